This is an optimization exercise on Yosys and OpenROAD, whose aim is small area, a short achievable clock period and few clock cycles per item, not a production implementation.
At most, simulation tests tie the RTL to the original design; equivalence was not proved.
Order is by start time. A run may have started before the one above it ended, and the first run may already hold edits.
Some runs may be left out. An edit can pass the tests and still lose a function that they never use.
The RTL of runs 3, 4, 12, 13, 16, 20, 27 and 29 to 31 was laid out without a check of its function.

==> flow/run.sh <==
#!/bin/bash
# synth_recipe.tcl (not shown) runs the flow's synth.tcl, then flattens the netlist and writes it again
# the make line also repeats each setting of config.mk as NAME=value (left out here)
make -C /OpenROAD-flow-scripts/flow DESIGN_CONFIG=/design/flow/config.mk WORK_HOME=/design/flow/orfs CLKGATE_MAP_FILE= SYNTH_SCRIPT=/design/flow/synth_recipe.tcl finish
==> flow/config.mk <==
export PLATFORM = sky130hd
export DESIGN_NAME = MS_DMAC_AHBL
export DESIGN_NICKNAME = MS_DMAC_AHBL
export VERILOG_FILES = /design/flow/design.v
export SDC_FILE = /design/flow/constraint.sdc
export NUM_CORES = 4
export LEC_CHECK = 0
export CAP_MARGIN = 20
export CORE_MARGIN = 2
export CORE_UTILIZATION = 40
export SLEW_MARGIN = 20
==> flow/constraint.sdc <==
create_clock -name core_clock -period 7.0 [get_ports {HCLK}]
set_input_delay 1.4000 -clock core_clock [delete_from_list [all_inputs] [get_ports {HCLK}]]
set_output_delay 1.4000 -clock core_clock [all_outputs]
set_load 0.01 [all_outputs]
==> flow/design.v <==
`timescale          1ns/1ps
`default_nettype    none
module MS_DMAC_AHBL (
    input   wire    HCLK,
    input   wire    HRESETn,
    output  wire    IRQ,
    input wire          HSEL,
    input wire [31:0]   HADDR,
    input wire [1:0]    HTRANS,
    input wire          HWRITE,
    input wire          HREADY,
    input wire [31:0]   HWDATA,
    input wire [2:0]    HSIZE,
    output wire         HREADYOUT,
    output wire [31:0]  HRDATA,
    output wire [31:0]  M_HADDR,
    output wire [1:0]   M_HTRANS,
    output wire [2:0] 	M_HSIZE,
    output wire         M_HWRITE,
    output wire [31:0]  M_HWDATA,
    input wire          M_HREADY,
    input wire [31:0]   M_HRDATA
);
    localparam  CTRL_REG_OFF    =   8'h00, 
                STATUS_REG_OFF  =   8'h04, 
                SADDR_REG_OFF   =   8'h08,
                DADDR_REG_OFF   =   8'h0C,
                SIZE_REG_OFF    =   8'h10,
                TRIG_REG_OFF    =   8'h14;
    wire [31:0] STATUS_REG;
    wire done;
    wire last;
    wire done_set;
    assign      STATUS_REG  = {31'h0,done};
    assign      IRQ         = done;
    reg             last_HSEL;
    reg [31:0]      last_HADDR;
    reg             last_HWRITE;
    reg [1:0]       last_HTRANS;
    always@ (posedge HCLK) begin
        if(HREADY) begin
            last_HSEL       <= HSEL;
            last_HADDR      <= HADDR;
            last_HWRITE     <= HWRITE;
            last_HTRANS     <= HTRANS;
        end
    end
    wire rd_enable = last_HSEL & (~last_HWRITE) & last_HTRANS[1];
    wire wr_enable = last_HSEL & (last_HWRITE) & last_HTRANS[1];
        reg [32-1:0] CTRL_REG;
        wire CTRL_REG_sel = wr_enable & (last_HADDR[15:0] == CTRL_REG_OFF);
        always @(posedge HCLK or negedge HRESETn)
            if (~HRESETn)
                CTRL_REG <= 'h0;
            else if (CTRL_REG_sel)
                CTRL_REG <= HWDATA[32-1:0];
        reg [32-1:0] SADDR_REG;
        wire SADDR_REG_sel = wr_enable & (last_HADDR[15:0] == SADDR_REG_OFF);
        always @(posedge HCLK or negedge HRESETn)
            if (~HRESETn)
                SADDR_REG <= 'h0;
            else if (SADDR_REG_sel)
                SADDR_REG <= HWDATA[32-1:0];
        reg [32-1:0] DADDR_REG;
        wire DADDR_REG_sel = wr_enable & (last_HADDR[15:0] == DADDR_REG_OFF);
        always @(posedge HCLK or negedge HRESETn)
            if (~HRESETn)
                DADDR_REG <= 'h0;
            else if (DADDR_REG_sel)
                DADDR_REG <= HWDATA[32-1:0];
        reg [16-1:0] SIZE_REG;
        wire SIZE_REG_sel = wr_enable & (last_HADDR[15:0] == SIZE_REG_OFF);
        always @(posedge HCLK or negedge HRESETn)
            if (~HRESETn)
                SIZE_REG <= 'h0;
            else if (SIZE_REG_sel)
                SIZE_REG <= HWDATA[16-1:0];
    reg             TRIG_REG;
    wire TRIG_REG_sel = wr_enable & (last_HADDR[15:0] == TRIG_REG_OFF);
    always @(posedge HCLK or negedge HRESETn)
    begin
        if (~HRESETn)
            TRIG_REG <= 1'h0;
        else if (TRIG_REG_sel)
            TRIG_REG <= HWDATA[0];
        else if(done_set)
            TRIG_REG <= 1'h0;
    end  
    wire [0-0:0] CTRL_REG_EN = CTRL_REG[0:0];
    wire [11-8:0] CTRL_REG_TRIGGER = CTRL_REG[11:8];
    wire [17-16:0] CTRL_REG_SRC_TYPE = CTRL_REG[17:16];
    wire [18-18:0] CTRL_REG_SRC_AI = CTRL_REG[18:18];
    wire [25-24:0] CTRL_REG_DEST_TYPE = CTRL_REG[25:24];
    wire [26-26:0] CTRL_REG_DEST_AI = CTRL_REG[26:26];
    assign HRDATA =
        (last_HADDR[15:0] == CTRL_REG_OFF) ? CTRL_REG :
        (last_HADDR[15:0] == STATUS_REG_OFF) ? STATUS_REG :
        (last_HADDR[15:0] == SADDR_REG_OFF) ? SADDR_REG :
        (last_HADDR[15:0] == DADDR_REG_OFF) ? DADDR_REG :
        (last_HADDR[15:0] == SIZE_REG_OFF) ? SIZE_REG :
        (last_HADDR[15:0] == TRIG_REG_OFF) ? TRIG_REG :
        32'hDEADBEEF; 
    localparam  IDLE_STATE  =   5'b00001,
                RA_STATE    =   5'b00010, 
                RD_STATE    =   5'b00100,
                WA_STATE    =   5'b01000,
                WD_STATE    =   5'b10000;
    reg [4:0] state, nstate;
    always @(posedge HCLK or negedge HRESETn)
        if(!HRESETn) state <= IDLE_STATE;
        else state <= nstate;
    always @*
        case(state)
            IDLE_STATE: if(TRIG_REG & CTRL_REG_EN) 
                            nstate = RA_STATE; 
                        else 
                            nstate = IDLE_STATE;
            RA_STATE:   if(M_HREADY) nstate = RD_STATE; else nstate = RA_STATE;
            RD_STATE:   if(M_HREADY) nstate = WA_STATE; else nstate = RD_STATE;
            WA_STATE:   if(M_HREADY) nstate = WD_STATE; else nstate = WA_STATE;
            WD_STATE:   if(M_HREADY) begin
                            if(last)
                                nstate = IDLE_STATE;
                            else  
                                nstate = RA_STATE; 
                        end else nstate = WD_STATE;
            default: nstate = state;
        endcase 
    reg  [15:0] CNTR;
    wire [17:0] R_CNTR_TYPE = CNTR << CTRL_REG_SRC_TYPE;
    wire [17:0] W_CNTR_TYPE = CNTR << CTRL_REG_DEST_TYPE;
    wire [31:0] R_ADDR = (CTRL_REG_SRC_AI) ? (SADDR_REG + R_CNTR_TYPE) : SADDR_REG;
    wire [31:0] W_ADDR = CTRL_REG_DEST_AI ? (DADDR_REG + W_CNTR_TYPE) : DADDR_REG;
    always @(posedge HCLK or negedge HRESETn)
        if(!HRESETn) CNTR <= 16'h0;
        else if (TRIG_REG_sel) CNTR <= 16'h0;
        else if((state==WD_STATE) & M_HREADY & ~last) CNTR <= CNTR + 16'h1;
    reg done_r;
    assign last     = (CNTR == SIZE_REG);
    assign done_set = (state==WD_STATE) & M_HREADY & last;
    always @(posedge HCLK or negedge HRESETn)
        if(!HRESETn) done_r <= 1'b0;
        else if (TRIG_REG_sel) done_r <= 1'b0;
        else if (done_set) done_r <= 1'b1;
    assign done = done_r & CTRL_REG_EN;
    assign HREADYOUT = 1'b1;
    reg [31:0] rdata;
    always @(posedge HCLK)
        if((state == RD_STATE) & M_HREADY)
            rdata <= M_HRDATA;
    assign M_HADDR = (state == RA_STATE) ? R_ADDR : W_ADDR;
    assign M_HTRANS =  M_HREADY & ((state == RA_STATE) || (state == WA_STATE)) ? 2'h2 : 2'h0;
    assign M_HWDATA = (state == WD_STATE)  ? rdata : 32'hEEEEEEEE;
    assign M_HWRITE = (state == WA_STATE)  ? 1'b1 : 1'b0; 
    assign M_HSIZE = (state == RA_STATE) ? CTRL_REG_SRC_TYPE : CTRL_REG_DEST_TYPE;
endmodule
==> qor.csv, run 1 <==
metric,value,unit
fp.dieH,181,um
die_x,181,um
areaGrowthSynthToFinish,21.5,%
grt_overflow,0,
port_buffers,187,
top_level_ports,211,
critPathMaxStageDelay,860,ps
gp_routability_congestion,0.871,
vias_per_cell,5.83,
fin_ws,603,ps
setup.worst_path.start_class,flip-flop,
worstSetupPathType,flip-flop to output pin,
cts_hold_buf,0,
hold_class,flip-flop to flip-flop,
setup_viol_count_final,0,
insertion_delay,440,ps
cts_setup_buffers,0,
cts_root_buf,clkbuf_16,
synth_flop_cell,dfrtp_1,
path_depth,12,
yosysTopAreaCellShare,26.9,%
core,0.0307,sq mm
cts_num_sinks,186,
initial_core_util,40.7,%
drt_first_pass_iters,6,
dr_total_vias,10125,
grt_pass1_wl,58400,um
path_buf_inv,2,
reg2reg_slack,2930,ps
crit_chain,buf_4 > mux2i_1 > nor2_1 > fa_1 > a211oi_1 > o211a_1 > o31ai_2 > a31oi_2 > nor2_1 > xnor2_1 > mux2i_1 > clkdlybuf4s50_1,
synth_edf_count,51,
ys_types,84,
finalClockSkew,13.7,ps
num-fill-cells,2808,
critPathArrivalTime,5000,ps
worst_pin_slew,1170,ps
drive_above_1_share,15.4,%
synth_seq_area_share,39.3,%
first_global_vias,9917,
holdPathStages,1,
hold_viol,0,
yosys-top-cells-area,"dfrtp_1, edfxtp_1, mux2_2",
synth_cells,1191,
antenna_found_initial,0,
clockBufferDepth,2,
path_max_fanout,15,
tns,0,ps
clkSlewWorstSetupHoldPaths,70,ps
synth_warnings,1,
synthArstFlopShare,72.6,%
reg2regPathDepth,6,
yosysTopAreaCell,dfrtp_1,
dp_hpwl,27200,um
grt_max_degree,87,
dieArea,0.0326,sq mm
cts_made_buffers,17,
drc,0,
cpMaxStageDelayCell,dfrtp_1,
cp-end-kind,output pin,
drt_iter0_drc,817,
period_share,91.4,%
cts_resized,0,
slew_violations,0,
relSlewSlack,21.8,%
htree_levels,4,
cts_tree,done,
min_period,6400,ps
routed_wl,37700,um
antenna_left,0,
dp_slack,1160,ps
final_nets,1473,
status,no timing/DRC/antenna violations,
avgSynthCellArea,10.5,sq um
maxCapViolations,0,
clock.fmax,0.156,GHz
yosysMostFrequentCell,dfrtp_1,
cpLargestDelayFamily,compound AO/OA/AOI/OAI gates,
finalHoldWorstSlack,487,ps
netlist_area,0.0125,sq mm
synth_common_cells,"dfrtp_1, nand2_1, mux2_2",
rows,64,
required,5600,ps
synth_seq_cells,186,
rsz0062_at_grt,no,
wire_per_inst,21.7,um
grt_util_all_layers,22.9,%
antenna_cells,0,
==> layer usage <==
| layer | vias to the layer above | global-route usage (%) | wire [um] |
|---|---|---|---|
| met1 | 4996 | 31.8 | 16900 |
| met2 | 393 | 35.4 | 17100 |
| met4 | 0 | 6.48 | 849 |
| met3 | 43 | 5.80 | 2850 |
| li1 | 4693 | - | - |
| met5 | - | 0 | 0 |
==> worst paths after layout <==
check	start	to
max	CTRL_REG[16]	M_HADDR[30]
min	CTRL_REG[14]	CTRL_REG[14]
max reg2reg	last_HADDR[1]	CTRL_REG[16]
min reg2reg	CTRL_REG[14]	CTRL_REG[14]
max in group asynchronous	HRESETn	DADDR_REG[24]
min in group asynchronous	HRESETn	CTRL_REG[19]
==> state kept, by name, summed over array words and instances (netlist names) <==
name and cells:
SIZE_REG 16, CTRL_REG 32, DADDR_REG 32, last_HWRITE 1, TRIG_REG 1, CNTR 16
last_HTRANS 1, rdata 32, last_HSEL 1, state 5, done_r 1, SADDR_REG 32
last_HADDR 16
==> cell usage in the layout, fill, tap and decap left out, types with 11 or more instances in the layout <==
| cell type | count |
|---|---|
| o21ai_0 | 52 |
| clkbuf_16 | 17 |
| mux2_2 | 80 |
| or3_1 | 11 |
| a21o_1 | 15 |
| dfrtp_1 | 134 |
| buf_4 | 16 |
| nand3_1 | 21 |
| nand2b_1 | 27 |
| clkdlybuf4s50_1 | 186 |
| and2_1 | 18 |
| a22o_1 | 12 |
| edfxtp_1 | 51 |
| nor2_1 | 55 |
| a211oi_1 | 18 |
| a21oi_1 | 78 |
| mux4_2 | 20 |
| xor2_1 | 32 |
| nor2b_1 | 22 |
| ha_1 | 37 |
| and3_1 | 18 |
| nand4_1 | 12 |
| inv_1 | 19 |
| o211ai_1 | 13 |
| mux2i_1 | 47 |
| a221o_1 | 15 |
| nand2_1 | 90 |
| xnor2_1 | 37 |
| mux2_4 | 30 |
==> cells by family (layout without fill, tap and decap cells) <==
kind of cell / after synthesis / count (layout) / synth area share, %
and+or+nand+nor: 320 / 320 / 13.6
AOI/OAI and AO/OA: 284 / 284 / 15.4
DFF: 186 / 186 / 39.3
muxes: 182 / 182 / 18.6
buffers and inverters: 109 / 257 / 4.11
xor gates and xnor gates: 69 / 69 / 4.84
adders and majority gates: 39 / 39 / 4.03
other: 2 / 3 / 0.0601
==> through the flow <==
stage | cell area [sq um] | util (%) | instances
floorplan | 12500 | - | 1192
global route | 15200 | 49.5 | 1736
finish | 15200 | 49.5 | 1736
global placement | 14600 | 47.4 | 1703
CTS | 15200 | 49.4 | 1735
detailed placement | 14600 | 47.4 | 1703
==> worst reg2reg max path, delay by kind of cell (launching register included) <==
kind             cells  cell delay (ps)
muxes                1              440
DFF                  1              390
and+or+nand+nor      5             3120
==> cell type report <==
| cell class | instances | area (sq um) | area share [%] |
|---|---|---|---|
| clock inverters | 15 | 175 | 1.15 |
| well taps | 396 | 495 | 3.27 |
| multi-input cells | 897 | 7070 | 46.6 |
| repair buffers | 204 | 2010 | 13.2 |
| inverters | 21 | 78.8 | 0.520 |
| flip-flops and latches | 186 | 4910 | 32.4 |
| clock buffers | 17 | 425 | 2.80 |
Testbench counts, summed over its fixed seeds: cycles 151,325, items 25,289.
Power of run 1 is not shown: the default activity estimate is doubtful for this run.
==> run 2: changes to the inputs <==
==> flow/design.v (replaced) <==
`timescale          1ns/1ps
`default_nettype    none
module MS_DMAC_AHBL (
    input   wire    HCLK,
    input   wire    HRESETn,
    output  wire    IRQ,
    input wire          HSEL,
    input wire [31:0]   HADDR,
    input wire [1:0]    HTRANS,
    input wire          HWRITE,
    input wire          HREADY,
    input wire [31:0]   HWDATA,
    input wire [2:0]    HSIZE,
    output wire         HREADYOUT,
    output wire [31:0]  HRDATA,
    output wire [31:0]  M_HADDR,
    output wire [1:0]   M_HTRANS,
    output wire [2:0] 	M_HSIZE,
    output wire         M_HWRITE,
    output wire [31:0]  M_HWDATA,
    input wire          M_HREADY,
    input wire [31:0]   M_HRDATA
);
    reg [5:0]   sel;
    reg         sel_none;
    reg         wflag;
    wire [15:0] a = HADDR[15:0];
    wire [5:0]  dec = { a == 16'h14, a == 16'h10, a == 16'h0C,
                        a == 16'h08, a == 16'h04, a == 16'h00 };
    always @(posedge HCLK) begin
        if (HREADY) begin
            sel      <= dec;
            sel_none <= ~|dec;
            wflag    <= HSEL & HWRITE & HTRANS[1];
        end
    end
    wire we_ctrl  = wflag & sel[0];
    wire we_saddr = wflag & sel[2];
    wire we_daddr = wflag & sel[3];
    wire we_size  = wflag & sel[4];
    wire we_trig  = wflag & sel[5];
    reg [31:0]  CTRL_REG;
    reg [31:0]  SADDR_REG;
    reg [31:0]  DADDR_REG;
    reg [15:0]  SIZE_REG;
    reg         TRIG_REG;
    reg         done_r;
    wire        done_set;
    always @(posedge HCLK or negedge HRESETn)
        if (~HRESETn) CTRL_REG <= 32'h0;
        else if (we_ctrl) CTRL_REG <= HWDATA;
    always @(posedge HCLK or negedge HRESETn)
        if (~HRESETn) SADDR_REG <= 32'h0;
        else if (we_saddr) SADDR_REG <= HWDATA;
    always @(posedge HCLK or negedge HRESETn)
        if (~HRESETn) DADDR_REG <= 32'h0;
        else if (we_daddr) DADDR_REG <= HWDATA;
    always @(posedge HCLK or negedge HRESETn)
        if (~HRESETn) SIZE_REG <= 16'h0;
        else if (we_size) SIZE_REG <= HWDATA[15:0];
    always @(posedge HCLK or negedge HRESETn)
        if (~HRESETn) TRIG_REG <= 1'b0;
        else if (we_trig) TRIG_REG <= HWDATA[0];
        else if (done_set) TRIG_REG <= 1'b0;
    always @(posedge HCLK or negedge HRESETn)
        if (~HRESETn) done_r <= 1'b0;
        else if (we_trig) done_r <= 1'b0;
        else if (done_set) done_r <= 1'b1;
    wire        EN        = CTRL_REG[0];
    wire [1:0]  SRC_TYPE  = CTRL_REG[17:16];
    wire        SRC_AI    = CTRL_REG[18];
    wire [1:0]  DEST_TYPE = CTRL_REG[25:24];
    wire        DEST_AI   = CTRL_REG[26];
    assign IRQ = done_r & EN;
    assign HRDATA = ({32{sel[0]}}   & CTRL_REG)
                  | ({32{sel[1]}}   & {31'h0, IRQ})
                  | ({32{sel[2]}}   & SADDR_REG)
                  | ({32{sel[3]}}   & DADDR_REG)
                  | ({32{sel[4]}}   & {16'h0, SIZE_REG})
                  | ({32{sel[5]}}   & {31'h0, TRIG_REG})
                  | ({32{sel_none}} & 32'hDEADBEEF);
    assign HREADYOUT = 1'b1;
    localparam  S_IDLE = 3'd0,   
                S_R0   = 3'd1,   
                S_RD   = 3'd2,   
                S_WN   = 3'd3,   
                S_WP   = 3'd4,   
                S_WF   = 3'd5,   
                S_BUB  = 3'd6,   
                S_FDP  = 3'd7;   
    reg [2:0]   st, nst;
    reg         htrans_r;
    reg         hwrite_r;
    reg [15:0]  rem;             
    reg [31:0]  cur;             
    reg [31:0]  alt;             
    wire last = (rem == 16'h0);
    wire trig_nx = we_trig ? HWDATA[0] : TRIG_REG;
    wire en_nx   = we_ctrl ? HWDATA[0] : EN;
    wire start   = trig_nx & en_nx;
    always @* begin
        nst = st;
        case (st)
            S_IDLE: if (start)    nst = S_R0;
            S_R0:   if (M_HREADY) nst = last ? S_BUB : S_RD;
            S_RD:   if (M_HREADY) nst = last ? S_WP  : S_WN;
            S_WN:   if (M_HREADY) nst = S_RD;
            S_WP:   if (M_HREADY) nst = S_WF;
            S_WF:   if (M_HREADY) nst = S_FDP;
            S_BUB:  if (M_HREADY) nst = S_WF;
            S_FDP:  if (M_HREADY) nst = S_IDLE;
        endcase
    end
    always @(posedge HCLK or negedge HRESETn)
        if (~HRESETn) begin
            st       <= S_IDLE;
            htrans_r <= 1'b0;
            hwrite_r <= 1'b0;
        end else begin
            st       <= nst;
            htrans_r <= (nst == S_R0) | (nst == S_RD) | (nst == S_WN) |
                        (nst == S_WP) | (nst == S_WF);
            hwrite_r <= (nst == S_WN) | (nst == S_WP) | (nst == S_WF);
        end
    assign done_set = (st == S_FDP) & M_HREADY;
    wire is_rd = (st == S_R0) | (st == S_RD);
    wire swap  = ((st == S_R0) & last) | (st == S_RD) | (st == S_WN);
    wire incr  = ((st == S_R0) & ~last) | (st == S_WP);
    wire [1:0]  typ  = is_rd ? SRC_TYPE : DEST_TYPE;
    wire        ai   = is_rd ? SRC_AI   : DEST_AI;
    wire [3:0]  step = ai ? (4'h1 << typ) : 4'h0;
    wire [31:0] nxt  = cur + {28'h0, step};
    always @(posedge HCLK) begin
        if (st == S_IDLE) begin
            cur <= SADDR_REG;
            alt <= DADDR_REG;
            rem <= SIZE_REG;
        end else if (M_HREADY) begin
            if (swap) begin
                cur <= alt;
                alt <= nxt;
            end else if (incr)
                cur <= nxt;
            if (is_rd)
                rem <= rem - 16'h1;
        end
    end
    reg         dp_r, dp_w;
    reg         rsel, wsel;
    reg [31:0]  buf0, buf1;
    always @(posedge HCLK)
        if (M_HREADY) begin
            dp_r <= htrans_r & ~hwrite_r;
            dp_w <= htrans_r &  hwrite_r;
        end
    always @(posedge HCLK)
        if (st == S_IDLE) begin
            rsel <= 1'b0;
            wsel <= 1'b0;
        end else if (M_HREADY) begin
            if (dp_r) rsel <= ~rsel;
            if (dp_w) wsel <= ~wsel;
        end
    always @(posedge HCLK) begin
        if (dp_r & ~rsel) buf0 <= M_HRDATA;
        if (dp_r &  rsel) buf1 <= M_HRDATA;
    end
    assign M_HADDR  = cur;
    assign M_HTRANS = {htrans_r, 1'b0};
    assign M_HWRITE = hwrite_r;
    assign M_HSIZE  = {1'b0, hwrite_r ? DEST_TYPE : SRC_TYPE};
    assign M_HWDATA = wsel ? buf1 : buf0;
endmodule
==> qor.csv, run 2 <==
metric,value,unit
dieArea,0.0329,sq mm
grt_pass1_wl,52600,um
dp_slack,3030,ps
critPathMostFrequentCell,nand2_1,
cpMaxStageDelayCell,nor2_4,
finalClockSkew,16.7,ps
setup.worst_path.start_class,flip-flop,
first_global_vias,9048,
hold_viol,0,
cts_setup_buffers,0,
gp_routability_congestion,0.765,
antenna_left,0,
synth_common_cells,"mux2_2, edfxtp_1, dfrtp_1",
avgSynthCellArea,12.7,sq um
grt_max_degree,73,
dr_total_vias,8782,
synthArstFlopShare,43.3,%
worstSetupPathType,flip-flop to flip-flop,
top_level_ports,211,
netlist_area,0.0126,sq mm
cts_tree,done,
tns,0,ps
cts_num_sinks,275,
vias_per_cell,5.52,
drive_above_1_share,20.6,%
insertion_delay,550,ps
core,0.0307,sq mm
clock.fmax,0.251,GHz
areaGrowthSynthToFinish,26.7,%
rows,64,
port_buffers,187,
initial_core_util,40.9,%
worst_pin_slew,1000,ps
synth_cells,994,
fin_ws,3020,ps
yosys-top-cells-area,"edfxtp_1, dfrtp_1, mux2_2",
required,7220,ps
antenna_found_initial,0,
slew_violations,0,
synth_seq_area_share,60.7,%
fp.dieH,181,um
setup_viol_count_final,0,
path_buf_inv,2,
cts_resized,0,
layout_commonest_cell,clkdlybuf4s50_1,
antenna_cells,0,
synth_edf_count,154,
final_nets,1286,
path_max_fanout,25,
status,no timing/DRC/antenna violations,
rsz0062_at_grt,no,
dp_hpwl,21000,um
htree_levels,1,
die_x,181,um
clkSlewWorstSetupHoldPaths,60,ps
cts_root_buf,clkbuf_16,
maxCapViolations,0,
drc,0,
drt_iter0_drc,751,
relSlewSlack,32.7,%
yosysMostFrequentCell,mux2_2,
synth_flop_cell,edfxtp_1,
cpLargestDelayFamily,simple AND/OR/NAND/NOR gates,
yosysTopAreaCell,edfxtp_1,
grt_overflow,0,
synth_seq_cells,275,
clockBufferDepth,3,
critPathMaxStageDelay,720,ps
yosysTopAreaCellShare,36.8,%
routed_wl,33700,um
cts_hold_buf,0,
cts_made_buffers,31,
ys_types,57,
critPathArrivalTime,4200,ps
drt_first_pass_iters,7,
grt_util_all_layers,20.5,%
hold_class,flip-flop to flip-flop,
cp-end-kind,flip-flop,
period_share,56.8,%
layout_common_cells,"clkdlybuf4s50_1, mux2_2, edfxtp_1",
crit_chain,inv_1 > ha_1 > nor3b_2 > nand3b_2 > o41a_1 > nor2_4 > nand2_1 > nand2_1 > buf_4,
wire_per_inst,21.2,um
min_period,3980,ps
synth_warnings,1,
==> run 2: cell count changes in the layout (fill, tap and decap cells not counted), sizes merged, moves of 18 or more <==
cell / delta
a222oi: +18
edfxtp: +103
ha: -32
mux2: +46
mux2i: -45
mux4: -20
nand2b: -28
nor2b: -18
==> run 2: final timing paths <==
kind / from / endpoint / slack [ps] / cells past startpoint
setup reg to reg: rem[0] / alt[24] / 3020 / 9
hold / removal: CTRL_REG[12] / CTRL_REG[12] / 500 / 1
hold reg to reg: CTRL_REG[12] / CTRL_REG[12] / 500 / 1
setup / recovery: rem[0] / alt[24] / 3020 / 9
max in group asynchronous: HRESETn / SADDR_REG[23] / 4690 / 2
min in group asynchronous: HRESETn / CTRL_REG[12] / 860 / 1
==> run 2: area by class of cell <==
| type | count | area, sq um |
|---|---|---|
| clock buffer | 34 | 787 |
| clock inverter | 22 | 332 |
| fill | 2694 | 14800 |
| inverter | 15 | 56.3 |
| multi-input combinational | 646 | 4630 |
| sequential | 275 | 7640 |
| tap | 396 | 495 |
| timing repair buffer | 204 | 2000 |
==> run 2: metrics by stage <==
step | area, sq um | utilization, % | std cells | hold slack, ps
finish | 15900 | 51.8 | 1592 | 504
global route | 15900 | 51.8 | 1592 | 515
CTS | 15900 | 51.8 | 1592 | 506
detailed placement | 14800 | 48.2 | 1536 | 493
global placement | 14800 | 48.2 | 1536 | 487
floorplan | 12600 | - | 995 | 478
==> run 2: worst reg2reg max path, cell delays in order, from the launching register on <==
cell and delay (ps):
edfxtp_1 430, inv_1 90, ha_1 180, nor3b_2 280, nand3b_2 250, o41a_1 560, nor2_4 730, nand2_1 120
nand2_1 550, buf_4 460
==> run 2: cell families (layout without fill, tap and decap cells) <==
group,Yosys count,in the layout,share of synthesized area [%]
AOI/OAI and AO/OA,186,186,9.38
xor gates and xnor gates,44,44,3.06
adders and majority gates,7,7,0.736
buffers and inverters,74,275,2.60
DFF,275,275,60.7
muxes,163,163,14.6
other,2,3,0.0597
and+or+nand+nor,243,243,8.85
==> run 2: metal layers <==
metal	GRT usage [%]	wire length, um
met5	0	0
met4	5.33	624
met3	3.04	1970
met2	34.4	16300
met1	27.9	14800
Testbench counts for the RTL of run 2, summed over its fixed seeds: cycles 100,757, items 25,289.
Power of run 2 is not shown: the default activity estimate is doubtful for this run.
==> run 3: changes to the inputs <==
==> flow/design.v (replaced) <==
`timescale          1ns/1ps
`default_nettype    none
module MS_DMAC_AHBL (
    input   wire    HCLK,
    input   wire    HRESETn,
    output  wire    IRQ,
    input wire          HSEL,
    input wire [31:0]   HADDR,
    input wire [1:0]    HTRANS,
    input wire          HWRITE,
    input wire          HREADY,
    input wire [31:0]   HWDATA,
    input wire [2:0]    HSIZE,
    output wire         HREADYOUT,
    output wire [31:0]  HRDATA,
    output wire [31:0]  M_HADDR,
    output wire [1:0]   M_HTRANS,
    output wire [2:0] 	M_HSIZE,
    output wire         M_HWRITE,
    output wire [31:0]  M_HWDATA,
    input wire          M_HREADY,
    input wire [31:0]   M_HRDATA
);
    reg         we_ctrl, we_saddr, we_daddr, we_size, we_trig;
    wire [15:0] a = HADDR[15:0];
    wire        a_ctrl  = (a == 16'h00);
    wire        a_stat  = (a == 16'h04);
    wire        a_saddr = (a == 16'h08);
    wire        a_daddr = (a == 16'h0C);
    wire        a_size  = (a == 16'h10);
    wire        a_trig  = (a == 16'h14);
    wire        a_none  = ~(a_ctrl | a_stat | a_saddr | a_daddr | a_size | a_trig);
    wire        wr_ap   = HSEL & HWRITE & HTRANS[1];
    always @(posedge HCLK) begin
        if (HREADY) begin
            we_ctrl  <= wr_ap & a_ctrl;
            we_saddr <= wr_ap & a_saddr;
            we_daddr <= wr_ap & a_daddr;
            we_size  <= wr_ap & a_size;
            we_trig  <= wr_ap & a_trig;
        end
    end
    reg [31:0]  CTRL_REG;
    reg [31:0]  SADDR_REG;
    reg [31:0]  DADDR_REG;
    reg [15:0]  SIZE_REG;
    reg         TRIG_REG;
    reg         done_r;
    reg         irq_r;
    wire        done_set;
    wire [31:0] ctrl_nx  = we_ctrl  ? HWDATA        : CTRL_REG;
    wire [31:0] saddr_nx = we_saddr ? HWDATA        : SADDR_REG;
    wire [31:0] daddr_nx = we_daddr ? HWDATA        : DADDR_REG;
    wire [15:0] size_nx  = we_size  ? HWDATA[15:0]  : SIZE_REG;
    wire        trig_nx  = we_trig  ? HWDATA[0]     : (TRIG_REG & ~done_set);
    wire        done_nx  = we_trig  ? 1'b0          : (done_r | done_set);
    wire        irq_nx   = done_nx & ctrl_nx[0];
    always @(posedge HCLK or negedge HRESETn)
        if (~HRESETn) begin
            CTRL_REG  <= 32'h0;
            SADDR_REG <= 32'h0;
            DADDR_REG <= 32'h0;
            SIZE_REG  <= 16'h0;
            TRIG_REG  <= 1'b0;
            done_r    <= 1'b0;
            irq_r     <= 1'b0;
        end else begin
            CTRL_REG  <= ctrl_nx;
            SADDR_REG <= saddr_nx;
            DADDR_REG <= daddr_nx;
            SIZE_REG  <= size_nx;
            TRIG_REG  <= trig_nx;
            done_r    <= done_nx;
            irq_r     <= irq_nx;
        end
    wire        EN        = CTRL_REG[0];
    wire [1:0]  SRC_TYPE  = CTRL_REG[17:16];
    wire        SRC_AI    = CTRL_REG[18];
    wire [1:0]  DEST_TYPE = CTRL_REG[25:24];
    wire        DEST_AI   = CTRL_REG[26];
    assign IRQ = irq_r;
    reg [31:0]  rdata_r;
    always @(posedge HCLK)
        rdata_r <= ({32{a_ctrl}}  & ctrl_nx)
                 | ({32{a_stat}}  & {31'h0, irq_nx})
                 | ({32{a_saddr}} & saddr_nx)
                 | ({32{a_daddr}} & daddr_nx)
                 | ({32{a_size}}  & {16'h0, size_nx})
                 | ({32{a_trig}}  & {31'h0, trig_nx})
                 | ({32{a_none}}  & 32'hDEADBEEF);
    assign HRDATA    = rdata_r;
    assign HREADYOUT = 1'b1;
    reg         s_r0;        
    reg         s_rd;        
    reg         s_wn;        
    reg         s_wp;        
    reg         s_wf;        
    reg         s_bub;       
    reg         s_fdp;       
    reg         htrans_r;
    reg         hwrite_r;
    reg [1:0]   hsize_r;
    reg [15:0]  rem;         
    reg         last;        
    reg [31:0]  cur;         
    reg [31:0]  alt;         
    wire idle  = ~(s_r0 | s_rd | s_wn | s_wp | s_wf | s_bub | s_fdp);
    wire rdy   = M_HREADY;
    wire start = idle & trig_nx & ctrl_nx[0];
    wire n_r0  = start;
    wire n_rd  = rdy ? ((s_r0 & ~last) | s_wn)  : s_rd;
    wire n_wn  = rdy ? (s_rd & ~last)           : s_wn;
    wire n_wp  = rdy ? (s_rd & last)            : s_wp;
    wire n_wf  = rdy ? (s_wp | s_bub)           : s_wf;
    wire n_bub = rdy ? (s_r0 & last)            : s_bub;
    wire n_fdp = rdy ? s_wf                     : s_fdp;
    wire n_r0h = ~rdy & s_r0;
    assign done_set = s_fdp & rdy;
    always @(posedge HCLK or negedge HRESETn)
        if (~HRESETn) begin
            s_r0     <= 1'b0;
            s_rd     <= 1'b0;
            s_wn     <= 1'b0;
            s_wp     <= 1'b0;
            s_wf     <= 1'b0;
            s_bub    <= 1'b0;
            s_fdp    <= 1'b0;
            htrans_r <= 1'b0;
            hwrite_r <= 1'b0;
        end else begin
            s_r0     <= n_r0 | n_r0h;
            s_rd     <= n_rd;
            s_wn     <= n_wn;
            s_wp     <= n_wp;
            s_wf     <= n_wf;
            s_bub    <= n_bub;
            s_fdp    <= n_fdp;
            htrans_r <= n_r0 | n_r0h | n_rd | n_wn | n_wp | n_wf;
            hwrite_r <= n_wn | n_wp | n_wf;
        end
    always @(posedge HCLK)
        hsize_r <= (n_wn | n_wp | n_wf) ? ctrl_nx[25:24] : ctrl_nx[17:16];
    wire is_rd = s_r0 | s_rd;
    wire swap  = rdy & ((s_r0 & last) | s_rd | s_wn);
    wire incr  = rdy & ((s_r0 & ~last) | s_wp);
    wire [1:0]  typ  = is_rd ? SRC_TYPE : DEST_TYPE;
    wire        ai   = is_rd ? SRC_AI   : DEST_AI;
    wire [3:0]  step = ai ? (4'h1 << typ) : 4'h0;
    wire [31:0] nxt  = cur + {28'h0, step};
    always @(posedge HCLK) begin
        if (idle) begin
            cur  <= SADDR_REG;
            alt  <= DADDR_REG;
            rem  <= SIZE_REG;
            last <= (SIZE_REG == 16'h0);
        end else begin
            if (swap) begin
                cur <= alt;
                alt <= nxt;
            end else if (incr)
                cur <= nxt;
            if (rdy & is_rd) begin
                rem  <= rem - 16'h1;
                last <= (rem == 16'h1);
            end
        end
    end
    reg         dp_r, dp_r0, dp_w;
    reg [31:0]  qa, qb;
    always @(posedge HCLK)
        if (rdy) begin
            dp_r  <= htrans_r & ~hwrite_r;
            dp_r0 <= s_r0;
            dp_w  <= htrans_r &  hwrite_r;
        end
    always @(posedge HCLK) begin
        if (dp_r & dp_r0)
            qa <= M_HRDATA;
        else if (dp_w & rdy)
            qa <= qb;
        if (dp_r & ~dp_r0)
            qb <= M_HRDATA;
    end
    assign M_HADDR  = cur;
    assign M_HTRANS = {htrans_r, 1'b0};
    assign M_HWRITE = hwrite_r;
    assign M_HSIZE  = {1'b0, hsize_r};
    assign M_HWDATA = qa;
endmodule
--- a/flow/config.mk
+++ b/flow/config.mk
@@ -5,7 +5,10 @@
 export SDC_FILE = /design/flow/constraint.sdc
 export NUM_CORES = 4
 export LEC_CHECK = 0
+export ABC_CLOCK_PERIOD_IN_PS = 2500
 export CAP_MARGIN = 20
 export CORE_MARGIN = 2
 export CORE_UTILIZATION = 40
+export SETUP_SLACK_MARGIN = 4.5
 export SLEW_MARGIN = 20
+export TNS_END_PERCENT = 100
==> qor.csv, run 3 <==
metric,value,unit
wire_per_inst,21.2,um
grt_overflow,0,
yosysMostFrequentCell,edfxtp_1,
crit_path_start,s_r0,
path_max_fanout,5,
cts_tree,done,
critPathCapture,alt[16],
clockBufferDepth,3,
core,0.0328,sq mm
finalClockSkew,16.6,ps
htree_levels,2,
dp_hpwl,22700,um
dp_slack,2450,ps
setup_viol_count_final,0,
setup.worst_path.start_class,flip-flop,
required,7250,ps
fin_ws,4140,ps
cts_made_buffers,35,
relSlewSlack,31.6,%
dieArea,0.0350,sq mm
antenna_cells,0,
layout_commonest_cell,edfxtp_1,
top_level_ports,211,
layout_common_cells,"edfxtp_1, mux2_2, dfrtp_1",
gp_routability_congestion,0.791,
tns,0,ps
avgSynthCellArea,12.9,sq um
antenna_left,0,
synth_warnings,1,
worstSetupPathType,flip-flop to flip-flop,
critPathArrivalTime,3110,ps
drive_above_1_share,38.1,%
cts_num_sinks,311,
rows,66,
cp-end-kind,flip-flop,
drc,0,
areaGrowthSynthToFinish,34.7,%
grt_pass1_wl,57700,um
port_buffers,187,
synth_edf_count,153,
grt_max_degree,77,
synth_common_cells,"edfxtp_1, mux2_2, dfrtp_1",
dr_total_vias,9514,
fp.dieH,187,um
rr_endpoint,alt[16],
synth_cells,1041,
worst_pin_slew,1020,ps
cts_root_buf,clkbuf_16,
synth_seq_area_share,62.6,%
slew_violations,0,
antenna_found_initial,0,
netlist_area,0.0134,sq mm
hold_viol,0,
rsz0062_at_grt,yes,
grt_util_all_layers,21.2,%
yosys-top-cells-area,"edfxtp_1, dfrtp_1, mux2_2",
min_period,2860,ps
final_nets,1424,
first_global_vias,9748,
clock.fmax,0.350,GHz
insertion_delay,520,ps
drt_first_pass_iters,5,
reg2regPathDepth,13,
maxCapViolations,0,
cts_hold_buf,0,
hold_class,flip-flop to flip-flop,
synthArstFlopShare,39.9,%
vias_per_cell,5.35,
yosysTopAreaCellShare,34.3,%
synth_seq_cells,311,
yosysTopAreaCell,edfxtp_1,
synth_flop_cell,edfxtp_1,
initial_core_util,40.8,%
regToRegStartpoint,s_r0,
drt_iter0_drc,650,
period_share,40.9,%
routed_wl,37700,um
status,no timing/DRC/antenna violations,
reg2reg_slack,4140,ps
die_x,187,um
clkSlewWorstSetupHoldPaths,60,ps
ys_types,59,
run 3: cell count changes in the layout (fill, tap and decap cells not counted), sizes merged, moves of 11 or more:
cell	previous run	this run
buf	18	181
clkdlybuf4s50	186	67
clkbuf	34	67
dfxtp	2	34
a222oi	18	0
o21ai	55	38
a22o	0	15
clkdlybuf4s15	0	15
a211o	0	14
mux2	161	147
a21oi	63	52
a221oi	0	11
xnor2	26	15
run 3: how the worst min path moves through the flow:
stage,startpoint,to,slack (ps),cells after the start
6_report,CTRL_REG[2],CTRL_REG[2],500,1
3_3_place_gp,CTRL_REG[29],CTRL_REG[29],480,1
2_1_floorplan,CTRL_REG[29],CTRL_REG[29],470,1
3_5_place_dp,CTRL_REG[29],CTRL_REG[29],490,1
4_1_cts,CTRL_REG[29],CTRL_REG[29],500,1
5_1_grt,CTRL_REG[29],CTRL_REG[29],510,1
run 3: cell type report:
type,instances,area [sq um]
Clock inverter,15,140
Multi-Input combinational cell,657,5400
Timing Repair Buffer,291,2490
Inverter,14,57.6
Sequential cell,311,8380
Tap cell,442,553
Clock buffer,49,1000
Fill cell,2820,14800
run 3: critical path, cell delays in order (launching register included):
cell      delay [ps]
dfrtp_2          440
nor2_4           190
nor3b_2           80
a31oi_2          270
nor2_4            80
ha_4             170
fa_2             390
a211oi_4         260
buf_12           170
nor2_4            70
buf_4            140
nand3_4           80
xor2_4           170
a21oi_1           80
run 3: repair_timing:
item,CTS,global route
setup buffers,60,26
resized for setup,458,77
gates cloned,8,0
setup endpoints to repair,332,155
pin swaps,68,53
run 3: per-stage QoR:
step                hold WS (ps)  area (sq um)  util (%)  std cells
finish                       496         18000      55.0       1779
CTS                          500         17600      53.8       1753
floorplan                    472         13600         -       1042
detailed placement           487         15900      48.4       1621
global route                 510         18000      55.0       1779
global placement             480         15900      48.4       1621
run 3: layer usage:
| metal | vias up | global-route usage [%] | wire [um] |
|---|---|---|---|
| li1 | 4383 | - | - |
| met3 | 44 | 4.18 | 2360 |
| met2 | 345 | 34.3 | 17600 |
| met1 | 4742 | 29.7 | 17100 |
| met5 | - | 0 | 0 |
| met4 | 0 | 4.70 | 698 |
run 3: cells by family after synthesis:
group / share of synthesized area (%)
buffers and inverters: 2.50
multiplexers: 12.6
flip-flops: 62.6
XOR/XNOR: 2.75
AND/OR/NAND/NOR: 9.67
adder cells (fa/ha/maj): 0.710
other: 0.0561
AO/OA/AOI/OAI: 9.15
Power of run 3 is not shown: the default activity estimate is doubtful for this run.
==> run 4: changes to the inputs <==
==> flow/config.mk (replaced) <==
export PLATFORM = sky130hd
export DESIGN_NAME = MS_DMAC_AHBL
export DESIGN_NICKNAME = MS_DMAC_AHBL
export VERILOG_FILES = /design/flow/design.v
export SDC_FILE = /design/flow/constraint.sdc
export NUM_CORES = 4
export LEC_CHECK = 0
export CAP_MARGIN = 20
export CORE_MARGIN = 2
export CORE_UTILIZATION = 40
export SLEW_MARGIN = 20
==> qor.csv, run 4 <==
metric,value,unit
htree_levels,2,
clkSlewWorstSetupHoldPaths,60,ps
grt_pass1_wl,53800,um
critPathMostFrequentCell,nor2_2,
gp_routability_congestion,0.803,
die_x,187,um
layout_common_cells,"clkdlybuf4s50_1, edfxtp_1, mux2_2",
finalClockSkew,11.3,ps
setup_viol_count_final,0,
worstSetupPathType,flip-flop to flip-flop,
finalHoldWorstSlack,497,ps
cpMaxStageDelayCell,a211oi_1,
synth_cells,1041,
yosysTopAreaCell,edfxtp_1,
synth_edf_count,153,
dp_cells,1627,
yosysTopAreaCellShare,34.3,%
setup.worst_path.start_class,flip-flop,
top_level_ports,211,
drt_first_pass_iters,7,
fp.dieH,187,um
dieArea,0.0350,sq mm
period_share,51.9,%
clockBufferDepth,3,
synth_common_cells,"edfxtp_1, mux2_2, dfrtp_1",
min_period,3640,ps
first_global_vias,9104,
cts_root_buf,clkbuf_16,
avgSynthCellArea,12.9,sq um
drt_iter0_drc,584,
slew_violations,0,
path_max_fanout,10,
antenna_cells,0,
seqCellArea,0.00838,sq mm
hold_class,flip-flop to flip-flop,
critPathMaxStageDelay,520,ps
cts_setup_buffers,0,
synth_flop_cell,edfxtp_1,
crit_chain,nor2_2 > nor3b_1 > a31oi_1 > nor2_1 > ha_1 > fa_1 > a211oi_1 > nor2_2 > nand3_1 > xor2_1 > a21oi_1,
ys_types,59,
synth_seq_cells,311,
drive_above_1_share,19.6,%
dr_total_vias,9090,
grt_util_all_layers,19.6,%
maxCapViolations,0,
core,0.0328,sq mm
status,no timing/DRC/antenna violations,
antenna_left,0,
insertion_delay,510,ps
multiInputGateArea,0.00472,sq mm
cts_resized,0,
rows,66,
cp-end-kind,flip-flop,
drc,0,
routed_wl,34300,um
dp_slack,3020,ps
synth_warnings,1,
port_buffers,187,
wire_per_inst,20.3,um
cts_hold_buf,0,
layout_commonest_cell,clkdlybuf4s50_1,
netlist_area,0.0134,sq mm
cts_made_buffers,36,
required,7240,ps
final_nets,1337,
cts_num_sinks,311,
final_cells,1691,
synthArstFlopShare,39.9,%
antenna_found_initial,0,
synth_seq_area_share,62.6,%
reg2regPathDepth,11,
dp_hpwl,22500,um
rsz0062_at_grt,no,
holdPathStages,1,
relSlewSlack,28.4,%
tns,0,ps
grt_max_degree,75,
critPathArrivalTime,3880,ps
yosysMostFrequentCell,edfxtp_1,
worst_pin_slew,1070,ps
vias_per_cell,5.38,
hold_viol,0,
fin_ws,3360,ps
grt_overflow,0,
yosys-top-cells-area,"edfxtp_1, dfrtp_1, mux2_2",
areaGrowthSynthToFinish,26.3,%
cts_tree,done,
num-fill-cells,2875,
initial_core_util,40.8,%
clock.fmax,0.275,GHz
-- run 4: cell families (layout without fill, tap and decap cells) --
| family | count (synthesis) | after routing | synth area share (%) |
|---|---|---|---|
| and+or+nand+nor | 266 | 266 | 9.67 |
| xor gates and xnor gates | 42 | 42 | 2.75 |
| other | 2 | 3 | 0.0561 |
| buffers and inverters | 76 | 283 | 2.50 |
| AOI/OAI and AO/OA | 187 | 187 | 9.15 |
| adders and majority gates | 7 | 7 | 0.710 |
| muxes | 150 | 150 | 12.6 |
| DFF | 311 | 311 | 62.6 |
-- run 4: final cells by class --
class / count / share of cell area, %
sequential: 311 / 49.5
multi-input combinational: 655 / 27.9
timing repair buffer: 205 / 11.9
clock buffer: 45 / 6.01
tap: 442 / 3.27
clock inverter: 19 / 1.08
inverter: 14 / 0.311
-- run 4: path summary, 6_finish.rpt --
kind,end,startpoint,slack [ps]
worst max-delay path,alt[20],s_rd,3360
worst min-delay path,CTRL_REG[21],CTRL_REG[21],500
worst max register to register,alt[20],s_rd,3360
worst min register to register,CTRL_REG[21],CTRL_REG[21],500
max in group asynchronous,DADDR_REG[13],HRESETn,4580
min in group asynchronous,CTRL_REG[21],HRESETn,930
-- run 4: per-stage QoR --
step	util, %	instance area [sq um]
finish	51.6	16900
global placement	47.9	15700
global route	51.6	16900
floorplan	-	13400
detailed placement	47.9	15700
CTS	51.6	16900
-- run 4: worst max-delay path: cells and delay by family (launching register included) --
family	cells	cell delay [ps]
DFF	1	450
AOI/OAI and AO/OA	3	850
and+or+nand+nor	5	1020
adders and majority gates	2	660
xor gates and xnor gates	1	370
-- run 4: layer usage --
layer  GRT usage, %  share of wire [%]
met1           29.0                 48
met2           29.9                 44
met3           3.64                6.0
met4           4.30                1.5
met5              0                  0
Power of run 4 is not shown: the default activity estimate is doubtful for this run.
==> run 5: changes to the inputs <==
--- a/flow/design.v
+++ b/flow/design.v
@@ -102,6 +102,7 @@
     reg [1:0]   hsize_r;
     reg [15:0]  rem;         
     reg         last;        
+    wire        last_nx;
     reg [31:0]  cur;         
     reg [31:0]  alt;         
     wire idle  = ~(s_r0 | s_rd | s_wn | s_wp | s_wf | s_bub | s_fdp);
@@ -138,32 +139,42 @@
             htrans_r <= n_r0 | n_r0h | n_rd | n_wn | n_wp | n_wf;
             hwrite_r <= n_wn | n_wp | n_wf;
         end
-    always @(posedge HCLK)
-        hsize_r <= (n_wn | n_wp | n_wf) ? ctrl_nx[25:24] : ctrl_nx[17:16];
+    wire n_wr   = n_wn | n_wp | n_wf;
+    wire n_swap = ((n_r0 | n_r0h) & last_nx) | n_rd | n_wn;
+    wire n_incr = ((n_r0 | n_r0h) & ~last_nx) | n_wp;
+    wire [1:0]  n_typ = n_wr ? ctrl_nx[25:24] : ctrl_nx[17:16];
+    wire        n_ai  = n_wr ? ctrl_nx[26]    : ctrl_nx[18];
+    reg         op_swap, op_incr;
+    reg [3:0]   step;
+    always @(posedge HCLK or negedge HRESETn)
+        if (~HRESETn) begin
+            op_swap <= 1'b0;
+            op_incr <= 1'b0;
+        end else begin
+            op_swap <= n_swap;
+            op_incr <= n_incr;
+        end
+    always @(posedge HCLK) begin
+        hsize_r <= n_typ;
+        step    <= n_ai ? (4'h1 << n_typ) : 4'h0;
+    end
     wire is_rd = s_r0 | s_rd;
-    wire swap  = rdy & ((s_r0 & last) | s_rd | s_wn);
-    wire incr  = rdy & ((s_r0 & ~last) | s_wp);
-    wire [1:0]  typ  = is_rd ? SRC_TYPE : DEST_TYPE;
-    wire        ai   = is_rd ? SRC_AI   : DEST_AI;
-    wire [3:0]  step = ai ? (4'h1 << typ) : 4'h0;
-    wire [31:0] nxt  = cur + {28'h0, step};
-    always @(posedge HCLK) begin
+    wire swap  = rdy & op_swap;
+    wire incr  = rdy & op_incr;
+    wire [31:0] nxt = cur + {28'h0, step};
+    wire [15:0] rem_nx  = idle ? SIZE_REG : (rdy & is_rd) ? rem - 16'h1 : rem;
+    assign      last_nx = idle ? (SIZE_REG == 16'h0) : (rdy & is_rd) ? (rem == 16'h1) : last;
+    always @(posedge HCLK) begin
+        rem  <= rem_nx;
+        last <= last_nx;
         if (idle) begin
             cur  <= SADDR_REG;
             alt  <= DADDR_REG;
-            rem  <= SIZE_REG;
-            last <= (SIZE_REG == 16'h0);
-        end else begin
-            if (swap) begin
-                cur <= alt;
-                alt <= nxt;
-            end else if (incr)
-                cur <= nxt;
-            if (rdy & is_rd) begin
-                rem  <= rem - 16'h1;
-                last <= (rem == 16'h1);
-            end
-        end
+        end else if (swap) begin
+            cur <= alt;
+            alt <= nxt;
+        end else if (incr)
+            cur <= nxt;
     end
     reg         dp_r, dp_r0, dp_w;
     reg [31:0]  qa, qb;
--- a/flow/config.mk
+++ b/flow/config.mk
@@ -5,7 +5,10 @@
 export SDC_FILE = /design/flow/constraint.sdc
 export NUM_CORES = 4
 export LEC_CHECK = 0
+export ABC_CLOCK_PERIOD_IN_PS = 2000
 export CAP_MARGIN = 20
 export CORE_MARGIN = 2
 export CORE_UTILIZATION = 40
+export SETUP_SLACK_MARGIN = 5
 export SLEW_MARGIN = 20
+export TNS_END_PERCENT = 100
==> qor.csv, run 5 <==
metric,value,unit
status,no timing/DRC/antenna violations,
initial_core_util,40.4,%
synth_flop_cell,edfxtp_1,
finalClockSkew,16.8,ps
hold_class,flip-flop to flip-flop,
insertion_delay,520,ps
die_x,190,um
synth_edf_count,152,
synth_seq_area_share,61.3,%
worstSetupPathType,flip-flop to output pin,
routed_wl,44800,um
worst_pin_slew,888,ps
dieArea,0.0362,sq mm
core,0.0344,sq mm
relSlewSlack,40.8,%
cts_num_sinks,317,
num-fill-cells,2660,
cts_made_buffers,36,
dp_hpwl,25400,um
drive_above_1_share,49.1,%
yosysTopAreaCellShare,32.9,%
tns,0,ps
drc,0,
wire_per_inst,23.1,um
clockBufferDepth,3,
critPathMaxStageDelay,490,ps
maxCapViolations,0,
layout_common_cells,"edfxtp_1, mux2_2, dfrtp_1",
path_max_fanout,5,
drt_first_pass_iters,5,
synth_common_cells,"edfxtp_1, mux2_2, dfrtp_1",
synth_cells,1124,
areaGrowthSynthToFinish,49.1,%
layout_commonest_cell,edfxtp_1,
netlist_area,0.0139,sq mm
crit_chain,buf_6,
rows,68,
setup_viol_count_final,0,
port_buffers,187,
min_period,2580,ps
yosys-top-cells-area,"edfxtp_1, dfrtp_1, mux2_2",
synth_seq_cells,317,
grt_pass1_wl,65200,um
ys_types,62,
cpLargestDelayFamily,flip-flops,
yosysMostFrequentCell,edfxtp_1,
required,5600,ps
critPathArrivalTime,1180,ps
antenna_left,0,
clock.fmax,0.387,GHz
cts_tree,done,
dr_total_vias,10734,
slew_violations,0,
cp-end-kind,output pin,
grt_overflow,0,
setup.worst_path.start_class,flip-flop,
period_share,36.9,%
gp_routability_congestion,0.771,
first_global_vias,10671,
top_level_ports,211,
vias_per_cell,5.54,
cts_root_buf,clkbuf_16,
avgSynthCellArea,12.3,sq um
antenna_cells,0,
drt_iter0_drc,765,
grt_max_degree,87,
grt_util_all_layers,23.8,%
antenna_found_initial,0,
synthArstFlopShare,39.7,%
yosysTopAreaCell,edfxtp_1,
synth_warnings,1,
fp.dieH,190,um
cpMaxStageDelayCell,edfxtp_1,
rsz0062_at_grt,yes,
htree_levels,2,
clkSlewWorstSetupHoldPaths,60,ps
hold_viol,0,
final_nets,1571,
path_buf_inv,1,
[run 5: metrics by stage]
step	std cells	hold slack [ps]	setup WS, ps	instance area (sq um)	utilization (%)
6_report	1937	496	4420	20700	60.2
5_1_grt	1937	514	4390	20700	60.2
4_1_cts	1895	498	4400	19800	57.5
3_5_place_dp	1715	479	2320	16500	48.0
3_3_place_gp	1715	470	2360	16500	48.0
2_1_floorplan	1125	449	4170	14400	-
[run 5: repair_timing]
item,in CTS,in global routing
gates resized for setup,763,127
pin swaps,90,61
gates cloned,21,4
endpoints found under the setup margin,350,386
setup buffers,96,38
hold buffers,0,0
[run 5: final timing paths]
kind	from	cells past startpoint	slack (ps)	end
worst max register to register	cur[0]	10	4480	cur[14]
max in group asynchronous	HRESETn	2	5270	SADDR_REG[15]
worst max-delay path	cur[16]	1	4420	M_HADDR[16]
worst min-delay path	CTRL_REG[13]	1	500	CTRL_REG[13]
worst min register to register	CTRL_REG[13]	1	500	CTRL_REG[13]
min in group asynchronous	HRESETn	1	870	SADDR_REG[24]
[run 5: logic make-up (layout without fill, tap and decap cells)]
group / Yosys count / after routing / synth area share (%)
simple gates: 309 / 316 / 10.6
buf+inv: 92 / 440 / 2.72
compound gates: 191 / 193 / 8.85
mux: 168 / 168 / 13.4
xor+xnor: 38 / 38 / 2.40
fa+ha+maj: 7 / 7 / 0.685
other cells: 2 / 3 / 0.0541
flops: 317 / 317 / 61.3
[run 5: final cells by class]
type | count | area [sq um] | area share (%)
Sequential cell | 317 | 8530 | 41.3
Multi-Input combinational cell | 725 | 6680 | 32.3
Timing Repair Buffer | 345 | 3390 | 16.4
Clock buffer | 45 | 1020 | 4.92
Tap cell | 455 | 569 | 2.75
Clock inverter | 18 | 238 | 1.15
Inverter | 25 | 133 | 0.641
Timing Repair inverter | 7 | 126 | 0.611
[run 5: layer usage]
layer,vias up,routed length (um),GRT usage (%)
met4,0,1460,8.77
met5,-,0,0
met1,5396,19300,33.7
met2,451,20700,37.0
li1,4795,-,-
met3,92,3320,3.94
Testbench counts for the RTL of run 5, summed over its fixed seeds: cycles 100,757, items 25,289.
Power of run 5 is not shown: the default activity estimate is doubtful for this run.
==> run 6: changes to the inputs <==
--- a/flow/config.mk
+++ b/flow/config.mk
@@ -5,10 +5,10 @@
 export SDC_FILE = /design/flow/constraint.sdc
 export NUM_CORES = 4
 export LEC_CHECK = 0
-export ABC_CLOCK_PERIOD_IN_PS = 2000
+export ABC_CLOCK_PERIOD_IN_PS = 2500
 export CAP_MARGIN = 20
 export CORE_MARGIN = 2
 export CORE_UTILIZATION = 40
-export SETUP_SLACK_MARGIN = 5
+export SETUP_SLACK_MARGIN = 4.5
 export SLEW_MARGIN = 20
 export TNS_END_PERCENT = 100
==> qor.csv, run 6 <==
metric,value,unit
status,no timing/DRC/antenna violations,
period_share,36.7,%
synth_cells,1124,
drt_first_pass_iters,5,
relSlewSlack,40.7,%
synth_flop_cell,edfxtp_1,
die_x,190,um
cts_num_sinks,317,
worst_pin_slew,889,ps
dr_total_vias,10014,
cts_root_buf,clkbuf_16,
areaGrowthSynthToFinish,29.8,%
routed_wl,39500,um
cpLargestDelayFamily,flip-flops,
slew_violations,0,
dp_hpwl,25200,um
setup_viol_count_final,0,
grt_pass1_wl,59900,um
stdcell_area,0.0180,sq mm
yosysMostFrequentCell,edfxtp_1,
netlist_area,0.0139,sq mm
synth_seq_area_share,61.3,%
maxCapViolations,0,
multiInputGateArea,0.00544,sq mm
hold_viol,0,
seqCellArea,0.00851,sq mm
clkSlewWorstSetupHoldPaths,60,ps
wire_per_inst,21.5,um
worstSetupPathType,flip-flop to output pin,
finalClockSkew,28.8,ps
drive_above_1_share,32.6,%
hold_class,flip-flop to flip-flop,
crit_chain,buf_2,
synth_seq_cells,317,
placed_area,0.0162,sq mm
gp_routability_congestion,0.862,
vias_per_cell,5.45,
antenna_found_initial,0,
min_period,2570,ps
path_max_fanout,2,
antenna_left,0,
cts_tree,done,
synth_common_cells,"edfxtp_1, mux2_2, dfrtp_1",
grt_overflow,0,
synth_edf_count,152,
setup.worst_path.start_class,flip-flop,
clockBufferDepth,3,
grt_max_degree,69,
critPathMaxStageDelay,450,ps
yosysTopAreaCell,edfxtp_1,
drc,0,
grt_util_all_layers,21.7,%
initial_core_util,40.4,%
critPathArrivalTime,1170,ps
top_level_ports,211,
htree_levels,2,
tns,0,ps
utilization,52.4,%
synthArstFlopShare,39.7,%
fp.dieH,190,um
port_buffers,187,
first_global_vias,9947,
antenna_cells,0,
drt_iter0_drc,777,
rows,68,
layout_common_cells,"edfxtp_1, mux2_2, dfrtp_1",
cpMaxStageDelayCell,edfxtp_1,
yosysTopAreaCellShare,32.9,%
cts_made_buffers,36,
path_buf_inv,1,
avgSynthCellArea,12.3,sq um
cts_hold_buf,0,
clock.fmax,0.390,GHz
synth_warnings,1,
required,5600,ps
dieArea,0.0362,sq mm
rsz0062_at_grt,yes,
final_nets,1471,
layout_commonest_cell,edfxtp_1,
cp-end-kind,output pin,
yosys-top-cells-area,"edfxtp_1, dfrtp_1, mux2_2",
core,0.0344,sq mm
insertion_delay,530,ps
ys_types,62,
num-fill-cells,3036,
-- run 6: cell types whose count changed in the layout (fill, tap and decap cells not counted), sizes merged --
cell	delta
nand3	+1
inv	-4
and3	-2
clkdlybuf4s15	+11
dlymetal6s2s	+4
dlygate4sd2	-5
bufinv	-3
clkdlybuf4s50	+3
buf	-117
clkbuf	+23
a21o	-1
nand2	-4
clkinv	-4
-- run 6: kinds of logic (layout without fill, tap and decap cells) --
| kind of cell | count (synthesis) | in the layout | share of synthesized area, % |
|---|---|---|---|
| buf+inv | 92 | 348 | 2.72 |
| fa+ha+maj | 7 | 7 | 0.685 |
| compound gates | 191 | 192 | 8.85 |
| xor+xnor | 38 | 38 | 2.40 |
| mux | 168 | 168 | 13.4 |
| other cells | 2 | 3 | 0.0541 |
| simple gates | 309 | 311 | 10.6 |
| flops | 317 | 317 | 61.3 |
-- run 6: cell type report --
type | instances | area share (%)
Timing Repair Buffer | 258 | 12.1
Multi-Input combinational cell | 719 | 30.2
Tap cell | 455 | 3.16
Inverter | 25 | 0.598
Clock inverter | 14 | 0.792
Sequential cell | 317 | 47.3
Clock buffer | 51 | 5.84
-- run 6: per-stage QoR --
step | hold slack, ps | cells | worst slack, ps
final | 498 | 1839 | 4430
after global routing | 510 | 1839 | 4410
after CTS | 493 | 1828 | 4410
after detailed placement | 471 | 1713 | 2620
after global placement | 470 | 1713 | 2650
after floorplan | 449 | 1125 | 4170
-- run 6: worst register-to-register path, stage by stage, from the launching register on --
cell and delay (ps):
edfxtp_1 420, ha_1 230, inv_1 70, fa_2 380, nor2b_4 170, o211ai_4 200, a2111oi_4 420, xnor2_2 200
o22ai_1 120
-- run 6: metal layers --
metal  track usage [%]  vias to the layer above  wire length, um
met5                 0                        -                0
met4              5.84                        0              832
met3              3.31                       63             2360
met2              33.2                      364            17700
met1              32.1                     4986            18600
li1                  -                     4601                -
-- run 6: worst paths after layout --
kind / from / to / slack (ps) / cells past startpoint
worst max-delay path: cur[0] / M_HADDR[0] / 4430 / 1
worst min-delay path: done_r / done_r / 500 / 2
worst max register to register: cur[0] / cur[28] / 4530 / 8
worst min register to register: done_r / done_r / 500 / 2
max in group asynchronous: HRESETn / SIZE_REG[7] / 4950 / 2
min in group asynchronous: HRESETn / SADDR_REG[19] / 970 / 1
-- run 6: what timing repair did --
action                     in CTS  in global routing
setup endpoints to repair     310                186
cloned                          5                  3
setup buffers                  45                  8
resized for setup             458                 73
pin swaps                      15                 12
Power of run 6 is not shown: the default activity estimate is doubtful for this run.
==> run 7: changes to the inputs <==
--- a/flow/config.mk
+++ b/flow/config.mk
@@ -8,7 +8,8 @@
 export ABC_CLOCK_PERIOD_IN_PS = 2500
 export CAP_MARGIN = 20
 export CORE_MARGIN = 2
-export CORE_UTILIZATION = 40
+export CORE_UTILIZATION = 65
+export PLACE_DENSITY = 0.75
 export SETUP_SLACK_MARGIN = 4.5
 export SLEW_MARGIN = 20
 export TNS_END_PERCENT = 100
==> qor.csv, run 7 <==
metric,value,unit
hold_viol,0,
setup_viol_count_final,0,
vias_per_cell,6.35,
first_global_vias,10205,
grt_pass1_wl,57400,um
required,5600,ps
htree_levels,1,
cts_made_buffers,31,
yosysMostFrequentCell,edfxtp_1,
port_buffers,187,
ys_types,62,
num-fill-cells,1094,
setup.worst_path.start_class,flip-flop,
fp.dieH,150,um
slew_violations,0,
synth_seq_cells,317,
crit_chain,buf_6,
dr_total_vias,10571,
cp-end-kind,output pin,
drt_iter0_drc,1079,
finalHoldWorstSlack,498,ps
synth_flop_cell,edfxtp_1,
path_max_fanout,4,
core,0.0210,sq mm
wire_per_inst,23.3,um
drc,0,
drt_first_pass_iters,6,
status,no timing/DRC/antenna violations,
rows,53,
synth_cells,1124,
dieArea,0.0225,sq mm
routed_wl,38800,um
finalClockSkew,26.4,ps
cpMaxStageDelayCell,edfxtp_1,
period_share,37.6,%
grt_overflow,0,
yosysTopAreaCellShare,32.9,%
yosysTopAreaCell,edfxtp_1,
die_x,150,um
relSlewSlack,38.3,%
cts_tree,done,
seqCellArea,0.00851,sq mm
clkSlewWorstSetupHoldPaths,70,ps
critPathArrivalTime,1230,ps
avgSynthCellArea,12.3,sq um
hold_class,flip-flop to flip-flop,
synth_common_cells,"edfxtp_1, mux2_2, dfrtp_1",
worstSetupPathType,flip-flop to output pin,
path_buf_inv,1,
dp_hpwl,23100,um
top_level_ports,211,
synth_edf_count,152,
clockBufferDepth,3,
antenna_found_initial,0,
cts_num_sinks,317,
rsz0062_at_grt,yes,
grt_max_degree,90,
critPathMaxStageDelay,490,ps
areaGrowthSynthToFinish,28.3,%
final_nets,1480,
tns,0,ps
initial_core_util,66.2,%
layout_common_cells,"edfxtp_1, mux2_2, dfrtp_1",
drive_above_1_share,33.6,%
synth_seq_area_share,61.3,%
insertion_delay,570,ps
antenna_left,0,
synth_warnings,1,
grt_util_all_layers,33.3,%
netlist_area,0.0139,sq mm
maxCapViolations,0,
gp_routability_congestion,0.827,
synthArstFlopShare,39.7,%
cpLargestDelayFamily,flip-flops,
min_period,2630,ps
clock.fmax,0.380,GHz
cts_root_buf,clkbuf_16,
yosys-top-cells-area,"edfxtp_1, dfrtp_1, mux2_2",
layout_commonest_cell,edfxtp_1,
multiInputGateArea,0.00540,sq mm
antenna_cells,0,
worst_pin_slew,925,ps
run 7: cell counts after synthesis:
Identical to the previous run, type by type.
run 7: logic make-up after synthesis:
family / share of synthesized area (%)
buf+inv: 2.72
fa+ha+maj: 0.685
xor+xnor: 2.40
flops: 61.3
other cells: 0.0541
simple gates: 10.6
compound gates: 8.85
mux: 13.4
run 7: layer usage:
layer  share of wire [%]  GRT usage [%]  vias up
li1                    -              -     4603
met1                  41           48.1     5185
met2                  47           52.5      688
met3                 9.6           5.91       95
met4                 2.6           9.34        0
met5                   0              0        -
run 7: final cells by class:
| type | instances | share of cell area (%) |
|---|---|---|
| Timing Repair inverter | 1 | 0.0492 |
| Multi-Input combinational cell | 716 | 30.3 |
| Inverter | 25 | 0.745 |
| Sequential cell | 317 | 47.8 |
| Clock buffer | 42 | 5.56 |
| Timing Repair Buffer | 274 | 13.0 |
| Tap cell | 275 | 1.93 |
| Clock inverter | 16 | 0.654 |
run 7: worst paths after layout:
check,depth (start not counted),startpoint,end,slack (ps)
setup / recovery,1,cur[17],M_HADDR[17],4370
min in group asynchronous,1,HRESETn,CTRL_REG[7],910
hold reg to reg,1,CTRL_REG[3],CTRL_REG[3],500
setup reg to reg,7,cur[4],alt[24],4460
hold / removal,1,CTRL_REG[3],CTRL_REG[3],500
max in group asynchronous,2,HRESETn,CTRL_REG[25],5020
run 7: timing repair:
item	CTS	global route
gates cloned	4	0
endpoints found under the setup margin	304	210
pin swaps	13	14
hold buffers	0	0
setup buffers	54	18
hold endpoints to repair	0	0
gates resized for setup	482	61
run 7: stage by stage:
step / instances / instance area (sq um) / utilization (%) / setup WS, ps
finish: 1666 / 17800 / 85.0 / 4370
global route: 1666 / 17800 / 85.0 / 4360
CTS: 1648 / 17600 / 83.8 / 4350
detailed placement: 1532 / 16000 / 76.4 / 2510
global placement: 1532 / 16000 / 76.4 / 2540
floorplan: 1125 / 14000 / - / 4170
Power of run 7 is not shown: the default activity estimate is doubtful for this run.
==> run 8: changes to the inputs <==
--- a/flow/config.mk
+++ b/flow/config.mk
@@ -8,8 +8,8 @@
 export ABC_CLOCK_PERIOD_IN_PS = 2500
 export CAP_MARGIN = 20
 export CORE_MARGIN = 2
-export CORE_UTILIZATION = 65
-export PLACE_DENSITY = 0.75
+export CORE_UTILIZATION = 40
+export CTS_BUF_LIST = sky130_fd_sc_hd__clkbuf_4 sky130_fd_sc_hd__clkbuf_8
 export SETUP_SLACK_MARGIN = 4.5
 export SLEW_MARGIN = 20
 export TNS_END_PERCENT = 100
==> qor.csv, run 8 <==
metric,value,unit
synth_cells,1124,
grt_overflow,0,
yosysMostFrequentCell,edfxtp_1,
utilization,53.1,%
setup_viol_count_final,0,
slew_violations,0,
rr_endpoint,cur[26],
dieArea,0.0362,sq mm
finalClockSkew,38.2,ps
status,no timing/DRC/antenna violations,
initial_core_util,40.4,%
grt_util_all_layers,21.8,%
cts_tree,done,
crit_path_start,cur[0],
critPathMaxStageDelay,410,ps
wire_per_inst,21.1,um
critPathMostFrequentCell,buf_6,
reg2reg_slack,4420,ps
synth_seq_area_share,61.3,%
clockBufferDepth,3,
antenna_cells,0,
first_global_vias,10095,
critPathArrivalTime,1260,ps
cts_num_sinks,317,
tns,0,ps
insertion_delay,600,ps
cpLargestDelayFamily,flip-flops,
antenna_found_initial,0,
die_x,190,um
fp.dieH,190,um
grt_max_degree,69,
grt_pass1_wl,60400,um
reg2regPathDepth,10,
avgSynthCellArea,12.3,sq um
synth_seq_cells,317,
netlist_area,0.0139,sq mm
hold_class,flip-flop to flip-flop,
synthArstFlopShare,39.7,%
drive_above_1_share,36.9,%
critPathCapture,M_HADDR[0],
synth_flop_cell,edfxtp_1,
port_buffers,187,
hp-start,done_r,
cpMaxStageDelayCell,edfxtp_1,
routed_wl,40100,um
crit_chain,buf_6 > buf_6,
drt_first_pass_iters,7,
rows,68,
relSlewSlack,39.7,%
yosys-top-cells-area,"edfxtp_1, dfrtp_1, mux2_2",
drt_iter0_drc,725,
dr_total_vias,10228,
path_depth,2,
layout_common_cells,"edfxtp_1, mux2_2, dfrtp_1",
rsz0062_at_grt,yes,
cts_root_buf,clkbuf_8,
synth_warnings,1,
cts_made_buffers,54,
vias_per_cell,5.40,
layout_commonest_cell,edfxtp_1,
ys_types,62,
antenna_left,0,
path_buf_inv,2,
worst_pin_slew,904,ps
yosysTopAreaCellShare,32.9,%
cp-end-kind,output pin,
htree_levels,2,
min_period,2660,ps
synth_common_cells,"edfxtp_1, mux2_2, dfrtp_1",
worstSetupPathType,flip-flop to output pin,
clock.fmax,0.376,GHz
setup.worst_path.start_class,flip-flop,
gp_routability_congestion,0.862,
clkSlewWorstSetupHoldPaths,60,ps
top_level_ports,211,
hold_viol,0,
period_share,38.0,%
regToRegStartpoint,cur[0],
drc,0,
cts_hold_buf,0,
areaGrowthSynthToFinish,31.5,%
yosysTopAreaCell,edfxtp_1,
synth_edf_count,152,
required,5600,ps
maxCapViolations,0,
holdPathStages,2,
final_nets,1508,
dp_hpwl,25200,um
core,0.0344,sq mm
path_max_fanout,2,
==> run 8: changes by cell type in the layout (fill, tap and decap cells not counted), moves of 7 or more <==
cell / before / now
clkbuf_8: 2 / 66
clkbuf_16: 38 / 2
clkbuf_4: 2 / 21
buf_6: 23 / 32
clkinv_1: 1 / 8
==> run 8: worst min path at each step <==
stage                        end  slack (ps)
finish                    done_r         490
global route        CTRL_REG[31]         510
CTS                       done_r         490
detailed placement        done_r         470
global placement          done_r         470
floorplan                 done_r         450
==> run 8: worst min-delay path: stages (launching register included) <==
cell     delay, ps
dfrtp_1        320
a21oi_1         60
nor2_1          80
==> run 8: per-layer routing <==
layer  vias up  part of all wire (%)  wire length (um)  GRT usage, %
met4         0                   2.3               920          6.47
met1      5087                    47             18900          31.9
met5         -                     0                 0             0
met3        62                   6.4              2550          3.75
li1       4678                     -                 -             -
met2       401                    44             17700          33.3
==> run 8: metrics by stage <==
stage / area (sq um) / setup slack (ps) / hold WS (ps) / instances
after floorplan: 14000 / 4170 / 449 / 1125
after global placement: 16200 / 2650 / 470 / 1713
after detailed placement: 16200 / 2620 / 471 / 1713
after CTS: 17800 / 4340 / 487 / 1872
after global routing: 18200 / 4300 / 510 / 1895
final: 18200 / 4340 / 493 / 1895
==> run 8: kinds of logic after synthesis <==
| kind of cell | synth area share, % |
|---|---|
| AND/OR/NAND/NOR | 10.6 |
| AO/OA/AOI/OAI | 8.85 |
| flip-flops | 61.3 |
| adder cells (fa/ha/maj) | 0.685 |
| multiplexers | 13.4 |
| XOR/XNOR | 2.40 |
| buffers and inverters | 2.72 |
| other | 0.0541 |
==> run 8: cell type report <==
| type | count | area (sq um) |
|---|---|---|
| sequential | 317 | 8510 |
| fill | 3023 | 16100 |
| timing repair buffer | 277 | 2380 |
| clock inverter | 16 | 113 |
| multi-input combinational | 719 | 5500 |
| tap | 455 | 569 |
| inverter | 25 | 108 |
| clock buffer | 86 | 1060 |
==> run 8: repair_timing <==
| action | CTS | global route |
|---|---|---|
| gates cloned | 6 | 3 |
| setup endpoints to repair | 309 | 210 |
| pin swaps | 18 | 28 |
| resized for setup | 510 | 83 |
| buffers inserted | 51 | 20 |
Power of run 8 is not shown: the default activity estimate is doubtful for this run.
==> run 9: changes to the inputs <==
==> flow/flow/run.sh (new file) <==
#!/bin/bash
# Standard layout, with every port buffered by the smallest buffer
# (timing repair resizes them where it needs to).
set -euo pipefail
export BUFFER_PORTS_ARGS="-buffer_cell sky130_fd_sc_hd__buf_1"
bash standard.sh synth > synth.log 2>&1
bash standard.sh > layout.log 2>&1
==> flow/standard.sh (new file) <==
#!/bin/bash
# synth_recipe.tcl (not shown) runs the flow's synth.tcl, then flattens the netlist and writes it again
# the make line also repeats each setting of config.mk as NAME=value (left out here)
make -C /OpenROAD-flow-scripts/flow DESIGN_CONFIG=/design/flow/config.mk WORK_HOME=/design/flow/orfs CLKGATE_MAP_FILE= SYNTH_SCRIPT=/design/flow/synth_recipe.tcl "${@:-finish}"
==> flow/config.mk (replaced) <==
export PLATFORM = sky130hd
export DESIGN_NAME = MS_DMAC_AHBL
export DESIGN_NICKNAME = MS_DMAC_AHBL
export VERILOG_FILES = /design/flow/design.v
export SDC_FILE = /design/flow/constraint.sdc
export NUM_CORES = 4
export LEC_CHECK = 0
export ABC_AREA = 1
export ABC_CLOCK_PERIOD_IN_PS = 2500
export CAP_MARGIN = 20
export CORE_MARGIN = 2
export CORE_UTILIZATION = 40
export SETUP_SLACK_MARGIN = 4.5
export SLEW_MARGIN = 20
export TNS_END_PERCENT = 100
removed: flow/run.sh
==> qor.csv, run 9 <==
metric,value,unit
num-fill-cells,3393,
drive_above_1_share,11.8,%
crit_chain,buf_1,
fp.dieH,194,um
synth_edf_count,152,
dieArea,0.0376,sq mm
yosysTopAreaCell,edfxtp_1,
status,no timing/DRC/antenna violations,
cts_made_buffers,36,
antenna_cells,0,
port_buffers,187,
worstSetupPathType,flip-flop to output pin,
relSlewSlack,38.0,%
drt_iter0_drc,843,
netlist_area,0.0144,sq mm
initial_core_util,40.6,%
core,0.0355,sq mm
grt_pass1_wl,61200,um
areaGrowthSynthToFinish,20.2,%
setup.worst_path.start_class,flip-flop,
cp-end-kind,output pin,
htree_levels,2,
avgSynthCellArea,8.99,sq um
dr_total_vias,11514,
yosys-top-cells-area,"edfxtp_1, dfrtp_1, nand2_1",
required,5600,ps
antenna_left,0,
drt_first_pass_iters,5,
seqCellArea,0.00850,sq mm
wire_per_inst,17.0,um
cpMaxStageDelayCell,edfxtp_1,
dp_hpwl,26800,um
drc,0,
maxCapViolations,0,
cts_tree,done,
cpLargestDelayFamily,flip-flops,
insertion_delay,530,ps
clockBufferDepth,3,
path_buf_inv,1,
rsz0062_at_grt,yes,
clock.fmax,0.382,GHz
path_max_fanout,5,
synth_seq_cells,317,
antenna_found_initial,0,
cts_num_sinks,317,
synth_common_cells,"nand2_1, nor2_1, edfxtp_1",
ys_types,47,
period_share,37.4,%
gp_routability_congestion,0.852,
top_level_ports,211,
grt_overflow,0,
critPathArrivalTime,1220,ps
synthArstFlopShare,39.7,%
yosysTopAreaCellShare,31.7,%
finalClockSkew,17.7,ps
clkSlewWorstSetupHoldPaths,60,ps
synth_cells,1603,
worst_pin_slew,931,ps
yosysMostFrequentCell,nand2_1,
synth_seq_area_share,59.0,%
grt_util_all_layers,20.6,%
cts_root_buf,clkbuf_16,
hold_viol,0,
layout_common_cells,"nand2_1, buf_1, nor2_1",
grt_max_degree,87,
hold_class,flip-flop to flip-flop,
vias_per_cell,4.99,
min_period,2620,ps
multiInputGateArea,0.00518,sq mm
first_global_vias,10904,
final_nets,1933,
synth_warnings,1,
cts_hold_buf,0,
tns,0,ps
slew_violations,0,
die_x,194,um
critPathMaxStageDelay,510,ps
layout_commonest_cell,nand2_1,
setup_viol_count_final,0,
routed_wl,39300,um
rows,69,
synth_flop_cell,edfxtp_1,
==> run 9: cell count changes in the layout (fill, tap and decap cells not counted), moves of 22 or more <==
cell / change
a21oi_1: -22
buf_1: +160
buf_2: -79
clkbuf_16: +35
clkbuf_8: -58
clkdlybuf4s50_1: -68
inv_1: +121
mux2_2: -109
mux2i_1: -22
nand2_1: +407
nand3_1: +45
nor2_1: +82
o21ai_0: +87
==> run 9: cells by family after synthesis <==
| family | synth area share, % |
|---|---|
| multiplexers | 2.81 |
| XOR/XNOR | 1.03 |
| AND/OR/NAND/NOR | 23.3 |
| AO/OA/AOI/OAI | 7.21 |
| other | 0.0521 |
| buffers and inverters | 5.96 |
| adder cells (fa/ha/maj) | 0.660 |
| flip-flops | 59.0 |
==> run 9: layout make-up <==
type                            instances  share of cell area (%)
Inverter                              147                    3.26
Timing Repair inverter                  1                  0.0434
Clock inverter                         17                   0.990
Timing Repair Buffer                  240                    7.34
Clock buffer                           49                    6.01
Multi-Input combinational cell       1076                    29.9
Tap cell                              461                    3.33
Sequential cell                       317                    49.1
==> run 9: worst paths after layout <==
path,start,to,slack [ps],cells after the start
max,cur[25],M_HADDR[25],4390,1
max reg2reg,cur[0],alt[30],4640,11
min,CTRL_REG[19],CTRL_REG[19],470,2
min reg2reg,CTRL_REG[19],CTRL_REG[19],470,2
min in group asynchronous,HRESETn,SADDR_REG[27],970,1
max in group asynchronous,HRESETn,s_bub,4860,2
==> run 9: through the flow <==
stage / util [%] / worst slack, ps / instance area, sq um / hold WS [ps] / instances
floorplan: - / 4480 / 14500 / 438 / 1604
global placement: 43.8 / 3270 / 15500 / 451 / 2199
detailed placement: 43.8 / 3260 / 15500 / 457 / 2199
CTS: 48.4 / 4370 / 17200 / 471 / 2300
global route: 48.8 / 4360 / 17300 / 495 / 2308
finish: 48.8 / 4390 / 17300 / 467 / 2308
==> run 9: repair_timing <==
action                                  4_1_cts  5_1_grt
endpoints found under the setup margin      315      135
resized for setup                            51       34
cloned                                        1        1
pin swaps                                     2        5
buffers inserted                             34        7
==> run 9: per-layer routing <==
metal  vias to the layer above  global-route usage [%]  wire (um)  share of wire [%]
li1                       5667                       -          -                  -
met1                      5407                    30.5      18800                 48
met2                       369                    31.0      17100                 44
met3                        69                    3.22       2350                6.0
met4                         2                    6.36       1040                2.6
met5                         -                    1.02         51               0.13
Power of run 9 is not shown: the default activity estimate is doubtful for this run.
==> run 10: changes to the inputs <==
--- a/flow/config.mk
+++ b/flow/config.mk
@@ -5,11 +5,11 @@
 export SDC_FILE = /design/flow/constraint.sdc
 export NUM_CORES = 4
 export LEC_CHECK = 0
-export ABC_AREA = 1
 export ABC_CLOCK_PERIOD_IN_PS = 2500
 export CAP_MARGIN = 20
 export CORE_MARGIN = 2
 export CORE_UTILIZATION = 40
+export GPL_TIMING_DRIVEN = 0
 export SETUP_SLACK_MARGIN = 4.5
 export SLEW_MARGIN = 20
 export TNS_END_PERCENT = 100
==> qor.csv, run 10 <==
metric,value,unit
synth_common_cells,"edfxtp_1, mux2_2, dfrtp_1",
antenna_found_initial,0,
synth_edf_count,152,
antenna_cells,0,
fp.dieH,190,um
worstSetupPathType,flip-flop to output pin,
initial_core_util,40.4,%
wire_per_inst,21.2,um
relSlewSlack,46.6,%
synth_seq_cells,317,
synth_seq_area_share,61.3,%
layout_common_cells,"buf_1, edfxtp_1, mux2_2",
synth_flop_cell,edfxtp_1,
synthArstFlopShare,39.7,%
setup.worst_path.start_class,flip-flop,
netlist_area,0.0139,sq mm
htree_levels,2,
clockBufferDepth,3,
final_nets,1518,
yosysTopAreaCell,edfxtp_1,
first_global_vias,10038,
hold_class,flip-flop to flip-flop,
drt_iter0_drc,820,
yosysMostFrequentCell,edfxtp_1,
clkSlewWorstSetupHoldPaths,60,ps
period_share,37.3,%
cts_num_sinks,317,
routed_wl,40000,um
dr_total_vias,10227,
critPathMaxStageDelay,510,ps
final_cells,1886,
maxCapViolations,0,
path_buf_inv,1,
min_period,2610,ps
cpLargestDelayFamily,flip-flops,
cts_tree,done,
avgSynthCellArea,12.3,sq um
critPathArrivalTime,1210,ps
hold_viol,0,
yosysTopAreaCellShare,32.9,%
grt_max_degree,42,
port_buffers,186,
grt_util_met2,34.0,%
drc,0,
required,5600,ps
core,0.0344,sq mm
die_x,190,um
slew_violations,0,
status,no timing/DRC/antenna violations,
drt_first_pass_iters,5,
crit_chain,clkbuf_2,
setup_viol_count_final,0,
rsz0062_at_grt,yes,
num-fill-cells,3026,
gp_routability_congestion,0.852,
finalClockSkew,22.7,ps
antenna_left,0,
path_max_fanout,6,
insertion_delay,530,ps
ys_types,62,
vias_per_cell,5.42,
drive_above_1_share,26.5,%
grt_util_all_layers,21.5,%
areaGrowthSynthToFinish,25.9,%
clock.fmax,0.383,GHz
cts_root_buf,clkbuf_16,
synth_warnings,1,
cts_hold_buf,0,
grt_pass1_wl,59200,um
grt_util_met1,30.3,%
dp_hpwl,28500,um
rows,68,
yosys-top-cells-area,"edfxtp_1, dfrtp_1, mux2_2",
grtUsageMet3,3.46,%
cpMaxStageDelayCell,edfxtp_1,
worst_pin_slew,800,ps
cp-end-kind,output pin,
dieArea,0.0362,sq mm
grt.busiest_layer,met2,
cts_made_buffers,35,
synth_cells,1124,
layout_commonest_cell,buf_1,
grt_overflow,0,
dp_cells,1772,
top_level_ports,211,
run 10: cell families (layout without fill, tap and decap cells):
| family | after synthesis | in the layout | synth area share, % |
|---|---|---|---|
| xor+xnor | 38 | 38 | 2.40 |
| mux | 168 | 168 | 13.4 |
| other cells | 2 | 3 | 0.0541 |
| compound gates | 191 | 191 | 8.85 |
| buf+inv | 92 | 398 | 2.72 |
| flops | 317 | 317 | 61.3 |
| fa+ha+maj | 7 | 7 | 0.685 |
| simple gates | 309 | 309 | 10.6 |
run 10: layout make-up:
| cell class | count | area (sq um) | area share, % |
|---|---|---|---|
| Timing Repair Buffer | 242 | 1390 | 7.95 |
| Sequential cell | 317 | 8500 | 48.7 |
| Buffer | 67 | 419 | 2.40 |
| Tap cell | 455 | 569 | 3.26 |
| Clock buffer | 53 | 1060 | 6.10 |
| Inverter | 25 | 97.6 | 0.559 |
| Clock inverter | 11 | 67.6 | 0.387 |
| Multi-Input combinational cell | 716 | 5350 | 30.7 |
run 10: metrics by stage:
step	cell area, sq um	setup TNS [ps]	hold slack (ps)	utilization (%)	worst slack, ps
floorplan	14000	0	449	-	4170
global placement	15300	-191650	478	44.5	-1540
detailed placement	15500	0	475	45.0	3500
CTS	17000	0	493	49.5	4370
global route	17500	0	503	50.8	4360
finish	17500	0	495	50.8	4390
run 10: final timing paths:
check | startpoint | to | slack, ps | depth (start not counted)
max | cur[24] | M_HADDR[24] | 4390 | 1
min | s_bub | s_bub | 500 | 1
max reg2reg | cur[0] | cur[30] | 4510 | 9
min reg2reg | s_bub | s_bub | 500 | 1
max in group asynchronous | HRESETn | DADDR_REG[10] | 5140 | 5
min in group asynchronous | HRESETn | s_wn | 790 | 1
run 10: timing repair:
action,CTS,global route
pin swaps,6,19
endpoints found under the hold margin,0,0
gates cloned,0,3
buffers inserted,31,16
endpoints found under the setup margin,172,131
resized for setup,71,81
run 10: per-layer routing:
metal | share of wire, % | wire length, um
met5 | 0 | 0
met4 | 2.8 | 1120
met3 | 6.7 | 2670
met2 | 45 | 18200
met1 | 45 | 18000
Power of run 10 is not shown: the default activity estimate is doubtful for this run.
==> run 11: changes to the inputs <==
--- a/flow/config.mk
+++ b/flow/config.mk
@@ -9,7 +9,6 @@
 export CAP_MARGIN = 20
 export CORE_MARGIN = 2
 export CORE_UTILIZATION = 40
-export GPL_TIMING_DRIVEN = 0
 export SETUP_SLACK_MARGIN = 4.5
 export SLEW_MARGIN = 20
 export TNS_END_PERCENT = 100
==> qor.csv, run 11 <==
metric,value,unit
tns,0,ps
grt_util_all_layers,20.9,%
slew_violations,0,
cts_tree,done,
grt_pass1_wl,58100,um
hold_viol,0,
netlist_area,0.0139,sq mm
reg2regPathDepth,7,
fp.dieH,190,um
yosysTopAreaCell,edfxtp_1,
critPathMaxStageDelay,460,ps
vias_per_cell,5.46,
final_nets,1467,
holdPathStages,2,
synthArstFlopShare,39.7,%
dieArea,0.0362,sq mm
synth_seq_area_share,61.3,%
multiInputGateArea,0.00534,sq mm
reg2reg_slack,4500,ps
top_level_ports,211,
yosysMostFrequentCell,edfxtp_1,
antenna_left,0,
min_period,2550,ps
required,5600,ps
path_buf_inv,1,
grt_overflow,0,
setup.worst_path.start_class,flip-flop,
htree_levels,2,
fin_ws,4450,ps
cts_hold_buf,0,
insertion_delay,530,ps
cpMaxStageDelayCell,edfxtp_1,
layout_commonest_cell,edfxtp_1,
drt_first_pass_iters,5,
cts_num_sinks,317,
synth_flop_cell,edfxtp_1,
clock.fmax,0.392,GHz
ys_types,62,
cts_made_buffers,35,
gp_routability_congestion,0.838,
rr_endpoint,cur[27],
antenna_found_initial,1,
crit_chain,clkbuf_2,
worst_pin_slew,840,ps
initial_core_util,40.4,%
worstSetupPathType,flip-flop to output pin,
layout_common_cells,"edfxtp_1, buf_1, mux2_2",
cp-end-kind,output pin,
dp_slack,2860,ps
dr_total_vias,10007,
avgSynthCellArea,12.3,sq um
finalHoldWorstSlack,490,ps
yosys-top-cells-area,"edfxtp_1, dfrtp_1, mux2_2",
yosysTopAreaCellShare,32.9,%
synth_common_cells,"edfxtp_1, mux2_2, dfrtp_1",
rows,68,
wire_per_inst,20.9,um
period_share,36.4,%
grt_max_degree,69,
clockBufferDepth,3,
areaGrowthSynthToFinish,23.2,%
antenna_cells,0,
relSlewSlack,44.0,%
die_x,190,um
synth_edf_count,152,
dp_cells,1715,
first_global_vias,9633,
critPathArrivalTime,1150,ps
cts_root_buf,clkbuf_16,
final_cells,1834,
min_to,done_r,
routed_wl,38300,um
maxCapViolations,0,
port_buffers,187,
synth_seq_cells,317,
num-fill-cells,3094,
synth_warnings,1,
finalClockSkew,14.2,ps
cpLargestDelayFamily,flip-flops,
hold_class,flip-flop to flip-flop,
drc,0,
drt_iter0_drc,573,
hp-start,done_r,
seqCellArea,0.00850,sq mm
synth_cells,1124,
clkSlewWorstSetupHoldPaths,60,ps
path_max_fanout,2,
setup_viol_count_final,0,
dp_hpwl,24900,um
regToRegStartpoint,cur[3],
rsz0062_at_grt,yes,
drive_above_1_share,25.6,%
core,0.0344,sq mm
status,no timing/DRC/antenna violations,
## run 11: cell counts after synthesis
Identical to the previous run, type by type.
## run 11: what timing repair did
item,CTS,global route
buffers inserted,40,13
pin swaps,7,7
cloned,2,1
setup endpoints to repair,159,72
resized for setup,70,50
## run 11: worst max-delay path by stage
stage	cells past startpoint	slack, ps	from	endpoint
after floorplan	5	4170	HADDR[8]	we_daddr
after global placement	7	2870	HADDR[3]	rdata_r[14]
after detailed placement	7	2860	HADDR[3]	rdata_r[14]
after CTS	1	4380	cur[28]	M_HADDR[28]
after global routing	1	4420	cur[15]	M_HADDR[15]
final	1	4450	cur[20]	M_HADDR[20]
## run 11: layer usage
metal / track usage, % / wire, um / up-vias
met5: 0 / 0 / -
met4: 5.72 / 810 / 0
met3: 4.10 / 2630 / 62
met2: 31.6 / 17000 / 357
met1: 30.8 / 17900 / 4993
li1: - / - / 4595
## run 11: kinds of logic after synthesis
logic type      Yosys count  synth area share, %
flops                   317                 61.3
simple gates            309                 10.6
compound gates          191                 8.85
mux                     168                 13.4
buf+inv                  92                 2.72
xor+xnor                 38                 2.40
fa+ha+maj                 7                0.685
other cells               2               0.0541
## run 11: stage by stage
step | utilization [%] | cell area [sq um]
2_1_floorplan | - | 14000
3_3_place_gp | 43.9 | 15100
3_5_place_dp | 43.9 | 15100
4_1_cts | 48.8 | 16800
5_1_grt | 49.7 | 17100
6_report | 49.7 | 17100
## run 11: final cells by class
| class | count | share of cell area [%] |
|---|---|---|
| Clock inverter | 6 | 0.454 |
| Inverter | 25 | 0.776 |
| Sequential cell | 317 | 49.7 |
| Tap cell | 455 | 3.33 |
| Multi-Input combinational cell | 718 | 31.2 |
| Clock buffer | 57 | 5.96 |
| Timing Repair Buffer | 256 | 8.54 |
## run 11: worst min-delay path, cell delays in order (launching register included)
cell and delay, ps:
dfrtp_1 320, a21oi_1 50, nor2_1 80
Power of run 11 is not shown: the default activity estimate is doubtful for this run.
==> run 12: changes to the inputs <==
--- a/flow/design.v
+++ b/flow/design.v
@@ -107,7 +107,7 @@
     reg [31:0]  alt;         
     wire idle  = ~(s_r0 | s_rd | s_wn | s_wp | s_wf | s_bub | s_fdp);
     wire rdy   = M_HREADY;
-    wire start = idle & trig_nx & ctrl_nx[0];
+    wire start = idle & (we_trig ? HWDATA[0] : TRIG_REG) & ctrl_nx[0];
     wire n_r0  = start;
     wire n_rd  = rdy ? ((s_r0 & ~last) | s_wn)  : s_rd;
     wire n_wn  = rdy ? (s_rd & ~last)           : s_wn;
@@ -142,10 +142,7 @@
     wire n_wr   = n_wn | n_wp | n_wf;
     wire n_swap = ((n_r0 | n_r0h) & last_nx) | n_rd | n_wn;
     wire n_incr = ((n_r0 | n_r0h) & ~last_nx) | n_wp;
-    wire [1:0]  n_typ = n_wr ? ctrl_nx[25:24] : ctrl_nx[17:16];
-    wire        n_ai  = n_wr ? ctrl_nx[26]    : ctrl_nx[18];
     reg         op_swap, op_incr;
-    reg [3:0]   step;
     always @(posedge HCLK or negedge HRESETn)
         if (~HRESETn) begin
             op_swap <= 1'b0;
@@ -154,14 +151,17 @@
             op_swap <= n_swap;
             op_incr <= n_incr;
         end
-    always @(posedge HCLK) begin
-        hsize_r <= n_typ;
-        step    <= n_ai ? (4'h1 << n_typ) : 4'h0;
-    end
+    always @(posedge HCLK)
+        hsize_r <= n_wr ? ctrl_nx[25:24] : ctrl_nx[17:16];
     wire is_rd = s_r0 | s_rd;
     wire swap  = rdy & op_swap;
     wire incr  = rdy & op_incr;
-    wire [31:0] nxt = cur + {28'h0, step};
+    wire [1:0]  typ  = hwrite_r ? DEST_TYPE : SRC_TYPE;
+    wire        ai   = hwrite_r ? DEST_AI   : SRC_AI;
+    wire [2:0]  st3  = {ai & (typ == 2'd2), ai & (typ == 2'd1), ai & (typ == 2'd0)};
+    wire [3:0]  lo   = {1'b0, cur[2:0]} + {1'b0, st3};
+    wire        c3   = lo[3] | (ai & (typ == 2'd3));
+    wire [31:0] nxt  = {cur[31:3] + {28'h0, c3}, lo[2:0]};
     wire [15:0] rem_nx  = idle ? SIZE_REG : (rdy & is_rd) ? rem - 16'h1 : rem;
     assign      last_nx = idle ? (SIZE_REG == 16'h0) : (rdy & is_rd) ? (rem == 16'h1) : last;
     always @(posedge HCLK) begin
==> qor.csv, run 12 <==
metric,value,unit
core,0.0335,sq mm
antenna_found_initial,1,
slew_violations,0,
crit_path_start,hwrite_r,
drive_above_1_share,32.3,%
htree_levels,2,
clock.fmax,0.296,GHz
grt_overflow,0,
drc,0,
netlist_area,0.0136,sq mm
grt_max_degree,93,
cts_hold_buf,0,
placed_area,0.0149,sq mm
num-fill-cells,2846,
synth_common_cells,"edfxtp_1, mux2_2, dfrtp_1",
cts_made_buffers,35,
grt_pass1_wl,58200,um
hold_viol,0,
dieArea,0.0355,sq mm
synth_seq_cells,313,
clockBufferDepth,3,
synth_seq_area_share,61.8,%
synthArstFlopShare,40.3,%
layout_common_cells,"buf_1, edfxtp_1, mux2_2",
critPathArrivalTime,3780,ps
insertion_delay,530,ps
finalClockSkew,27.8,ps
path_max_fanout,5,
cpLargestDelayFamily,simple AND/OR/NAND/NOR gates,
cpMaxStageDelayCell,dfrtp_2,
synth_cells,1074,
cts_tree,done,
hold_class,flip-flop to flip-flop,
drt_iter0_drc,861,
yosysMostFrequentCell,edfxtp_1,
clkSlewWorstSetupHoldPaths,60,ps
path_buf_inv,1,
dp_hpwl,23200,um
seqCellArea,0.00842,sq mm
maxCapViolations,0,
min_period,3380,ps
top_level_ports,211,
stdcell_area,0.0178,sq mm
cp-end-kind,flip-flop,
crit_chain,nand2b_4 > o22a_1 > or2_4 > inv_2 > ha_4 > a21o_1 > a21oi_2 > o21ai_2 > ha_2 > ha_4 > nand2_4 > or3_4 > or3_4 > or4_4 > nand3_2,
first_global_vias,9862,
ys_types,59,
rsz0062_at_grt,yes,
avgSynthCellArea,12.7,sq um
grt_util_all_layers,21.3,%
yosysTopAreaCell,edfxtp_1,
drt_first_pass_iters,5,
tns,0,ps
cts_num_sinks,313,
port_buffers,187,
rows,67,
cts_root_buf,clkbuf_16,
final_nets,1461,
worstSetupPathType,flip-flop to flip-flop,
gp_routability_congestion,0.781,
layout_commonest_cell,buf_1,
setup_viol_count_final,0,
routed_wl,38900,um
yosys-top-cells-area,"edfxtp_1, dfrtp_1, mux2_2",
period_share,48.3,%
fp.dieH,188,um
initial_core_util,40.6,%
dr_total_vias,9952,
synth_edf_count,152,
setup.worst_path.start_class,flip-flop,
multiInputGateArea,0.00561,sq mm
yosysTopAreaCellShare,33.5,%
synth_warnings,1,
status,no timing/DRC/antenna violations,
required,7400,ps
antenna_left,0,
hp-start,CTRL_REG[10],
worst_pin_slew,1180,ps
relSlewSlack,20.9,%
die_x,188,um
regToRegStartpoint,hwrite_r,
wire_per_inst,21.4,um
vias_per_cell,5.47,
areaGrowthSynthToFinish,30.6,%
synth_flop_cell,edfxtp_1,
critPathMaxStageDelay,440,ps
-- run 12: layout make-up --
type	instances	share of cell area, %
diodes	1	0.0141
well taps	448	3.15
inverters	25	0.549
clock buffers	52	5.86
clock inverters	12	0.690
repair inverters	1	0.0422
multi-input cells	676	31.5
flip-flops and latches	313	47.4
repair buffers	293	10.8
-- run 12: per-stage QoR --
| stage | hold slack [ps] | std cells | utilization (%) | setup WS [ps] |
|---|---|---|---|---|
| 6_report | 495 | 1821 | 53.0 | 3620 |
| 4_1_cts | 499 | 1796 | 51.0 | 3680 |
| 2_1_floorplan | 472 | 1075 | - | 3710 |
| 5_1_grt | 512 | 1821 | 53.0 | 3530 |
| 3_3_place_gp | 479 | 1661 | 44.4 | 2840 |
| 3_5_place_dp | 486 | 1661 | 44.4 | 2830 |
-- run 12: logic make-up (layout without fill, tap and decap cells) --
kind of cell             Yosys count  in the layout  share of synthesized area [%]
adder cells (fa/ha/maj)            9              9                          0.882
AND/OR/NAND/NOR                  297            297                           10.5
multiplexers                     155            155                           12.7
flip-flops                       313            313                           61.8
buffers and inverters             88            383                           2.75
AO/OA/AOI/OAI                    179            181                           9.22
other                              2              4                         0.0552
XOR/XNOR                          31             31                           1.99
-- run 12: timing repair --
item / 4_1_cts / 5_1_grt
setup buffers: 63 / 23
endpoints found under the hold margin: 0 / 0
pin swaps: 49 / 69
setup endpoints to repair: 232 / 133
gates cloned: 8 / 1
gates resized for setup: 99 / 101
-- run 12: metal layers --
metal / track usage, % / share of wire, %
met1: 30.7 / 45
met2: 32.9 / 45
met3: 4.13 / 7.4
met4: 5.86 / 2.7
met5: 0 / 0
-- run 12: final timing paths --
path	endpoint	slack (ps)	cells after the start
worst min-delay path	CTRL_REG[10]	500	1
worst min register to register	CTRL_REG[10]	500	1
max in group asynchronous	htrans_r	4820	2
worst max register to register	alt[31]	3620	15
worst max-delay path	alt[31]	3620	15
min in group asynchronous	SADDR_REG[23]	1030	1
Power of run 12 is not shown: the default activity estimate is doubtful for this run.
==> run 13: changes to the inputs <==
--- a/flow/design.v
+++ b/flow/design.v
@@ -161,7 +161,17 @@
     wire [2:0]  st3  = {ai & (typ == 2'd2), ai & (typ == 2'd1), ai & (typ == 2'd0)};
     wire [3:0]  lo   = {1'b0, cur[2:0]} + {1'b0, st3};
     wire        c3   = lo[3] | (ai & (typ == 2'd3));
-    wire [31:0] nxt  = {cur[31:3] + {28'h0, c3}, lo[2:0]};
+    wire [31:0] nxt;
+    assign nxt[2:0] = lo[2:0];
+    genvar i;
+    generate
+        for (i = 3; i < 32; i = i + 1) begin : g_inc
+            if (i == 3)
+                assign nxt[i] = cur[i] ^ c3;
+            else
+                assign nxt[i] = cur[i] ^ (c3 & (&cur[i-1:3]));
+        end
+    endgenerate
     wire [15:0] rem_nx  = idle ? SIZE_REG : (rdy & is_rd) ? rem - 16'h1 : rem;
     assign      last_nx = idle ? (SIZE_REG == 16'h0) : (rdy & is_rd) ? (rem == 16'h1) : last;
     always @(posedge HCLK) begin
==> qor.csv, run 13 <==
metric,value,unit
status,no timing/DRC/antenna violations,
htree_levels,2,
setup_viol_count_final,0,
dieArea,0.0360,sq mm
stdcell_area,0.0178,sq mm
wire_per_inst,21.4,um
yosys-top-cells-area,"edfxtp_1, dfrtp_1, mux2_2",
insertion_delay,540,ps
yosysTopAreaCellShare,33.0,%
cts_tree,done,
relSlewSlack,43.4,%
vias_per_cell,5.52,
synth_common_cells,"edfxtp_1, mux2_2, nand2_1",
grt_max_degree,64,
path_max_fanout,8,
cts_root_buf,clkbuf_16,
gp_routability_congestion,0.811,
final_nets,1501,
crit_path_start,hwrite_r,
synth_edf_count,152,
antenna_left,0,
yosysTopAreaCell,edfxtp_1,
maxCapViolations,0,
grt_pass1_wl,60400,um
setup.worst_path.start_class,flip-flop,
antenna_cells,0,
synth-xor-area-share,1.90,%
fp.dieH,190,um
cp-end-kind,flip-flop,
port_buffers,187,
worstSetupPathType,flip-flop to flip-flop,
antenna_found_initial,1,
ys_types,66,
worst_pin_slew,849,ps
yosysMostFrequentCell,edfxtp_1,
utilization,51.9,%
dr_total_vias,10326,
clkSlewWorstSetupHoldPaths,60,ps
top_level_ports,211,
initial_core_util,40.3,%
synth_warnings,1,
cts_num_sinks,313,
synthAdderAreaFrac,0.688,%
clock.fmax,0.360,GHz
core,0.0343,sq mm
required,7250,ps
num-fill-cells,2961,
die_x,190,um
layout_commonest_cell,buf_1,
clockBufferDepth,3,
areaGrowthSynthToFinish,28.9,%
grt_overflow,0,
synth_flop_cell,edfxtp_1,
hp-start,CTRL_REG[7],
tns,0,ps
hold_viol,0,
synthMuxAreaShare,12.5,%
avgSynthCellArea,12.0,sq um
period_share,39.7,%
rsz0062_at_grt,yes,
cts_made_buffers,37,
hold_class,flip-flop to flip-flop,
netlist_area,0.0138,sq mm
dp_hpwl,24600,um
seqCellArea,0.00842,sq mm
layout_common_cells,"buf_1, edfxtp_1, mux2_2",
multiInputGateArea,0.00581,sq mm
cts_hold_buf,0,
rows,68,
synth_seq_area_share,60.9,%
drt_first_pass_iters,5,
regToRegStartpoint,hwrite_r,
drt_iter0_drc,696,
synth_top_family_by_area,simple AND/OR/NAND/NOR gates,
synthArstFlopShare,40.3,%
synth_cells,1147,
critPathArrivalTime,3030,ps
finalClockSkew,26.0,ps
routed_wl,40000,um
min_period,2780,ps
slew_violations,0,
grt_util_all_layers,21.8,%
yosys.area_share.simple,12.7,%
drive_above_1_share,30.8,%
placed_area,0.0153,sq mm
drc,0,
synth-compound-area-share,8.26,%
synth_seq_cells,313,
first_global_vias,10040,
==> run 13: changes by cell type after synthesis, sizes merged, moves of 9 or more <==
cell    change
nand2      +56
a221o      -38
nand3      +18
nor2       -15
a21o       -14
o21ai      +14
a221oi     +13
nand4      +11
clkbuf     +10
a21oi       +9
==> run 13: final cells by class <==
class,count,area share [%]
well taps,455,3.20
inverters,18,0.421
multi-input cells,747,32.6
clock buffers,52,6.15
clock inverters,16,1.07
repair buffers,270,9.28
flip-flops and latches,313,47.3
==> run 13: logic make-up after synthesis <==
logic type      Yosys count
simple gates            366
flops                   313
compound gates          180
mux                     155
buf+inv                  94
xor+xnor                 30
fa+ha+maj                 7
other cells               2
==> run 13: metrics by stage <==
stage	hold WS (ps)	std cells	setup WS [ps]
after CTS	499	1862	4230
after global placement	477	1729	3130
after global routing	506	1871	4080
final	494	1871	4220
after floorplan	460	1148	4210
after detailed placement	485	1729	3130
==> run 13: worst paths after layout <==
path / endpoint / slack (ps) / depth (start not counted)
min in group asynchronous: irq_r / 740 / 1
max in group asynchronous: SADDR_REG[31] / 5140 / 2
worst max register to register: cur[4] / 4220 / 11
worst min register to register: CTRL_REG[7] / 490 / 1
worst max-delay path: cur[4] / 4220 / 11
worst min-delay path: CTRL_REG[7] / 490 / 1
==> run 13: metal layers <==
metal | vias to the layer above | share of wire, % | GRT usage (%)
li1 | 4722 | - | -
met1 | 5079 | 45 | 31.5
met2 | 449 | 45 | 33.7
met3 | 74 | 7.3 | 3.74
met4 | 2 | 2.7 | 6.65
met5 | - | 0.033 | 0
==> run 13: repair_timing <==
item | in CTS | in global routing
buffers inserted | 56 | 7
resized for setup | 94 | 52
endpoints found under the setup margin | 186 | 120
pin swaps | 57 | 31
cloned | 9 | 2
==> run 13: critical path, stage by stage (launching register included) <==
cell and delay, ps:
dfrtp_2 450, o32a_1 380, nor2_1 210, ha_4 260, a2111oi_4 430, buf_12 190
inv_8 50, ha_4 150, xnor2_2 140, nand2_1 70, o21ai_1 80, a21oi_1 70
Power of run 13 is not shown: the default activity estimate is doubtful for this run.
==> run 14: changes to the inputs <==
--- a/flow/design.v
+++ b/flow/design.v
@@ -107,7 +107,7 @@
     reg [31:0]  alt;         
     wire idle  = ~(s_r0 | s_rd | s_wn | s_wp | s_wf | s_bub | s_fdp);
     wire rdy   = M_HREADY;
-    wire start = idle & (we_trig ? HWDATA[0] : TRIG_REG) & ctrl_nx[0];
+    wire start = idle & trig_nx & ctrl_nx[0];
     wire n_r0  = start;
     wire n_rd  = rdy ? ((s_r0 & ~last) | s_wn)  : s_rd;
     wire n_wn  = rdy ? (s_rd & ~last)           : s_wn;
@@ -142,7 +142,10 @@
     wire n_wr   = n_wn | n_wp | n_wf;
     wire n_swap = ((n_r0 | n_r0h) & last_nx) | n_rd | n_wn;
     wire n_incr = ((n_r0 | n_r0h) & ~last_nx) | n_wp;
+    wire [1:0]  n_typ = n_wr ? ctrl_nx[25:24] : ctrl_nx[17:16];
+    wire        n_ai  = n_wr ? ctrl_nx[26]    : ctrl_nx[18];
     reg         op_swap, op_incr;
+    reg [3:0]   step;
     always @(posedge HCLK or negedge HRESETn)
         if (~HRESETn) begin
             op_swap <= 1'b0;
@@ -151,27 +154,14 @@
             op_swap <= n_swap;
             op_incr <= n_incr;
         end
-    always @(posedge HCLK)
-        hsize_r <= n_wr ? ctrl_nx[25:24] : ctrl_nx[17:16];
+    always @(posedge HCLK) begin
+        hsize_r <= n_typ;
+        step    <= n_ai ? (4'h1 << n_typ) : 4'h0;
+    end
     wire is_rd = s_r0 | s_rd;
     wire swap  = rdy & op_swap;
     wire incr  = rdy & op_incr;
-    wire [1:0]  typ  = hwrite_r ? DEST_TYPE : SRC_TYPE;
-    wire        ai   = hwrite_r ? DEST_AI   : SRC_AI;
-    wire [2:0]  st3  = {ai & (typ == 2'd2), ai & (typ == 2'd1), ai & (typ == 2'd0)};
-    wire [3:0]  lo   = {1'b0, cur[2:0]} + {1'b0, st3};
-    wire        c3   = lo[3] | (ai & (typ == 2'd3));
-    wire [31:0] nxt;
-    assign nxt[2:0] = lo[2:0];
-    genvar i;
-    generate
-        for (i = 3; i < 32; i = i + 1) begin : g_inc
-            if (i == 3)
-                assign nxt[i] = cur[i] ^ c3;
-            else
-                assign nxt[i] = cur[i] ^ (c3 & (&cur[i-1:3]));
-        end
-    endgenerate
+    wire [31:0] nxt = cur + {28'h0, step};
     wire [15:0] rem_nx  = idle ? SIZE_REG : (rdy & is_rd) ? rem - 16'h1 : rem;
     assign      last_nx = idle ? (SIZE_REG == 16'h0) : (rdy & is_rd) ? (rem == 16'h1) : last;
     always @(posedge HCLK) begin
--- a/flow/config.mk
+++ b/flow/config.mk
@@ -9,6 +9,8 @@
 export CAP_MARGIN = 20
 export CORE_MARGIN = 2
 export CORE_UTILIZATION = 40
+export CTS_CLUSTER_DIAMETER = 60
+export CTS_CLUSTER_SIZE = 30
 export SETUP_SLACK_MARGIN = 4.5
 export SLEW_MARGIN = 20
 export TNS_END_PERCENT = 100
==> qor.csv, run 14 <==
metric,value,unit
status,no timing/DRC/antenna violations,
worst_pin_slew,842,ps
grt_max_degree,69,
critPathMaxStageDelay,480,ps
placed_area,0.0151,sq mm
top_level_ports,211,
cpLargestDelayFamily,flip-flops,
synth_flop_cell,edfxtp_1,
insertion_delay,560,ps
wire_per_inst,20.7,um
maxCapViolations,0,
antenna_cells,0,
vias_per_cell,5.42,
drt_first_pass_iters,5,
synth_edf_count,152,
clkSlewWorstSetupHoldPaths,90,ps
dp_hpwl,24900,um
drc,0,
final_nets,1454,
initial_core_util,40.4,%
grt_overflow,0,
yosysTopAreaCell,edfxtp_1,
path_max_fanout,4,
synth_common_cells,"edfxtp_1, mux2_2, dfrtp_1",
synth_seq_cells,317,
dr_total_vias,9840,
cts_root_buf,clkbuf_16,
antenna_found_initial,0,
rsz0062_at_grt,yes,
layout_common_cells,"edfxtp_1, mux2_2, buf_1",
cts_tree,done,
period_share,37.1,%
die_x,190,um
hold_class,flip-flop to flip-flop,
gp_routability_congestion,0.838,
routed_wl,37600,um
clockBufferDepth,3,
critPathArrivalTime,1200,ps
synth_cells,1124,
core,0.0344,sq mm
ys_types,62,
layout_commonest_cell,edfxtp_1,
synth_warnings,1,
synthArstFlopShare,39.7,%
netlist_area,0.0139,sq mm
cpMaxStageDelayCell,edfxtp_1,
finalHoldWorstSlack,493,ps
stdcell_area,0.0169,sq mm
htree_levels,1,
slew_violations,0,
dp_cells,1715,
drive_above_1_share,27.1,%
final_cells,1814,
port_buffers,187,
rows,68,
first_global_vias,9461,
setup.worst_path.start_class,flip-flop,
antenna_left,0,
cts_num_sinks,317,
hold_viol,0,
clock.fmax,0.385,GHz
fp.dieH,190,um
grt_util_all_layers,20.4,%
cts_hold_buf,0,
path_buf_inv,1,
cts_made_buffers,25,
drt_iter0_drc,676,
relSlewSlack,43.9,%
synth_seq_area_share,61.3,%
yosysMostFrequentCell,edfxtp_1,
dieArea,0.0362,sq mm
crit_chain,clkbuf_2,
yosysTopAreaCellShare,32.9,%
min_period,2600,ps
finalClockSkew,20.2,ps
yosys-top-cells-area,"edfxtp_1, dfrtp_1, mux2_2",
cp-end-kind,output pin,
setup_viol_count_final,0,
areaGrowthSynthToFinish,21.9,%
tns,0,ps
avgSynthCellArea,12.3,sq um
required,5600,ps
worstSetupPathType,flip-flop to output pin,
grt_pass1_wl,57100,um
## run 14: cell types whose count changed in the layout (fill, tap and decap cells not counted), moves of 11 or more
cell | previous run | this run
a221oi_2 | 11 | 0
nand4_1 | 21 | 9
clkbuf_2 | 10 | 28
o21ai_1 | 20 | 9
a221o_1 | 1 | 21
clkbuf_16 | 41 | 28
a21oi_2 | 12 | 0
a21oi_1 | 33 | 63
o21ai_0 | 30 | 42
buf_1 | 156 | 135
a31oi_1 | 14 | 3
nand3_1 | 39 | 20
mux2i_1 | 11 | 23
## run 14: per-stage QoR
stage               util, %  setup slack (ps)
global route           49.2              4380
CTS                    48.3              4370
global placement       43.9              2870
detailed placement     43.9              2860
floorplan                 -              4170
finish                 49.2              4400
## run 14: logic make-up after synthesis
group / share of synthesized area, %
adders and majority gates: 0.685
other: 0.0541
muxes: 13.4
buffers and inverters: 2.72
and+or+nand+nor: 10.6
AOI/OAI and AO/OA: 8.85
xor gates and xnor gates: 2.40
DFF: 61.3
## run 14: worst reg2reg max path: stages, from the launching register on
cell and delay [ps]:
edfxtp_1 440, buf_4 160, buf_4 140, ha_4 280, nor2b_4 220, o211ai_4 200
a2111oi_4 480, xnor2_2 220, o22ai_2 120
## run 14: what timing repair did
| action | CTS | global route |
|---|---|---|
| resized for setup | 70 | 65 |
| buffers inserted | 41 | 9 |
| gates cloned | 2 | 1 |
| endpoints found under the setup margin | 161 | 112 |
| pin swaps | 4 | 9 |
## run 14: final timing paths
path | startpoint | end | depth (start not counted) | slack, ps
setup / recovery | cur[28] | M_HADDR[28] | 1 | 4400
hold / removal | done_r | done_r | 2 | 490
setup reg to reg | cur[2] | cur[28] | 8 | 4480
hold reg to reg | done_r | done_r | 2 | 490
max in group asynchronous | HRESETn | DADDR_REG[5] | 2 | 4980
min in group asynchronous | HRESETn | DADDR_REG[23] | 1 | 820
## run 14: metal layers
| layer | global-route usage (%) | share of wire [%] | routed length [um] | vias to the layer above |
|---|---|---|---|---|
| li1 | - | - | - | 4564 |
| met5 | 0 | 0 | 0 | - |
| met3 | 3.61 | 7.6 | 2850 | 49 |
| met1 | 30.1 | 46 | 17300 | 4865 |
| met2 | 31.4 | 44 | 16600 | 362 |
| met4 | 4.50 | 2.1 | 773 | 0 |
## run 14: layout make-up
type                       count  area (sq um)
fill                        3087         17500
sequential                   317          8500
multi-input combinational    719          5380
timing repair buffer         252          1420
clock buffer                  28           701
tap                          455           569
clock inverter                18           199
inverter                      25           133
Testbench counts for the RTL of run 14, summed over its fixed seeds: cycles 100,757, items 25,289.
Power of run 14 is not shown: the default activity estimate is doubtful for this run.
==> run 15: changes to the inputs <==
--- a/flow/config.mk
+++ b/flow/config.mk
@@ -9,8 +9,8 @@
 export CAP_MARGIN = 20
 export CORE_MARGIN = 2
 export CORE_UTILIZATION = 40
-export CTS_CLUSTER_DIAMETER = 60
-export CTS_CLUSTER_SIZE = 30
+export CTS_CLUSTER_DIAMETER = 120
+export CTS_CLUSTER_SIZE = 28
 export SETUP_SLACK_MARGIN = 4.5
 export SLEW_MARGIN = 20
 export TNS_END_PERCENT = 100
==> qor.csv, run 15 <==
metric,value,unit
num-fill-cells,3145,
dieArea,0.0362,sq mm
wire_per_inst,20.9,um
cpMaxStageDelayCell,edfxtp_1,
antenna_left,0,
cts_num_sinks,317,
drt_iter0_drc,687,
dr_total_vias,9807,
port_buffers,187,
grt_max_degree,69,
critPathArrivalTime,1170,ps
maxCapViolations,0,
synth_common_cells,"edfxtp_1, mux2_2, dfrtp_1",
cpLargestDelayFamily,flip-flops,
first_global_vias,9434,
synth_edf_count,152,
synth_seq_cells,317,
slew_violations,0,
dp_hpwl,24900,um
crit_chain,buf_6,
synthArstFlopShare,39.7,%
rows,68,
clockBufferDepth,3,
htree_levels,1,
cts_hold_buf,0,
areaGrowthSynthToFinish,18.5,%
gp_routability_congestion,0.838,
routed_wl,37600,um
hold_viol,0,
synth_warnings,1,
die_x,190,um
vias_per_cell,5.46,
grt_util_all_layers,20.4,%
setup_viol_count_final,0,
required,5600,ps
drc,0,
setup.worst_path.start_class,flip-flop,
clock.fmax,0.390,GHz
ys_types,62,
relSlewSlack,45.3,%
critPathMaxStageDelay,470,ps
layout_common_cells,"edfxtp_1, buf_1, mux2_2",
fp.dieH,190,um
worstSetupPathType,flip-flop to output pin,
core,0.0344,sq mm
antenna_cells,0,
path_buf_inv,1,
drive_above_1_share,24.8,%
yosysTopAreaCell,edfxtp_1,
min_period,2570,ps
cp-end-kind,output pin,
final_nets,1446,
clkSlewWorstSetupHoldPaths,120,ps
yosysMostFrequentCell,edfxtp_1,
finalClockSkew,22.7,ps
rsz0062_at_grt,yes,
worst_pin_slew,821,ps
yosysTopAreaCellShare,32.9,%
status,no timing/DRC/antenna violations,
synth_seq_area_share,61.3,%
period_share,36.7,%
top_level_ports,211,
hold_class,flip-flop to flip-flop,
avgSynthCellArea,12.3,sq um
grt_overflow,0,
grt_pass1_wl,57200,um
seqCellArea,0.00850,sq mm
multiInputGateArea,0.00537,sq mm
tns,0,ps
antenna_found_initial,0,
drt_first_pass_iters,5,
cts_root_buf,clkbuf_16,
synth_flop_cell,edfxtp_1,
insertion_delay,520,ps
synth_cells,1124,
layout_commonest_cell,edfxtp_1,
cts_made_buffers,15,
path_max_fanout,2,
netlist_area,0.0139,sq mm
initial_core_util,40.4,%
yosys-top-cells-area,"edfxtp_1, dfrtp_1, mux2_2",
cts_tree,done,
==> run 15: per-layer routing <==
layer  up-vias  wire [um]  GRT usage, %
met5         -          0             0
met4         0        637          4.50
met3        35       2530          3.51
met2       338      16800          31.3
met1      4905      17600          30.3
li1       4529          -             -
==> run 15: worst paths after layout <==
path / slack, ps / depth (start not counted) / end / from
setup / recovery: 4430 / 1 / M_HADDR[15] / cur[15]
hold / removal: 500 / 2 / done_r / done_r
setup reg to reg: 4560 / 9 / cur[22] / cur[0]
hold reg to reg: 500 / 2 / done_r / done_r
max in group asynchronous: 4950 / 2 / SADDR_REG[5] / HRESETn
min in group asynchronous: 860 / 1 / DADDR_REG[23] / HRESETn
==> run 15: repair_timing <==
item	4_1_cts	5_1_grt
buffers inserted	42	10
endpoints found under the setup margin	160	88
gates resized for setup	71	56
pin swaps	8	6
gates cloned	2	1
==> run 15: cell type report <==
cell class	count	share of cell area, %
sequential	317	51.7
tap	455	3.46
clock buffer	22	2.44
timing repair buffer	254	8.70
multi-input combinational	718	32.6
clock inverter	4	0.213
timing repair inverter	1	0.0533
inverter	25	0.807
==> run 15: cells by family after synthesis <==
logic type	share of synthesized area, %
flip-flops	61.3
AND/OR/NAND/NOR	10.6
AO/OA/AOI/OAI	8.85
multiplexers	13.4
buffers and inverters	2.72
XOR/XNOR	2.40
adder cells (fa/ha/maj)	0.685
other	0.0541
==> run 15: stage by stage <==
stage | utilization, % | hold slack (ps) | cell area, sq um | std cells | worst slack (ps)
floorplan | - | 449 | 14000 | 1125 | 4170
detailed placement | 43.9 | 473 | 15100 | 1715 | 2860
finish | 47.8 | 501 | 16400 | 1796 | 4430
global route | 47.8 | 518 | 16400 | 1796 | 4400
global placement | 43.9 | 472 | 15100 | 1715 | 2870
CTS | 47.0 | 501 | 16200 | 1785 | 4390
Power of run 15 is not shown: the default activity estimate is doubtful for this run.
==> run 16: changes to the inputs <==
--- a/flow/design.v
+++ b/flow/design.v
@@ -107,7 +107,7 @@
     reg [31:0]  alt;         
     wire idle  = ~(s_r0 | s_rd | s_wn | s_wp | s_wf | s_bub | s_fdp);
     wire rdy   = M_HREADY;
-    wire start = idle & trig_nx & ctrl_nx[0];
+    wire start = idle & (we_trig ? HWDATA[0] : TRIG_REG) & ctrl_nx[0];
     wire n_r0  = start;
     wire n_rd  = rdy ? ((s_r0 & ~last) | s_wn)  : s_rd;
     wire n_wn  = rdy ? (s_rd & ~last)           : s_wn;
@@ -161,7 +161,20 @@
     wire is_rd = s_r0 | s_rd;
     wire swap  = rdy & op_swap;
     wire incr  = rdy & op_incr;
-    wire [31:0] nxt = cur + {28'h0, step};
+    wire        in1 = step[1] | (step[0] & cur[0]);
+    wire        in2 = step[2] | (in1 & cur[1]);
+    wire        in3 = step[3] | (in2 & cur[2]);
+    wire [31:0] nxt;
+    assign nxt[0] = cur[0] ^ step[0];
+    assign nxt[1] = cur[1] ^ in1;
+    assign nxt[2] = cur[2] ^ in2;
+    assign nxt[3] = cur[3] ^ in3;
+    genvar i;
+    generate
+        for (i = 4; i < 32; i = i + 1) begin : g_inc
+            assign nxt[i] = cur[i] ^ (in3 & (&cur[i-1:3]));
+        end
+    endgenerate
     wire [15:0] rem_nx  = idle ? SIZE_REG : (rdy & is_rd) ? rem - 16'h1 : rem;
     assign      last_nx = idle ? (SIZE_REG == 16'h0) : (rdy & is_rd) ? (rem == 16'h1) : last;
     always @(posedge HCLK) begin
--- a/flow/config.mk
+++ b/flow/config.mk
@@ -9,8 +9,8 @@
 export CAP_MARGIN = 20
 export CORE_MARGIN = 2
 export CORE_UTILIZATION = 40
-export CTS_CLUSTER_DIAMETER = 120
-export CTS_CLUSTER_SIZE = 28
+export CTS_CLUSTER_DIAMETER = 100
+export CTS_CLUSTER_SIZE = 25
 export SETUP_SLACK_MARGIN = 4.5
 export SLEW_MARGIN = 20
 export TNS_END_PERCENT = 100
==> qor.csv, run 16 <==
metric,value,unit
drt_first_pass_iters,5,
dr_total_vias,9776,
clkSlewWorstSetupHoldPaths,100,ps
worst_pin_slew,897,ps
synth_cells,1109,
fp.dieH,189,um
finalClockSkew,32.8,ps
grt_overflow,0,
slew_violations,0,
grt_util_all_layers,20.4,%
layout_commonest_cell,edfxtp_1,
cts_made_buffers,17,
top_level_ports,211,
drive_above_1_share,30.8,%
num-fill-cells,2955,
core,0.0336,sq mm
vias_per_cell,5.40,
hold_class,flip-flop to flip-flop,
min_period,2690,ps
finalHoldWorstSlack,506,ps
clockBufferDepth,3,
clock.fmax,0.372,GHz
synth_edf_count,152,
drc,0,
initial_core_util,40.7,%
cts_num_sinks,317,
status,no timing/DRC/antenna violations,
gp_routability_congestion,0.813,
synth_warnings,1,
synth_seq_area_share,62.2,%
required,7260,ps
layout_common_cells,"edfxtp_1, buf_1, mux2_2",
tns,0,ps
antenna_found_initial,1,
areaGrowthSynthToFinish,24.5,%
netlist_area,0.0137,sq mm
critPathArrivalTime,2950,ps
htree_levels,1,
antenna_cells,0,
wire_per_inst,20.5,um
relSlewSlack,40.2,%
maxCapViolations,0,
hold_viol,0,
dp_hpwl,24200,um
utilization,50.6,%
worstSetupPathType,flip-flop to flip-flop,
setup.worst_path.start_class,flip-flop,
first_global_vias,9814,
synth_common_cells,"edfxtp_1, mux2_2, dfrtp_1",
yosysMostFrequentCell,edfxtp_1,
cts_root_buf,clkbuf_16,
path_max_fanout,7,
avgSynthCellArea,12.3,sq um
yosys-top-cells-area,"edfxtp_1, dfrtp_1, mux2_2",
insertion_delay,530,ps
ys_types,64,
final_nets,1464,
die_x,189,um
cp-end-kind,flip-flop,
rows,67,
cts_hold_buf,0,
grt_max_degree,74,
yosysTopAreaCell,edfxtp_1,
period_share,38.5,%
port_buffers,187,
rsz0062_at_grt,yes,
routed_wl,37100,um
grt_pass1_wl,57000,um
setup_viol_count_final,0,
yosysTopAreaCellShare,33.4,%
antenna_left,0,
dieArea,0.0357,sq mm
synth_flop_cell,edfxtp_1,
drt_iter0_drc,658,
cts_tree,done,
synth_seq_cells,317,
synthArstFlopShare,39.7,%
-- run 16: worst paths after layout --
check	cells past startpoint	from	to	slack, ps
max	12	cur[0]	cur[20]	4310
min	1	CTRL_REG[6]	CTRL_REG[6]	510
max reg2reg	12	cur[0]	cur[20]	4310
min reg2reg	1	CTRL_REG[6]	CTRL_REG[6]	510
max in group asynchronous	2	HRESETn	SIZE_REG[3]	4910
min in group asynchronous	1	HRESETn	DADDR_REG[20]	840
-- run 16: worst max-delay path: stages (launching register included) --
cell	delay (ps)
edfxtp_1	400
ha_2	180
or2_4	240
ha_4	150
or2_4	240
ha_4	170
o2111a_2	340
nand4_1	140
buf_6	140
buf_4	120
nor4_4	30
nor3_1	150
o21ai_1	100
-- run 16: timing repair --
item                                    CTS  global route
endpoints found under the setup margin  188           141
setup buffers                            66            18
gates cloned                              3             0
resized for setup                       101            65
pin swaps                                61            36
-- run 16: kinds of logic (layout without fill, tap and decap cells) --
family | after synthesis | in the layout | synth area share [%]
AND/OR/NAND/NOR | 348 | 349 | 12.6
flip-flops | 317 | 317 | 62.2
AO/OA/AOI/OAI | 164 | 165 | 7.54
multiplexers | 151 | 151 | 12.4
buffers and inverters | 90 | 340 | 2.76
XOR/XNOR | 31 | 31 | 1.99
adder cells (fa/ha/maj) | 6 | 6 | 0.549
other | 2 | 3 | 0.0549
-- run 16: through the flow --
| stage | std cells | area [sq um] | setup slack, ps |
|---|---|---|---|
| floorplan | 1110 | 14100 | 3870 |
| global placement | 1693 | 15100 | 3070 |
| detailed placement | 1693 | 15100 | 3040 |
| CTS | 1792 | 16600 | 4310 |
| global route | 1810 | 17000 | 4200 |
| finish | 1810 | 17000 | 4310 |
-- run 16: area by class of cell --
class	count	area, sq um	share of cell area (%)
Tap cell	448	561	3.29
Timing Repair inverter	1	7.51	0.0441
Timing Repair Buffer	287	1760	10.3
Multi-Input combinational cell	705	5600	32.9
Inverter	22	86.3	0.507
Clock inverter	4	48.8	0.287
Sequential cell	317	8500	49.9
Clock buffer	26	459	2.70
-- run 16: per-layer routing --
| layer | part of all wire, % | track usage, % | up-vias |
|---|---|---|---|
| met5 | 0.035 | 0 | - |
| met4 | 1.4 | 4.36 | 2 |
| met3 | 6.9 | 3.39 | 33 |
| met2 | 45 | 32.3 | 336 |
| met1 | 47 | 29.7 | 4851 |
| li1 | - | - | 4554 |
Power of run 16 is not shown: the default activity estimate is doubtful for this run.
==> run 17: changes to the inputs <==
--- a/flow/design.v
+++ b/flow/design.v
@@ -107,7 +107,7 @@
     reg [31:0]  alt;         
     wire idle  = ~(s_r0 | s_rd | s_wn | s_wp | s_wf | s_bub | s_fdp);
     wire rdy   = M_HREADY;
-    wire start = idle & (we_trig ? HWDATA[0] : TRIG_REG) & ctrl_nx[0];
+    wire start = idle & trig_nx & ctrl_nx[0];
     wire n_r0  = start;
     wire n_rd  = rdy ? ((s_r0 & ~last) | s_wn)  : s_rd;
     wire n_wn  = rdy ? (s_rd & ~last)           : s_wn;
@@ -161,20 +161,7 @@
     wire is_rd = s_r0 | s_rd;
     wire swap  = rdy & op_swap;
     wire incr  = rdy & op_incr;
-    wire        in1 = step[1] | (step[0] & cur[0]);
-    wire        in2 = step[2] | (in1 & cur[1]);
-    wire        in3 = step[3] | (in2 & cur[2]);
-    wire [31:0] nxt;
-    assign nxt[0] = cur[0] ^ step[0];
-    assign nxt[1] = cur[1] ^ in1;
-    assign nxt[2] = cur[2] ^ in2;
-    assign nxt[3] = cur[3] ^ in3;
-    genvar i;
-    generate
-        for (i = 4; i < 32; i = i + 1) begin : g_inc
-            assign nxt[i] = cur[i] ^ (in3 & (&cur[i-1:3]));
-        end
-    endgenerate
+    wire [31:0] nxt = cur + {28'h0, step};
     wire [15:0] rem_nx  = idle ? SIZE_REG : (rdy & is_rd) ? rem - 16'h1 : rem;
     assign      last_nx = idle ? (SIZE_REG == 16'h0) : (rdy & is_rd) ? (rem == 16'h1) : last;
     always @(posedge HCLK) begin
==> qor.csv, run 17 <==
metric,value,unit
critPathMaxStageDelay,470,ps
synth_top_family_by_area,multiplexers,
min_period,2550,ps
grt_pass1_wl,57000,um
antenna_left,0,
crit_chain,buf_6,
synthAdderAreaFrac,0.685,%
synthMuxAreaShare,13.4,%
layout_commonest_cell,edfxtp_1,
worstSetupPathType,flip-flop to output pin,
cts_hold_buf,0,
required,5600,ps
holdPathStages,2,
clkSlewWorstSetupHoldPaths,100,ps
dp_hpwl,24900,um
gp_routability_congestion,0.838,
critPathArrivalTime,1150,ps
min_to,done_r,
drt_iter0_drc,760,
dieArea,0.0362,sq mm
synth_seq_cells,317,
routed-wl-met3,2860,um
cp-end-kind,output pin,
drt_first_pass_iters,4,
netlist_area,0.0139,sq mm
clock.fmax,0.391,GHz
cts_root_buf,clkbuf_16,
cts_num_sinks,317,
synth_common_cells,"edfxtp_1, mux2_2, dfrtp_1",
rsz0062_at_grt,yes,
slew_violations,0,
hp-start,done_r,
regToRegStartpoint,cur[3],
drc,0,
worst_pin_slew,821,ps
first_global_vias,9488,
initial_core_util,40.4,%
dr_wl_met2,16900,um
hold_class,flip-flop to flip-flop,
htree_levels,1,
vias_per_cell,5.45,
synth-xor-area-share,2.40,%
top_level_ports,211,
fp.dieH,190,um
cts_tree,done,
port_buffers,187,
path_buf_inv,1,
die_x,190,um
finalHoldWorstSlack,498,ps
wire_per_inst,20.9,um
synth_warnings,1,
setup.worst_path.start_class,flip-flop,
finalClockSkew,19.6,ps
antenna_cells,0,
path_max_fanout,2,
yosysMostFrequentCell,edfxtp_1,
routed_wl,37800,um
reg2reg_slack,4530,ps
setup_viol_count_final,0,
synth_edf_count,152,
tns,0,ps
rows,68,
synthArstFlopShare,39.7,%
status,no timing/DRC/antenna violations,
cpLargestDelayFamily,flip-flops,
clockBufferDepth,3,
grt_max_degree,69,
ys_types,62,
cpMaxStageDelayCell,edfxtp_1,
grt_overflow,0,
antenna_found_initial,0,
relSlewSlack,45.2,%
synth_flop_cell,edfxtp_1,
yosys.area_share.simple,10.6,%
highest-signal-layer,met4,
rr_endpoint,cur[27],
avgSynthCellArea,12.3,sq um
drive_above_1_share,24.7,%
hold_viol,0,
path_depth,1,
dr_total_vias,9833,
num-fill-cells,3144,
drt-met1-wl,17300,um
final_nets,1454,
yosys-top-cells-area,"edfxtp_1, dfrtp_1, mux2_2",
synth-compound-area-share,8.85,%
yosysTopAreaCell,edfxtp_1,
core,0.0344,sq mm
synth_cells,1124,
yosysTopAreaCellShare,32.9,%
layout_common_cells,"edfxtp_1, buf_1, mux2_2",
maxCapViolations,0,
insertion_delay,520,ps
reg2regPathDepth,7,
areaGrowthSynthToFinish,19.3,%
grt_util_all_layers,20.4,%
period_share,36.5,%
synth_seq_area_share,61.3,%
cts_made_buffers,16,
-- run 17: cell types whose count changed in the layout (fill, tap and decap cells not counted), moves of 11 or more --
cell,delta
buf_4,-17
nand4_1,-17
nand3_1,-21
mux2i_1,+14
a221o_1,+21
a221oi_2,-17
mux2_2,+11
xnor2_1,+13
o21ai_0,+12
a21oi_1,+28
o22ai_1,+11
nand2_1,+14
a21oi_2,-11
-- run 17: kinds of logic (layout without fill, tap and decap cells) --
group / Yosys count / after routing
flops: 317 / 317
simple gates: 309 / 311
compound gates: 191 / 191
mux: 168 / 168
buf+inv: 92 / 315
xor+xnor: 38 / 38
fa+ha+maj: 7 / 7
other cells: 2 / 3
-- run 17: routing by layer --
metal	track usage, %	up-vias
li1	-	4535
met1	29.8	4897
met2	31.3	361
met3	3.77	40
met4	5.01	0
met5	0	-
-- run 17: final cells by class --
class / count / area, sq um / area share [%]
clock buffer: 26 / 469 / 2.84
sequential: 317 / 8500 / 51.4
clock inverter: 2 / 23.8 / 0.144
multi-input combinational: 718 / 5340 / 32.3
timing repair buffer: 261 / 1510 / 9.11
inverter: 25 / 133 / 0.802
tap: 455 / 569 / 3.44
timing repair inverter: 1 / 8.76 / 0.0529
-- run 17: worst max-delay path by stage --
stage                  endpoint  slack, ps     start
floorplan              we_daddr       4170  HADDR[8]
global placement    rdata_r[14]       2870  HADDR[3]
detailed placement  rdata_r[14]       2860  HADDR[3]
CTS                 M_HADDR[28]       4400   cur[28]
global route        M_HADDR[15]       4420   cur[15]
finish              M_HADDR[15]       4450   cur[15]
-- run 17: timing repair --
action / 4_1_cts / 5_1_grt
setup buffers: 44 / 14
gates cloned: 2 / 2
endpoints found under the setup margin: 159 / 81
gates resized for setup: 71 / 50
pin swaps: 7 / 7
-- run 17: through the flow --
| stage | instance area [sq um] | instances | setup slack [ps] | util [%] |
|---|---|---|---|---|
| after floorplan | 14000 | 1125 | 4170 | - |
| after global placement | 15100 | 1715 | 2870 | 43.9 |
| after detailed placement | 15100 | 1715 | 2860 | 43.9 |
| after CTS | 16200 | 1789 | 4400 | 47.2 |
| after global routing | 16500 | 1805 | 4420 | 48.1 |
| final | 16500 | 1805 | 4450 | 48.1 |
Testbench counts for the RTL of run 17, summed over its fixed seeds: cycles 100,757, items 25,289.
Power of run 17 is not shown: the default activity estimate is doubtful for this run.
==> run 18: changes to the inputs <==
--- a/flow/config.mk
+++ b/flow/config.mk
@@ -11,6 +11,6 @@
 export CORE_UTILIZATION = 40
 export CTS_CLUSTER_DIAMETER = 100
 export CTS_CLUSTER_SIZE = 25
-export SETUP_SLACK_MARGIN = 4.5
+export SETUP_SLACK_MARGIN = 4.6
 export SLEW_MARGIN = 20
 export TNS_END_PERCENT = 100
==> qor.csv, run 18 <==
metric,value,unit
relSlewSlack,40.3,%
worstSetupPathType,flip-flop to output pin,
first_global_vias,9474,
synthArstFlopShare,39.7,%
synth_common_cells,"edfxtp_1, mux2_2, dfrtp_1",
hold_viol,0,
slew_violations,0,
yosys-top-cells-area,"edfxtp_1, dfrtp_1, mux2_2",
finalClockSkew,34.3,ps
antenna_left,0,
status,no timing/DRC/antenna violations,
netlist_area,0.0139,sq mm
initial_core_util,40.4,%
grt_util_all_layers,20.1,%
routed_wl,37800,um
reg2regPathDepth,9,
crit_chain,clkbuf_2,
antenna_found_initial,1,
maxCapViolations,0,
cpLargestDelayFamily,flip-flops,
core,0.0344,sq mm
required,5600,ps
setup.worst_path.start_class,flip-flop,
path_max_fanout,2,
tns,0,ps
port_buffers,187,
synth_warnings,1,
path_buf_inv,1,
synth_edf_count,152,
rows,68,
grt_pass1_wl,56200,um
synth_cells,1124,
finalHoldWorstSlack,501,ps
critPathArrivalTime,1170,ps
final_cells,1809,
synth_seq_cells,317,
rsz0062_at_grt,yes,
routed-wl-met3,2570,um
holdPathStages,2,
dr_total_vias,9836,
setup_viol_count_final,0,
insertion_delay,530,ps
critPathMaxStageDelay,470,ps
vias_per_cell,5.44,
antenna_cells,0,
worst_pin_slew,895,ps
fin_ws,4430,ps
dp_hpwl,24700,um
die_x,190,um
cts_made_buffers,17,
clkSlewWorstSetupHoldPaths,100,ps
drive_above_1_share,32.6,%
multiInputGateArea,0.00548,sq mm
drt_first_pass_iters,6,
gp_routability_congestion,0.847,
path_depth,1,
seqCellArea,0.00853,sq mm
avgSynthCellArea,12.3,sq um
dieArea,0.0362,sq mm
clock.fmax,0.389,GHz
hold_class,flip-flop to flip-flop,
drt_iter0_drc,800,
synth_flop_cell,edfxtp_1,
cts_num_sinks,317,
layout_commonest_cell,edfxtp_1,
yosysTopAreaCell,edfxtp_1,
yosysMostFrequentCell,edfxtp_1,
cts_hold_buf,0,
top_level_ports,211,
cpMaxStageDelayCell,edfxtp_1,
cp-end-kind,output pin,
dp_cells,1714,
dr_wl_met2,17200,um
drc,0,
cts_tree,done,
clockBufferDepth,3,
layout_common_cells,"edfxtp_1, mux2_2, dfrtp_1",
synth_seq_area_share,61.3,%
drt-met1-wl,17200,um
cts_root_buf,clkbuf_16,
grt_overflow,0,
areaGrowthSynthToFinish,23.4,%
ys_types,62,
highest-signal-layer,met5,
grt_max_degree,79,
final_nets,1457,
htree_levels,1,
wire_per_inst,20.9,um
yosysTopAreaCellShare,32.9,%
fp.dieH,190,um
num-fill-cells,3052,
dp_slack,2860,ps
period_share,36.7,%
min_period,2570,ps
## run 18: cell counts after synthesis
Identical to the previous run, type by type.
## run 18: layout make-up
| type | instances | share of cell area (%) |
|---|---|---|
| well taps | 455 | 3.33 |
| clock buffers | 26 | 2.74 |
| clock inverters | 4 | 0.270 |
| multi-input cells | 718 | 32.0 |
| flip-flops and latches | 317 | 49.9 |
| inverters | 25 | 0.775 |
| repair inverters | 1 | 0.0512 |
| repair buffers | 263 | 11.0 |
## run 18: path summary, 6_finish.rpt
check	start	end	slack (ps)
worst max-delay path	cur[3]	M_HADDR[3]	4430
worst min-delay path	done_r	done_r	500
worst max register to register	cur[0]	cur[26]	4510
worst min register to register	done_r	done_r	500
max in group asynchronous	HRESETn	SADDR_REG[5]	4880
min in group asynchronous	HRESETn	DADDR_REG[19]	990
## run 18: what timing repair did
item                                    CTS  global route
gates resized for setup                 136           143
endpoints found under the setup margin  289           175
cloned                                    2             4
buffers inserted                         33            26
pin swaps                                 8            29
## run 18: stage by stage
| stage | util (%) | area, sq um |
|---|---|---|
| global placement | 44.0 | 15100 |
| floorplan | - | 14100 |
| finish | 49.8 | 17100 |
| global route | 49.8 | 17100 |
| detailed placement | 44.1 | 15100 |
| CTS | 47.6 | 16400 |
## run 18: cells by family (layout without fill, tap and decap cells)
logic type / after synthesis / in the layout / share of synthesized area, %
XOR/XNOR: 38 / 38 / 2.40
multiplexers: 168 / 168 / 13.4
AND/OR/NAND/NOR: 309 / 310 / 10.6
buffers and inverters: 92 / 319 / 2.72
flip-flops: 317 / 317 / 61.3
other: 2 / 3 / 0.0541
AO/OA/AOI/OAI: 191 / 192 / 8.85
adder cells (fa/ha/maj): 7 / 7 / 0.685
## run 18: layer usage
metal	vias up	global-route usage (%)
met4	2	6.11
met5	-	0
met1	4878	29.9
li1	4531	-
met3	49	2.74
met2	376	30.5
## run 18: worst reg2reg max path, cell delays in order, from the launching register on
cell,delay (ps)
edfxtp_1,430
ha_4,180
inv_2,40
fa_2,380
nor2b_4,160
o211ai_4,150
buf_6,160
a2111oi_4,400
xnor2_2,190
o22ai_1,130
Power of run 18 is not shown: the default activity estimate is doubtful for this run.
==> run 19: changes to the inputs <==
--- a/flow/config.mk
+++ b/flow/config.mk
@@ -11,6 +11,6 @@
 export CORE_UTILIZATION = 40
 export CTS_CLUSTER_DIAMETER = 100
 export CTS_CLUSTER_SIZE = 25
-export SETUP_SLACK_MARGIN = 4.6
+export SETUP_SLACK_MARGIN = 4.4
 export SLEW_MARGIN = 20
 export TNS_END_PERCENT = 100
==> qor.csv, run 19 <==
metric,value,unit
cpLargestDelayFamily,flip-flops,
required,5600,ps
critPathMostFrequentCell,buf_6,
drt_first_pass_iters,6,
critPathMaxStageDelay,420,ps
synth_seq_cells,317,
dp_hpwl,24700,um
worst_pin_slew,921,ps
port_buffers,187,
cp-end-kind,output pin,
path_buf_inv,2,
grt_max_degree,69,
gp_routability_congestion,0.853,
clockBufferDepth,3,
yosysTopAreaCell,edfxtp_1,
drc,0,
synth_flop_cell,edfxtp_1,
htree_levels,1,
clkSlewWorstSetupHoldPaths,110,ps
routed_wl,38000,um
wire_per_inst,21.3,um
synthArstFlopShare,39.7,%
tns,0,ps
yosysTopAreaCellShare,32.9,%
netlist_area,0.0139,sq mm
num-fill-cells,3220,
dr_wl_met2,16900,um
synth_edf_count,152,
synth_cells,1124,
dr_total_vias,9795,
vias_per_cell,5.48,
min_period,2620,ps
insertion_delay,540,ps
synth_seq_area_share,61.3,%
critPathArrivalTime,1220,ps
cpMaxStageDelayCell,edfxtp_1,
finalClockSkew,40.4,ps
initial_core_util,40.4,%
cts_hold_buf,0,
yosys-top-cells-area,"edfxtp_1, dfrtp_1, mux2_2",
yosysMostFrequentCell,edfxtp_1,
status,no timing/DRC/antenna violations,
core,0.0344,sq mm
drt-met1-wl,17500,um
synth_warnings,1,
grt_overflow,0,
period_share,37.5,%
rows,68,
relSlewSlack,38.6,%
hold_viol,0,
layout_commonest_cell,buf_1,
areaGrowthSynthToFinish,16.9,%
setup.worst_path.start_class,flip-flop,
reg2reg_slack,4500,ps
dieArea,0.0362,sq mm
grt_util_all_layers,20.5,%
cts_num_sinks,317,
rsz0062_at_grt,yes,
clock.fmax,0.381,GHz
maxCapViolations,0,
fp.dieH,190,um
first_global_vias,9670,
drt_iter0_drc,743,
highest-signal-layer,met5,
cts_root_buf,clkbuf_16,
top_level_ports,211,
path_max_fanout,2,
ys_types,62,
cts_tree,done,
routed-wl-met3,2490,um
worstSetupPathType,flip-flop to output pin,
crit_chain,buf_6 > buf_6,
antenna_left,0,
drive_above_1_share,21.3,%
slew_violations,0,
layout_common_cells,"buf_1, edfxtp_1, mux2_2",
cts_made_buffers,17,
die_x,190,um
grt_pass1_wl,57500,um
antenna_cells,0,
final_nets,1435,
synth_common_cells,"edfxtp_1, mux2_2, dfrtp_1",
setup_viol_count_final,0,
avgSynthCellArea,12.3,sq um
hold_class,flip-flop to flip-flop,
antenna_found_initial,1,
-- run 19: cell types whose count changed in the layout (fill, tap and decap cells not counted), sizes merged --
cell / previous run / this run
a21o: 4 / 3
buf: 219 / 234
clkbuf: 70 / 34
inv: 27 / 26
nand2: 119 / 120
-- run 19: per-stage QoR --
step | utilization, % | setup slack [ps] | hold WS [ps] | std cells | instance area, sq um
after detailed placement | 43.8 | 2690 | 483 | 1714 | 15100
final | 47.2 | 4380 | 506 | 1787 | 16200
after CTS | 46.7 | 4340 | 508 | 1778 | 16000
after global routing | 47.2 | 4330 | 521 | 1787 | 16200
after global placement | 43.8 | 2680 | 469 | 1714 | 15100
after floorplan | - | 4170 | 449 | 1125 | 14000
-- run 19: layout make-up --
cell class              instances  area [sq um]  share of cell area, %
clock buffers                  27           463                   2.86
clock inverters                 3          45.0                  0.278
inverters                      25           119                  0.733
multi-input cells             718          5290                   32.6
flip-flops and latches        317          8500                   52.4
well taps                     455           569                   3.51
repair buffers                241          1220                   7.54
repair inverters                1          8.76                 0.0540
-- run 19: repair_timing --
action,4_1_cts,5_1_grt
pin swaps,6,2
cloned,2,1
gates resized for setup,36,31
setup endpoints to repair,159,87
setup buffers,32,8
-- run 19: routing by layer --
layer | up-vias | GRT usage (%)
met4 | 2 | 6.02
met5 | - | 0
met2 | 361 | 31.4
met1 | 4869 | 30.3
met3 | 53 | 3.02
li1 | 4510 | -
-- run 19: final timing paths --
check	cells after the start	endpoint	startpoint
worst max register to register	7	alt[29]	cur[3]
min in group asynchronous	1	DADDR_REG[23]	HRESETn
max in group asynchronous	2	DADDR_REG[11]	HRESETn
worst min-delay path	1	CTRL_REG[2]	CTRL_REG[2]
worst max-delay path	2	M_HADDR[0]	cur[0]
worst min register to register	1	CTRL_REG[2]	CTRL_REG[2]
-- run 19: kinds of logic after synthesis --
| kind of cell | after synthesis | synth area share [%] |
|---|---|---|
| DFF | 317 | 61.3 |
| and+or+nand+nor | 309 | 10.6 |
| AOI/OAI and AO/OA | 191 | 8.85 |
| muxes | 168 | 13.4 |
| buffers and inverters | 92 | 2.72 |
| xor gates and xnor gates | 38 | 2.40 |
| adders and majority gates | 7 | 0.685 |
| other | 2 | 0.0541 |
Power of run 19 is not shown: the default activity estimate is doubtful for this run.
==> run 20: changes to the inputs <==
--- a/flow/design.v
+++ b/flow/design.v
@@ -164,17 +164,16 @@
     wire [31:0] nxt = cur + {28'h0, step};
     wire [15:0] rem_nx  = idle ? SIZE_REG : (rdy & is_rd) ? rem - 16'h1 : rem;
     assign      last_nx = idle ? (SIZE_REG == 16'h0) : (rdy & is_rd) ? (rem == 16'h1) : last;
+    wire        cur_upd = idle | swap | incr;
+    wire [31:0] cur_new = idle ? SADDR_REG : (op_swap ? alt : nxt);
     always @(posedge HCLK) begin
         rem  <= rem_nx;
         last <= last_nx;
-        if (idle) begin
-            cur  <= SADDR_REG;
-            alt  <= DADDR_REG;
-        end else if (swap) begin
-            cur <= alt;
+        cur  <= cur ^ ({32{cur_upd}} & (cur_new ^ cur));
+        if (idle)
+            alt <= DADDR_REG;
+        else if (swap)
             alt <= nxt;
-        end else if (incr)
-            cur <= nxt;
     end
     reg         dp_r, dp_r0, dp_w;
     reg [31:0]  qa, qb;
--- a/flow/config.mk
+++ b/flow/config.mk
@@ -11,6 +11,6 @@
 export CORE_UTILIZATION = 40
 export CTS_CLUSTER_DIAMETER = 100
 export CTS_CLUSTER_SIZE = 25
-export SETUP_SLACK_MARGIN = 4.4
+export SETUP_SLACK_MARGIN = 4.5
 export SLEW_MARGIN = 20
 export TNS_END_PERCENT = 100
==> qor.csv, run 20 <==
metric,value,unit
hold_class,flip-flop to flip-flop,
yosysTopAreaCell,edfxtp_1,
rows,68,
gp_routability_congestion,0.819,
cts_tree,done,
clkSlewWorstSetupHoldPaths,100,ps
min_to,done_r,
slew_violations,0,
final_nets,1408,
min_period,2580,ps
synth_seq_area_share,61.6,%
grt_util_met1,30.5,%
worst_pin_slew,975,ps
crit_chain,clkbuf_2,
grt_pass1_wl,57200,um
synth_flop_cell,edfxtp_1,
relSlewSlack,35.0,%
cts_root_buf,clkbuf_16,
reg2reg_slack,4530,ps
yosysTopAreaCellShare,33.1,%
top_level_ports,211,
hold_viol,0,
grtUsageMet3,2.73,%
dp_hpwl,24000,um
critPathArrivalTime,1180,ps
vias_per_cell,5.52,
rsz0062_at_grt,yes,
grt_overflow,0,
setup.worst_path.start_class,flip-flop,
synth_warnings,1,
areaGrowthSynthToFinish,19.3,%
cts_hold_buf,0,
cpMaxStageDelayCell,edfxtp_1,
port_buffers,187,
wire_per_inst,21.6,um
holdPathStages,1,
initial_core_util,40.2,%
antenna_cells,0,
grt_util_all_layers,20.5,%
clockBufferDepth,3,
synthArstFlopShare,39.7,%
htree_levels,1,
period_share,36.8,%
critPathMaxStageDelay,480,ps
cpLargestDelayFamily,flip-flops,
netlist_area,0.0138,sq mm
grt_util_met2,31.8,%
grt_max_degree,68,
synth_cells,1080,
synth_common_cells,"edfxtp_1, mux2_2, dfrtp_1",
cp-end-kind,output pin,
avgSynthCellArea,12.8,sq um
dieArea,0.0360,sq mm
first_global_vias,9561,
tns,0,ps
finalClockSkew,38.6,ps
dr_total_vias,9722,
yosys-top-cells-area,"edfxtp_1, dfrtp_1, mux2_2",
reg2regPathDepth,10,
fp.dieH,190,um
die_x,190,um
ys_types,76,
drive_above_1_share,25.6,%
clock.fmax,0.388,GHz
layout_common_cells,"edfxtp_1, buf_1, mux2_2",
grt.busiest_layer,met2,
required,5600,ps
layout_commonest_cell,edfxtp_1,
routed_wl,38000,um
cts_num_sinks,317,
maxCapViolations,0,
setup_viol_count_final,0,
antenna_found_initial,0,
drt_first_pass_iters,5,
cts_made_buffers,17,
core,0.0343,sq mm
worstSetupPathType,flip-flop to output pin,
path_buf_inv,1,
status,no timing/DRC/antenna violations,
drt_iter0_drc,685,
synth_edf_count,152,
synth_seq_cells,317,
insertion_delay,530,ps
drc,0,
antenna_left,0,
yosysMostFrequentCell,edfxtp_1,
path_max_fanout,2,
hp-start,we_trig,
==> run 20: cell types whose count changed after synthesis, sizes merged, moves of 9 or more <==
cell   previous run  this run
o22ai            18         8
a21oi            64        47
and2              4        15
or3               7        16
a21o              3        16
o21ai            51        42
a221o            21        40
mux2i            23         5
nand2           119        70
==> run 20: final cells by class <==
type                            count  area, sq um
Fill cell                        3109        17800
Sequential cell                   317         8500
Multi-Input combinational cell    678         5210
Timing Repair Buffer              254         1540
Tap cell                          455          569
Clock buffer                       27          494
Inverter                           26          105
Clock inverter                      3         41.3
==> run 20: timing repair <==
item | in CTS | in global routing
setup buffers | 37 | 11
gates resized for setup | 77 | 65
pin swaps | 6 | 19
gates cloned | 3 | 2
endpoints found under the setup margin | 149 | 99
==> run 20: worst max-delay path by stage <==
stage,end,slack (ps),depth (start not counted)
3_5_place_dp,rdata_r[1],3710,7
4_1_cts,M_HADDR[3],4390,1
2_1_floorplan,flip-flop,4140,4
5_1_grt,M_HADDR[3],4390,1
3_3_place_gp,flip-flop,3720,6
6_report,M_HADDR[3],4420,1
==> run 20: kinds of logic (layout without fill, tap and decap cells) <==
logic type	Yosys count	after routing	share of synthesized area [%]
xor gates and xnor gates	32	32	2.03
other	2	3	0.0544
DFF	317	317	61.6
AOI/OAI and AO/OA	198	199	10.2
muxes	154	154	12.5
and+or+nand+nor	282	283	10.2
buffers and inverters	88	310	2.69
adders and majority gates	7	7	0.689
==> run 20: layer usage <==
layer  vias to the layer above  share of wire [%]
li1                       4454                  -
met5                         -                  0
met3                        53                6.3
met1                      4847                 46
met2                       368                 45
met4                         0                2.6
==> run 20: metrics by stage <==
stage	hold slack (ps)	utilization (%)	area, sq um	setup WS, ps	instances
2_1_floorplan	432	-	13900	4140	1081
3_3_place_gp	465	43.8	15000	3720	1677
3_5_place_dp	457	43.8	15000	3710	1677
4_1_cts	468	47.0	16100	4390	1747
5_1_grt	504	48.0	16500	4390	1760
6_report	468	48.0	16500	4420	1760
Power of run 20 is not shown: the default activity estimate is doubtful for this run.
==> run 21: changes to the inputs <==
--- a/flow/design.v
+++ b/flow/design.v
@@ -164,16 +164,17 @@
     wire [31:0] nxt = cur + {28'h0, step};
     wire [15:0] rem_nx  = idle ? SIZE_REG : (rdy & is_rd) ? rem - 16'h1 : rem;
     assign      last_nx = idle ? (SIZE_REG == 16'h0) : (rdy & is_rd) ? (rem == 16'h1) : last;
-    wire        cur_upd = idle | swap | incr;
-    wire [31:0] cur_new = idle ? SADDR_REG : (op_swap ? alt : nxt);
     always @(posedge HCLK) begin
         rem  <= rem_nx;
         last <= last_nx;
-        cur  <= cur ^ ({32{cur_upd}} & (cur_new ^ cur));
-        if (idle)
-            alt <= DADDR_REG;
-        else if (swap)
+        if (idle) begin
+            cur  <= SADDR_REG;
+            alt  <= DADDR_REG;
+        end else if (swap) begin
+            cur <= alt;
             alt <= nxt;
+        end else if (incr)
+            cur <= nxt;
     end
     reg         dp_r, dp_r0, dp_w;
     reg [31:0]  qa, qb;
--- a/flow/config.mk
+++ b/flow/config.mk
@@ -11,6 +11,7 @@
 export CORE_UTILIZATION = 40
 export CTS_CLUSTER_DIAMETER = 100
 export CTS_CLUSTER_SIZE = 25
+export PLACE_DENSITY = 0.8
 export SETUP_SLACK_MARGIN = 4.5
 export SLEW_MARGIN = 20
 export TNS_END_PERCENT = 100
==> qor.csv, run 21 <==
metric,value,unit
status,no timing/DRC/antenna violations,
gp_routability_congestion,0.870,
dieArea,0.0362,sq mm
dr_total_vias,10247,
finalClockSkew,44.6,ps
layout_commonest_cell,edfxtp_1,
areaGrowthSynthToFinish,19.1,%
grt_util_all_layers,20.0,%
tns,0,ps
rows,68,
routed_wl,37800,um
synth_seq_cells,317,
first_global_vias,9992,
drt_iter0_drc,1118,
cp-end-kind,output pin,
required,5600,ps
ys_types,62,
htree_levels,1,
final_nets,1445,
layout_common_cells,"edfxtp_1, buf_1, mux2_2",
clkSlewWorstSetupHoldPaths,100,ps
cts_tree,done,
holdPathStages,2,
critPathMaxStageDelay,510,ps
crit_chain,buf_1,
cpMaxStageDelayCell,edfxtp_1,
antenna_found_initial,3,
hold_class,flip-flop to flip-flop,
clock.fmax,0.381,GHz
synth_cells,1124,
rsz0062_at_grt,yes,
core,0.0344,sq mm
avgSynthCellArea,12.3,sq um
path_max_fanout,5,
cpLargestDelayFamily,flip-flops,
regToRegStartpoint,cur[12],
reg2regPathDepth,7,
setup.worst_path.start_class,flip-flop,
synthArstFlopShare,39.7,%
synth_common_cells,"edfxtp_1, mux2_2, dfrtp_1",
cts_made_buffers,17,
cts_num_sinks,317,
die_x,190,um
synth_seq_area_share,61.3,%
top_level_ports,211,
hp-start,done_r,
vias_per_cell,5.69,
min_period,2620,ps
clockBufferDepth,3,
path_buf_inv,1,
cts_root_buf,clkbuf_16,
synth_flop_cell,edfxtp_1,
wire_per_inst,21.0,um
synth_warnings,1,
min_to,done_r,
drive_above_1_share,24.9,%
worst_pin_slew,860,ps
fp.dieH,190,um
port_buffers,187,
critPathArrivalTime,1220,ps
setup_viol_count_final,0,
initial_core_util,40.4,%
slew_violations,0,
drt_first_pass_iters,5,
dp_hpwl,24300,um
worstSetupPathType,flip-flop to output pin,
maxCapViolations,0,
period_share,37.5,%
synth_edf_count,152,
rr_endpoint,cur[31],
insertion_delay,540,ps
relSlewSlack,42.7,%
yosys-top-cells-area,"edfxtp_1, dfrtp_1, mux2_2",
reg2reg_slack,4470,ps
yosysTopAreaCellShare,32.9,%
grt_overflow,0,
antenna_left,0,
netlist_area,0.0139,sq mm
drc,0,
yosysTopAreaCell,edfxtp_1,
hold_viol,0,
grt_pass1_wl,56600,um
yosysMostFrequentCell,edfxtp_1,
grt_max_degree,72,
-- run 21: cell count changes after synthesis, sizes merged, moves of 4 or more --
cell	previous run	this run
nand2	70	119
a221o	40	21
mux2i	5	23
a21oi	47	64
a21o	16	3
and2	15	4
o22ai	8	18
o21ai	42	51
or3	16	7
clkbuf	31	38
nor2	71	77
mux2	149	145
xor2	8	12
-- run 21: per-stage QoR --
stage | utilization (%) | area (sq um) | instances | hold WS, ps | worst slack (ps)
CTS | 47.1 | 16200 | 1784 | 497 | 4370
finish | 48.1 | 16500 | 1800 | 502 | 4380
floorplan | - | 14000 | 1125 | 449 | 4170
global route | 48.1 | 16500 | 1799 | 517 | 4340
detailed placement | 43.8 | 15100 | 1712 | 472 | 3080
global placement | 43.8 | 15100 | 1712 | 472 | 3100
-- run 21: how the worst max path moves through the flow --
stage | slack [ps] | endpoint | depth (start not counted) | from
finish | 4380 | M_HADDR[22] | 1 | cur[22]
global route | 4340 | M_HADDR[22] | 1 | cur[22]
CTS | 4370 | M_HADDR[22] | 1 | cur[22]
detailed placement | 3080 | rdata_r[0] | 6 | HADDR[13]
global placement | 3100 | rdata_r[8] | 7 | HADDR[3]
floorplan | 4170 | we_daddr | 5 | HADDR[8]
-- run 21: final cells by class --
cell class                 instances  area (sq um)
fill                            2948         17900
sequential                       317          8500
multi-input combinational        717          5370
timing repair buffer             252          1430
tap                              455           569
clock buffer                      26           460
inverter                          25           133
clock inverter                     4          52.6
timing repair inverter             1          8.76
antenna                            3          7.51
-- run 21: cells by family after synthesis --
kind of cell	count (synthesis)	synth area share, %
muxes	168	13.4
DFF	317	61.3
and+or+nand+nor	309	10.6
xor gates and xnor gates	38	2.40
AOI/OAI and AO/OA	191	8.85
other	2	0.0541
buffers and inverters	92	2.72
adders and majority gates	7	0.685
-- run 21: per-layer routing --
metal	vias up	wire length (um)	share of wire [%]	GRT usage (%)
met1	5048	15500	41	27.4
met3	95	3230	8.5	2.93
met5	-	0	0	0
met2	582	17500	46	32.3
met4	0	1540	4.1	7.48
li1	4522	-	-	-
-- run 21: repair_timing --
action,CTS,global route
setup endpoints to repair,236,152
resized for setup,76,63
hold buffers,0,0
pin swaps,6,15
buffers inserted,41,12
gates cloned,1,1
Testbench counts for the RTL of run 21, summed over its fixed seeds: cycles 100,757, items 25,289.
Power of run 21 is not shown: the default activity estimate is doubtful for this run.
==> run 22: changes to the inputs <==
--- a/flow/config.mk
+++ b/flow/config.mk
@@ -8,10 +8,9 @@
 export ABC_CLOCK_PERIOD_IN_PS = 2500
 export CAP_MARGIN = 20
 export CORE_MARGIN = 2
-export CORE_UTILIZATION = 40
+export CORE_UTILIZATION = 68
 export CTS_CLUSTER_DIAMETER = 100
 export CTS_CLUSTER_SIZE = 25
-export PLACE_DENSITY = 0.8
 export SETUP_SLACK_MARGIN = 4.5
 export SLEW_MARGIN = 20
 export TNS_END_PERCENT = 100
==> qor.csv, run 22 <==
metric,value,unit
clock.fmax,0.391,GHz
layout_common_cells,"buf_1, edfxtp_1, mux2_2",
vias_per_cell,6.21,
drc,0,
min_period,2560,ps
cts_hold_buf,0,
path_buf_inv,1,
hold_class,flip-flop to flip-flop,
dieArea,0.0216,sq mm
critPathArrivalTime,1160,ps
antenna_cells,0,
first_global_vias,9672,
synth_flop_cell,edfxtp_1,
ys_types,62,
finalClockSkew,18.5,ps
grt_pass1_wl,53300,um
die_x,147,um
hold_viol,0,
grtUsageMet3,4.07,%
cts_made_buffers,16,
crit_chain,buf_6,
layout_commonest_cell,buf_1,
fin_ws,4440,ps
yosys.area_share.simple,10.6,%
cp-end-kind,output pin,
synth_common_cells,"edfxtp_1, mux2_2, dfrtp_1",
cpLargestDelayFamily,flip-flops,
synth_seq_cells,317,
initial_core_util,69.0,%
synth_warnings,1,
cpMaxStageDelayCell,edfxtp_1,
clkSlewWorstSetupHoldPaths,100,ps
synth-compound-area-share,8.85,%
grt_util_met1,48.0,%
clockBufferDepth,3,
period_share,36.6,%
antenna_found_initial,1,
dp_hpwl,22500,um
synth_edf_count,152,
netlist_area,0.0139,sq mm
routed_wl,35400,um
status,no timing/DRC/antenna violations,
grt.busiest_layer,met2,
grt_max_degree,90,
rows,52,
grt_overflow,0,
drt_first_pass_iters,5,
synth-xor-area-share,2.40,%
synthMuxAreaShare,13.4,%
grt_util_met2,49.8,%
insertion_delay,510,ps
dr_total_vias,10029,
yosys-top-cells-area,"edfxtp_1, dfrtp_1, mux2_2",
wire_per_inst,21.9,um
path_max_fanout,2,
required,5600,ps
worstSetupPathType,flip-flop to output pin,
synth_cells,1124,
antenna_left,0,
cts_num_sinks,317,
drt_iter0_drc,887,
synth_top_family_by_area,multiplexers,
yosysTopAreaCell,edfxtp_1,
areaGrowthSynthToFinish,16.7,%
yosysTopAreaCellShare,32.9,%
slew_violations,0,
core,0.0201,sq mm
rsz0062_at_grt,yes,
htree_levels,1,
tns,0,ps
drive_above_1_share,23.4,%
critPathMaxStageDelay,480,ps
synthArstFlopShare,39.7,%
cts_tree,done,
worst_pin_slew,971,ps
cts_root_buf,clkbuf_16,
top_level_ports,211,
setup_viol_count_final,0,
maxCapViolations,0,
synth_seq_area_share,61.3,%
avgSynthCellArea,12.3,sq um
final_nets,1450,
setup.worst_path.start_class,flip-flop,
gp_routability_congestion,0.846,
grt_util_all_layers,31.6,%
yosysMostFrequentCell,edfxtp_1,
dp_slack,2950,ps
fp.dieH,147,um
synthAdderAreaFrac,0.685,%
relSlewSlack,35.3,%
port_buffers,187,
==> run 22: cell count changes in the layout (fill, tap and decap cells not counted), sizes merged <==
cell	previous run	this run
clkbuf	43	53
buf	235	232
clkinv	6	3
diode	3	0
nand3	23	22
o211ai	4	5
==> run 22: layout make-up <==
cell class | instances | area, sq um
repair buffers | 258 | 1450
multi-input cells | 717 | 5290
well taps | 270 | 338
inverters | 25 | 133
repair inverters | 1 | 8.76
clock inverters | 1 | 8.76
flip-flops and latches | 317 | 8500
fillers | 1194 | 3920
clock buffers | 27 | 463
==> run 22: worst paths after layout <==
kind	startpoint	end	slack [ps]	depth (start not counted)
max reg2reg	cur[0]	alt[28]	4530	8
min	s_bub	s_bub	500	1
min reg2reg	s_bub	s_bub	500	1
max in group asynchronous	HRESETn	DADDR_REG[7]	4890	2
min in group asynchronous	HRESETn	SIZE_REG[5]	1010	1
max	cur[15]	M_HADDR[15]	4440	1
==> run 22: repair_timing <==
| action | in CTS | in global routing |
|---|---|---|
| gates cloned | 1 | 3 |
| pin swaps | 5 | 10 |
| setup buffers | 39 | 17 |
| setup endpoints to repair | 164 | 226 |
| resized for setup | 30 | 58 |
==> run 22: layer usage <==
| layer | routed length, um | share of wire, % |
|---|---|---|
| met5 | 13 | 0.037 |
| met4 | 605 | 1.7 |
| met3 | 2740 | 7.7 |
| met2 | 16800 | 47 |
| met1 | 15300 | 43 |
==> run 22: cell families (layout without fill, tap and decap cells) <==
group           count (synthesis)  in the layout
fa+ha+maj                       7              7
xor+xnor                       38             38
other cells                     2              3
compound gates                191            192
mux                           168            168
simple gates                  309            309
buf+inv                        92            312
flops                         317            317
==> run 22: stage by stage <==
step / hold WS (ps) / instance area [sq um] / util (%) / instances
after floorplan: 449 / 14000 / - / 1125
after global routing: 512 / 16200 / 80.5 / 1616
final: 497 / 16200 / 80.5 / 1616
after detailed placement: 468 / 14800 / 73.8 / 1528
after CTS: 491 / 15800 / 78.6 / 1596
after global placement: 462 / 14800 / 73.8 / 1528
Power of run 22 is not shown: the default activity estimate is doubtful for this run.
==> run 23: changes to the inputs <==
--- a/flow/config.mk
+++ b/flow/config.mk
@@ -8,7 +8,7 @@
 export ABC_CLOCK_PERIOD_IN_PS = 2500
 export CAP_MARGIN = 20
 export CORE_MARGIN = 2
-export CORE_UTILIZATION = 68
+export CORE_UTILIZATION = 55
 export CTS_CLUSTER_DIAMETER = 100
 export CTS_CLUSTER_SIZE = 25
 export SETUP_SLACK_MARGIN = 4.5
==> qor.csv, run 23 <==
metric,value,unit
wire_per_inst,21.4,um
worstSetupPathType,input pin to flip-flop,
htree_levels,1,
avgSynthCellArea,12.3,sq um
worst_pin_slew,1040,ps
critPathMaxStageDelay,280,ps
drive_above_1_share,23.1,%
top_level_ports,211,
core,0.0250,sq mm
cts_num_sinks,317,
maxCapViolations,0,
insertion_delay,520,ps
num-fill-cells,1999,
clockBufferDepth,3,
gp_routability_congestion,0.791,
rows,58,
grt_overflow,0,
antenna_found_initial,1,
port_buffers,187,
initial_core_util,55.6,%
clkSlewWorstSetupHoldPaths,100,ps
die_x,163,um
cpMaxStageDelayCell,nor4_4,
hold_class,flip-flop to flip-flop,
layout_commonest_cell,buf_1,
yosysMostFrequentCell,edfxtp_1,
grt_max_degree,96,
drc,0,
slew_violations,0,
setup_viol_count_final,0,
final_nets,1444,
finalHoldWorstSlack,495,ps
areaGrowthSynthToFinish,16.4,%
routed_wl,35700,um
antenna_left,0,
dr_total_vias,9745,
cpLargestDelayFamily,simple AND/OR/NAND/NOR gates,
first_global_vias,9159,
grt_pass1_wl,54000,um
rsz0062_at_grt,yes,
cts_root_buf,clkbuf_16,
relSlewSlack,30.9,%
yosysTopAreaCell,edfxtp_1,
drt_first_pass_iters,7,
clock.fmax,0.396,GHz
synth_edf_count,152,
synth_seq_cells,317,
path_max_fanout,8,
drt_iter0_drc,813,
finalClockSkew,25.4,ps
synth_flop_cell,edfxtp_1,
cts_made_buffers,16,
synth_common_cells,"edfxtp_1, mux2_2, dfrtp_1",
synthArstFlopShare,39.7,%
period_share,36.1,%
yosys-top-cells-area,"edfxtp_1, dfrtp_1, mux2_2",
fp.dieH,163,um
dieArea,0.0265,sq mm
synth_cells,1124,
dp_hpwl,23200,um
ys_types,62,
synth_seq_area_share,61.3,%
synth_warnings,1,
status,no timing/DRC/antenna violations,
grt_util_all_layers,26.5,%
crit_chain,buf_1 > nor4_4 > nand4_1 > buf_6 > nor4_4 > buf_6 > buf_4 > and4_1,
layout_common_cells,"buf_1, edfxtp_1, mux2_2",
hold_viol,0,
cts_tree,done,
netlist_area,0.0139,sq mm
required,7390,ps
critPathArrivalTime,2920,ps
cp-end-kind,flip-flop,
yosysTopAreaCellShare,32.9,%
vias_per_cell,5.83,
path_buf_inv,4,
min_period,2530,ps
setup.worst_path.start_class,input pin,
tns,0,ps
[run 23: logic make-up after synthesis]
family | share of synthesized area [%]
buffers and inverters | 2.72
xor gates and xnor gates | 2.40
muxes | 13.4
adders and majority gates | 0.685
AOI/OAI and AO/OA | 8.85
other | 0.0541
DFF | 61.3
and+or+nand+nor | 10.6
[run 23: through the flow]
stage	instances	area (sq um)	setup slack (ps)	util (%)
2_1_floorplan	1125	14000	4170	-
3_3_place_gp	1587	14900	2770	59.8
3_5_place_dp	1587	14900	2780	59.8
4_1_cts	1656	15900	4420	63.7
5_1_grt	1670	16100	4410	64.7
6_report	1671	16200	4470	64.7
[run 23: per-layer routing]
metal / vias up / routed length, um / GRT usage (%)
met5: - / 0 / 0
met4: 0 / 475 / 4.79
met3: 36 / 2470 / 4.76
met2: 330 / 16000 / 40.2
met1: 4849 / 16800 / 40.7
li1: 4530 / - / -
[run 23: final timing paths]
kind,start,to,slack (ps),cells past startpoint
hold reg to reg,done_r,done_r,490,2
max in group asynchronous,HRESETn,DADDR_REG[22],4890,2
min in group asynchronous,HRESETn,SIZE_REG[15],980,1
setup / recovery,HADDR[14],we_daddr,4470,8
setup reg to reg,cur[5],alt[14],4560,7
hold / removal,done_r,done_r,490,2
[run 23: tightest hold or removal path: cells and delay by family, from the launching register on]
family	cells	cell delay, ps
AOI/OAI and AO/OA	1	50
DFF	1	330
and+or+nand+nor	1	80
[run 23: cell type report]
type                    instances  area [sq um]  share of cell area, %
clock buffers                  27           463                   2.87
multi-input cells             716          5230                   32.3
inverters                      25           133                  0.821
diodes                          1          2.50                 0.0155
flip-flops and latches        317          8500                   52.6
repair buffers                254          1410                   8.72
clock inverters                 1          8.76                 0.0542
well taps                     330           413                   2.56
[run 23: repair_timing]
item / 4_1_cts / 5_1_grt
hold buffers: 0 / 0
cloned: 0 / 2
endpoints found under the setup margin: 220 / 97
resized for setup: 43 / 47
pin swaps: 5 / 5
setup buffers: 41 / 12
Power of run 23 is not shown: the default activity estimate is doubtful for this run.
==> run 24: changes to the inputs <==
--- a/flow/design.v
+++ b/flow/design.v
@@ -167,15 +167,20 @@
     always @(posedge HCLK) begin
         rem  <= rem_nx;
         last <= last_nx;
-        if (idle) begin
-            cur  <= SADDR_REG;
-            alt  <= DADDR_REG;
-        end else if (swap) begin
+        if (idle)
+            alt <= DADDR_REG;
+        else if (swap)
+            alt <= nxt;
+    end
+    always @(posedge HCLK or negedge HRESETn)
+        if (~HRESETn)
+            cur <= 32'h0;
+        else if (idle)
+            cur <= SADDR_REG;
+        else if (swap)
             cur <= alt;
-            alt <= nxt;
-        end else if (incr)
+        else if (incr)
             cur <= nxt;
-    end
     reg         dp_r, dp_r0, dp_w;
     reg [31:0]  qa, qb;
     always @(posedge HCLK)
--- a/flow/config.mk
+++ b/flow/config.mk
@@ -11,6 +11,6 @@
 export CORE_UTILIZATION = 55
 export CTS_CLUSTER_DIAMETER = 100
 export CTS_CLUSTER_SIZE = 25
-export SETUP_SLACK_MARGIN = 4.5
+export SETUP_SLACK_MARGIN = 4.58
 export SLEW_MARGIN = 20
 export TNS_END_PERCENT = 100
==> qor.csv, run 24 <==
metric,value,unit
status,no timing/DRC/antenna violations,
tns,0,ps
synth_flop_cell,dfrtp_1,
rr_endpoint,alt[12],
critPathMaxStageDelay,300,ps
grt_util_all_layers,28.0,%
routed_wl,39300,um
crit_path_start,HADDR[7],
min_period,2530,ps
hold_class,flip-flop to flip-flop,
cp-end-kind,flip-flop,
regToRegStartpoint,cur[0],
synth_common_cells,"dfrtp_1, mux2_2, edfxtp_1",
port_buffers,187,
critPathCapture,rdata_r[21],
relSlewSlack,21.4,%
cts_made_buffers,16,
slew_violations,0,
antenna_cells,0,
path_max_fanout,6,
layout_common_cells,"mux2_2, dfrtp_1, edfxtp_1",
worstSetupPathType,input pin to flip-flop,
synth_seq_area_share,60.0,%
hp-start,SADDR_REG[4],
crit_chain,clkbuf_2 > nor4_4 > nand4_1 > a21o_4 > clkbuf_16 > a221o_1 > a21o_1,
die_x,163,um
rsz0062_at_grt,yes,
yosys-top-cells-area,"dfrtp_1, edfxtp_1, mux2_2",
setup.worst_path.start_class,input pin,
avgSynthCellArea,12.3,sq um
antenna_left,0,
ys_types,68,
wire_per_inst,23.2,um
cpMaxStageDelayCell,a21o_4,
reg2regPathDepth,10,
finalClockSkew,23.8,ps
drc,0,
insertion_delay,520,ps
final_nets,1469,
yosysTopAreaCellShare,28.4,%
worst_pin_slew,1180,ps
reg2reg_slack,4620,ps
layout_commonest_cell,mux2_2,
hold_viol,0,
yosysMostFrequentCell,dfrtp_1,
grt_pass1_wl,56600,um
cts_root_buf,clkbuf_16,
initial_core_util,55.7,%
vias_per_cell,6.01,
htree_levels,1,
critPathArrivalTime,2950,ps
cts_hold_buf,0,
dr_total_vias,10193,
antenna_found_initial,0,
clockBufferDepth,3,
setup_viol_count_final,0,
drt_first_pass_iters,6,
synthArstFlopShare,49.8,%
drt_iter0_drc,985,
cts_num_sinks,317,
synth_seq_cells,317,
yosysTopAreaCell,dfrtp_1,
grt_max_degree,108,
clock.fmax,0.395,GHz
core,0.0250,sq mm
required,7420,ps
areaGrowthSynthToFinish,21.5,%
drive_above_1_share,31.6,%
top_level_ports,211,
rows,58,
gp_routability_congestion,0.806,
period_share,36.2,%
grt_overflow,0,
first_global_vias,9596,
cts_tree,done,
netlist_area,0.0139,sq mm
synth_edf_count,120,
fp.dieH,163,um
synth_cells,1126,
dp_hpwl,23000,um
clkSlewWorstSetupHoldPaths,100,ps
synth_warnings,1,
dieArea,0.0266,sq mm
maxCapViolations,0,
[run 24: cell count changes after synthesis, moves of 17 or more]
cell / before / now
a221oi_1: 0 / 25
buf_2: 5 / 27
a22oi_1: 3 / 20
mux2i_1: 23 / 6
edfxtp_1: 152 / 120
nor2_1: 77 / 53
dfrtp_1: 126 / 158
a21oi_1: 64 / 31
[run 24: how the worst min path moves through the flow]
| stage | end | slack (ps) | cells after the start |
|---|---|---|---|
| 6_report | cur[4] | 500 | 2 |
| 3_3_place_gp | done_r | 470 | 1 |
| 4_1_cts | done_r | 500 | 1 |
| 5_1_grt | CTRL_REG[27] | 520 | 1 |
| 3_5_place_dp | done_r | 470 | 1 |
| 2_1_floorplan | cur[16] | 440 | 2 |
[run 24: cell families (layout without fill, tap and decap cells)]
logic type               after synthesis  count (layout)  share of synthesized area, %
buffers and inverters                 88             325                          2.92
adder cells (fa/ha/maj)                7               7                         0.684
AO/OA/AOI/OAI                        198             198                          9.73
XOR/XNOR                              46              46                          2.90
AND/OR/NAND/NOR                      310             311                          11.0
other                                  2               3                        0.0540
multiplexers                         158             158                          12.7
flip-flops                           317             317                          60.0
[run 24: repair_timing]
item                       in CTS  in global routing
hold endpoints to repair        0                  0
buffers inserted               48                 21
cloned                          3                  7
setup endpoints to repair     231                204
resized for setup             124                 87
pin swaps                      10                 19
[run 24: metrics by stage]
stage               instance area (sq um)  cells  hold WS [ps]  setup WS, ps  utilization [%]
global route                        16900   1695           520          4400             67.7
finish                              16900   1695           499          4470             67.7
floorplan                           14200   1127           445          4230                -
detailed placement                  15000   1588           470          3500             60.1
global placement                    15000   1588           470          3490             60.1
CTS                                 16300   1667           496          4480             65.3
[run 24: cell type report]
| type | count | area (sq um) |
|---|---|---|
| Clock buffer | 26 | 459 |
| Clock inverter | 2 | 12.5 |
| Fill cell | 1925 | 8070 |
| Inverter | 16 | 76.3 |
| Multi-Input combinational cell | 723 | 5560 |
| Sequential cell | 317 | 8360 |
| Tap cell | 330 | 413 |
| Timing Repair Buffer | 280 | 2000 |
| Timing Repair inverter | 1 | 8.76 |
[run 24: critical path, delay by kind of cell]
family | cells | cell delay, ps
buffers and inverters | 2 | 310
AO/OA/AOI/OAI | 3 | 710
AND/OR/NAND/NOR | 2 | 520
[run 24: metal layers]
layer  share of wire, %  track usage (%)  wire (um)
met1                 44             40.6      17300
met2                 45             44.3      17700
met3                7.8             3.87       3070
met4                3.2             8.45       1280
met5                  0                0          0
Testbench counts for the RTL of run 24, summed over its fixed seeds: cycles 100,757, items 25,289.
Power of run 24 is not shown: the default activity estimate is doubtful for this run.
==> run 25: changes to the inputs <==
==> flow/config.mk (replaced) <==
export PLATFORM = sky130hd
export DESIGN_NAME = MS_DMAC_AHBL
export DESIGN_NICKNAME = MS_DMAC_AHBL
export VERILOG_FILES = /design/flow/design.v
export SDC_FILE = /design/flow/constraint.sdc
export NUM_CORES = 4
export LEC_CHECK = 0
export ABC_CLOCK_PERIOD_IN_PS = 2000
export CAP_MARGIN = 20
export CORE_MARGIN = 2
export CORE_UTILIZATION = 55
export CTS_CLUSTER_DIAMETER = 100
export CTS_CLUSTER_SIZE = 25
export SETUP_SLACK_MARGIN = 4.5
export SLEW_MARGIN = 20
export TNS_END_PERCENT = 100
==> qor.csv, run 25 <==
metric,value,unit
synth-compound-area-share,9.73,%
yosysTopAreaCell,dfrtp_1,
ys_types,68,
finalClockSkew,20.7,ps
synthArstFlopShare,49.8,%
status,no timing/DRC/antenna violations,
layout_common_cells,"buf_1, mux2_2, dfrtp_1",
netlist_area,0.0139,sq mm
yosysMostFrequentCell,dfrtp_1,
period_share,35.6,%
yosys-top-cells-area,"dfrtp_1, edfxtp_1, mux2_2",
avgSynthCellArea,12.3,sq um
reg2regPathDepth,6,
rsz0062_at_grt,yes,
worst_pin_slew,753,ps
synthAdderAreaFrac,0.684,%
synth_top_family_by_area,multiplexers,
rr_endpoint,cur[5],
insertion_delay,520,ps
synthMuxAreaShare,12.7,%
tns,0,ps
clkSlewWorstSetupHoldPaths,110,ps
cts_tree,done,
synth_common_cells,"dfrtp_1, mux2_2, edfxtp_1",
drt_first_pass_iters,5,
grt_util_all_layers,27.6,%
synth_edf_count,120,
dr_total_vias,9839,
fp.dieH,163,um
grt_pass1_wl,55900,um
hold_class,flip-flop to flip-flop,
worstSetupPathType,flip-flop to output pin,
rows,58,
final_nets,1443,
cts_num_sinks,317,
critPathArrivalTime,1090,ps
crit_chain,buf_6,
antenna_left,0,
critPathCapture,M_HADDR[19],
top_level_ports,211,
slew_violations,0,
cp-end-kind,output pin,
layout_commonest_cell,buf_1,
critPathMaxStageDelay,450,ps
maxCapViolations,0,
initial_core_util,55.7,%
antenna_found_initial,0,
synth-xor-area-share,2.90,%
grt_max_degree,60,
gp_routability_congestion,0.884,
htree_levels,1,
synth_seq_cells,317,
clock.fmax,0.402,GHz
first_global_vias,9482,
synth_cells,1126,
vias_per_cell,5.90,
antenna_cells,0,
synth_warnings,1,
grt_overflow,0,
min_period,2490,ps
synth_flop_cell,dfrtp_1,
yosysTopAreaCellShare,28.4,%
path_depth,1,
die_x,163,um
yosys.area_share.simple,11.0,%
relSlewSlack,49.8,%
path_buf_inv,1,
hold_viol,0,
port_buffers,187,
drt_iter0_drc,982,
areaGrowthSynthToFinish,16.2,%
regToRegStartpoint,s_wf,
setup_viol_count_final,0,
dp_hpwl,23300,um
cts_hold_buf,0,
core,0.0250,sq mm
cpMaxStageDelayCell,dfrtp_2,
wire_per_inst,22.1,um
cpLargestDelayFamily,flip-flops,
reg2reg_slack,4560,ps
clockBufferDepth,3,
drive_above_1_share,24.0,%
drc,0,
cts_made_buffers,16,
path_max_fanout,2,
routed_wl,36800,um
dieArea,0.0266,sq mm
crit_path_start,cur[19],
synth_seq_area_share,60.0,%
setup.worst_path.start_class,flip-flop,
required,5600,ps
cts_root_buf,clkbuf_16,
-- run 25: changes by cell type in the layout (fill, tap and decap cells not counted), moves of 4 or more --
cell | previous run | this run
a221oi_1 | 9 | 25
buf_4 | 66 | 55
buf_1 | 107 | 161
a221oi_2 | 15 | 0
buf_6 | 38 | 16
clkbuf_16 | 22 | 18
clkbuf_2 | 41 | 4
buf_12 | 12 | 7
-- run 25: repair_timing --
action / 4_1_cts / 5_1_grt
setup buffers: 45 / 4
setup endpoints to repair: 161 / 104
gates resized for setup: 55 / 46
pin swaps: 6 / 3
cloned: 1 / 1
-- run 25: how the worst min path moves through the flow --
stage / from / to / slack [ps] / cells after the start
6_report: CTRL_REG[6] / CTRL_REG[6] / 500 / 1
5_1_grt: CTRL_REG[29] / CTRL_REG[29] / 520 / 1
4_1_cts: done_r / done_r / 500 / 2
3_5_place_dp: done_r / done_r / 470 / 2
3_3_place_gp: done_r / done_r / 470 / 2
2_1_floorplan: SADDR_REG[16] / cur[16] / 440 / 2
-- run 25: cells by family after synthesis --
family / count (synthesis)
AO/OA/AOI/OAI: 198
multiplexers: 158
flip-flops: 317
other: 2
buffers and inverters: 88
adder cells (fa/ha/maj): 7
AND/OR/NAND/NOR: 310
XOR/XNOR: 46
-- run 25: through the flow --
step	setup WS, ps	util [%]	cells	area [sq um]	hold slack, ps
after floorplan	4230	-	1127	14100	445
after CTS	4460	63.9	1663	16000	497
after detailed placement	3520	60.0	1590	15000	474
after global placement	3520	60.0	1589	15000	473
after global routing	4450	64.7	1668	16200	516
final	4510	64.7	1668	16200	503
-- run 25: area by class of cell --
class	instances	area (sq um)
Clock buffer	25	455
Clock inverter	2	11.3
Fill cell	2010	8810
Inverter	16	72.6
Multi-Input combinational cell	722	5370
Sequential cell	317	8360
Tap cell	330	413
Timing Repair Buffer	255	1460
Timing Repair inverter	1	8.76
-- run 25: layer usage --
layer	up-vias	routed length, um	GRT usage, %	part of all wire (%)
li1	4548	-	-	-
met1	4921	17300	42.3	47
met2	325	16400	42.2	45
met3	45	2290	3.97	6.2
met4	0	797	6.15	2.2
met5	-	0	0	0
Power of run 25 is not shown: the default activity estimate is doubtful for this run.
==> run 26: changes to the inputs <==
--- a/flow/config.mk
+++ b/flow/config.mk
@@ -5,7 +5,7 @@
 export SDC_FILE = /design/flow/constraint.sdc
 export NUM_CORES = 4
 export LEC_CHECK = 0
-export ABC_CLOCK_PERIOD_IN_PS = 2000
+export ABC_CLOCK_PERIOD_IN_PS = 2500
 export CAP_MARGIN = 20
 export CORE_MARGIN = 2
 export CORE_UTILIZATION = 55
==> qor.csv, run 26 <==
metric,value,unit
status,no timing/DRC/antenna violations,
fp.dieH,163,um
clock.fmax,0.402,GHz
path_buf_inv,1,
avgSynthCellArea,12.3,sq um
cts_root_buf,clkbuf_16,
clockBufferDepth,3,
antenna_found_initial,0,
antenna_cells,0,
cts_hold_buf,0,
rows,58,
synth_edf_count,120,
finalClockSkew,20.7,ps
initial_core_util,55.7,%
drt_iter0_drc,982,
dr_total_vias,9839,
grt_max_degree,60,
yosysTopAreaCellShare,28.4,%
regToRegStartpoint,s_wf,
routed_wl,36800,um
hold_viol,0,
antenna_left,0,
cts_made_buffers,16,
setup.worst_path.start_class,flip-flop,
hold_class,flip-flop to flip-flop,
maxCapViolations,0,
cts_tree,done,
port_buffers,187,
slew_violations,0,
die_x,163,um
crit_path_start,cur[19],
synth_seq_area_share,60.0,%
tns,0,ps
yosysMostFrequentCell,dfrtp_1,
drive_above_1_share,24.0,%
drc,0,
rsz0062_at_grt,yes,
grt_pass1_wl,55900,um
worstSetupPathType,flip-flop to output pin,
synth_flop_cell,dfrtp_1,
drt_first_pass_iters,5,
insertion_delay,520,ps
period_share,35.6,%
cp-end-kind,output pin,
final_nets,1443,
critPathMaxStageDelay,450,ps
cpMaxStageDelayCell,dfrtp_2,
gp_routability_congestion,0.884,
layout_commonest_cell,buf_1,
relSlewSlack,49.8,%
netlist_area,0.0139,sq mm
crit_chain,buf_6,
cpLargestDelayFamily,flip-flops,
yosys-top-cells-area,"dfrtp_1, edfxtp_1, mux2_2",
htree_levels,1,
path_max_fanout,2,
first_global_vias,9482,
synth_common_cells,"dfrtp_1, mux2_2, edfxtp_1",
dieArea,0.0266,sq mm
synthArstFlopShare,49.8,%
synth_seq_cells,317,
clkSlewWorstSetupHoldPaths,110,ps
critPathArrivalTime,1090,ps
core,0.0250,sq mm
yosysTopAreaCell,dfrtp_1,
grt_util_all_layers,27.6,%
worst_pin_slew,753,ps
min_period,2490,ps
wire_per_inst,22.1,um
layout_common_cells,"buf_1, mux2_2, dfrtp_1",
synth_warnings,1,
required,5600,ps
top_level_ports,211,
hp-start,CTRL_REG[6],
areaGrowthSynthToFinish,16.2,%
ys_types,68,
setup_viol_count_final,0,
vias_per_cell,5.90,
synth_cells,1126,
cts_num_sinks,317,
dp_hpwl,23300,um
grt_overflow,0,
-- run 26: cell counts after synthesis --
Identical to the previous run, type by type.
-- run 26: worst paths after layout --
kind	end	slack (ps)	cells after the start
worst max-delay path	M_HADDR[19]	4510	1
worst min-delay path	CTRL_REG[6]	500	1
worst max register to register	cur[5]	4560	6
worst min register to register	CTRL_REG[6]	500	1
max in group asynchronous	cur[16]	4790	2
min in group asynchronous	cur[19]	950	1
-- run 26: layout make-up --
type / instances / area (sq um)
multi-input combinational: 722 / 5370
clock buffer: 25 / 455
sequential: 317 / 8360
timing repair buffer: 255 / 1460
clock inverter: 2 / 11.3
fill: 2010 / 8810
tap: 330 / 413
timing repair inverter: 1 / 8.76
inverter: 16 / 72.6
-- run 26: timing repair --
item | CTS | global route
gates cloned | 1 | 1
gates resized for setup | 55 | 46
pin swaps | 6 | 3
buffers inserted | 45 | 4
endpoints found under the setup margin | 161 | 104
-- run 26: cells by family (layout without fill, tap and decap cells) --
family,Yosys count,count (layout),share of synthesized area (%)
and+or+nand+nor,310,310,11.0
AOI/OAI and AO/OA,198,198,9.73
muxes,158,158,12.7
xor gates and xnor gates,46,46,2.90
buffers and inverters,88,299,2.92
adders and majority gates,7,7,0.684
DFF,317,317,60.0
other,2,3,0.0540
-- run 26: metrics by stage --
| stage | worst slack, ps | util (%) | hold slack (ps) | std cells | cell area, sq um |
|---|---|---|---|---|---|
| 2_1_floorplan | 4230 | - | 445 | 1127 | 14100 |
| 3_3_place_gp | 3520 | 60.0 | 473 | 1589 | 15000 |
| 3_5_place_dp | 3520 | 60.0 | 474 | 1590 | 15000 |
| 4_1_cts | 4460 | 63.9 | 497 | 1663 | 16000 |
| 5_1_grt | 4450 | 64.7 | 516 | 1668 | 16200 |
| 6_report | 4510 | 64.7 | 503 | 1668 | 16200 |
-- run 26: per-layer routing --
layer  up-vias  GRT usage (%)  wire (um)
li1       4548              -          -
met1      4921           42.3      17300
met2       325           42.2      16400
met3        45           3.97       2290
met4         0           6.15        797
met5         -              0          0
Power of run 26 is not shown: the default activity estimate is doubtful for this run.
==> run 27: changes to the inputs <==
--- a/flow/design.v
+++ b/flow/design.v
@@ -159,28 +159,28 @@
         step    <= n_ai ? (4'h1 << n_typ) : 4'h0;
     end
     wire is_rd = s_r0 | s_rd;
-    wire swap  = rdy & op_swap;
-    wire incr  = rdy & op_incr;
     wire [31:0] nxt = cur + {28'h0, step};
-    wire [15:0] rem_nx  = idle ? SIZE_REG : (rdy & is_rd) ? rem - 16'h1 : rem;
-    assign      last_nx = idle ? (SIZE_REG == 16'h0) : (rdy & is_rd) ? (rem == 16'h1) : last;
-    always @(posedge HCLK) begin
-        rem  <= rem_nx;
-        last <= last_nx;
-        if (idle)
-            alt <= DADDR_REG;
-        else if (swap)
-            alt <= nxt;
+    wire [31:0] cur_val = idle ? SADDR_REG : (op_swap ? alt : nxt);
+    wire [31:0] alt_val = idle ? DADDR_REG : nxt;
+    wire [15:0] rem_val = idle ? SIZE_REG  : rem - 16'h1;
+    wire        lst_val = idle ? (SIZE_REG == 16'h0) : (rem == 16'h1);
+    wire        cur_en  = idle | (rdy & (op_swap | op_incr));
+    wire        alt_en  = idle | (rdy & op_swap);
+    wire        rem_en  = idle | (rdy & is_rd);
+    assign      last_nx = rem_en ? lst_val : last;
+    always @(posedge HCLK) begin
+        if (rem_en) begin
+            rem  <= rem_val;
+            last <= lst_val;
+        end
+        if (alt_en)
+            alt <= alt_val;
     end
     always @(posedge HCLK or negedge HRESETn)
         if (~HRESETn)
             cur <= 32'h0;
-        else if (idle)
-            cur <= SADDR_REG;
-        else if (swap)
-            cur <= alt;
-        else if (incr)
-            cur <= nxt;
+        else if (cur_en)
+            cur <= cur_val;
     reg         dp_r, dp_r0, dp_w;
     reg [31:0]  qa, qb;
     always @(posedge HCLK)
==> qor.csv, run 27 <==
metric,value,unit
synth_seq_area_share,59.0,%
status,no timing/DRC/antenna violations,
finalClockSkew,31.9,ps
first_global_vias,9718,
layout_common_cells,"buf_1, mux2_2, dfrtp_1",
layout_commonest_cell,buf_1,
cts_root_buf,clkbuf_16,
reg2reg_slack,4560,ps
min_period,2580,ps
grt_overflow,0,
maxCapViolations,0,
worst_pin_slew,1100,ps
synth_flop_cell,dfrtp_1,
worstSetupPathType,input pin to flip-flop,
dp_hpwl,24700,um
grt_max_degree,72,
path_max_fanout,7,
required,7380,ps
grt_pass1_wl,58000,um
clockBufferDepth,3,
yosysTopAreaCell,dfrtp_1,
netlist_area,0.0141,sq mm
core,0.0252,sq mm
synth_common_cells,"dfrtp_1, mux2_2, edfxtp_1",
synth_cells,1147,
htree_levels,1,
seqCellArea,0.00836,sq mm
cp-end-kind,flip-flop,
critPathCapture,rdata_r[10],
clock.fmax,0.387,GHz
holdPathStages,1,
relSlewSlack,26.8,%
synthArstFlopShare,49.8,%
regToRegStartpoint,cur[0],
cts_tree,done,
areaGrowthSynthToFinish,18.1,%
dr_total_vias,10241,
yosysMostFrequentCell,dfrtp_1,
synth_warnings,1,
initial_core_util,56.1,%
dieArea,0.0270,sq mm
avgSynthCellArea,12.3,sq um
placed_area,0.0152,sq mm
crit_path_start,HADDR[7],
grt_util_met1,43.6,%
vias_per_cell,6.02,
grt_util_all_layers,28.5,%
antenna_left,0,
yosys-top-cells-area,"dfrtp_1, edfxtp_1, mux2_2",
stdcell_area,0.0167,sq mm
top_level_ports,211,
gp_routability_congestion,0.863,
rsz0062_at_grt,yes,
die_x,164,um
cts_made_buffers,16,
reg2regPathDepth,8,
yosysTopAreaCellShare,28.0,%
rr_endpoint,alt[30],
clkSlewWorstSetupHoldPaths,100,ps
wire_per_inst,22.7,um
drc,0,
ys_types,76,
tns,0,ps
routed_wl,38700,um
fp.dieH,164,um
drt_first_pass_iters,5,
drt_iter0_drc,917,
multiInputGateArea,0.00569,sq mm
port_buffers,187,
final_nets,1476,
grtUsageMet3,4.44,%
utilization,66.3,%
drive_above_1_share,25.0,%
hold_class,flip-flop to flip-flop,
insertion_delay,520,ps
hold_viol,0,
setup_viol_count_final,0,
critPathArrivalTime,2960,ps
rows,58,
grt.busiest_layer,met1,
antenna_found_initial,1,
synth_seq_cells,317,
setup.worst_path.start_class,input pin,
slew_violations,0,
grt_util_met2,42.6,%
period_share,36.9,%
cts_hold_buf,0,
num-fill-cells,2035,
synth_edf_count,120,
cts_num_sinks,317,
## run 27: changes by cell type in the layout (fill, tap and decap cells not counted), moves of 8 or more
cell / delta
a221o_1: +24
a221oi_1: -17
a22oi_1: -14
xor2_1: -13
nand3_1: +9
and3_1: -8
buf_6: +8
nand4_1: -8
o21ai_0: +8
## run 27: metal layers
layer	vias to the layer above	part of all wire, %
met5	-	0
met4	0	2.1
met3	50	8.1
met2	442	44
met1	5063	45
li1	4686	-
## run 27: worst min path at each step
stage | end | start | slack, ps
after floorplan | cur[0] | SADDR_REG[0] | 450
after global placement | cur[1] | SADDR_REG[1] | 470
after detailed placement | cur[1] | SADDR_REG[1] | 480
after CTS | CTRL_REG[30] | CTRL_REG[30] | 510
after global routing | CTRL_REG[1] | CTRL_REG[1] | 520
final | CTRL_REG[7] | CTRL_REG[7] | 500
## run 27: cell type report
type	instances	area share (%)
Multi-Input combinational cell	741	34.1
Timing Repair Buffer	265	10.0
Antenna cell	1	0.0150
Clock buffer	25	2.73
Clock inverter	2	0.0675
Inverter	21	0.472
Sequential cell	317	50.1
Tap cell	330	2.47
## run 27: what timing repair did
item,in CTS,in global routing
resized for setup,78,54
endpoints found under the setup margin,173,76
cloned,8,1
setup buffers,47,8
pin swaps,15,7
## run 27: cell families after synthesis
logic type | after synthesis | share of synthesized area, %
flip-flops | 317 | 59.0
AND/OR/NAND/NOR | 299 | 11.1
AO/OA/AOI/OAI | 231 | 11.4
multiplexers | 157 | 12.4
buffers and inverters | 94 | 2.86
XOR/XNOR | 40 | 2.48
adder cells (fa/ha/maj) | 7 | 0.673
other | 2 | 0.0532
## run 27: critical path: stages
cell,delay [ps]
buf_6,100
nor4_4,310
nand4_4,150
buf_12,180
a21o_4,220
a221o_1,270
a221o_1,320
## run 27: per-stage QoR
step                worst slack [ps]  hold WS, ps  cells
floorplan                       4120          446   1148
global placement                3180          468   1610
detailed placement              3170          484   1610
CTS                             4380          507   1692
global route                    4360          519   1702
finish                          4420          504   1702
Power of run 27 is not shown: the default activity estimate is doubtful for this run.
==> run 28: changes to the inputs <==
--- a/flow/design.v
+++ b/flow/design.v
@@ -159,28 +159,28 @@
         step    <= n_ai ? (4'h1 << n_typ) : 4'h0;
     end
     wire is_rd = s_r0 | s_rd;
+    wire swap  = rdy & op_swap;
+    wire incr  = rdy & op_incr;
     wire [31:0] nxt = cur + {28'h0, step};
-    wire [31:0] cur_val = idle ? SADDR_REG : (op_swap ? alt : nxt);
-    wire [31:0] alt_val = idle ? DADDR_REG : nxt;
-    wire [15:0] rem_val = idle ? SIZE_REG  : rem - 16'h1;
-    wire        lst_val = idle ? (SIZE_REG == 16'h0) : (rem == 16'h1);
-    wire        cur_en  = idle | (rdy & (op_swap | op_incr));
-    wire        alt_en  = idle | (rdy & op_swap);
-    wire        rem_en  = idle | (rdy & is_rd);
-    assign      last_nx = rem_en ? lst_val : last;
-    always @(posedge HCLK) begin
-        if (rem_en) begin
-            rem  <= rem_val;
-            last <= lst_val;
-        end
-        if (alt_en)
-            alt <= alt_val;
+    wire [15:0] rem_nx  = idle ? SIZE_REG : (rdy & is_rd) ? rem - 16'h1 : rem;
+    assign      last_nx = idle ? (SIZE_REG == 16'h0) : (rdy & is_rd) ? (rem == 16'h1) : last;
+    always @(posedge HCLK) begin
+        rem  <= rem_nx;
+        last <= last_nx;
+        if (idle)
+            alt <= DADDR_REG;
+        else if (swap)
+            alt <= nxt;
     end
     always @(posedge HCLK or negedge HRESETn)
         if (~HRESETn)
             cur <= 32'h0;
-        else if (cur_en)
-            cur <= cur_val;
+        else if (idle)
+            cur <= SADDR_REG;
+        else if (swap)
+            cur <= alt;
+        else if (incr)
+            cur <= nxt;
     reg         dp_r, dp_r0, dp_w;
     reg [31:0]  qa, qb;
     always @(posedge HCLK)
--- a/flow/config.mk
+++ b/flow/config.mk
@@ -8,7 +8,7 @@
 export ABC_CLOCK_PERIOD_IN_PS = 2500
 export CAP_MARGIN = 20
 export CORE_MARGIN = 2
-export CORE_UTILIZATION = 55
+export CORE_UTILIZATION = 48
 export CTS_CLUSTER_DIAMETER = 100
 export CTS_CLUSTER_SIZE = 25
 export SETUP_SLACK_MARGIN = 4.5
==> qor.csv, run 28 <==
metric,value,unit
status,no timing/DRC/antenna violations,
avgSynthCellArea,12.3,sq um
synth_flop_cell,dfrtp_1,
drive_above_1_share,25.3,%
rows,62,
dieArea,0.0303,sq mm
yosysMostFrequentCell,dfrtp_1,
dr_total_vias,9857,
ys_types,68,
cts_hold_buf,0,
maxCapViolations,0,
areaGrowthSynthToFinish,17.7,%
hold_class,flip-flop to flip-flop,
synth_warnings,1,
cts_root_buf,clkbuf_16,
grt_util_all_layers,23.9,%
critPathArrivalTime,1110,ps
grtUsageMet3,3.61,%
dp_hpwl,23000,um
synth_seq_cells,317,
cp-end-kind,output pin,
clkSlewWorstSetupHoldPaths,100,ps
final_nets,1450,
hold_viol,0,
final_cells,1730,
core,0.0286,sq mm
grt_util_met1,36.2,%
gp_routability_congestion,0.789,
insertion_delay,520,ps
synth_common_cells,"dfrtp_1, mux2_2, edfxtp_1",
cts_made_buffers,16,
drc,0,
grt.busiest_layer,met2,
worstSetupPathType,flip-flop to output pin,
path_buf_inv,1,
synth_seq_area_share,60.0,%
relSlewSlack,28.0,%
wire_per_inst,21.0,um
cts_tree,done,
vias_per_cell,5.70,
reg2regPathDepth,6,
dp_cells,1642,
clock.fmax,0.399,GHz
top_level_ports,211,
finalClockSkew,15.5,ps
routed_wl,36400,um
grt_pass1_wl,56900,um
slew_violations,0,
netlist_area,0.0139,sq mm
fp.dieH,174,um
worst_pin_slew,1080,ps
layout_common_cells,"buf_1, mux2_2, dfrtp_1",
port_buffers,187,
required,5600,ps
setup.worst_path.start_class,flip-flop,
tns,0,ps
grt_overflow,0,
antenna_left,0,
clockBufferDepth,3,
cpLargestDelayFamily,flip-flops,
critPathMaxStageDelay,460,ps
die_x,174,um
synth_cells,1126,
htree_levels,1,
yosysTopAreaCellShare,28.4,%
initial_core_util,48.6,%
num-fill-cells,2431,
drt_first_pass_iters,5,
path_max_fanout,2,
rsz0062_at_grt,yes,
setup_viol_count_final,0,
grt_util_met2,37.3,%
multiInputGateArea,0.00542,sq mm
crit_chain,clkbuf_2,
min_period,2510,ps
grt_max_degree,64,
cpMaxStageDelayCell,dfrtp_2,
layout_commonest_cell,buf_1,
seqCellArea,0.00836,sq mm
antenna_found_initial,0,
cts_num_sinks,317,
yosys-top-cells-area,"dfrtp_1, edfxtp_1, mux2_2",
drt_iter0_drc,772,
period_share,35.8,%
path_depth,1,
first_global_vias,9822,
synthArstFlopShare,49.8,%
holdPathStages,2,
yosysTopAreaCell,dfrtp_1,
synth_edf_count,120,
antenna_cells,0,
-- run 28: cell count changes in the layout (fill, tap and decap cells not counted), moves of 8 or more --
| cell | change |
|---|---|
| nand3_1 | -9 |
| a221oi_1 | +17 |
| a22oi_1 | +14 |
| nand4_1 | +8 |
| xor2_1 | +13 |
| a221o_1 | -24 |
| and3_1 | +8 |
| o21ai_0 | -8 |
| xnor2_1 | -8 |
-- run 28: path summary, 6_finish.rpt --
check / startpoint / end / slack (ps)
setup / recovery: cur[4] / M_HADDR[4] / 4490
hold / removal: SADDR_REG[16] / cur[16] / 470
setup reg to reg: cur[4] / cur[31] / 4560
hold reg to reg: SADDR_REG[16] / cur[16] / 470
max in group asynchronous: HRESETn / cur[16] / 4830
min in group asynchronous: HRESETn / SIZE_REG[5] / 920
-- run 28: metrics by stage --
| step | setup WS, ps | utilization, % | hold WS (ps) | area (sq um) |
|---|---|---|---|---|
| 2_1_floorplan | 4230 | - | 445 | 14100 |
| 3_3_place_gp | 3510 | 52.5 | 462 | 15000 |
| 3_5_place_dp | 3420 | 52.5 | 469 | 15000 |
| 4_1_cts | 4460 | 56.2 | 483 | 16100 |
| 5_1_grt | 4450 | 57.2 | 517 | 16400 |
| 6_report | 4490 | 57.2 | 473 | 16400 |
-- run 28: per-layer routing --
layer  share of wire (%)  wire [um]  up-vias
met5                   0          0        -
li1                    -          -     4573
met2                  45      16200      312
met3                 6.1       2230       27
met1                  48      17500     4945
met4                 1.0        363        0
-- run 28: final cells by class --
| class | instances | area share, % |
|---|---|---|
| Clock buffer | 26 | 2.81 |
| Sequential cell | 317 | 51.1 |
| Multi-Input combinational cell | 723 | 33.1 |
| Tap cell | 384 | 2.94 |
| Timing Repair Buffer | 261 | 9.48 |
| Inverter | 16 | 0.444 |
| Clock inverter | 2 | 0.0688 |
| Timing Repair inverter | 1 | 0.0535 |
-- run 28: timing repair --
action | 4_1_cts | 5_1_grt
resized for setup | 77 | 46
cloned | 2 | 2
setup endpoints to repair | 148 | 88
buffers inserted | 47 | 9
pin swaps | 8 | 4
endpoints found under the hold margin | 0 | 0
-- run 28: kinds of logic (layout without fill, tap and decap cells) --
group,Yosys count,after routing,share of synthesized area (%)
flops,317,317,60.0
simple gates,310,311,11.0
compound gates,198,198,9.73
mux,158,158,12.7
buf+inv,88,306,2.92
xor+xnor,46,46,2.90
fa+ha+maj,7,7,0.684
other cells,2,3,0.0540
Testbench counts for the RTL of run 28, summed over its fixed seeds: cycles 100,757, items 25,289.
Power of run 28 is not shown: the default activity estimate is doubtful for this run.
==> run 29: changes to the inputs <==
--- a/flow/design.v
+++ b/flow/design.v
@@ -189,14 +189,16 @@
             dp_r0 <= s_r0;
             dp_w  <= htrans_r &  hwrite_r;
         end
-    always @(posedge HCLK) begin
-        if (dp_r & dp_r0)
+    always @(posedge HCLK or negedge HRESETn)
+        if (~HRESETn)
+            qa <= 32'h0;
+        else if (dp_r & dp_r0)
             qa <= M_HRDATA;
         else if (dp_w & rdy)
             qa <= qb;
+    always @(posedge HCLK)
         if (dp_r & ~dp_r0)
             qb <= M_HRDATA;
-    end
     assign M_HADDR  = cur;
     assign M_HTRANS = {htrans_r, 1'b0};
     assign M_HWRITE = hwrite_r;
--- a/flow/config.mk
+++ b/flow/config.mk
@@ -8,7 +8,7 @@
 export ABC_CLOCK_PERIOD_IN_PS = 2500
 export CAP_MARGIN = 20
 export CORE_MARGIN = 2
-export CORE_UTILIZATION = 48
+export CORE_UTILIZATION = 55
 export CTS_CLUSTER_DIAMETER = 100
 export CTS_CLUSTER_SIZE = 25
 export SETUP_SLACK_MARGIN = 4.5
==> qor.csv, run 29 <==
metric,value,unit
antenna_found_initial,1,
crit_path_start,cur[3],
yosys.area_share.simple,11.9,%
hold_class,flip-flop to flip-flop,
clkSlewWorstSetupHoldPaths,100,ps
finalClockSkew,29.4,ps
yosysTopAreaCell,dfrtp_1,
synthMuxAreaShare,12.7,%
grt_max_degree,156,
synth_edf_count,88,
ys_types,71,
hp-start,SADDR_REG[17],
synth_flop_cell,dfrtp_1,
path_buf_inv,1,
crit_chain,buf_6,
status,no timing/DRC/antenna violations,
worstSetupPathType,flip-flop to output pin,
initial_core_util,55.5,%
synth_top_family_by_area,multiplexers,
maxCapViolations,0,
layout_common_cells,"dfrtp_1, buf_1, nand2_1",
avgSynthCellArea,11.6,sq um
drt_first_pass_iters,7,
rsz0062_at_grt,yes,
dp_cells,1695,
period_share,36.1,%
slew_violations,0,
min_period,2520,ps
cp-end-kind,output pin,
grt.busiest_layer,met2,
synth-xor-area-share,2.87,%
port_buffers,187,
final_cells,1811,
reg2reg_slack,4600,ps
drt_iter0_drc,826,
holdPathStages,2,
cpLargestDelayFamily,flip-flops,
dr_total_vias,10689,
relSlewSlack,28.6,%
synth_seq_area_share,57.1,%
hold_viol,0,
synthAdderAreaFrac,0.663,%
synth-compound-area-share,11.8,%
clock.fmax,0.396,GHz
core,0.0258,sq mm
grt_util_met2,44.4,%
synth_warnings,1,
yosys-top-cells-area,"dfrtp_1, edfxtp_1, mux2_2",
min_to,cur[17],
gp_routability_congestion,0.831,
cts_tree,done,
dp_hpwl,24700,um
layout_commonest_cell,dfrtp_1,
netlist_area,0.0143,sq mm
synth_common_cells,"dfrtp_1, nand2_1, mux2_2",
insertion_delay,530,ps
antenna_left,0,
reg2regPathDepth,8,
setup_viol_count_final,0,
grtUsageMet3,5.17,%
tns,0,ps
num-fill-cells,2123,
final_nets,1580,
synth_seq_cells,317,
critPathMaxStageDelay,460,ps
finalHoldWorstSlack,477,ps
cpMaxStageDelayCell,dfrtp_2,
first_global_vias,10371,
required,5600,ps
drive_above_1_share,24.9,%
synth_cells,1241,
worst_pin_slew,1070,ps
antenna_cells,0,
vias_per_cell,5.90,
grt_util_met1,39.3,%
clockBufferDepth,3,
fp.dieH,165,um
drc,0,
dieArea,0.0274,sq mm
routed_wl,39000,um
critPathArrivalTime,1120,ps
cts_num_sinks,317,
yosysTopAreaCellShare,33.2,%
wire_per_inst,21.5,um
grt_overflow,0,
cts_root_buf,clkbuf_16,
path_max_fanout,3,
yosysMostFrequentCell,dfrtp_1,
cts_made_buffers,16,
top_level_ports,211,
rows,59,
rr_endpoint,cur[10],
htree_levels,1,
areaGrowthSynthToFinish,19.3,%
cts_hold_buf,0,
regToRegStartpoint,cur[0],
die_x,165,um
synthArstFlopShare,59.9,%
grt_pass1_wl,58300,um
grt_util_all_layers,27.9,%
setup.worst_path.start_class,flip-flop,
[run 29: changes by cell type after synthesis, moves of 30 or more]
cell	previous run	this run
o21ai_0	39	83
mux2i_1	6	48
dfrtp_1	158	190
edfxtp_1	120	88
clkbuf_1	25	56
mux2_2	149	119
[run 29: metal layers]
metal | wire length (um) | share of wire (%)
met1 | 17400 | 44
met2 | 18200 | 47
met3 | 2650 | 6.8
met4 | 826 | 2.1
met5 | 13 | 0.033
[run 29: through the flow]
step	util, %	area [sq um]	setup slack [ps]
after floorplan	-	14500	4140
after global placement	59.4	15400	3180
after detailed placement	59.4	15400	3140
after CTS	64.0	16500	4440
after global routing	66.2	17100	4450
final	66.2	17100	4480
[run 29: cells by family after synthesis]
| family | Yosys count |
|---|---|
| AOI/OAI and AO/OA | 256 |
| xor gates and xnor gates | 47 |
| adders and majority gates | 7 |
| buffers and inverters | 105 |
| DFF | 317 |
| muxes | 167 |
| other | 2 |
| and+or+nand+nor | 340 |
[run 29: worst max-delay path by stage]
stage / endpoint / slack, ps / cells after the start
6_report: M_HADDR[3] / 4480 / 1
5_1_grt: M_HADDR[2] / 4450 / 1
2_1_floorplan: rdata_r[1] / 4140 / 7
3_5_place_dp: rdata_r[10] / 3140 / 6
4_1_cts: cur[15] / 4440 / 10
3_3_place_gp: rdata_r[10] / 3180 / 6
[run 29: repair_timing]
action,4_1_cts,5_1_grt
setup endpoints to repair,195,154
hold endpoints to repair,0,0
setup buffers,52,29
resized for setup,96,82
gates cloned,4,3
pin swaps,7,4
[run 29: final cells by class]
cell class | instances | area, sq um | share of cell area [%]
clock inverters | 2 | 12.5 | 0.0731
repair inverters | 1 | 8.76 | 0.0512
multi-input cells | 824 | 6050 | 35.4
repair buffers | 284 | 1850 | 10.8
clock buffers | 26 | 459 | 2.68
well taps | 335 | 419 | 2.45
flip-flops and latches | 317 | 8210 | 48.0
inverters | 22 | 95.1 | 0.556
[run 29: worst reg2reg max path: stages, from the launching register on]
cell	delay, ps
dfrtp_1	420
ha_2	220
inv_1	60
fa_2	360
nand2b_4	180
a21o_4	270
or4_1	510
a31o_1	240
o21ai_1	110
Power of run 29 is not shown: the default activity estimate is doubtful for this run.
==> run 30: changes to the inputs <==
==> flow/design.v (replaced) <==
`timescale          1ns/1ps
`default_nettype    none
module MS_DMAC_AHBL (
    input   wire    HCLK,
    input   wire    HRESETn,
    output  wire    IRQ,
    input wire          HSEL,
    input wire [31:0]   HADDR,
    input wire [1:0]    HTRANS,
    input wire          HWRITE,
    input wire          HREADY,
    input wire [31:0]   HWDATA,
    input wire [2:0]    HSIZE,
    output wire         HREADYOUT,
    output wire [31:0]  HRDATA,
    output wire [31:0]  M_HADDR,
    output wire [1:0]   M_HTRANS,
    output wire [2:0] 	M_HSIZE,
    output wire         M_HWRITE,
    output wire [31:0]  M_HWDATA,
    input wire          M_HREADY,
    input wire [31:0]   M_HRDATA
);
    reg         we_ctrl, we_saddr, we_daddr, we_size, we_trig;
    wire [15:0] a = HADDR[15:0];
    wire        a_ctrl  = (a == 16'h00);
    wire        a_stat  = (a == 16'h04);
    wire        a_saddr = (a == 16'h08);
    wire        a_daddr = (a == 16'h0C);
    wire        a_size  = (a == 16'h10);
    wire        a_trig  = (a == 16'h14);
    wire        a_none  = ~(a_ctrl | a_stat | a_saddr | a_daddr | a_size | a_trig);
    wire        wr_ap   = HSEL & HWRITE & HTRANS[1];
    always @(posedge HCLK) begin
        if (HREADY) begin
            we_ctrl  <= wr_ap & a_ctrl;
            we_saddr <= wr_ap & a_saddr;
            we_daddr <= wr_ap & a_daddr;
            we_size  <= wr_ap & a_size;
            we_trig  <= wr_ap & a_trig;
        end
    end
    reg [31:0]  CTRL_REG;
    reg [31:0]  SADDR_REG;
    reg [31:0]  DADDR_REG;
    reg [15:0]  SIZE_REG;
    reg         TRIG_REG;
    reg         done_r;
    reg         irq_r;
    wire        done_set;
    wire [31:0] ctrl_nx  = we_ctrl  ? HWDATA        : CTRL_REG;
    wire [31:0] saddr_nx = we_saddr ? HWDATA        : SADDR_REG;
    wire [31:0] daddr_nx = we_daddr ? HWDATA        : DADDR_REG;
    wire [15:0] size_nx  = we_size  ? HWDATA[15:0]  : SIZE_REG;
    wire        trig_nx  = we_trig  ? HWDATA[0]     : (TRIG_REG & ~done_set);
    wire        done_nx  = we_trig  ? 1'b0          : (done_r | done_set);
    wire        irq_nx   = done_nx & ctrl_nx[0];
    always @(posedge HCLK or negedge HRESETn)
        if (~HRESETn) begin
            CTRL_REG  <= 32'h0;
            SADDR_REG <= 32'h0;
            DADDR_REG <= 32'h0;
            SIZE_REG  <= 16'h0;
            TRIG_REG  <= 1'b0;
            done_r    <= 1'b0;
            irq_r     <= 1'b0;
        end else begin
            CTRL_REG  <= ctrl_nx;
            SADDR_REG <= saddr_nx;
            DADDR_REG <= daddr_nx;
            SIZE_REG  <= size_nx;
            TRIG_REG  <= trig_nx;
            done_r    <= done_nx;
            irq_r     <= irq_nx;
        end
    assign IRQ = irq_r;
    reg [31:0]  rdata_r;
    always @(posedge HCLK)
        rdata_r <= ({32{a_ctrl}}  & ctrl_nx)
                 | ({32{a_stat}}  & {31'h0, irq_nx})
                 | ({32{a_saddr}} & saddr_nx)
                 | ({32{a_daddr}} & daddr_nx)
                 | ({32{a_size}}  & {16'h0, size_nx})
                 | ({32{a_trig}}  & {31'h0, trig_nx})
                 | ({32{a_none}}  & 32'hDEADBEEF);
    assign HRDATA    = rdata_r;
    assign HREADYOUT = 1'b1;
    reg         s_rd;        
    reg         s_wr;        
    reg         s_wl;        
    reg         s_fdp;       
    reg         htrans_r;
    reg         hwrite_r;
    reg [1:0]   hsize_r;
    reg [15:0]  rem;         
    reg         last;        
    reg [31:0]  cur;         
    reg [31:0]  alt;         
    wire idle  = ~(s_rd | s_wr | s_wl | s_fdp);
    wire rdy   = M_HREADY;
    wire start = idle & (we_trig ? HWDATA[0] : TRIG_REG) & ctrl_nx[0];
    wire n_rd  = rdy ? (start | s_wr)   : (s_rd | start);
    wire n_wr  = rdy ? (s_rd & ~last)   : s_wr;
    wire n_wl  = rdy ? (s_rd & last)    : s_wl;
    wire n_fdp = rdy ? s_wl             : s_fdp;
    assign done_set = s_fdp & rdy;
    always @(posedge HCLK or negedge HRESETn)
        if (~HRESETn) begin
            s_rd     <= 1'b0;
            s_wr     <= 1'b0;
            s_wl     <= 1'b0;
            s_fdp    <= 1'b0;
            htrans_r <= 1'b0;
            hwrite_r <= 1'b0;
        end else begin
            s_rd     <= n_rd;
            s_wr     <= n_wr;
            s_wl     <= n_wl;
            s_fdp    <= n_fdp;
            htrans_r <= n_rd | n_wr | n_wl;
            hwrite_r <= n_wr | n_wl;
        end
    wire        n_w   = n_wr | n_wl;
    wire [1:0]  n_typ = n_w ? ctrl_nx[25:24] : ctrl_nx[17:16];
    wire        n_ai  = n_w ? ctrl_nx[26]    : ctrl_nx[18];
    reg [3:0]   step;
    always @(posedge HCLK) begin
        hsize_r <= n_typ;
        step    <= n_ai ? (4'h1 << n_typ) : 4'h0;
    end
    wire swap = rdy & (s_rd | s_wr);
    wire [31:0] nxt = cur + {28'h0, step};
    always @(posedge HCLK) begin
        if (idle) begin
            rem  <= SIZE_REG;
            last <= (SIZE_REG == 16'h0);
            alt  <= DADDR_REG;
        end else begin
            if (rdy & s_rd) begin
                rem  <= rem - 16'h1;
                last <= (rem == 16'h1);
            end
            if (swap)
                alt <= nxt;
        end
    end
    always @(posedge HCLK or negedge HRESETn)
        if (~HRESETn)
            cur <= 32'h0;
        else if (idle)
            cur <= SADDR_REG;
        else if (swap)
            cur <= alt;
    reg         dp_r;
    reg [31:0]  wdata;
    always @(posedge HCLK)
        if (rdy)
            dp_r <= htrans_r & ~hwrite_r;
    always @(posedge HCLK)
        if (dp_r)
            wdata <= M_HRDATA;
    assign M_HADDR  = cur;
    assign M_HTRANS = {htrans_r, 1'b0};
    assign M_HWRITE = hwrite_r;
    assign M_HSIZE  = {1'b0, hsize_r};
    assign M_HWDATA = wdata;
endmodule
==> qor.csv, run 30 <==
metric,value,unit
min_to,done_r,
min_period,2680,ps
tns,0,ps
vias_per_cell,5.81,
cts_tree,done,
final_nets,1358,
status,no timing/DRC/antenna violations,
cts_hold_buf,0,
hold_class,flip-flop to flip-flop,
maxCapViolations,0,
regToRegStartpoint,cur[0],
grt_max_degree,102,
dr_total_vias,8871,
drt_first_pass_iters,5,
finalClockSkew,24.0,ps
hp-start,done_r,
yosysTopAreaCell,dfrtp_1,
clockBufferDepth,3,
avgSynthCellArea,11.8,sq um
dp_slack,2950,ps
drive_above_1_share,23.5,%
slew_violations,0,
wire_per_inst,21.5,um
cp-end-kind,flip-flop,
core,0.0212,sq mm
grt_pass1_wl,47800,um
synth_seq_area_share,60.1,%
synth_cells,1019,
yosysMostFrequentCell,nand2_1,
rr_endpoint,alt[30],
areaGrowthSynthToFinish,20.8,%
fin_ws,4320,ps
ys_types,65,
worst_pin_slew,1060,ps
synth_flop_cell,dfrtp_1,
required,7370,ps
synth_edf_count,87,
routed_wl,32800,um
clock.fmax,0.373,GHz
die_x,152,um
initial_core_util,56.4,%
cts_made_buffers,15,
first_global_vias,8392,
drt_iter0_drc,650,
htree_levels,1,
antenna_found_initial,0,
setup_viol_count_final,0,
dp_hpwl,19800,um
reg2reg_slack,4510,ps
drc,0,
num-fill-cells,1622,
hold_viol,0,
crit_chain,buf_8 > or4_4 > a21oi_4 > buf_6 > buf_12 > nand4_4 > buf_6 > a221oi_2 > o211ai_1,
holdPathStages,2,
critPathArrivalTime,3050,ps
dieArea,0.0230,sq mm
layout_commonest_cell,nand2_1,
period_share,38.3,%
synth_warnings,1,
path_buf_inv,4,
top_level_ports,211,
cts_root_buf,clkbuf_16,
critPathMaxStageDelay,560,ps
synth_seq_cells,278,
cpLargestDelayFamily,simple AND/OR/NAND/NOR gates,
relSlewSlack,29.5,%
grt_util_all_layers,27.5,%
finalHoldWorstSlack,513,ps
antenna_cells,0,
port_buffers,187,
netlist_area,0.0120,sq mm
worstSetupPathType,input pin to flip-flop,
antenna_left,0,
path_max_fanout,4,
fp.dieH,152,um
setup.worst_path.start_class,input pin,
gp_routability_congestion,0.807,
grt_overflow,0,
layout_common_cells,"nand2_1, buf_1, dfrtp_1",
utilization,68.2,%
rows,53,
reg2regPathDepth,8,
cpMaxStageDelayCell,or4_4,
insertion_delay,490,ps
clkSlewWorstSetupHoldPaths,100,ps
rsz0062_at_grt,yes,
yosys-top-cells-area,"dfrtp_1, edfxtp_1, mux2_2",
cts_num_sinks,278,
yosysTopAreaCellShare,32.0,%
synthArstFlopShare,55.0,%
critPathMostFrequentCell,buf_6,
synth_common_cells,"nand2_1, dfrtp_1, mux2_2",
run 30: changes by cell type after synthesis, moves of 14 or more:
cell | previous run | this run
o21ai_0 | 83 | 35
a21oi_1 | 32 | 18
dfrtp_1 | 190 | 153
clkbuf_1 | 56 | 25
mux2_2 | 119 | 95
a21o_1 | 31 | 2
a221o_1 | 24 | 4
nand3_1 | 30 | 12
mux2i_1 | 48 | 17
a31oi_1 | 5 | 37
nand2_1 | 126 | 171
run 30: final cells by class:
type	count	area, sq um	area share [%]
sequential	278	7230	50.0
clock inverter	1	30.0	0.208
tap	275	344	2.38
clock buffer	24	409	2.83
multi-input combinational	662	4860	33.6
timing repair buffer	259	1490	10.3
inverter	28	105	0.727
run 30: how the worst max path moves through the flow:
stage,from,to,slack [ps],depth (start not counted)
after global routing,HADDR[12],rdata_r[9],4270,9
after floorplan,HADDR[13],rdata_r[23],4150,6
after detailed placement,HADDR[13],rdata_r[2],2950,6
after CTS,M_HREADY,step[2],4220,5
final,HADDR[12],rdata_r[9],4320,9
after global placement,HADDR[13],rdata_r[2],3010,6
run 30: worst reg2reg max path, cell delays in order, from the launching register on:
cell and delay (ps):
dfrtp_1 420, ha_1 210, inv_1 60, fa_1 450
nor2b_4 190, o21ai_4 150, a2111oi_4 460, xnor2_2 180
o21ai_1 80
run 30: timing repair:
action / in CTS / in global routing
endpoints found under the setup margin: 155 / 128
resized for setup: 83 / 47
gates cloned: 3 / 3
endpoints found under the hold margin: 0 / 0
buffers inserted: 44 / 16
pin swaps: 28 / 21
run 30: cell families (layout without fill, tap and decap cells):
logic type / after synthesis / in the layout / share of synthesized area, %
XOR/XNOR: 41 / 41 / 3.00
buffers and inverters: 85 / 312 / 3.09
adder cells (fa/ha/maj): 7 / 7 / 0.794
flip-flops: 278 / 278 / 60.1
AND/OR/NAND/NOR: 333 / 338 / 13.2
other: 2 / 3 / 0.0627
multiplexers: 113 / 113 / 10.4
AO/OA/AOI/OAI: 160 / 160 / 9.28
run 30: through the flow:
| stage | cell area [sq um] | std cells |
|---|---|---|
| floorplan | 12000 | 1020 |
| global placement | 12900 | 1436 |
| detailed placement | 12900 | 1436 |
| CTS | 14100 | 1508 |
| global route | 14500 | 1527 |
| finish | 14500 | 1527 |
run 30: routing by layer:
layer	track usage (%)	vias up	part of all wire, %
li1	-	4111	-
met2	42.8	314	46
met5	0	-	0
met1	40.9	4416	45
met3	5.24	30	7.4
met4	5.05	0	1.5
Power of run 30 is not shown: the default activity estimate is doubtful for this run.
==> run 31: changes to the inputs <==
--- a/flow/config.mk
+++ b/flow/config.mk
@@ -11,6 +11,6 @@
 export CORE_UTILIZATION = 55
 export CTS_CLUSTER_DIAMETER = 100
 export CTS_CLUSTER_SIZE = 25
-export SETUP_SLACK_MARGIN = 4.5
+export SETUP_SLACK_MARGIN = 4.55
 export SLEW_MARGIN = 20
 export TNS_END_PERCENT = 100
==> qor.csv, run 31 <==
metric,value,unit
fp.dieH,152,um
insertion_delay,490,ps
cts_tree,done,
path_max_fanout,7,
reg2reg_slack,4570,ps
finalClockSkew,27.6,ps
synth_common_cells,"nand2_1, dfrtp_1, mux2_2",
layout_common_cells,"nand2_1, buf_1, dfrtp_1",
critPathArrivalTime,3010,ps
gp_routability_congestion,0.822,
status,no timing/DRC/antenna violations,
ys_types,65,
htree_levels,1,
final_nets,1356,
clkSlewWorstSetupHoldPaths,100,ps
yosysTopAreaCellShare,32.0,%
min_period,2640,ps
drt_iter0_drc,630,
layout_commonest_cell,nand2_1,
grt_max_degree,102,
dp_hpwl,19700,um
cts_root_buf,clkbuf_16,
dr_total_vias,8789,
required,7370,ps
num-fill-cells,1628,
antenna_found_initial,0,
antenna_cells,0,
cts_made_buffers,15,
tns,0,ps
rsz0062_at_grt,yes,
top_level_ports,211,
cp-end-kind,flip-flop,
grt_util_all_layers,27.0,%
grt_pass1_wl,47300,um
clock.fmax,0.378,GHz
areaGrowthSynthToFinish,21.5,%
die_x,152,um
rows,53,
setup.worst_path.start_class,input pin,
synthArstFlopShare,55.0,%
port_buffers,187,
relSlewSlack,30.1,%
initial_core_util,56.4,%
vias_per_cell,5.76,
dieArea,0.0230,sq mm
netlist_area,0.0120,sq mm
period_share,37.7,%
worst_pin_slew,1050,ps
cts_num_sinks,278,
worstSetupPathType,input pin to flip-flop,
setup_viol_count_final,0,
antenna_left,0,
grt_overflow,0,
yosysMostFrequentCell,nand2_1,
yosys-top-cells-area,"dfrtp_1, edfxtp_1, mux2_2",
core,0.0212,sq mm
synth_cells,1019,
synth_seq_area_share,60.1,%
drc,0,
clockBufferDepth,3,
synth_seq_cells,278,
routed_wl,32100,um
wire_per_inst,21.0,um
hold_class,flip-flop to flip-flop,
maxCapViolations,0,
first_global_vias,8230,
drive_above_1_share,25.6,%
slew_violations,0,
avgSynthCellArea,11.8,sq um
synth_warnings,1,
yosysTopAreaCell,dfrtp_1,
synth_flop_cell,dfrtp_1,
drt_first_pass_iters,5,
synth_edf_count,87,
hold_viol,0,
==> run 31: path summary, 6_finish.rpt <==
check | cells past startpoint | end | from
max | 8 | rdata_r[10] | HADDR[14]
min | 2 | cur[0] | alt[0]
max reg2reg | 7 | alt[25] | cur[11]
min reg2reg | 2 | cur[0] | alt[0]
max in group asynchronous | 2 | cur[29] | HRESETn
min in group asynchronous | 1 | cur[4] | HRESETn
==> run 31: area by class of cell <==
class	count	area, sq um	area share [%]
inverters	28	105	0.722
flip-flops and latches	278	7230	49.7
clock inverters	1	30.0	0.206
well taps	275	344	2.36
repair buffers	259	1610	11.1
clock buffers	24	409	2.81
multi-input cells	660	4830	33.2
==> run 31: what timing repair did <==
| item | CTS | global route |
|---|---|---|
| gates cloned | 2 | 3 |
| resized for setup | 105 | 82 |
| pin swaps | 20 | 12 |
| buffers inserted | 43 | 15 |
| hold buffers | 0 | 0 |
| endpoints found under the setup margin | 158 | 158 |
==> run 31: critical path: stages <==
cell and delay [ps]:
buf_8 90, or4_4 550, a21oi_4 200, buf_12 140, nand4_4 140, buf_12 200, a221oi_4 170, o211ai_1 110
==> run 31: metrics by stage <==
step | util (%) | setup slack [ps] | area, sq um | hold WS [ps] | cells
floorplan | - | 4150 | 12000 | 457 | 1020
global placement | 60.8 | 3010 | 12900 | 480 | 1437
detailed placement | 60.8 | 2960 | 12900 | 485 | 1437
CTS | 66.5 | 4400 | 14100 | 511 | 1507
global route | 68.6 | 4310 | 14600 | 507 | 1525
finish | 68.6 | 4360 | 14600 | 502 | 1525
==> run 31: cell families after synthesis <==
kind of cell / after synthesis / synth area share, %
AND/OR/NAND/NOR: 333 / 13.2
flip-flops: 278 / 60.1
AO/OA/AOI/OAI: 160 / 9.28
multiplexers: 113 / 10.4
buffers and inverters: 85 / 3.09
XOR/XNOR: 41 / 3.00
adder cells (fa/ha/maj): 7 / 0.794
other: 2 / 0.0627
==> run 31: routing by layer <==
metal | vias up | track usage (%) | routed length [um]
met5 | - | 0 | 0
met4 | 0 | 4.54 | 395
met3 | 35 | 3.71 | 2220
met2 | 321 | 40.9 | 14600
met1 | 4330 | 42.5 | 14900
li1 | 4103 | - | -
Power of run 31 is not shown: the default activity estimate is doubtful for this run.
==> run 32: changes to the inputs <==
--- a/flow/design.v
+++ b/flow/design.v
@@ -24,12 +24,10 @@
     reg         we_ctrl, we_saddr, we_daddr, we_size, we_trig;
     wire [15:0] a = HADDR[15:0];
     wire        a_ctrl  = (a == 16'h00);
-    wire        a_stat  = (a == 16'h04);
     wire        a_saddr = (a == 16'h08);
     wire        a_daddr = (a == 16'h0C);
     wire        a_size  = (a == 16'h10);
     wire        a_trig  = (a == 16'h14);
-    wire        a_none  = ~(a_ctrl | a_stat | a_saddr | a_daddr | a_size | a_trig);
     wire        wr_ap   = HSEL & HWRITE & HTRANS[1];
     always @(posedge HCLK) begin
         if (HREADY) begin
@@ -75,14 +73,21 @@
         end
     assign IRQ = irq_r;
     reg [31:0]  rdata_r;
+    reg [31:0]  rsel;
+    wire        a_ok = (a[15:5] == 11'h0) & (a[1:0] == 2'h0);
+    always @* begin
+        case (a[4:2])
+            3'd0:    rsel = ctrl_nx;
+            3'd1:    rsel = {31'h0, irq_nx};
+            3'd2:    rsel = saddr_nx;
+            3'd3:    rsel = daddr_nx;
+            3'd4:    rsel = {16'h0, size_nx};
+            3'd5:    rsel = {31'h0, trig_nx};
+            default: rsel = 32'hDEADBEEF;
+        endcase
+    end
     always @(posedge HCLK)
-        rdata_r <= ({32{a_ctrl}}  & ctrl_nx)
-                 | ({32{a_stat}}  & {31'h0, irq_nx})
-                 | ({32{a_saddr}} & saddr_nx)
-                 | ({32{a_daddr}} & daddr_nx)
-                 | ({32{a_size}}  & {16'h0, size_nx})
-                 | ({32{a_trig}}  & {31'h0, trig_nx})
-                 | ({32{a_none}}  & 32'hDEADBEEF);
+        rdata_r <= a_ok ? rsel : 32'hDEADBEEF;
     assign HRDATA    = rdata_r;
     assign HREADYOUT = 1'b1;
     reg         s_rd;        
--- a/flow/config.mk
+++ b/flow/config.mk
@@ -11,6 +11,6 @@
 export CORE_UTILIZATION = 55
 export CTS_CLUSTER_DIAMETER = 100
 export CTS_CLUSTER_SIZE = 25
-export SETUP_SLACK_MARGIN = 4.55
+export SETUP_SLACK_MARGIN = 4.5
 export SLEW_MARGIN = 20
 export TNS_END_PERCENT = 100
==> qor.csv, run 32 <==
metric,value,unit
status,no timing/DRC/antenna violations,
drt_iter0_drc,592,
setup_viol_count_final,0,
layout_commonest_cell,buf_1,
htree_levels,1,
avgSynthCellArea,11.9,sq um
grt_overflow,0,
vias_per_cell,5.76,
drt_first_pass_iters,5,
synth_flop_cell,dfrtp_1,
routed_wl,31000,um
final_nets,1305,
path_buf_inv,1,
antenna_left,0,
utilization,64.9,%
rows,53,
cts_root_buf,clkbuf_16,
synth_warnings,1,
synth_edf_count,87,
synth_cells,991,
setup.worst_path.start_class,flip-flop,
dp_hpwl,19600,um
clock.fmax,0.397,GHz
grt_max_degree,82,
worst_pin_slew,954,ps
synthArstFlopShare,55.0,%
cts_tree,done,
antenna_found_initial,0,
drc,0,
clockBufferDepth,3,
min_period,2520,ps
dp_cells,1406,
synth_seq_area_share,61.2,%
fp.dieH,150,um
core,0.0210,sq mm
cts_num_sinks,278,
antenna_cells,0,
yosysTopAreaCellShare,32.5,%
grt_pass1_wl,47700,um
maxCapViolations,0,
relSlewSlack,36.4,%
tns,0,ps
hold_viol,0,
yosysMostFrequentCell,dfrtp_1,
finalClockSkew,45.7,ps
port_buffers,187,
crit_chain,buf_6,
synth_common_cells,"dfrtp_1, nand2_1, mux2_2",
num-fill-cells,1710,
initial_core_util,56.0,%
final_cells,1474,
worstSetupPathType,flip-flop to output pin,
period_share,36.0,%
clkSlewWorstSetupHoldPaths,100,ps
slew_violations,0,
insertion_delay,500,ps
yosys-top-cells-area,"dfrtp_1, edfxtp_1, mux2_2",
die_x,150,um
first_global_vias,8137,
required,5600,ps
netlist_area,0.0118,sq mm
ys_types,53,
rsz0062_at_grt,yes,
hold_class,flip-flop to flip-flop,
cpLargestDelayFamily,flip-flops,
dieArea,0.0226,sq mm
wire_per_inst,21.0,um
drive_above_1_share,20.4,%
grt_util_all_layers,27.7,%
synth_seq_cells,278,
yosysTopAreaCell,dfrtp_1,
dr_total_vias,8488,
layout_common_cells,"buf_1, nand2_1, dfrtp_1",
gp_routability_congestion,0.780,
cpMaxStageDelayCell,dfrtp_2,
top_level_ports,211,
cts_made_buffers,15,
cp-end-kind,output pin,
path_max_fanout,2,
critPathArrivalTime,1120,ps
areaGrowthSynthToFinish,15.9,%
critPathMaxStageDelay,480,ps
[run 32: changes by cell type after synthesis, moves of 9 or more]
cell	delta
a22oi_1	+43
nand2_1	-32
buf_2	+9
nand3_1	+19
mux2i_1	-12
inv_1	-14
a221oi_1	-15
mux2_2	+15
o211ai_1	-10
[run 32: cells by family (layout without fill, tap and decap cells)]
group,count (synthesis),after routing,synth area share [%]
AND/OR/NAND/NOR,314,315,12.5
flip-flops,278,278,61.2
AO/OA/AOI/OAI,159,160,8.47
multiplexers,115,115,11.0
buffers and inverters,76,281,2.98
XOR/XNOR,40,40,2.98
adder cells (fa/ha/maj),7,7,0.808
other,2,3,0.0638
[run 32: repair_timing]
item | CTS | global route
pin swaps | 2 | 3
hold buffers | 0 | 0
endpoints found under the setup margin | 152 | 42
gates resized for setup | 41 | 33
setup buffers | 38 | 3
cloned | 2 | 0
[run 32: final timing paths]
check / from / endpoint / slack, ps / cells past startpoint
setup reg to reg: cur[0] / alt[20] / 4560 / 8
max in group asynchronous: HRESETn / cur[5] / 4880 / 2
hold / removal: CTRL_REG[29] / CTRL_REG[29] / 500 / 1
hold reg to reg: CTRL_REG[29] / CTRL_REG[29] / 500 / 1
min in group asynchronous: HRESETn / SADDR_REG[18] / 810 / 1
setup / recovery: cur[20] / M_HADDR[20] / 4480 / 1
[run 32: area by class of cell]
class | instances | area, sq um | share of cell area (%)
clock buffers | 24 | 409 | 3.00
multi-input cells | 640 | 4350 | 31.9
well taps | 275 | 344 | 2.52
inverters | 14 | 52.6 | 0.385
repair buffers | 242 | 1230 | 9.03
clock inverters | 1 | 30.0 | 0.220
flip-flops and latches | 278 | 7230 | 53.0
[run 32: metrics by stage]
step                      setup slack (ps)  hold slack (ps)  area [sq um]
after floorplan                       4480              437         11800
after global placement                3760              474         12700
after detailed placement              3760              468         12700
after CTS                             4450              506         13500
after global routing                  4440              514         13600
final                                 4480              503         13600
[run 32: routing by layer]
layer  global-route usage, %  part of all wire [%]  vias to the layer above
met2                    40.3                    43                      304
met4                    4.76                   1.0                        0
met5                       0                     0                        -
met3                    5.97                   8.4                       26
li1                        -                     -                     3947
met1                    43.5                    47                     4211
Testbench counts for the RTL of run 32, summed over its fixed seeds: cycles 100,747, items 25,289.
Power of run 32 is not shown: the default activity estimate is doubtful for this run.
==> run 33: changes to the inputs <==
--- a/flow/config.mk
+++ b/flow/config.mk
@@ -11,6 +11,6 @@
 export CORE_UTILIZATION = 55
 export CTS_CLUSTER_DIAMETER = 100
 export CTS_CLUSTER_SIZE = 25
-export SETUP_SLACK_MARGIN = 4.5
+export SETUP_SLACK_MARGIN = 4.55
 export SLEW_MARGIN = 20
 export TNS_END_PERCENT = 100
==> qor.csv, run 33 <==
metric,value,unit
placed_area,0.0127,sq mm
dr_total_vias,8492,
relSlewSlack,27.3,%
stdcell_area,0.0138,sq mm
layout_common_cells,"buf_1, nand2_1, dfrtp_1",
areaGrowthSynthToFinish,17.3,%
cts_root_buf,clkbuf_16,
insertion_delay,500,ps
routed_wl,30500,um
layout_commonest_cell,buf_1,
first_global_vias,8170,
path_buf_inv,1,
worstSetupPathType,flip-flop to output pin,
grt_overflow,0,
critPathArrivalTime,1090,ps
cpMaxStageDelayCell,dfrtp_2,
cp-end-kind,output pin,
grt_util_all_layers,27.3,%
fin_ws,4510,ps
die_x,150,um
ys_types,53,
drc,0,
tns,0,ps
antenna_cells,0,
dp_slack,3690,ps
wire_per_inst,20.7,um
rows,53,
num-fill-cells,1718,
finalClockSkew,28.3,ps
yosys-top-cells-area,"dfrtp_1, edfxtp_1, mux2_2",
hold_class,flip-flop to flip-flop,
maxCapViolations,0,
cts_num_sinks,278,
crit_chain,buf_6,
clkSlewWorstSetupHoldPaths,100,ps
initial_core_util,56.0,%
clockBufferDepth,3,
dp_hpwl,19200,um
status,no timing/DRC/antenna violations,
worst_pin_slew,1090,ps
clock.fmax,0.401,GHz
dieArea,0.0226,sq mm
yosysTopAreaCell,dfrtp_1,
cts_made_buffers,15,
port_buffers,187,
top_level_ports,211,
drive_above_1_share,22.9,%
synth_seq_cells,278,
final_cells,1478,
critPathMaxStageDelay,460,ps
seqCellArea,0.00723,sq mm
grt_pass1_wl,46800,um
gp_routability_congestion,0.822,
synth_warnings,1,
fp.dieH,150,um
path_max_fanout,2,
required,5600,ps
yosysTopAreaCellShare,32.5,%
min_period,2490,ps
drt_iter0_drc,655,
multiInputGateArea,0.00437,sq mm
netlist_area,0.0118,sq mm
htree_levels,1,
avgSynthCellArea,11.9,sq um
antenna_left,0,
core,0.0210,sq mm
slew_violations,0,
synth_common_cells,"dfrtp_1, nand2_1, mux2_2",
synthArstFlopShare,55.0,%
yosysMostFrequentCell,dfrtp_1,
cts_tree,done,
rsz0062_at_grt,yes,
grt_max_degree,107,
cpLargestDelayFamily,flip-flops,
antenna_found_initial,0,
synth_edf_count,87,
setup.worst_path.start_class,flip-flop,
hold_viol,0,
period_share,35.6,%
dp_cells,1405,
cts_hold_buf,0,
synth_seq_area_share,61.2,%
synth_flop_cell,dfrtp_1,
drt_first_pass_iters,5,
synth_cells,991,
final_nets,1309,
vias_per_cell,5.75,
setup_viol_count_final,0,
## run 33: repair_timing
action / 4_1_cts / 5_1_grt
setup endpoints to repair: 157 / 177
pin swaps: 3 / 3
buffers inserted: 37 / 9
gates resized for setup: 72 / 43
cloned: 2 / 0
## run 33: layout make-up
class | count | area share, %
Clock buffer | 24 | 2.96
Clock inverter | 1 | 0.218
Inverter | 14 | 0.381
Multi-Input combinational cell | 640 | 31.7
Sequential cell | 278 | 52.4
Tap cell | 275 | 2.49
Timing Repair Buffer | 246 | 9.91
## run 33: per-layer routing
layer | share of wire [%] | global-route usage, % | up-vias
met5 | 0 | 0 | -
met4 | 1.6 | 4.67 | 0
met3 | 7.9 | 5.12 | 29
met1 | 48 | 43.3 | 4192
li1 | - | - | 3952
met2 | 43 | 39.8 | 319
## run 33: final timing paths
check                               from     endpoint  slack (ps)  cells after the start
min in group asynchronous        HRESETn      cur[18]        1010                      1
worst min-delay path             we_trig       done_r         500                      1
worst min register to register   we_trig       done_r         500                      1
max in group asynchronous        HRESETn       cur[5]        4900                      2
worst max register to register  we_daddr  rdata_r[12]        4600                      4
worst max-delay path             cur[31]  M_HADDR[31]        4510                      1
## run 33: stage by stage
stage	hold slack, ps	utilization, %
after floorplan	437	-
after global placement	455	60.3
after detailed placement	471	60.3
after CTS	496	64.7
after global routing	524	65.6
final	497	65.6
## run 33: worst reg2reg max path, delay by kind of cell, from the launching register on
kind | cells | cell delay (ps)
compound gates | 1 | 320
buf+inv | 1 | 440
flops | 1 | 980
mux | 1 | 400
simple gates | 1 | 140
## run 33: cells by family after synthesis
group | count (synthesis) | share of synthesized area (%)
and+or+nand+nor | 314 | 12.5
DFF | 278 | 61.2
AOI/OAI and AO/OA | 159 | 8.47
muxes | 115 | 11.0
buffers and inverters | 76 | 2.98
xor gates and xnor gates | 40 | 2.98
adders and majority gates | 7 | 0.808
other | 2 | 0.0638
Power of run 33 is not shown: the default activity estimate is doubtful for this run.
==> run 34: changes to the inputs <==
--- a/flow/config.mk
+++ b/flow/config.mk
@@ -9,8 +9,8 @@
 export CAP_MARGIN = 20
 export CORE_MARGIN = 2
 export CORE_UTILIZATION = 55
-export CTS_CLUSTER_DIAMETER = 100
-export CTS_CLUSTER_SIZE = 25
-export SETUP_SLACK_MARGIN = 4.55
+export CTS_CLUSTER_DIAMETER = 80
+export CTS_CLUSTER_SIZE = 20
+export SETUP_SLACK_MARGIN = 4.5
 export SLEW_MARGIN = 20
 export TNS_END_PERCENT = 100
==> qor.csv, run 34 <==
metric,value,unit
rr_endpoint,rem[4],
slew_violations,0,
yosysMostFrequentCell,dfrtp_1,
synth_edf_count,87,
cp-end-kind,flip-flop,
regToRegStartpoint,s_wr,
cts_num_sinks,278,
dp_hpwl,19600,um
synth_cells,991,
yosysTopAreaCellShare,32.5,%
antenna_left,0,
antenna_found_initial,0,
antenna_cells,0,
cts_tree,done,
ys_types,53,
synth_seq_area_share,61.2,%
period_share,36.4,%
drive_above_1_share,20.6,%
top_level_ports,211,
crit_chain,or4_2 > buf_4 > nand2_2,
netlist_area,0.0118,sq mm
cpMaxStageDelayCell,or4_2,
tns,0,ps
layout_common_cells,"buf_1, nand2_1, dfrtp_1",
grt_overflow,0,
grt_util_met2,39.9,%
cpLargestDelayFamily,simple AND/OR/NAND/NOR gates,
first_global_vias,8058,
yosysTopAreaCell,dfrtp_1,
critPathArrivalTime,2690,ps
yosys-top-cells-area,"dfrtp_1, edfxtp_1, mux2_2",
grt_max_degree,97,
routed_wl,31600,um
rows,53,
path_max_fanout,58,
final_nets,1309,
vias_per_cell,5.81,
grt_util_met1,43.3,%
insertion_delay,510,ps
drt_first_pass_iters,5,
worstSetupPathType,flip-flop to flip-flop,
dr_total_vias,8600,
avgSynthCellArea,11.9,sq um
synth_common_cells,"dfrtp_1, nand2_1, mux2_2",
worst_pin_slew,903,ps
finalClockSkew,27.5,ps
reg2reg_slack,4450,ps
rsz0062_at_grt,yes,
clock.fmax,0.393,GHz
core,0.0210,sq mm
hold_viol,0,
layout_commonest_cell,buf_1,
port_buffers,187,
areaGrowthSynthToFinish,16.2,%
grt_util_all_layers,27.3,%
dieArea,0.0226,sq mm
cts_hold_buf,0,
num-fill-cells,1708,
clockBufferDepth,3,
holdPathStages,1,
min_to,s_wr,
reg2regPathDepth,3,
drt_iter0_drc,686,
grtUsageMet3,5.27,%
clkSlewWorstSetupHoldPaths,80,ps
hp-start,last,
dp_cells,1406,
required,7150,ps
synth_warnings,1,
die_x,150,um
initial_core_util,56.0,%
hold_class,flip-flop to flip-flop,
grt_pass1_wl,47200,um
htree_levels,1,
fp.dieH,150,um
status,no timing/DRC/antenna violations,
dp_slack,3760,ps
maxCapViolations,0,
cts_made_buffers,17,
synthArstFlopShare,55.0,%
wire_per_inst,21.4,um
relSlewSlack,39.8,%
grt.busiest_layer,met1,
critPathMaxStageDelay,870,ps
min_period,2550,ps
setup_viol_count_final,0,
synth_flop_cell,dfrtp_1,
cts_root_buf,clkbuf_16,
utilization,65.0,%
drc,0,
setup.worst_path.start_class,flip-flop,
final_cells,1481,
gp_routability_congestion,0.780,
path_buf_inv,1,
fin_ws,4450,ps
synth_seq_cells,278,
## run 34: cell types whose count changed in the layout (fill, tap and decap cells not counted), sizes merged
cell and delta:
buf +7, clkbuf -6, clkinv -1, inv +1, nand2 +2
## run 34: layout make-up
type | instances | area (sq um) | share of cell area [%]
Clock buffer | 29 | 470 | 3.44
Clock inverter | 1 | 8.76 | 0.0641
Inverter | 14 | 52.6 | 0.384
Multi-Input combinational cell | 642 | 4350 | 31.8
Sequential cell | 278 | 7230 | 52.9
Tap cell | 275 | 344 | 2.52
Timing Repair Buffer | 242 | 1220 | 8.93
## run 34: cell families (layout without fill, tap and decap cells)
| group | Yosys count | after routing | synth area share, % |
|---|---|---|---|
| DFF | 278 | 278 | 61.2 |
| adders and majority gates | 7 | 7 | 0.808 |
| other | 2 | 3 | 0.0638 |
| AOI/OAI and AO/OA | 159 | 160 | 8.47 |
| buffers and inverters | 76 | 286 | 2.98 |
| muxes | 115 | 115 | 11.0 |
| and+or+nand+nor | 314 | 317 | 12.5 |
| xor gates and xnor gates | 40 | 40 | 2.98 |
## run 34: worst max path at each step
stage,start,to,slack [ps],cells past startpoint
after floorplan,HADDR[4],we_daddr,4480,6
after global placement,M_HREADY,alt[25],3760,3
after detailed placement,M_HREADY,alt[23],3760,3
after CTS,cur[3],M_HADDR[3],4460,1
after global routing,s_wr,rem[5],4340,3
final,s_wr,rem[4],4450,3
## run 34: repair_timing
action	4_1_cts	5_1_grt
gates cloned	1	3
buffers inserted	36	5
pin swaps	1	7
endpoints found under the setup margin	155	114
resized for setup	37	29
## run 34: per-layer routing
metal	share of wire, %	up-vias
li1	-	3971
met2	44	333
met1	47	4262
met3	8.1	34
met4	1.4	0
met5	0	-
## run 34: stage by stage
step           hold WS (ps)  cell area [sq um]
2_1_floorplan           437              11800
3_3_place_gp            474              12700
3_5_place_dp            468              12700
4_1_cts                 481              13500
5_1_grt                 488              13700
6_report                473              13700
Power of run 34 is not shown: the default activity estimate is doubtful for this run.
==> run 35: changes to the inputs <==
--- a/flow/config.mk
+++ b/flow/config.mk
@@ -8,9 +8,9 @@
 export ABC_CLOCK_PERIOD_IN_PS = 2500
 export CAP_MARGIN = 20
 export CORE_MARGIN = 2
-export CORE_UTILIZATION = 55
-export CTS_CLUSTER_DIAMETER = 80
-export CTS_CLUSTER_SIZE = 20
+export CORE_UTILIZATION = 65
+export CTS_CLUSTER_DIAMETER = 100
+export CTS_CLUSTER_SIZE = 25
 export SETUP_SLACK_MARGIN = 4.5
 export SLEW_MARGIN = 20
 export TNS_END_PERCENT = 100
==> qor.csv, run 35 <==
metric,value,unit
cts_tree,done,
cp-end-kind,flip-flop,
placed_area,0.0126,sq mm
status,no timing/DRC/antenna violations,
grt_pass1_wl,47600,um
initial_core_util,66.0,%
cts_num_sinks,278,
clock.fmax,0.397,GHz
port_buffers,187,
reg2regPathDepth,8,
drc,0,
synth_flop_cell,dfrtp_1,
dp_hpwl,19200,um
yosysTopAreaCell,dfrtp_1,
path_buf_inv,1,
tns,0,ps
setup_viol_count_final,0,
yosys-top-cells-area,"dfrtp_1, edfxtp_1, mux2_2",
stdcell_area,0.0135,sq mm
avgSynthCellArea,11.9,sq um
grt_util_all_layers,31.4,%
insertion_delay,490,ps
min_period,2520,ps
areaGrowthSynthToFinish,14.5,%
cpLargestDelayFamily,adder cells,
synth_edf_count,87,
path_depth,8,
utilization,75.5,%
clkSlewWorstSetupHoldPaths,100,ps
cts_made_buffers,15,
htree_levels,1,
routed_wl,30300,um
drt_iter0_drc,906,
final_nets,1298,
antenna_left,0,
drive_above_1_share,19.2,%
maxCapViolations,0,
critPathArrivalTime,2720,ps
fp.dieH,139,um
synthArstFlopShare,55.0,%
period_share,36.0,%
yosysTopAreaCellShare,32.5,%
drt_first_pass_iters,5,
layout_common_cells,"buf_1, nand2_1, dfrtp_1",
hold_viol,0,
dieArea,0.0192,sq mm
cts_hold_buf,0,
required,7200,ps
grt_max_degree,107,
antenna_cells,0,
path_max_fanout,8,
relSlewSlack,27.2,%
crit_chain,ha_1 > fa_1 > a21o_1 > a21oi_1 > buf_6 > nor4_1 > xnor2_1 > o21ai_0,
gp_routability_congestion,0.862,
setup.worst_path.start_class,flip-flop,
vias_per_cell,6.13,
ys_types,53,
worstSetupPathType,flip-flop to flip-flop,
die_x,139,um
dp_slack,3700,ps
netlist_area,0.0118,sq mm
grt_overflow,0,
synth_cells,991,
rsz0062_at_grt,yes,
worst_pin_slew,1090,ps
critPathMaxStageDelay,430,ps
cts_root_buf,clkbuf_16,
dr_total_vias,8712,
fin_ws,4480,ps
synth_seq_cells,278,
yosysMostFrequentCell,dfrtp_1,
core,0.0178,sq mm
clockBufferDepth,3,
rows,49,
finalClockSkew,29.0,ps
wire_per_inst,21.3,um
hold_class,flip-flop to flip-flop,
synth_common_cells,"dfrtp_1, nand2_1, mux2_2",
antenna_found_initial,0,
holdPathStages,1,
synth_seq_area_share,61.2,%
first_global_vias,8457,
slew_violations,0,
layout_commonest_cell,buf_1,
synth_warnings,1,
cpMaxStageDelayCell,xnor2_1,
top_level_ports,211,
run 35: changes by cell type in the layout (fill, tap and decap cells not counted), sizes merged:
cell / before / now
clkinv: 0 / 1
a21oi: 21 / 20
inv: 15 / 14
nand2: 142 / 141
buf: 237 / 231
clkbuf: 34 / 28
run 35: cells by family (layout without fill, tap and decap cells):
group,after synthesis,after routing,synth area share (%)
mux,115,115,11.0
buf+inv,76,274,2.98
compound gates,159,159,8.47
xor+xnor,40,40,2.98
flops,278,278,61.2
other cells,2,3,0.0638
fa+ha+maj,7,7,0.808
simple gates,314,316,12.5
run 35: layout make-up:
class                      instances  area, sq um
clock buffer                      24          409
clock inverter                     1         30.0
fill                            1255         4370
inverter                          14         52.6
multi-input combinational        640         4320
sequential                       278         7220
tap                              229          287
timing repair buffer             235         1150
run 35: timing repair:
| item | 4_1_cts | 5_1_grt |
|---|---|---|
| gates resized for setup | 36 | 19 |
| pin swaps | 3 | 1 |
| setup buffers | 25 | 8 |
| gates cloned | 2 | 0 |
| endpoints found under the setup margin | 116 | 63 |
run 35: final timing paths:
kind / startpoint / to / slack, ps
max: cur[0] / alt[20] / 4480
min: last / s_wr / 480
max reg2reg: cur[0] / alt[20] / 4480
min reg2reg: last / s_wr / 480
max in group asynchronous: HRESETn / cur[29] / 5010
min in group asynchronous: HRESETn / cur[16] / 910
run 35: metal layers:
layer	global-route usage, %	routed length, um	vias to the layer above
met5	0	0	-
met4	5.10	421	0
met3	7.63	3290	33
met2	47.3	13600	450
met1	48.1	13000	4291
li1	-	-	3938
run 35: through the flow:
step / cells / hold WS, ps
finish: 1421 / 484
detailed placement: 1361 / 478
floorplan: 992 / 437
CTS: 1413 / 492
global placement: 1360 / 470
global route: 1421 / 517
Power of run 35 is not shown: the default activity estimate is doubtful for this run.
==> run 36: changes to the inputs <==
--- a/flow/config.mk
+++ b/flow/config.mk
@@ -8,9 +8,9 @@
 export ABC_CLOCK_PERIOD_IN_PS = 2500
 export CAP_MARGIN = 20
 export CORE_MARGIN = 2
-export CORE_UTILIZATION = 65
+export CORE_UTILIZATION = 60
 export CTS_CLUSTER_DIAMETER = 100
 export CTS_CLUSTER_SIZE = 25
-export SETUP_SLACK_MARGIN = 4.5
+export SETUP_SLACK_MARGIN = 4.52
 export SLEW_MARGIN = 20
 export TNS_END_PERCENT = 100
==> qor.csv, run 36 <==
metric,value,unit
worstSetupPathType,flip-flop to output pin,
rows,51,
hold_class,flip-flop to flip-flop,
period_share,35.6,%
dr_wl_met2,13000,um
rsz0062_at_grt,yes,
fp.dieH,144,um
first_global_vias,8127,
avgSynthCellArea,11.9,sq um
slew_violations,0,
cpLargestDelayFamily,flip-flops,
synth-xor-area-share,2.98,%
critPathMaxStageDelay,470,ps
yosys-top-cells-area,"dfrtp_1, edfxtp_1, mux2_2",
synth_flop_cell,dfrtp_1,
grt_util_all_layers,29.1,%
path_buf_inv,1,
cpMaxStageDelayCell,dfrtp_2,
dieArea,0.0207,sq mm
routed_wl,30200,um
ys_types,53,
synthArstFlopShare,55.0,%
antenna_cells,0,
tns,0,ps
synthAdderAreaFrac,0.808,%
finalHoldWorstSlack,493,ps
setup_viol_count_final,0,
synth_edf_count,87,
layout_common_cells,"buf_1, nand2_1, dfrtp_1",
dp_hpwl,18800,um
finalClockSkew,29.5,ps
netlist_area,0.0118,sq mm
vias_per_cell,5.86,
port_buffers,187,
die_x,144,um
insertion_delay,490,ps
clkSlewWorstSetupHoldPaths,90,ps
synth-compound-area-share,8.47,%
utilization,70.8,%
layout_commonest_cell,buf_1,
cp-end-kind,output pin,
drt-met1-wl,13700,um
relSlewSlack,43.3,%
core,0.0193,sq mm
clockBufferDepth,3,
synth_common_cells,"dfrtp_1, nand2_1, mux2_2",
yosysTopAreaCell,dfrtp_1,
drc,0,
antenna_left,0,
grt_pass1_wl,45800,um
yosysTopAreaCellShare,32.5,%
fin_ws,4510,ps
min_period,2490,ps
setup.worst_path.start_class,flip-flop,
critPathArrivalTime,1090,ps
hold_viol,0,
antenna_found_initial,0,
drt_iter0_drc,776,
top_level_ports,211,
initial_core_util,60.9,%
yosys.area_share.simple,12.5,%
gp_routability_congestion,0.841,
clock.fmax,0.401,GHz
maxCapViolations,0,
drt_first_pass_iters,5,
synth_warnings,1,
dr_total_vias,8596,
cts_made_buffers,15,
required,5600,ps
synth_cells,991,
highest-signal-layer,met4,
status,no timing/DRC/antenna violations,
cts_tree,done,
synthMuxAreaShare,11.0,%
wire_per_inst,20.6,um
dp_slack,3640,ps
synth_top_family_by_area,simple AND/OR/NAND/NOR gates,
yosysMostFrequentCell,dfrtp_1,
htree_levels,1,
areaGrowthSynthToFinish,16.3,%
cts_root_buf,clkbuf_16,
drive_above_1_share,21.1,%
worst_pin_slew,851,ps
synth_seq_area_share,61.2,%
cts_hold_buf,0,
grt_overflow,0,
crit_chain,buf_6,
grt_max_degree,83,
cts_num_sinks,278,
routed-wl-met3,2930,um
final_nets,1307,
synth_seq_cells,278,
path_max_fanout,3,
run 36: cell counts after synthesis:
No cell type changed its count.
run 36: metrics by stage:
| stage | std cells | area, sq um |
|---|---|---|
| CTS | 1458 | 13500 |
| finish | 1466 | 13700 |
| global placement | 1395 | 12700 |
| detailed placement | 1395 | 12700 |
| global route | 1466 | 13700 |
| floorplan | 992 | 11800 |
run 36: final timing paths:
check	from	cells after the start	slack, ps	to
max	cur[20]	1	4510	M_HADDR[20]
min	last	1	490	s_wr
max reg2reg	cur[0]	8	4590	alt[20]
min reg2reg	last	1	490	s_wr
max in group asynchronous	HRESETn	2	4890	cur[29]
min in group asynchronous	HRESETn	1	850	cur[31]
run 36: area by class of cell:
class                   instances  area (sq um)
well taps                     265           332
clock inverters                 1          30.0
flip-flops and latches        278          7230
fillers                      1475          5640
inverters                      14          52.6
repair buffers                243          1260
clock buffers                  24           409
multi-input cells             641          4380
run 36: routing by layer:
metal / vias to the layer above / track usage, %
met5: - / 0
li1: 3956 / -
met2: 372 / 41.9
met1: 4228 / 45.0
met4: 0 / 6.40
met3: 40 / 7.35
run 36: timing repair:
item                       CTS  global route
setup buffers               35             7
pin swaps                    5             5
gates resized for setup     55            30
cloned                       3             1
setup endpoints to repair  168           124
run 36: cell families (layout without fill, tap and decap cells):
logic type	count (synthesis)	in the layout
adders and majority gates	7	7
and+or+nand+nor	314	316
DFF	278	278
muxes	115	115
buffers and inverters	76	282
xor gates and xnor gates	40	40
AOI/OAI and AO/OA	159	160
other	2	3
Power of run 36 is not shown: the default activity estimate is doubtful for this run.
==> run 37: changes to the inputs <==
--- a/flow/config.mk
+++ b/flow/config.mk
@@ -8,9 +8,10 @@
 export ABC_CLOCK_PERIOD_IN_PS = 2500
 export CAP_MARGIN = 20
 export CORE_MARGIN = 2
-export CORE_UTILIZATION = 60
+export CORE_UTILIZATION = 55
 export CTS_CLUSTER_DIAMETER = 100
 export CTS_CLUSTER_SIZE = 25
-export SETUP_SLACK_MARGIN = 4.52
+export GPL_ROUTABILITY_DRIVEN = 0
+export SETUP_SLACK_MARGIN = 4.5
 export SLEW_MARGIN = 20
 export TNS_END_PERCENT = 100
==> qor.csv, run 37 <==
metric,value,unit
antenna_found_initial,0,
synth_flop_cell,dfrtp_1,
yosys-top-cells-area,"dfrtp_1, edfxtp_1, mux2_2",
synth_edf_count,87,
synth_seq_area_share,61.2,%
cpLargestDelayFamily,flip-flops,
wire_per_inst,21.0,um
synth_warnings,1,
vias_per_cell,5.76,
synthArstFlopShare,55.0,%
hp-start,CTRL_REG[29],
finalClockSkew,45.7,ps
setup.worst_path.start_class,flip-flop,
yosysTopAreaCell,dfrtp_1,
core,0.0210,sq mm
rr_endpoint,alt[20],
final_nets,1305,
tns,0,ps
worstSetupPathType,flip-flop to output pin,
top_level_ports,211,
dr_total_vias,8488,
clkSlewWorstSetupHoldPaths,100,ps
status,no timing/DRC/antenna violations,
grt_util_all_layers,27.7,%
drt_iter0_drc,592,
drc,0,
hold_class,flip-flop to flip-flop,
holdPathStages,1,
grt_pass1_wl,47700,um
layout_common_cells,"buf_1, nand2_1, dfrtp_1",
synth_common_cells,"dfrtp_1, nand2_1, mux2_2",
rsz0062_at_grt,yes,
htree_levels,1,
netlist_area,0.0118,sq mm
ys_types,53,
cts_root_buf,clkbuf_16,
synth_cells,991,
yosysMostFrequentCell,dfrtp_1,
cts_made_buffers,15,
maxCapViolations,0,
grt_max_degree,82,
cts_tree,done,
critPathArrivalTime,1120,ps
fp.dieH,150,um
synth_seq_cells,278,
setup_viol_count_final,0,
drive_above_1_share,20.4,%
min_period,2520,ps
antenna_left,0,
initial_core_util,56.0,%
drt_first_pass_iters,5,
dieArea,0.0226,sq mm
antenna_cells,0,
cpMaxStageDelayCell,dfrtp_2,
path_buf_inv,1,
port_buffers,187,
min_to,CTRL_REG[29],
relSlewSlack,36.4,%
cp-end-kind,output pin,
required,5600,ps
insertion_delay,500,ps
layout_commonest_cell,buf_1,
critPathMaxStageDelay,480,ps
first_global_vias,8137,
clock.fmax,0.397,GHz
dp_hpwl,19600,um
cts_num_sinks,278,
die_x,150,um
avgSynthCellArea,11.9,sq um
slew_violations,0,
hold_viol,0,
rows,53,
crit_chain,buf_6,
worst_pin_slew,954,ps
period_share,36.0,%
areaGrowthSynthToFinish,15.9,%
reg2reg_slack,4560,ps
regToRegStartpoint,cur[0],
grt_overflow,0,
clockBufferDepth,3,
routed_wl,31000,um
path_max_fanout,2,
reg2regPathDepth,8,
yosysTopAreaCellShare,32.5,%
## run 37: cell families after synthesis
| kind of cell | synth area share [%] |
|---|---|
| simple gates | 12.5 |
| flops | 61.2 |
| other cells | 0.0638 |
| xor+xnor | 2.98 |
| compound gates | 8.47 |
| buf+inv | 2.98 |
| fa+ha+maj | 0.808 |
| mux | 11.0 |
## run 37: area by class of cell
cell class                      instances  area (sq um)
Clock buffer                           24           409
Clock inverter                          1          30.0
Fill cell                            1710          7380
Inverter                               14          52.6
Multi-Input combinational cell        640          4350
Sequential cell                       278          7230
Tap cell                              275           344
Timing Repair Buffer                  242          1230
## run 37: per-stage QoR
step | hold slack, ps | setup WS, ps | area (sq um) | instances | util, %
2_1_floorplan | 437 | 4480 | 11800 | 992 | -
3_3_place_gp | 474 | 3760 | 12700 | 1406 | 60.3
3_5_place_dp | 468 | 3760 | 12700 | 1406 | 60.3
4_1_cts | 506 | 4450 | 13500 | 1471 | 64.4
5_1_grt | 514 | 4440 | 13600 | 1474 | 64.9
6_report | 503 | 4480 | 13600 | 1474 | 64.9
## run 37: routing by layer
| metal | global-route usage (%) | vias to the layer above | part of all wire [%] |
|---|---|---|---|
| met5 | 0 | - | 0 |
| met4 | 4.76 | 0 | 1.0 |
| met3 | 5.97 | 26 | 8.4 |
| met2 | 40.3 | 304 | 43 |
| met1 | 43.5 | 4211 | 47 |
| li1 | - | 3947 | - |
## run 37: worst max-delay path by stage
stage | startpoint | endpoint | slack [ps] | depth (start not counted)
final | cur[20] | M_HADDR[20] | 4480 | 1
after CTS | cur[3] | M_HADDR[3] | 4450 | 1
after detailed placement | M_HREADY | alt[23] | 3760 | 3
after global routing | cur[20] | M_HADDR[20] | 4440 | 1
after floorplan | HADDR[4] | we_daddr | 4480 | 6
after global placement | M_HREADY | alt[25] | 3760 | 3
## run 37: timing repair
item                                    4_1_cts  5_1_grt
pin swaps                                     2        3
hold endpoints to repair                      0        0
gates resized for setup                      41       33
buffers inserted                             38        3
endpoints found under the setup margin      152       42
gates cloned                                  2        0
hold buffers                                  0        0
Power of run 37 is not shown: the default activity estimate is doubtful for this run.

==> static timing again, ports no longer ideal <==
The flow's constraints put no driver on any port. The routed layouts listed below were extracted and timed again, unchanged, in two steps.
Step 1: set_driving_cell puts a clkbuf_16 on HCLK and a buf_2 on each other input, an assumption about the parent block.
Step 2 adds t to the input delays and takes it off the output delays; t is the mean of the earliest and latest rising clock arrival at the registers after step 1. Input paths then give back, and output paths get back, about the clock's delay inside the block.
a / b / c = ideal / step 1 / step 2; a / b = the first two.
| run | shift t [ns] | slack for setup (ns) | hold slack, ns | cell pins on the clock port's net |
|---|---|---|---|---|
| run 1 | 0.487 | 0.603 / 0.551 / 1.038 | 0.487 / 0.487 / 0.487 | 1 |
| run 2 | 0.599 | 3.023 / 3.023 / 3.023 | 0.504 / 0.504 / 0.504 | 1 |
| run 3 | 0.556 | 4.139 / 4.139 / 4.001 | 0.496 / 0.496 / 0.496 | 1 |
| run 4 | 0.552 | 3.364 / 3.364 / 3.001 | 0.497 / 0.497 / 0.497 | 1 |
| run 5 | 0.569 | 4.419 / 4.366 / 3.971 | 0.496 / 0.496 / 0.496 | 1 |
| run 6 | 0.570 | 4.433 / 4.382 / 3.967 | 0.498 / 0.498 / 0.498 | 1 |
| run 7 | 0.603 | 4.368 / 4.320 / 3.900 | 0.498 / 0.498 / 0.498 | 1 |
| run 8 | 0.631 | 4.339 / 4.290 / 3.873 | 0.493 / 0.493 / 0.493 | 1 |
| run 9 | 0.573 | 4.385 / 4.331 / 4.054 | 0.467 / 0.467 / 0.467 | 1 |
| run 10 | 0.569 | 4.388 / 4.336 / 3.974 | 0.495 / 0.495 / 0.495 | 1 |
| run 11 | 0.577 | 4.450 / 4.399 / 3.955 | 0.490 / 0.490 / 0.490 | 1 |
| run 12 | 0.566 | 3.618 / 3.618 / 3.618 | 0.495 / 0.495 / 0.495 | 1 |
| run 13 | 0.577 | 4.223 / 4.223 / 3.995 | 0.494 / 0.494 / 0.494 | 1 |
| run 14 | 0.596 | 4.401 / 4.354 / 3.983 | 0.493 / 0.493 / 0.493 | 1 |
| run 15 | 0.561 | 4.434 / 4.384 / 3.914 | 0.501 / 0.501 / 0.501 | 1 |
| run 16 | 0.567 | 4.308 / 4.308 / 3.923 | 0.506 / 0.506 / 0.506 | 1 |
| run 17 | 0.557 | 4.446 / 4.396 / 3.975 | 0.498 / 0.498 / 0.498 | 1 |
| run 18 | 0.564 | 4.429 / 4.380 / 3.996 | 0.501 / 0.501 / 0.501 | 1 |
| run 19 | 0.570 | 4.378 / 4.326 / 3.923 | 0.506 / 0.506 / 0.506 | 1 |
| run 20 | 0.561 | 4.422 / 4.374 / 3.919 | 0.468 / 0.468 / 0.468 | 1 |
| run 21 | 0.567 | 4.378 / 4.327 / 3.946 | 0.502 / 0.502 / 0.502 | 1 |
| run 22 | 0.554 | 4.441 / 4.392 / 3.958 | 0.497 / 0.497 / 0.497 | 1 |
| run 23 | 0.559 | 4.473 / 4.422 / 3.939 | 0.495 / 0.495 / 0.495 | 1 |
| run 24 | 0.565 | 4.469 / 4.434 / 3.936 | 0.499 / 0.499 / 0.499 | 1 |
| run 25 | 0.554 | 4.511 / 4.462 / 4.004 | 0.503 / 0.503 / 0.503 | 1 |
| run 26 | 0.554 | 4.511 / 4.462 / 4.004 | 0.503 / 0.503 / 0.503 | 1 |
| run 27 | 0.557 | 4.417 / 4.434 / 3.877 | 0.504 / 0.504 / 0.504 | 1 |
| run 28 | 0.565 | 4.491 / 4.440 / 4.020 | 0.473 / 0.473 / 0.473 | 1 |
| run 29 | 0.567 | 4.476 / 4.425 / 3.951 | 0.477 / 0.477 / 0.477 | 1 |
| run 30 | 0.524 | 4.322 / 4.324 / 3.800 | 0.513 / 0.513 / 0.513 | 1 |
| run 31 | 0.530 | 4.358 / 4.369 / 3.839 | 0.502 / 0.502 / 0.502 | 1 |
| run 32 | 0.528 | 4.480 / 4.433 / 4.092 | 0.503 / 0.503 / 0.503 | 1 |
| run 33 | 0.530 | 4.507 / 4.460 / 4.114 | 0.497 / 0.497 / 0.497 | 1 |
| run 34 | 0.542 | 4.453 / 4.440 / 4.079 | 0.473 / 0.473 / 0.473 | 1 |
| run 35 | 0.519 | 4.483 / 4.457 / 4.091 | 0.484 / 0.484 / 0.484 | 1 |
| run 36 | 0.523 | 4.506 / 4.463 / 4.121 | 0.493 / 0.493 / 0.493 | 1 |
| run 37 | 0.528 | 4.480 / 4.433 / 4.092 | 0.503 / 0.503 / 0.503 | 1 |
After both steps setup and hold are still met in every run listed. The setup slack of run 27, which loses most, moves by +0.017 ns with the drivers and by -0.540 ns with both steps.
